Source: an optimization exercise on an open RTL-to-GDS flow (aim: small area). Production flows keep margins and buffers that such runs may drop.
Where RTL was checked, it was by simulation tests only, not by an equivalence proof against the original.
Order is by start time. A run may have started before the one above it ended, and the first run may already hold edits.
The series may have gaps, and a smaller design here may also do less where the tests do not look.
No functional check of the RTL was part of runs 1 and 4.
Power and IR drop assume default switching activity.

==> flow/design.v <==
module testpattern
(
    input              I_pxl_clk   , 
    input              I_rst_n     , 
    input      [2:0]   I_mode      , 
    input      [15:0]  I_sqr_width ,
    input      [7:0]   I_single_r  ,
    input      [7:0]   I_single_g  ,
    input      [7:0]   I_single_b  ,
    input      [15:0]  I_h_total   , 
    input      [15:0]  I_h_sync    , 
    input      [15:0]  I_h_bporch  , 
    input      [15:0]  I_h_res     , 
    input      [15:0]  I_v_total   , 
    input      [15:0]  I_v_sync    , 
    input      [15:0]  I_v_bporch  , 
    input      [15:0]  I_v_res     , 
    input              I_hs_pol    , 
    input              I_vs_pol    , 
    output             O_de        ,   
    output reg         O_hs        ,
    output reg         O_vs        ,
    output     [7:0]   O_data_r    ,    
    output     [7:0]   O_data_g    ,
    output     [7:0]   O_data_b    
); 
localparam N = 5;  
localparam    WHITE   = {8'd255 , 8'd255 , 8'd255 }; 
localparam    YELLOW  = {8'd0   , 8'd255 , 8'd255 };
localparam    CYAN    = {8'd255 , 8'd255 , 8'd0   };
localparam    GREEN   = {8'd0   , 8'd255 , 8'd0   };
localparam    MAGENTA = {8'd255 , 8'd0   , 8'd255 };
localparam    RED     = {8'd0   , 8'd0   , 8'd255 };
localparam    BLUE    = {8'd255 , 8'd0   , 8'd0   };
localparam    BLACK   = {8'd0   , 8'd0   , 8'd0   };
reg  [15:0]   V_cnt     ;
reg  [15:0]   H_cnt     ;
wire          Pout_de_w    ;                          
wire          Pout_hs_w    ;
wire          Pout_vs_w    ;
reg  [N-1:0]  Pout_de_dn   ;                          
reg  [N-1:0]  Pout_hs_dn   ;
reg  [N-1:0]  Pout_vs_dn   ;
wire          De_pos;
wire          De_neg;
wire          Vs_pos;
reg  [15:0]   De_vcnt     ;
reg  [15:0]   De_hcnt     ;
reg  [15:0]   De_hcnt_d1  ;
reg  [15:0]   De_hcnt_d2  ;
reg  [15:0]   De_cyc_vcnt ;
reg  [15:0]   De_cyc_hcnt ;
reg  [15:0]   Color_trig_num; 
reg           Color_trig    ;
reg  [3:0]    Color_cnt     ;
reg  [23:0]   Color_bar     ;
reg           Net_h_trig;
reg           Net_v_trig;
wire [1:0]    Net_pos   ;
reg  [23:0]   Net_grid  ;
reg  [23:0]   Gray;
reg  [23:0]   Gray_d1;
reg           Sqr_h_trig ;
reg           Sqr_v_trig ;
wire [1:0]    Sqr_pos    ;
reg  [23:0]   Sqr_data   ;
reg  [23:0]   Sqr_data_d1;
wire [23:0]   Single_color;
wire [23:0]   Data_sel;
reg  [23:0]   Data_tmp;
always@(posedge I_pxl_clk or negedge I_rst_n)
begin
    if(!I_rst_n)
        V_cnt <= 16'd0;
    else     
        begin
            if((V_cnt >= (I_v_total-1'b1)) && (H_cnt >= (I_h_total-1'b1)))
                V_cnt <= 16'd0;
            else if(H_cnt >= (I_h_total-1'b1))
                V_cnt <=  V_cnt + 1'b1;
            else
                V_cnt <= V_cnt;
        end
end
always @(posedge I_pxl_clk or negedge I_rst_n)
begin
    if(!I_rst_n)
        H_cnt <=  16'd0; 
    else if(H_cnt >= (I_h_total-1'b1))
        H_cnt <=  16'd0 ; 
    else 
        H_cnt <=  H_cnt + 1'b1 ;           
end
assign  Pout_de_w = ((H_cnt>=(I_h_sync+I_h_bporch))&(H_cnt<=(I_h_sync+I_h_bporch+I_h_res-1'b1)))&
                    ((V_cnt>=(I_v_sync+I_v_bporch))&(V_cnt<=(I_v_sync+I_v_bporch+I_v_res-1'b1))) ;
assign  Pout_hs_w =  ~((H_cnt>=16'd0) & (H_cnt<=(I_h_sync-1'b1))) ;
assign  Pout_vs_w =  ~((V_cnt>=16'd0) & (V_cnt<=(I_v_sync-1'b1))) ;  
always@(posedge I_pxl_clk or negedge I_rst_n)
begin
    if(!I_rst_n)
        begin
            Pout_de_dn  <= {N{1'b0}};                          
            Pout_hs_dn  <= {N{1'b1}};
            Pout_vs_dn  <= {N{1'b1}}; 
        end
    else 
        begin
            Pout_de_dn  <= {Pout_de_dn[N-2:0],Pout_de_w};                          
            Pout_hs_dn  <= {Pout_hs_dn[N-2:0],Pout_hs_w};
            Pout_vs_dn  <= {Pout_vs_dn[N-2:0],Pout_vs_w}; 
        end
end
assign O_de = Pout_de_dn[4]; 
always@(posedge I_pxl_clk or negedge I_rst_n)
begin
    if(!I_rst_n)
        begin                        
            O_hs  <= 1'b1;
            O_vs  <= 1'b1; 
        end
    else 
        begin                         
            O_hs  <= I_hs_pol ? ~Pout_hs_dn[3] : Pout_hs_dn[3] ;
            O_vs  <= I_vs_pol ? ~Pout_vs_dn[3] : Pout_vs_dn[3] ;
        end
end
assign De_pos    = !Pout_de_dn[1] & Pout_de_dn[0];  
assign De_neg    = Pout_de_dn[1] && !Pout_de_dn[0]; 
assign Vs_pos    = !Pout_vs_dn[1] && Pout_vs_dn[0]; 
always @(posedge I_pxl_clk or negedge I_rst_n)
begin
    if(!I_rst_n)
        De_hcnt <= 16'd0;
    else if (De_pos == 1'b1)
        De_hcnt <= 16'd0;
    else if (Pout_de_dn[1] == 1'b1)
        De_hcnt <= De_hcnt + 1'b1;
    else
        De_hcnt <= De_hcnt;
end
always @(posedge I_pxl_clk or negedge I_rst_n)
begin
    if(!I_rst_n) 
        De_vcnt <= 16'd0;
    else if (Vs_pos == 1'b1)
        De_vcnt <= 16'd0;
    else if (De_neg == 1'b1)
        De_vcnt <= De_vcnt + 1'b1;
    else
        De_vcnt <= De_vcnt;
end
always @(posedge I_pxl_clk or negedge I_rst_n)
begin
    if(!I_rst_n)
        De_cyc_hcnt <= 16'd0;
    else if (De_pos == 1'b1)
        De_cyc_hcnt <= 16'd0;
    else if (Pout_de_dn[1] == 1'b1)
        begin
            if(De_cyc_hcnt==(I_sqr_width-1'b1))
                De_cyc_hcnt <= 16'd0;
            else
                De_cyc_hcnt <= De_cyc_hcnt + 1'b1;
        end
    else
        De_cyc_hcnt <= De_cyc_hcnt;
end
always @(posedge I_pxl_clk or negedge I_rst_n)
begin
    if(!I_rst_n) 
        De_cyc_vcnt <= 16'd0;
    else if (Vs_pos == 1'b1)
        De_cyc_vcnt <= 16'd0;
    else if (De_neg == 1'b1)
        begin
            if(De_cyc_vcnt==(I_sqr_width-1'b1))
                De_cyc_vcnt <= 16'd0;
            else
                De_cyc_vcnt <= De_cyc_vcnt + 1'b1;
        end
    else
        De_cyc_vcnt <= De_cyc_vcnt;
end
always @(posedge I_pxl_clk or negedge I_rst_n)
begin
    if(!I_rst_n)
        Color_trig_num <= 16'd0;
    else if (Pout_de_dn[1] == 1'b0)
        Color_trig_num <= I_h_res[15:3];  
    else if ((Color_trig == 1'b1) && (Pout_de_dn[1] == 1'b1))
        Color_trig_num <= Color_trig_num + I_h_res[15:3];
    else
        Color_trig_num <= Color_trig_num;
end
always @(posedge I_pxl_clk or negedge I_rst_n)
begin
    if(!I_rst_n)
        Color_trig <= 1'b0;
    else if (De_hcnt == (Color_trig_num-1'b1)) 
        Color_trig <= 1'b1;
    else
        Color_trig <= 1'b0;
end
always @(posedge I_pxl_clk or negedge I_rst_n)
begin
    if(!I_rst_n)
        Color_cnt <= 3'd0;
    else if (Pout_de_dn[1] == 1'b0)
        Color_cnt <= 3'd0;
    else if ((Color_trig == 1'b1) && (Pout_de_dn[1] == 1'b1))
        Color_cnt <= Color_cnt + 1'b1;
    else
        Color_cnt <= Color_cnt;
end
always @(posedge I_pxl_clk or negedge I_rst_n)
begin
    if(!I_rst_n)
        Color_bar <= 24'd0;
    else if(Pout_de_dn[2] == 1'b1)
        case(Color_cnt)
            3'd0    :    Color_bar    <=    WHITE  ;
            3'd1    :    Color_bar    <=    YELLOW ;
            3'd2    :    Color_bar    <=    CYAN   ;
            3'd3    :    Color_bar    <=    GREEN  ;
            3'd4    :    Color_bar    <=    MAGENTA;
            3'd5    :    Color_bar    <=    RED    ;
            3'd6    :    Color_bar    <=    BLUE   ;
            3'd7    :    Color_bar    <=    BLACK  ;
            default :    Color_bar    <=    BLACK  ;
        endcase
    else
        Color_bar    <=    BLACK  ;
end
always @(posedge I_pxl_clk or negedge I_rst_n)
begin
    if(!I_rst_n)
        Net_h_trig <= 1'b0;
    else if (((De_hcnt[4:0] == 5'd0) || (De_hcnt == (I_h_res-1'b1))) && (Pout_de_dn[1] == 1'b1))
        Net_h_trig <= 1'b1;
    else
        Net_h_trig <= 1'b0;
end
always @(posedge I_pxl_clk or negedge I_rst_n)
begin
    if(!I_rst_n)
        Net_v_trig <= 1'b0;
    else if (((De_vcnt[4:0] == 5'd0) || (De_vcnt == (I_v_res-1'b1))) && (Pout_de_dn[1] == 1'b1))
        Net_v_trig <= 1'b1;
    else
        Net_v_trig <= 1'b0;
end
assign Net_pos = {Net_v_trig,Net_h_trig};
always @(posedge I_pxl_clk or negedge I_rst_n)
begin
    if(!I_rst_n)
        Net_grid <= 24'd0;
    else if(Pout_de_dn[2] == 1'b1)
        case(Net_pos)
            2'b00    :    Net_grid    <=    BLACK  ;
            2'b01    :    Net_grid    <=    RED    ;
            2'b10    :    Net_grid    <=    RED    ;
            2'b11    :    Net_grid    <=    RED    ;
            default  :    Net_grid    <=    BLACK  ;
        endcase
    else
        Net_grid    <=    BLACK  ;
end
always @(posedge I_pxl_clk or negedge I_rst_n)
begin
    if(!I_rst_n)
        Gray <= 24'd0;
    else
        Gray <= {De_hcnt[7:0],De_hcnt[7:0],De_hcnt[7:0]};
end
always @(posedge I_pxl_clk or negedge I_rst_n)
begin
    if(!I_rst_n)
        Gray_d1 <= 24'd0;
    else
        Gray_d1 <= Gray;
end
always @(posedge I_pxl_clk or negedge I_rst_n)
begin
    if(!I_rst_n)
        Sqr_h_trig <= 1'b0;
    else if(De_pos == 1'b1)
        Sqr_h_trig <= 1'b0;
    else if ((De_cyc_hcnt==(I_sqr_width-1'b1)) && (Pout_de_dn[1] == 1'b1))
        Sqr_h_trig <= ~Sqr_h_trig;
    else
        Sqr_h_trig <= Sqr_h_trig;
end
always @(posedge I_pxl_clk or negedge I_rst_n)
begin
    if(!I_rst_n)
        Sqr_v_trig <= 1'b0;
    else if (Vs_pos == 1'b1)
        Sqr_v_trig <= 1'b0;
    else if ((De_cyc_vcnt==(I_sqr_width-1'b1)) && De_neg == 1'b1)
        Sqr_v_trig <= ~Sqr_v_trig;
    else
        Sqr_v_trig <= Sqr_v_trig;
end
assign Sqr_pos = {Sqr_v_trig,Sqr_h_trig};
always @(posedge I_pxl_clk or negedge I_rst_n)
begin
    if(!I_rst_n)
        Sqr_data <= 24'd0;
    else if(Pout_de_dn[1] == 1'b1)
        case(Sqr_pos)
            2'b00    :    Sqr_data    <=    WHITE  ;
            2'b01    :    Sqr_data    <=    BLACK  ;
            2'b10    :    Sqr_data    <=    BLACK  ;
            2'b11    :    Sqr_data    <=    WHITE  ;
            default  :    Sqr_data    <=    BLACK  ;
        endcase
    else
        Sqr_data    <=    BLACK  ;
end
always @(posedge I_pxl_clk or negedge I_rst_n)
begin
    if(!I_rst_n)
        Sqr_data_d1 <= 24'd0;
    else
        Sqr_data_d1 <= Sqr_data;
end
assign Single_color = {I_single_b,I_single_g,I_single_r};
assign Data_sel = (I_mode[2:0] == 3'b000) ? Color_bar           : 
                  (I_mode[2:0] == 3'b001) ? Net_grid            : 
                  (I_mode[2:0] == 3'b010) ? Gray_d1             : 
                  (I_mode[2:0] == 3'b011) ? Sqr_data_d1         : 
                  (I_mode[2:0] == 3'b111) ? Single_color        : BLUE;
always @(posedge I_pxl_clk or negedge I_rst_n)
begin
    if(!I_rst_n) 
        Data_tmp <= 24'd0;
    else
        Data_tmp <= Data_sel;
end
assign O_data_r = Data_tmp[ 7: 0];
assign O_data_g = Data_tmp[15: 8];
assign O_data_b = Data_tmp[23:16];
endmodule       
==> flow/run.sh <==
#!/bin/bash
# synth_recipe.tcl (not shown) runs the flow's synth.tcl, then flattens the netlist and writes it again
# the make line also repeats each setting of config.mk as NAME=value (left out here)
make -C /OpenROAD-flow-scripts/flow DESIGN_CONFIG=/design/flow/config.mk WORK_HOME=/design/flow/orfs CLKGATE_MAP_FILE= SYNTH_SCRIPT=/design/flow/synth_recipe.tcl finish
==> flow/config.mk <==
export PLATFORM = sky130hd
export DESIGN_NAME = testpattern
export DESIGN_NICKNAME = testpattern
export VERILOG_FILES = /design/flow/design.v
export SDC_FILE = /design/flow/constraint.sdc
export NUM_CORES = 4
export LEC_CHECK = 0
export CAP_MARGIN = 20
export CORE_MARGIN = 2
export CORE_UTILIZATION = 40
export SLEW_MARGIN = 20
==> flow/constraint.sdc <==
create_clock -name core_clock -period 10.0 [get_ports {I_pxl_clk}]
set_input_delay 2.0000 -clock core_clock [delete_from_list [all_inputs] [get_ports {I_pxl_clk}]]
set_output_delay 2.0000 -clock core_clock [all_outputs]
set_load 0.01 [all_outputs]
==> results of run 1 <==
-- registers in the layout, summed over array words and instances, names as in the netlist, 5 cells and up --
signal,cells
De_hcnt,16
Color_trig_num,16
Data_tmp,24
V_cnt,16
De_cyc_vcnt,16
De_cyc_hcnt,16
Gray,8
De_vcnt,16
Pout_de_dn,5
H_cnt,16
Gray_d1,8
-- cells in the final DEF, fill, tap and decap left out, types with 10 or more instances in the layout --
cell / count
dfrtp_1: 171
nand4_1: 32
ha_1: 226
or2_2: 18
a31oi_1: 12
o21ai_0: 125
nand3_1: 70
dfstp_2: 10
a211oi_1: 11
or4_1: 15
nor3b_1: 30
o22ai_1: 10
or3_1: 29
nand2b_1: 22
xnor2_1: 154
inv_1: 118
and3_1: 43
nor4_1: 34
mux2i_1: 17
o211ai_1: 12
nor2b_1: 29
nand2_1: 102
nor2_1: 168
clkdlybuf4s50_1: 200
a21o_1: 68
o21a_1: 25
nor3_1: 67
and2_1: 11
a21oi_1: 106
clkbuf_16: 17
xor2_1: 107
-- worst paths after layout --
path / start / endpoint / slack (ns)
worst max-delay path: I_h_sync[0] / Pout_de_dn[0]$_DFF_PN0_ / 2.22
worst min-delay path: Pout_hs_dn[2]$_DFF_PN1_ / Pout_hs_dn[3]$_DFF_PN1_ / 0.36
worst max register to register: Color_trig_num[3]$_DFFE_PN0P_ / Color_trig$_DFF_PN0_ / 6.69
worst min register to register: Pout_hs_dn[2]$_DFF_PN1_ / Pout_hs_dn[3]$_DFF_PN1_ / 0.36
max in group asynchronous: I_rst_n / H_cnt[0]$_DFF_PN0_ / 7.32
min in group asynchronous: I_rst_n / De_cyc_vcnt[14]$_DFFE_PN0P_ / 1.46
-- where the power goes --
| group | total [mW] | internal, mW | switching (mW) |
|---|---|---|---|
| registers | 0.855 | 0.777 | 0.0777 |
| clock network | 0.749 | 0.356 | 0.393 |
| logic | 1.19 | 0.558 | 0.631 |
-- through the flow --
| step | utilization [%] | total power [mW] | cells | worst slack, ns |
|---|---|---|---|---|
| floorplan | - | 1.69 | 2024 | 2.93 |
| global placement | 46.3 | 2.03 | 2757 | 1.95 |
| detailed placement | 46.3 | 2.06 | 2757 | 1.78 |
| CTS | 47.8 | 2.82 | 2789 | 2.25 |
| global route | 47.9 | 3.02 | 2790 | 1.72 |
| finish | 47.9 | 2.79 | 2790 | 2.22 |
-- synthesized netlist by cell type (all sizes together) (68+ instances only) --
cell	instances
ha	226
dfrtp	172
nor2	168
xnor2	154
o21ai	125
inv	118
xor2	107
a21oi	106
nand2	102
nand3	70
nor3	69
a21o	68
-- cell type report --
type | count | area, µm² | share of cell area [%]
Clock inverter | 15 | 228 | 1.11
Multi-Input combinational cell | 1666 | 12100 | 58.8
Tap cell | 585 | 732 | 3.56
Sequential cell | 182 | 4570 | 22.2
Clock buffer | 17 | 425 | 2.07
Timing Repair Buffer | 207 | 2080 | 10.1
Inverter | 118 | 443 | 2.15
-- metal layers --
metal	wire, µm	part of all wire [%]
met1	21400	47
met2	21400	47
met3	1450	3.2
met4	1220	2.7
met5	0	0
-- kinds of logic (layout without fill, tap and decap cells) --
| kind of cell | after synthesis | count (layout) |
|---|---|---|
| multiplexers | 18 | 18 |
| AND/OR/NAND/NOR | 703 | 703 |
| AO/OA/AOI/OAI | 440 | 440 |
| buffers and inverters | 176 | 357 |
| flip-flops | 182 | 182 |
| XOR/XNOR | 270 | 270 |
| adder cells (fa/ha/maj) | 235 | 235 |
==> impl_metrics.ini, run 1 <==
[status]
status = complete, no violations

[finish]
num_antenna_cells = 0
area_delta_synth_final_pct = 18.7
finalNetCount = 2598
fillCellCount = 4186
fin_area_um2 = 20600
layout-drive-gt1-share_pct = 3.67

[timing]
tns_ns = 0
post-route-period-util_pct = 77.8
setup_viol = 0
hold_viol_final = 0
slew_headroom_pct = 35.0
rsz0062_at_grt = false
fmax_mhz = 129
clock-skew-final_ns = 0.0154
whs_ns = 0.357
tightest_slew_ns = 0.966
period_needed_ns = 7.78
slew_violations = 0

[clock_tree]
cts_resized = 0
cts_buffer_depth = 2
clock-sinks = 182
cts_tree = done
cts_hold_buf = 0
clk_latency_ns = 0.46
cts.htree.levels = 4
cts_buffers = 17
root_buffer = clkbuf_16
clk_pin_slew_ns = 0.09
post-cts-setup-buffers = 0

[grt]
met2_usage_pct = 34.7
grt_busiest_layer = met2
grt_pass1_vias = 14800
grt_use_total_pct = 20.4
grt_use_met3_pct = 2.56
use_met1_pct = 26.8
grt_antenna_before_repair = 0
grt_start_max_net_pins = 124
overflow = 0
grt_pass1_wl_um = 74300

[routing]
drt_iter0_drc = 733
viasPerCell = 5.42
wl_um = 45500
drc = 0
detail-route-antenna-nets = 0
routedWlPerCell_um = 16.3
firstDrtPassIters = 5
vias = 15100

[placement]
port_buffers = 201
place_congestion = 0.911
dpl-instance-area_um2 = 19900
hpwl_um = 36400

[logic_synthesis]
synth_top_family_by_area = simple AND/OR/NAND/NOR gates
ys_seq_elements = 182
synth_adder_area_share_pct = 17.1
synth.area.top_cells = dfrtp_1, ha_1, xnor2_1, xor2_1, nor2_1
netlist_area_um2 = 17300
yosysSeqAreaShare_pct = 26.3
synth_fp_nets = 2430
synth.avg_cell_area_um2 = 8.57
synth_top_area_cell = dfrtp_1
synth-main-ff-cell = dfrtp_1
async_flop_share_pct = 100
synth_edf_count = 0
synth_simple_gate_area_share_pct = 21.3
syn_inst = 2024
yosysTopAreaCellShare_pct = 24.8
synth-xor-area-share_pct = 14.3
ys_types = 73
muxShareOfSynthArea_pct = 1.05
yosys_warnings = 1
synth_compound_area_share_pct = 16.0

[min_path]
hold_class = reg -> reg
hold_depth = 0

[setup_path]
max_stage_delay_ns = 0.48
worstRegToRegCells = 9
worstPathRequired_ns = 10.39
end_kind = flip-flop
start_kind = primary input
crit_cells = 28
path_max_fanout = 5
critical-path-top-delay-family = compound AO/OA/AOI/OAI gates
path_buf_inv = 2
cp_slowest_cell = clkdlybuf4s50_1
crit_type = in -> reg
arrival_ns = 8.17
crit_top_cell = ha_1

[floorplan]
start_util_pct = 40.4
num_rows = 76
dieArea_um2 = 45000
die_w_um = 212
ios = 202
coreArea_um2 = 43000
die_height_um = 212

[pwr]
ir_worst_vdd_mv = 0.0929
p_leak_nw = 9.26
power.density_nw_per_um2 = 136

[run]
maxCapViolCount = 0
==> run 2, diff against run 1 <==
==> flow/design.v (replaced) <==
module testpattern
(
    input              I_pxl_clk   , 
    input              I_rst_n     , 
    input      [2:0]   I_mode      , 
    input      [15:0]  I_sqr_width ,
    input      [7:0]   I_single_r  ,
    input      [7:0]   I_single_g  ,
    input      [7:0]   I_single_b  ,
    input      [15:0]  I_h_total   , 
    input      [15:0]  I_h_sync    , 
    input      [15:0]  I_h_bporch  , 
    input      [15:0]  I_h_res     , 
    input      [15:0]  I_v_total   , 
    input      [15:0]  I_v_sync    , 
    input      [15:0]  I_v_bporch  , 
    input      [15:0]  I_v_res     , 
    input              I_hs_pol    , 
    input              I_vs_pol    , 
    output reg         O_de        ,
    output reg         O_hs        ,
    output reg         O_vs        ,
    output     [7:0]   O_data_r    ,
    output     [7:0]   O_data_g    ,
    output     [7:0]   O_data_b
);
reg           pre;       
reg           hs_a;      
reg           hbp;       
reg           hact;      
reg           vs_a;      
reg           vbp;       
reg           vact;      
reg  [15:0]   H_cnt;     
reg  [15:0]   V_cnt;     
reg  [15:0]   A_cnt;     
reg  [15:0]   C_cnt;     
reg  [15:0]   B_cnt;     
reg  [15:0]   Cv_cnt;    
reg  [12:0]   U_cnt;     
reg  [3:0]    K_cnt;     
reg           Sqr_h;
reg           Sqr_v;
reg  [23:0]   Data_tmp;
wire [15:0] H_inc    = H_cnt + 1'b1;
wire        start    = pre & (H_cnt[1:0] == 2'd3);
wire        line_end = ~pre & (H_inc == I_h_total);
wire        hs_end   = hs_a & (H_inc == I_h_sync);
wire        bp_zero  = (I_h_bporch == 16'd0);
wire [15:0] C_inc    = C_cnt + 1'b1;
wire        hbp_end  = hbp & (C_inc == I_h_bporch);
wire        act_start= (hs_end & bp_zero) | hbp_end;
wire        de       = hact & vact;
wire [15:0] A_inc    = A_cnt + de;
wire        act_last = hact & (A_inc == I_h_res);
wire        hact_n   = act_start | (hact & ~act_last & ~line_end);
wire [15:0] V_inc    = V_cnt + line_end;
wire        frame_end= line_end & (V_inc == I_v_total);
wire        vs_end   = line_end & vs_a & (V_inc == I_v_sync);
wire        vbp_zero = (I_v_bporch == 16'd0);
wire        B_last   = (B_cnt == I_v_res);
wire        vbp_end  = line_end & vbp & (B_cnt == I_v_bporch);
wire        vact_start = (vs_end & vbp_zero) | vbp_end;
wire        vact_end = line_end & vact & B_last;
wire        vact_n   = vact_start | (vact & ~vact_end);
wire        de_n     = hact_n & vact_n;
wire        de_start = act_start & vact;
wire        de_fall  = de & ~de_n;
always @(posedge I_pxl_clk or negedge I_rst_n)
begin
    if (!I_rst_n) begin
        pre  <= 1'b1;
        hs_a <= 1'b0;
        hbp  <= 1'b0;
        hact <= 1'b0;
        vs_a <= 1'b0;
        vbp  <= 1'b0;
        vact <= 1'b0;
        H_cnt[1:0] <= 2'd0;
    end else begin
        pre  <= pre & ~start;
        hs_a <= start | line_end | (hs_a & ~hs_end);
        hbp  <= (hs_end & ~bp_zero) | (hbp & ~hbp_end);
        hact <= hact_n;
        vs_a <= start | frame_end | (vs_a & ~vs_end);
        vbp  <= (vs_end & ~vbp_zero) | (vbp & ~vbp_end);
        vact <= vact_n;
        H_cnt[1:0] <= (start | line_end) ? 2'd0 : H_cnt[1:0] + 1'b1;
    end
end
always @(posedge I_pxl_clk)
begin
    H_cnt[15:2] <= (start | line_end) ? 14'd0 : H_inc[15:2];
    V_cnt  <= (start | frame_end) ? 16'd0 : V_inc;
    B_cnt  <= (vs_end | vact_start) ? 16'd1 : B_cnt + line_end;
end
always @(posedge I_pxl_clk or negedge I_rst_n)
begin
    if (!I_rst_n)
        A_cnt <= 16'd0;
    else if (de_start)
        A_cnt <= 16'd0;
    else
        A_cnt <= A_inc;
end
wire        sqr_h_hit = de & (C_inc == I_sqr_width);
wire [15:0] Cv_inc    = Cv_cnt + de_fall;
wire        sqr_v_hit = de_fall & (Cv_inc == I_sqr_width);
always @(posedge I_pxl_clk)
begin
    C_cnt  <= (hs_end | act_start | sqr_h_hit) ? 16'd0 : C_inc;
    Sqr_h  <= act_start ? 1'b0 : (Sqr_h ^ sqr_h_hit);
    Cv_cnt <= (vs_end | sqr_v_hit) ? 16'd0 : Cv_inc;
    Sqr_v  <= vs_end ? 1'b0 : (Sqr_v ^ sqr_v_hit);
end
wire [12:0] bar_w  = I_h_res[15:3];
wire [12:0] U_inc  = U_cnt + 1'b1;
wire        U_wrap = (U_inc == bar_w);
wire        w_one  = (bar_w == 13'd1);
wire [2:0]  res_r  = I_h_res[2:0];
reg         w_div;
always @(*) begin
    w_div = 1'b0;
    if (I_h_res[15:7] == 9'd0)
        case (I_h_res[6:3])
            4'd2: w_div = res_r[0];
            4'd3: w_div = (res_r == 3'd2) | (res_r == 3'd5);
            4'd4: w_div = (res_r[1:0] == 2'd3);
            4'd5: w_div = (res_r == 3'd4);
            4'd6: w_div = (res_r == 3'd5);
            4'd7: w_div = (res_r == 3'd6);
            4'd8: w_div = (res_r == 3'd7);
            default: w_div = 1'b0;
        endcase
end
reg         K_ch;
wire        K_t0   = O_de ? (w_one ? K_ch : w_div) : (w_one & ~A_cnt[3]);
wire        k_inc  = de_start ? K_t0 :
                     de & (w_one ? (K_ch | ~O_de) : (U_wrap & ~K_ch));
always @(posedge I_pxl_clk)
begin
    U_cnt <= (act_start | U_wrap) ? 13'd0 : U_inc;
    K_cnt <= de_n ? (K_cnt + k_inc) : 4'd0;
    K_ch  <= de_start ? K_t0 : (K_ch & ~(de & U_wrap & ~w_one));
end
wire        net  = de & ((A_cnt[4:0] == 5'd0) | act_last | (B_cnt[4:0] == 5'd1) | B_last);
wire        sqr  = de & (Sqr_h == Sqr_v);
wire        cb_r = de & ~K_cnt[3] & ~K_cnt[1];
wire        cb_g = de & ~K_cnt[3] & ~K_cnt[2];
wire        cb_b = de & ~K_cnt[3] & ~K_cnt[0];
wire        m_bar  = (I_mode == 3'b000);
wire        m_net  = (I_mode == 3'b001);
wire        m_gray = (I_mode == 3'b010);
wire        m_sqr  = (I_mode == 3'b011);
wire        m_one  = (I_mode == 3'b111);
wire        m_blue = I_mode[2] & ~m_one;
wire        r_c = (m_bar & cb_r) | (m_net & net) | (m_sqr & sqr);
wire        g_c = (m_bar & cb_g) | (m_sqr & sqr);
wire        b_c = (m_bar & cb_b) | (m_sqr & sqr) | m_blue;
wire [7:0]  gray = A_cnt[7:0];
always @(posedge I_pxl_clk or negedge I_rst_n)
begin
    if (!I_rst_n) begin
        O_de     <= 1'b0;
        O_hs     <= 1'b1;
        O_vs     <= 1'b1;
        Data_tmp <= 24'd0;
    end else begin
        O_de     <= de;
        O_hs     <= I_hs_pol ? hs_a : ~hs_a;
        O_vs     <= I_vs_pol ? vs_a : ~vs_a;
        Data_tmp <= {{8{b_c}} | ({8{m_gray}} & gray) | ({8{m_one}} & I_single_b),
                     {8{g_c}} | ({8{m_gray}} & gray) | ({8{m_one}} & I_single_g),
                     {8{r_c}} | ({8{m_gray}} & gray) | ({8{m_one}} & I_single_r)};
    end
end
assign O_data_r = Data_tmp[ 7: 0];
assign O_data_g = Data_tmp[15: 8];
assign O_data_b = Data_tmp[23:16];
endmodule
==> run 2 against run 1 <==
Effect of this change:
- fmax decreased by 17%
- synthesized cell count down 36%
- setup slack got worse by 1.6 ns
- sequential power shrank 14%
- largest cell class unchanged
- first-iteration DRC count is 12% higher
- largest power group is now sequential cells
==> impl_metrics.ini, run 2 <==
[status]
status = complete, no violations

[routing]
wl_um = 32800
drc = 0
firstDrtPassIters = 5
viasPerCell = 5.58
routedWlPerCell_um = 18.2
drt_iter0_drc = 823
detail-route-antenna-nets = 0
vias = 10100

[finish]
finalNetCount = 1646
largest_reg_flops = 24
largest-register = Data_tmp
layout_common_cells = clkdlybuf4s50_1, xnor2_1, nor2_1
layout.cells.most_common = clkdlybuf4s50_1
area_delta_synth_final_pct = 26.3
num_antenna_cells = 0
layout-drive-gt1-share_pct = 4.96

[setup_path]
cp_slowest_cell = or4_1
cp-endpoint = Sqr_v$_SDFF_PP0_
arrival_ns = 9.72
worstRegToRegCells = 29
reg2reg_from = H_cnt[3]$_SDFF_PP0_
crit_type = in -> reg
startpoint = I_h_total[5]
start_kind = primary input
r2r_slack_ns = 1.04
end_kind = flip-flop
crit_top_cell = ha_1
worstPathRequired_ns = 10.31
path_max_fanout = 7
rr_endpoint = Sqr_v$_SDFF_PP0_
max_stage_delay_ns = 0.64

[floorplan]
coreArea_um2 = 26200
start_util_pct = 41.0
dieArea_um2 = 28200
num_rows = 59
ios = 202
die_height_um = 168
die_w_um = 168

[timing]
slew_headroom_pct = 35.3
setup_viol = 0
whs_ns = 0.490
tightest_slew_ns = 0.964
fmax_mhz = 106
slew_violations = 0
post-route-period-util_pct = 94.1
period_needed_ns = 9.41
tns_ns = 0
rsz0062_at_grt = false
hold_viol_final = 0
clock-skew-final_ns = 0.0224

[clock_tree]
clk_pin_slew_ns = 0.07
root_buffer = clkbuf_16
clk_latency_ns = 0.44
cts_tree = done
cts_buffer_depth = 2
clock-sinks = 150
cts_buffers = 17
post-cts-setup-buffers = 0
cts.htree.levels = 4
cts_hold_buf = 0

[logic_synthesis]
yosys-top-cells-count = xnor2_1, nor2_1, dfxtp_1
ys_seq_elements = 150
async_flop_share_pct = 34.7
synth.area.top_cells = dfxtp_1, xnor2_1, dfrtp_1, xor2_1, nor2_1
yosysMostFrequentCell = xnor2_1
synth_fp_nets = 1477
yosysSeqAreaShare_pct = 30.4
synth_top_area_cell = dfxtp_1
netlist_area_um2 = 10700
synth.avg_cell_area_um2 = 8.34
synth_edf_count = 0
ys_types = 78
synth-main-ff-cell = dfxtp_1
yosysTopAreaCellShare_pct = 18.3
syn_inst = 1289
yosys_warnings = 1

[grt]
grt_pass1_wl_um = 52500
grt_pass1_vias = 9883
overflow = 0
grt_antenna_before_repair = 0
grt_use_total_pct = 23.1
grt_start_max_net_pins = 53

[pwr]
p_leak_nw = 4.92
pwr-share-clk_pct = 34.5
power.density_nw_per_um2 = 133
power_switching_uw = 584
swShare_pct = 32.4
power_frac_comb_pct = 24.7
seq_power_share_pct = 40.8
ir_worst_vdd_mv = 0.120
intPower_mw = 1.22

[min_path]
hold_class = reg -> reg
hold_depth = 1

[placement]
hpwl_um = 25500
place_congestion = 0.931
port_buffers = 201

[run]
maxCapViolCount = 0
-- run 2: cell count changes in the layout (fill, tap and decap cells not counted), moves of 62 or more --
| cell | before | now |
|---|---|---|
| ha_1 | 226 | 13 |
| dfxtp_1 | 0 | 98 |
| dfrtp_1 | 171 | 49 |
| a21o_1 | 68 | 6 |
| o21ai_0 | 125 | 52 |
| inv_1 | 118 | 32 |
-- run 2: routing by layer --
metal | vias up | track usage, % | wire [µm]
met4 | 0 | 5.94 | 496
met2 | 281 | 38.6 | 15600
met1 | 4824 | 31.8 | 15200
met5 | - | 0 | 0
li1 | 4941 | - | -
met3 | 31 | 3.01 | 1570
-- run 2: cell type report --
class / instances / area (µm²)
well taps: 335 / 419
fillers: 2503 / 12600
clock inverters: 13 / 110
inverters: 32 / 120
repair buffers: 211 / 2080
flip-flops and latches: 150 / 3270
multi-input cells: 1046 / 7130
clock buffers: 19 / 443
-- run 2: worst min-delay path by stage --
| stage | startpoint | end | slack (ns) |
|---|---|---|---|
| global route | pre$_DFF_PN1_ | pre$_DFF_PN1_ | 0.52 |
| CTS | U_cnt[0]$_SDFF_PP0_ | U_cnt[0]$_SDFF_PP0_ | 0.50 |
| finish | U_cnt[0]$_SDFF_PP0_ | U_cnt[0]$_SDFF_PP0_ | 0.49 |
| detailed placement | U_cnt[0]$_SDFF_PP0_ | U_cnt[0]$_SDFF_PP0_ | 0.48 |
| floorplan | vs_a$_DFF_PN0_ | O_vs$_DFF_PN1_ | 0.43 |
| global placement | U_cnt[0]$_SDFF_PP0_ | U_cnt[0]$_SDFF_PP0_ | 0.47 |
-- run 2: repair_timing --
action	CTS	global route
endpoints found under the hold margin	0	0
resized for setup	0	2
endpoints found under the setup margin	0	17
-- run 2: metrics by stage --
step / instances / worst slack (ns) / area [µm²] / utilization [%] / total power, mW
6_report: 1806 / 0.588 / 13600 / 51.8 / 1.80
5_1_grt: 1806 / 0.00987 / 13600 / 51.8 / 1.89
4_1_cts: 1806 / 0.458 / 13600 / 51.7 / 1.81
3_5_place_dp: 1774 / 0.0552 / 13000 / 49.6 / 1.19
3_3_place_gp: 1774 / 0.333 / 13000 / 49.6 / 1.18
2_1_floorplan: 1289 / 1.64 / 10700 / - / 1.01
-- run 2: cell families after synthesis --
| group | synth area share, % |
|---|---|
| DFF | 30.4 |
| muxes | 0.722 |
| adders and majority gates | 1.51 |
| AOI/OAI and AO/OA | 12.0 |
| and+or+nand+nor | 27.8 |
| xor gates and xnor gates | 24.1 |
| buffers and inverters | 3.48 |
-- run 2: worst max-delay path: cells and delay by family --
kind            cells  cell delay, ns
mux                 1            0.30
buf+inv             2            0.69
fa+ha+maj           4            0.90
compound gates     11            2.76
simple gates       12            3.05
-- run 2: power groups by stage --
stage	Sequential [mW]	Clock (mW)	Combinational, mW
after floorplan	0.696	0	0.316
after global placement	0.746	0	0.436
after detailed placement	0.747	0	0.440
after CTS	0.735	0.636	0.443
after global routing	0.744	0.662	0.487
final	0.736	0.622	0.446
==> run 3, diff against run 2 <==
==> flow/flow/run.sh (new file) <==
#!/bin/bash
# Standard ORFS layout, with the smallest buffer (buf_1) on the ports instead
# of the default port buffer. Make's full output goes to flow_make.log here;
# ORFS also keeps each step's log under orfs/logs/.
set -euo pipefail
bash standard.sh "BUFFER_PORTS_ARGS=-buffer_cell sky130_fd_sc_hd__buf_1" finish > flow_make.log 2>&1
==> flow/standard.sh (new file) <==
#!/bin/bash
# synth_recipe.tcl (not shown) runs the flow's synth.tcl, then flattens the netlist and writes it again
# the make line also repeats each setting of config.mk as NAME=value (left out here)
make -C /OpenROAD-flow-scripts/flow DESIGN_CONFIG=/design/flow/config.mk WORK_HOME=/design/flow/orfs CLKGATE_MAP_FILE= SYNTH_SCRIPT=/design/flow/synth_recipe.tcl "${@:-finish}"
removed: flow/run.sh
==> run 3 against run 2 <==
Effect of this change:
- critical path type unchanged
- combinational power fell by 12%
- count of clock-buffer cells in the layout rose by 3
- sequential share of layout area rose by 2.4 points
- power fell by 2.7%
- largest power group unchanged
- clock power rose by 1%
- via count fell by 0.29%
- still clean
- first-iteration DRC count fell by 13%
==> impl_metrics.ini, run 3 <==
[status]
status = complete, no violations

[placement]
hpwl_um = 24300
place_congestion = 1.01
place_inst = 1774
port_buffers = 201

[grt]
overflow = 0
grt_start_max_net_pins = 53
grt_use_total_pct = 21.8
grt_antenna_before_repair = 0
grt_pass1_vias = 9632
grt_pass1_wl_um = 49600

[logic_synthesis]
synth_fp_nets = 1477
synth-main-ff-cell = dfxtp_1
netlist_area_um2 = 10700
async_flop_share_pct = 34.7
yosysTopAreaCellShare_pct = 18.3
yosys_warnings = 1
synth.avg_cell_area_um2 = 8.34
synth_edf_count = 0
syn_inst = 1289
yosys-top-cells-count = xnor2_1, nor2_1, dfxtp_1
synth.area.top_cells = dfxtp_1, xnor2_1, dfrtp_1, xor2_1, nor2_1
ys_seq_elements = 150
yosysMostFrequentCell = xnor2_1
ys_types = 78
synth_top_area_cell = dfxtp_1
yosysSeqAreaShare_pct = 30.4

[finish]
largest-register = Data_tmp
layout_common_cells = buf_1, xnor2_1, nor2_1
layout-drive-gt1-share_pct = 4.96
largest_reg_flops = 24
finish.utilization_pct = 47.1
layout.cells.most_common = buf_1
fin_cells = 1806
fillCellCount = 2658
area_delta_synth_final_pct = 14.9
num_antenna_cells = 0
finalNetCount = 1646

[routing]
routedWlPerCell_um = 17.3
viasPerCell = 5.56
detail-route-antenna-nets = 0
drt_iter0_drc = 720
wl_um = 31300
vias = 10000
firstDrtPassIters = 7
drc = 0

[floorplan]
die_w_um = 168
die_height_um = 168
start_util_pct = 41.0
ios = 202
dieArea_um2 = 28200
num_rows = 59
coreArea_um2 = 26200

[timing]
whs_ns = 0.495
slew_headroom_pct = 43.0
tns_ns = 0
clock-skew-final_ns = 0.0204
setup_viol = 0
tightest_slew_ns = 0.855
post-route-period-util_pct = 92.7
hold_viol_final = 0
slew_violations = 0
period_needed_ns = 9.27
fmax_mhz = 108

[clock_tree]
clock-sinks = 150
cts.htree.levels = 4
cts_buffer_depth = 2
root_buffer = clkbuf_16
clk_latency_ns = 0.43
clk_pin_slew_ns = 0.07
cts_tree = done
cts_buffers = 17
cts_hold_buf = 0

[setup_path]
cp_slowest_cell = a311oi_4
end_kind = flip-flop
crit_top_cell = ha_1
crit_type = in -> reg
start_kind = primary input
r2r_slack_ns = 0.87
reg2reg_from = H_cnt[0]$_DFF_PN0_
worstRegToRegCells = 30
path_max_fanout = 14
max_stage_delay_ns = 0.64
worstPathRequired_ns = 10.32
rr_endpoint = Sqr_v$_SDFF_PP0_
arrival_ns = 9.58

[pwr]
finalPower_mw = 1.75
ir_worst_vdd_mv = 0.0955
power.density_nw_per_um2 = 142
p_leak_nw = 4.38

[min_path]
hold_class = reg -> reg
hold_depth = 1
min_to = O_hs$_DFF_PN1_
hp-start = hs_a$_DFF_PN0_

[run]
maxCapViolCount = 0
[run 3: final cells by class]
type	count	area [µm²]	share of cell area, %
repair buffers	211	831	6.73
flip-flops and latches	150	3270	26.5
clock inverters	10	87.6	0.710
multi-input cells	1046	7130	57.8
clock buffers	22	485	3.93
well taps	335	419	3.40
inverters	32	120	0.973
[run 3: repair_timing]
action | 4_1_cts | 5_1_grt
setup buffers | 0 | 0
endpoints found under the setup margin | 0 | 17
resized for setup | 0 | 4
[run 3: cells by family after synthesis]
| group | count (synthesis) | synth area share [%] |
|---|---|---|
| XOR/XNOR | 270 | 24.1 |
| AND/OR/NAND/NOR | 560 | 27.8 |
| flip-flops | 150 | 30.4 |
| adder cells (fa/ha/maj) | 13 | 1.51 |
| AO/OA/AOI/OAI | 196 | 12.0 |
| buffers and inverters | 93 | 3.48 |
| multiplexers | 7 | 0.722 |
[run 3: per-stage QoR]
step | area, µm² | setup slack, ns
after floorplan | 10700 | 1.64
after global placement | 11700 | 0.179
after detailed placement | 11800 | -0.0223
after CTS | 12300 | 0.418
after global routing | 12300 | -0.00166
final | 12300 | 0.733
[run 3: worst max-delay path, delay by kind of cell]
kind | cells | cell delay, ns
compound gates | 10 | 2.78
buf+inv | 2 | 0.28
fa+ha+maj | 4 | 0.93
xor+xnor | 1 | 0.12
simple gates | 12 | 3.16
mux | 1 | 0.33
[run 3: worst max-delay path by stage]
stage | end | start
floorplan | Sqr_v$_SDFF_PP0_ | I_h_total[5]
global placement | Sqr_v$_SDFF_PP0_ | I_h_total[5]
detailed placement | Sqr_v$_SDFF_PP0_ | I_h_total[5]
CTS | Sqr_v$_SDFF_PP0_ | I_h_total[5]
global route | Sqr_v$_SDFF_PP0_ | I_h_total[4]
finish | Sqr_v$_SDFF_PP0_ | I_h_total[5]
[run 3: metal layers]
metal / part of all wire [%] / wire length, µm / GRT usage [%] / up-vias
li1: - / - / - / 4939
met1: 46 / 14400 / 29.4 / 4743
met2: 47 / 14600 / 35.8 / 313
met3: 5.0 / 1580 / 3.29 / 53
met4: 2.2 / 693 / 7.18 / 0
met5: 0 / 0 / 0 / -
[run 3: where the power goes]
part | leakage, nW | switching (mW) | total [mW] | internal (mW)
clock network | 0.269 | 0.277 | 0.629 | 0.352
registers | 1.39 | 0.0815 | 0.733 | 0.651
logic | 2.72 | 0.209 | 0.393 | 0.183
total | 4.38 | 0.568 | 1.75 | 1.19
==> run 4, diff against run 3 <==
--- a/flow/design.v
+++ b/flow/design.v
@@ -54,9 +54,8 @@
 wire [15:0] A_inc    = A_cnt + de;
 wire        act_last = hact & (A_inc == I_h_res);
 wire        hact_n   = act_start | (hact & ~act_last & ~line_end);
-wire [15:0] V_inc    = V_cnt + line_end;
-wire        frame_end= line_end & (V_inc == I_v_total);
-wire        vs_end   = line_end & vs_a & (V_inc == I_v_sync);
+wire        frame_end= line_end & (V_cnt == I_v_total);
+wire        vs_end   = line_end & vs_a & (V_cnt == I_v_sync);
 wire        vbp_zero = (I_v_bporch == 16'd0);
 wire        B_last   = (B_cnt == I_v_res);
 wire        vbp_end  = line_end & vbp & (B_cnt == I_v_bporch);
@@ -91,7 +90,7 @@
 always @(posedge I_pxl_clk)
 begin
     H_cnt[15:2] <= (start | line_end) ? 14'd0 : H_inc[15:2];
-    V_cnt  <= (start | frame_end) ? 16'd0 : V_inc;
+    V_cnt  <= (start | frame_end) ? 16'd1 : V_cnt + line_end;
     B_cnt  <= (vs_end | vact_start) ? 16'd1 : B_cnt + line_end;
 end
 always @(posedge I_pxl_clk or negedge I_rst_n)
@@ -104,13 +103,12 @@
         A_cnt <= A_inc;
 end
 wire        sqr_h_hit = de & (C_inc == I_sqr_width);
-wire [15:0] Cv_inc    = Cv_cnt + de_fall;
-wire        sqr_v_hit = de_fall & (Cv_inc == I_sqr_width);
+wire        sqr_v_hit = de_fall & (Cv_cnt == I_sqr_width);
 always @(posedge I_pxl_clk)
 begin
     C_cnt  <= (hs_end | act_start | sqr_h_hit) ? 16'd0 : C_inc;
     Sqr_h  <= act_start ? 1'b0 : (Sqr_h ^ sqr_h_hit);
-    Cv_cnt <= (vs_end | sqr_v_hit) ? 16'd0 : Cv_inc;
+    Cv_cnt <= (vs_end | sqr_v_hit) ? 16'd1 : Cv_cnt + de_fall;
     Sqr_v  <= vs_end ? 1'b0 : (Sqr_v ^ sqr_v_hit);
 end
 wire [12:0] bar_w  = I_h_res[15:3];
==> flow/flow/run.sh (replaced) <==
#!/bin/bash
# Standard ORFS layout (standard.sh) with two changes:
#  - synthesis maps logic with an area-oriented ABC script (flow/synth.tcl);
#  - ports get the smallest buffer (buf_1).
# Make's full output goes to flow_make.log here; ORFS keeps each step's log
# under orfs/logs/.
set -euo pipefail
here=$(pwd)
export MY_ABC_SCRIPT=$here/flow/abc_area.script
bash standard.sh "SYNTH_SCRIPT=$here/flow/synth.tcl" \
  "BUFFER_PORTS_ARGS=-buffer_cell sky130_fd_sc_hd__buf_1" finish > flow_make.log 2>&1
==> flow/flow/abc_area.script (new file) <==
&get -n
&st
&dc2
&dch -f
&nf -R 2000 -a
&put
==> flow/flow/synth.tcl (new file) <==
# The standard synthesis script (synth_recipe.tcl), with one change: Yosys's
# abc mapping step runs an area-oriented ABC script (flow/abc_area.script)
# instead of ORFS's speed script. Everything before it (and so every
# register) is unchanged.
proc synth {args} { yosys synth -nofsm -noshare {*}$args }
proc abc {args} {
  set i [lsearch $args -script]
  set args [lreplace $args [expr {$i+1}] [expr {$i+1}] $::env(MY_ABC_SCRIPT)]
  yosys abc {*}$args
}
source $::env(SCRIPTS_DIR)/synth.tcl
# left out here: clear keep_hierarchy, flatten, clean up, hide names made inside functions, write 1_2_yosys.v
==> run 4 against run 3 <==
Effect of this change:
- largest cell class unchanged
- cell area shrank 19%
- non-clock buffer count is 8 lower
- critical path type unchanged
- synthesized area fell by 23%
==> impl_metrics.ini, run 4 <==
[status]
status = complete, no violations

[grt]
grt_start_max_net_pins = 53
grt_pass1_wl_um = 36300
grt_use_total_pct = 20.7
grt_pass1_vias = 7279
overflow = 0
grt_antenna_before_repair = 1

[clock_tree]
clock-sinks = 150
cts_tree = done
cts.htree.levels = 4
clk_latency_ns = 0.42
cts_hold_buf = 0
cts_resized = 0
cts_buffers = 17
cts_buffer_depth = 2
root_buffer = clkbuf_16
post-cts-setup-buffers = 0
clk_pin_slew_ns = 0.06

[min_path]
hold_class = reg -> reg
min_to = Sqr_h$_SDFF_PP0_
hp-start = Sqr_h$_SDFF_PP0_
hold_depth = 2

[setup_path]
worstPathRequired_ns = 10.29
end_kind = flip-flop
worstRegToRegCells = 20
path_max_fanout = 10
arrival_ns = 6.07
crit_type = in -> reg
rr_endpoint = Cv_cnt[15]$_SDFF_PP0_
r2r_slack_ns = 4.43
start_kind = primary input
reg2reg_from = H_cnt[0]$_DFF_PN0_

[routing]
drc = 0
wl_um = 22600
drt_iter0_drc = 389
detail-route-antenna-nets = 0
vias = 7685
routedWlPerCell_um = 15.5
firstDrtPassIters = 5
viasPerCell = 5.26

[timing]
tns_ns = 0
rsz0062_at_grt = false
slew_headroom_pct = 35.7
slew_violations = 0
tightest_slew_ns = 0.960
hold_viol_final = 0
fmax_mhz = 173
period_needed_ns = 5.78
post-route-period-util_pct = 57.8
clock-skew-final_ns = 0.00974
setup_viol = 0
whs_ns = 0.480

[logic_synthesis]
ys_seq_elements = 150
synth_fp_nets = 1144
yosysSeqAreaShare_pct = 39.5
yosysMostFrequentCell = xor2_1
synth.avg_cell_area_um2 = 8.65
synth.area.top_cells = dfxtp_1, dfrtp_1, xor2_1, xnor2_1, nor2_1
synth-main-ff-cell = dfxtp_1
ys_types = 54
synth_edf_count = 0
netlist_area_um2 = 8270
yosysTopAreaCellShare_pct = 23.7
yosys_warnings = 1
syn_inst = 956
yosys-top-cells-count = xor2_1, nor2_1, dfxtp_1
synth_top_area_cell = dfxtp_1
async_flop_share_pct = 34.7

[pwr]
p_leak_nw = 3.90
ir_worst_vdd_mv = 0.126
finalPower_mw = 1.54
power.density_nw_per_um2 = 154

[placement]
port_buffers = 201
dpl-instance-area_um2 = 9380
hpwl_um = 17800
place_congestion = 0.886

[floorplan]
die_height_um = 148
die_w_um = 148
num_rows = 52
ios = 202
dieArea_um2 = 21800
coreArea_um2 = 20200
start_util_pct = 40.9

[finish]
largest_reg_flops = 24
fin_area_um2 = 10000
largest-register = Data_tmp
layout.cells.most_common = buf_1
finish.utilization_pct = 49.4
finalNetCount = 1366
layout_common_cells = buf_1, xor2_1, nor2_1
area_delta_synth_final_pct = 20.9
layout-drive-gt1-share_pct = 3.19

[run]
maxCapViolCount = 0
==> run 4: cell types whose count changed in the layout (fill, tap and decap cells not counted), moves of 17 or more <==
cell      delta
and3_1      +20
clkinv_1    +39
inv_1       -32
nand2b_1    -17
o21ai_0     -37
nor4_1      -34
nand4_1     -17
nor2_1      -37
xor2_1      +31
and2_1      -25
xnor2_1     -95
==> run 4: how the worst max path moves through the flow <==
stage,from,to,slack (ns),cells past startpoint
floorplan,I_h_total[2],Cv_cnt[15]$_SDFF_PP0_,4.51,18
global placement,I_h_total[2],Cv_cnt[14]$_SDFF_PP0_,3.99,20
detailed placement,I_h_total[2],Cv_cnt[15]$_SDFF_PP0_,3.82,19
CTS,I_h_total[2],Cv_cnt[15]$_SDFF_PP0_,4.25,19
global route,I_h_total[2],Cv_cnt[14]$_SDFF_PP0_,3.79,20
finish,I_h_total[2],Cv_cnt[15]$_SDFF_PP0_,4.22,19
==> run 4: worst max-delay path, stage by stage <==
cell and delay, ns:
buf_1 0.08, xnor2_1 0.11, nor4_1 0.28, o21a_1 0.19
nand4_1 0.08, nor3_1 0.18, nand4_1 0.21, or4_1 0.76
o211ai_1 0.45, a21oi_1 0.17, ha_1 0.25, and4_1 0.22
and3_1 0.21, and3_1 0.21, and3_1 0.20, and3_1 0.19
nand2_1 0.07, xor2_1 0.15, nor2_1 0.06
==> run 4: cell families (layout without fill, tap and decap cells) <==
kind of cell | after synthesis | after routing | synth area share, %
fa+ha+maj | 13 | 13 | 1.97
other cells | 0 | 1 | 0
buf+inv | 39 | 274 | 1.77
simple gates | 424 | 424 | 25.1
flops | 150 | 150 | 39.5
compound gates | 139 | 139 | 11.4
xor+xnor | 190 | 190 | 20.1
mux | 1 | 1 | 0.121
==> run 4: power breakdown <==
part / total (mW) / leakage (nW) / switching, mW / internal, mW
Combinational: 0.213 / 2.21 / 0.126 / 0.0872
Sequential: 0.667 / 1.39 / 0.0290 / 0.638
Clock: 0.661 / 0.299 / 0.262 / 0.399
==> run 4: layer usage <==
layer  vias to the layer above  part of all wire, %  GRT usage [%]
li1                       3868                    -              -
met2                       237                   47           33.9
met5                         -                    0              0
met3                        29                  5.7           4.07
met4                         0                  1.7           6.35
met1                      3551                   46           27.7
==> run 4: area by class of cell <==
class	count	area (µm²)
Antenna cell	1	2.50
Clock buffer	20	478
Clock inverter	12	141
Fill cell	2033	10200
Inverter	39	146
Multi-Input combinational cell	767	4860
Sequential cell	150	3270
Tap cell	270	338
Timing Repair Buffer	203	771
==> run 4: per-stage QoR <==
stage | setup WS [ns] | cells
after global placement | 3.99 | 1429
after global routing | 3.79 | 1462
after CTS | 4.25 | 1461
after floorplan | 4.51 | 956
after detailed placement | 3.82 | 1429
final | 4.22 | 1462
==> run 5, diff against run 4 <==
--- a/flow/design.v
+++ b/flow/design.v
@@ -32,35 +32,37 @@
 reg           vbp;       
 reg           vact;      
 reg  [15:0]   H_cnt;     
+reg  [15:0]   C_cnt;     
 reg  [15:0]   V_cnt;     
-reg  [15:0]   A_cnt;     
-reg  [15:0]   C_cnt;     
 reg  [15:0]   B_cnt;     
 reg  [15:0]   Cv_cnt;    
+reg  [15:0]   A_cnt;     
 reg  [12:0]   U_cnt;     
 reg  [3:0]    K_cnt;     
+reg           K_ch;
 reg           Sqr_h;
 reg           Sqr_v;
 reg  [23:0]   Data_tmp;
-wire [15:0] H_inc    = H_cnt + 1'b1;
+wire        H_end    = (H_cnt == 16'hFFFE);
+wire        C_end    = (C_cnt == 16'hFFFE);
 wire        start    = pre & (H_cnt[1:0] == 2'd3);
-wire        line_end = ~pre & (H_inc == I_h_total);
-wire        hs_end   = hs_a & (H_inc == I_h_sync);
+wire        line_end = ~pre & H_end;
+wire        hs_end   = hs_a & C_end;
 wire        bp_zero  = (I_h_bporch == 16'd0);
-wire [15:0] C_inc    = C_cnt + 1'b1;
-wire        hbp_end  = hbp & (C_inc == I_h_bporch);
+wire        hbp_end  = hbp & C_end;
 wire        act_start= (hs_end & bp_zero) | hbp_end;
 wire        de       = hact & vact;
 wire [15:0] A_inc    = A_cnt + de;
 wire        act_last = hact & (A_inc == I_h_res);
 wire        hact_n   = act_start | (hact & ~act_last & ~line_end);
-wire        frame_end= line_end & (V_cnt == I_v_total);
-wire        vs_end   = line_end & vs_a & (V_cnt == I_v_sync);
+wire        V_end    = (V_cnt == 16'hFFFE);
+wire        B_end    = (B_cnt == 16'hFFFE);
+wire        frame_end= line_end & V_end;
+wire        vs_end   = line_end & vs_a & B_end;
 wire        vbp_zero = (I_v_bporch == 16'd0);
-wire        B_last   = (B_cnt == I_v_res);
-wire        vbp_end  = line_end & vbp & (B_cnt == I_v_bporch);
+wire        vbp_end  = line_end & vbp & B_end;
 wire        vact_start = (vs_end & vbp_zero) | vbp_end;
-wire        vact_end = line_end & vact & B_last;
+wire        vact_end = line_end & vact & B_end;
 wire        vact_n   = vact_start | (vact & ~vact_end);
 wire        de_n     = hact_n & vact_n;
 wire        de_start = act_start & vact;
@@ -84,14 +86,30 @@
         vs_a <= start | frame_end | (vs_a & ~vs_end);
         vbp  <= (vs_end & ~vbp_zero) | (vbp & ~vbp_end);
         vact <= vact_n;
-        H_cnt[1:0] <= (start | line_end) ? 2'd0 : H_cnt[1:0] + 1'b1;
+        H_cnt[1:0] <= (start | line_end) ? ~I_h_total[1:0] : H_cnt[1:0] + 1'b1;
     end
 end
+wire [15:0] H_inc = H_cnt + 1'b1;
 always @(posedge I_pxl_clk)
 begin
-    H_cnt[15:2] <= (start | line_end) ? 14'd0 : H_inc[15:2];
-    V_cnt  <= (start | frame_end) ? 16'd1 : V_cnt + line_end;
-    B_cnt  <= (vs_end | vact_start) ? 16'd1 : B_cnt + line_end;
+    H_cnt[15:2] <= (start | line_end) ? ~I_h_total[15:2] : H_inc[15:2];
+    if (start | line_end)
+        C_cnt <= ~I_h_sync;
+    else if (hs_end & ~bp_zero)
+        C_cnt <= ~I_h_bporch;
+    else if (act_start | (hact & C_end))
+        C_cnt <= ~I_sqr_width;
+    else
+        C_cnt <= C_cnt + 1'b1;
+    V_cnt <= (start | frame_end) ? ~I_v_total : V_cnt + line_end;
+    if (start | frame_end)
+        B_cnt <= ~I_v_sync;
+    else if (vs_end & ~vbp_zero)
+        B_cnt <= ~I_v_bporch;
+    else if (vact_start)
+        B_cnt <= ~I_v_res;
+    else
+        B_cnt <= B_cnt + line_end;
 end
 always @(posedge I_pxl_clk or negedge I_rst_n)
 begin
@@ -102,18 +120,16 @@
     else
         A_cnt <= A_inc;
 end
-wire        sqr_h_hit = de & (C_inc == I_sqr_width);
-wire        sqr_v_hit = de_fall & (Cv_cnt == I_sqr_width);
+wire        sqr_h_hit = de & C_end;
+wire        sqr_v_hit = de_fall & (Cv_cnt == 16'hFFFE);
 always @(posedge I_pxl_clk)
 begin
-    C_cnt  <= (hs_end | act_start | sqr_h_hit) ? 16'd0 : C_inc;
     Sqr_h  <= act_start ? 1'b0 : (Sqr_h ^ sqr_h_hit);
-    Cv_cnt <= (vs_end | sqr_v_hit) ? 16'd1 : Cv_cnt + de_fall;
+    Cv_cnt <= (vs_end | sqr_v_hit) ? ~I_sqr_width : Cv_cnt + de_fall;
     Sqr_v  <= vs_end ? 1'b0 : (Sqr_v ^ sqr_v_hit);
 end
 wire [12:0] bar_w  = I_h_res[15:3];
-wire [12:0] U_inc  = U_cnt + 1'b1;
-wire        U_wrap = (U_inc == bar_w);
+wire        U_wrap = (U_cnt == 13'h1FFE);
 wire        w_one  = (bar_w == 13'd1);
 wire [2:0]  res_r  = I_h_res[2:0];
 reg         w_div;
@@ -131,17 +147,16 @@
             default: w_div = 1'b0;
         endcase
 end
-reg         K_ch;
 wire        K_t0   = O_de ? (w_one ? K_ch : w_div) : (w_one & ~A_cnt[3]);
 wire        k_inc  = de_start ? K_t0 :
                      de & (w_one ? (K_ch | ~O_de) : (U_wrap & ~K_ch));
 always @(posedge I_pxl_clk)
 begin
-    U_cnt <= (act_start | U_wrap) ? 13'd0 : U_inc;
+    U_cnt <= (act_start | U_wrap) ? ~bar_w : U_cnt + 1'b1;
     K_cnt <= de_n ? (K_cnt + k_inc) : 4'd0;
     K_ch  <= de_start ? K_t0 : (K_ch & ~(de & U_wrap & ~w_one));
 end
-wire        net  = de & ((A_cnt[4:0] == 5'd0) | act_last | (B_cnt[4:0] == 5'd1) | B_last);
+wire        net  = de & ((A_cnt[4:0] == 5'd0) | act_last | (B_cnt[4:0] == ~I_v_res[4:0]) | B_end);
 wire        sqr  = de & (Sqr_h == Sqr_v);
 wire        cb_r = de & ~K_cnt[3] & ~K_cnt[1];
 wire        cb_g = de & ~K_cnt[3] & ~K_cnt[2];
==> run 5 against run 4 <==
Effect of this change:
- sequential share of layout area increased by 2.1 points
- fmax increased by 11%
- clock power decreased by 3.8%
- synthesized area decreased by 7.3%
- critical endpoint is now Cv_cnt[15]$_DFF_P_
- highest routed layer unchanged
- sequential power increased by 5.7%
- register-to-register slack improved by 0.38 ns
- critical path type is now reg -> reg
- clock skew increased by 0.0019 ns
==> impl_metrics.ini, run 5 <==
[status]
status = complete, no violations

[setup_path]
crit_type = reg -> reg
cp_slowest_cell = a211oi_1
crit_top_cell = nand3_1
reg2reg_from = vact$_DFF_PN0_
path_max_fanout = 8
end_kind = flip-flop
worstPathRequired_ns = 10.28
startpoint = vact$_DFF_PN0_
worstRegToRegCells = 24
rr_endpoint = Cv_cnt[15]$_DFF_P_
path_buf_inv = 1
max_stage_delay_ns = 0.46
arrival_ns = 5.47
critical-path-top-delay-family = simple AND/OR/NAND/NOR gates
crit_cells = 24
cp-endpoint = Cv_cnt[15]$_DFF_P_
r2r_slack_ns = 4.81
start_kind = flip-flop
path_cells = nand2_1, clkinv_1, ha_1, nand3_1, nor4_1, xnor2_1, xnor2_1, a221o_1, nor3_1, nand4_1, a211oi_1, o31ai_1, a21oi_1, ha_1, and3_1, nand3_1, nor2_1, nand3_1, nor2_1, and3_1, nand3_1, xnor2_1, nand2_1, o21ai_0

[finish]
fillCellCount = 1931
largest-register = Data_tmp
layout_common_cells = buf_1, nand2_1, o21ai_0
fin_area_um2 = 9390
layout-drive-gt1-share_pct = 3.99
largest_reg_flops = 24
area_delta_synth_final_pct = 22.6
finalNetCount = 1330
fin_cells = 1387
layout.cells.most_common = buf_1

[placement]
dpl-instance-area_um2 = 8790
place_inst = 1354
hpwl_um = 16200
port_buffers = 201
place_congestion = 0.859

[pwr]
p_leak_nw = 3.93
ir_worst_vdd_mv = 0.122
power.density_nw_per_um2 = 165
finalPower_mw = 1.55

[routing]
detail-route-antenna-nets = 0
drc = 0
routedWlPerCell_um = 15.5
drt_iter0_drc = 331
firstDrtPassIters = 7
vias = 7452
wl_um = 21500
viasPerCell = 5.37

[floorplan]
die_w_um = 142
dieArea_um2 = 20300
die_height_um = 142
coreArea_um2 = 18800
start_util_pct = 40.8
ios = 202
num_rows = 50

[timing]
post-route-period-util_pct = 51.9
tns_ns = 0
fmax_mhz = 193
setup_viol = 0
tightest_slew_ns = 1.05
clock-skew-final_ns = 0.0117
rsz0062_at_grt = false
hold_viol_final = 0
slew_violations = 0
whs_ns = 0.490
period_needed_ns = 5.19
slew_headroom_pct = 29.8

[logic_synthesis]
synth-main-ff-cell = dfxtp_1
yosysTopAreaCellShare_pct = 25.6
yosys_warnings = 1
synth_edf_count = 0
synth.avg_cell_area_um2 = 8.41
ys_seq_elements = 150
netlist_area_um2 = 7660
async_flop_share_pct = 34.7
yosys-top-cells-count = nand2_1, o21ai_0, dfxtp_1
synth_top_area_cell = dfxtp_1
syn_inst = 911
yosysSeqAreaShare_pct = 42.6
ys_types = 45
synth.area.top_cells = dfxtp_1, dfrtp_1, o21ai_0, nand2_1, xnor2_1
yosysMostFrequentCell = nand2_1
synth_fp_nets = 1102

[clock_tree]
root_buffer = clkbuf_16
cts_buffers = 17
clock-sinks = 150
clk_latency_ns = 0.43
cts.htree.levels = 4
post-cts-setup-buffers = 0
clk_pin_slew_ns = 0.06
cts_resized = 0
cts_buffer_depth = 2
cts_tree = done
cts_hold_buf = 0

[grt]
grt_pass1_wl_um = 34700
grt_start_max_net_pins = 53
grt_use_total_pct = 21.5
grt_antenna_before_repair = 1
overflow = 0
grt_pass1_vias = 7108

[run]
maxCapViolCount = 0

[min_path]
hold_class = reg -> reg
run 5: changes by cell type in the layout (fill, tap and decap cells not counted), sizes merged, moves of 33 or more:
cell and change:
a21oi +38, nand2 +44, nor2 -35, nor3 -33, o21ai +92, xor2 -71
run 5: worst min path at each step:
stage | start | end | slack, ns | depth (start not counted)
after floorplan | vbp$_DFF_PN0_ | vbp$_DFF_PN0_ | 0.45 | 2
after global placement | vbp$_DFF_PN0_ | vbp$_DFF_PN0_ | 0.47 | 2
after detailed placement | vbp$_DFF_PN0_ | vbp$_DFF_PN0_ | 0.47 | 2
after CTS | vbp$_DFF_PN0_ | vbp$_DFF_PN0_ | 0.49 | 2
after global routing | pre$_DFF_PN1_ | pre$_DFF_PN1_ | 0.52 | 1
final | vbp$_DFF_PN0_ | vbp$_DFF_PN0_ | 0.49 | 2
run 5: worst reg2reg max path: cells and delay by family (launching register included):
family                   cells  cell delay [ns]
AO/OA/AOI/OAI                5             1.27
XOR/XNOR                     3             0.47
adder cells (fa/ha/maj)      2             0.44
buffers and inverters        1             0.20
flip-flops                   1             0.44
AND/OR/NAND/NOR             13             2.24
run 5: layout make-up:
cell class	instances	area, µm²	share of cell area (%)
diodes	1	2.50	0.0266
clock buffers	22	497	5.29
clock inverters	10	92.6	0.986
inverters	14	52.6	0.559
multi-input cells	747	4370	46.5
flip-flops and latches	150	3270	34.8
well taps	234	293	3.12
repair buffers	209	823	8.77
run 5: cell families (layout without fill, tap and decap cells):
family                     Yosys count  in the layout  synth area share [%]
AOI/OAI and AO/OA                  230            230                  16.6
xor gates and xnor gates            99             99                  11.3
adders and majority gates           16             16                  2.61
buffers and inverters               14            255                 0.686
DFF                                150            150                  42.6
muxes                               13             13                  1.71
other                                0              1                     0
and+or+nand+nor                    389            389                  24.4
run 5: stage by stage:
stage                     util (%)  setup WS [ns]
final                         50.0           4.81
after global routing          50.0           4.38
after CTS                     50.0           4.75
after detailed placement      46.9           4.39
after global placement        46.7           4.53
after floorplan                  -           4.56
run 5: power breakdown:
| group | internal [mW] | switching [mW] |
|---|---|---|
| Combinational | 0.0913 | 0.117 |
| Clock | 0.379 | 0.257 |
| Sequential | 0.655 | 0.0507 |
run 5: metal layers:
metal | part of all wire (%) | vias up | wire length, µm | track usage, %
li1 | - | 3762 | - | -
met1 | 45 | 3430 | 9780 | 28.0
met2 | 46 | 224 | 9980 | 35.1
met3 | 6.0 | 36 | 1290 | 4.74
met4 | 2.1 | 0 | 449 | 8.18
met5 | 0 | - | 0 | 0
==> run 6, diff against run 5 <==
==> flow/flow/run.sh (replaced) <==
#!/bin/bash
# Standard ORFS layout (standard.sh) with three changes:
#  - synthesis maps logic with an area-oriented ABC script (flow/synth.tcl);
#  - ports get the smallest buffer (buf_1);
#  - clock tree: clkbuf_16 root, clkbuf_8 elsewhere.
# Make's full output goes to flow_make.log here; ORFS keeps each step's log
# under orfs/logs/.
set -euo pipefail
here=$(pwd)
export MY_ABC_SCRIPT=$here/flow/abc_area.script
bash standard.sh "SYNTH_SCRIPT=$here/flow/synth.tcl" \
  "BUFFER_PORTS_ARGS=-buffer_cell sky130_fd_sc_hd__buf_1" \
  "CTS_ARGS=-sink_clustering_enable -repair_clock_nets -root_buf sky130_fd_sc_hd__clkbuf_16 -buf_list sky130_fd_sc_hd__clkbuf_8" \
  finish > flow_make.log 2>&1
==> run 6 against run 5 <==
Effect of this change:
- routed wire length fell by 0.30%
- die area did not move
- sequential power barely moved
- largest cell class unchanged
- critical path depth did not move
- first-iteration DRC count rose by 3.9%
- non-clock buffer count did not move
- combinational power barely moved
- synthesized cell count did not move
- sequential cell count did not move
- via count fell by 0.60%
- cell area fell by 1.8%
==> impl_metrics.ini, run 6 <==
[status]
status = complete, no violations

[timing]
clock-skew-final_ns = 0.0134
post-route-period-util_pct = 51.8
fmax_mhz = 193
tns_ns = 0
slew_headroom_pct = 29.0
rsz0062_at_grt = false
fin_ws_ns = 4.82
tightest_slew_ns = 1.06
period_needed_ns = 5.18
setup_viol = 0
hold_viol_final = 0
slew_violations = 0
whs_ns = 0.494

[clock_tree]
cts_tree = done
cts_buffers = 17
root_buffer = clkbuf_16
clock-sinks = 150
cts_buffer_depth = 2
cts.htree.levels = 4
clk_latency_ns = 0.38
clk_pin_slew_ns = 0.08
cts_hold_buf = 0
cts_resized = 0
post-cts-setup-buffers = 0

[placement]
dp_slack_ns = 4.39
port_buffers = 201
dpl-instance-area_um2 = 8790
place_inst = 1354
hpwl_um = 16200
place_congestion = 0.859

[grt]
grt_antenna_before_repair = 1
overflow = 0
grt_pass1_vias = 7042
grt_use_total_pct = 21.4
grt_pass1_wl_um = 34500
grt_start_max_net_pins = 53

[routing]
wl_met3_um = 1290
viasPerCell = 5.34
drc = 0
dr_wl_met2_um = 9830
top_layer = met4
firstDrtPassIters = 5
met1Wirelength_um = 9970
wl_um = 21400
routedWlPerCell_um = 15.5
drt_iter0_drc = 344
vias = 7407
detail-route-antenna-nets = 0

[finish]
largest-register = Data_tmp
area_delta_synth_final_pct = 20.4
layout.cells.most_common = buf_1
finalNetCount = 1330
finish.utilization_pct = 49.1
largest_reg_flops = 24
layout-drive-gt1-share_pct = 3.99
layout_common_cells = buf_1, nand2_1, o21ai_0
fillCellCount = 1948
fin_area_um2 = 9220
fin_cells = 1387

[min_path]
hold_class = reg -> reg
hp-start = vbp$_DFF_PN0_
hold_depth = 2
min_to = vbp$_DFF_PN0_

[pwr]
power.density_nw_per_um2 = 153
ir_worst_vdd_mv = 0.0946
intPower_mw = 1.01
power_frac_comb_pct = 14.8
power_switching_uw = 402
swShare_pct = 28.6
finalPower_mw = 1.41
p_leak_nw = 3.86
pwr-share-clk_pct = 35.3
seq_power_share_pct = 50.0

[floorplan]
die_height_um = 142
num_rows = 50
ios = 202
dieArea_um2 = 20300
coreArea_um2 = 18800
start_util_pct = 40.8
die_w_um = 142

[setup_path]
path_cells = nand2_1, clkinv_1, ha_1, nand3_1, nor4_1, xnor2_1, xnor2_1, a221o_1, nor3_1, nand4_1, a211oi_1, o31ai_1, a21oi_1, ha_1, and3_1, nand3_1, nor2_1, nand3_1, nor2_1, and3_1, nand3_1, xnor2_1, nand2_1, o21ai_0
worstRegToRegCells = 24
worstPathRequired_ns = 10.24
critical-path-top-delay-family = simple AND/OR/NAND/NOR gates
start_kind = flip-flop
r2r_slack_ns = 4.82
rr_endpoint = Cv_cnt[15]$_DFF_P_
path_buf_inv = 1
end_kind = flip-flop
arrival_ns = 5.41
reg2reg_from = vact$_DFF_PN0_
crit_top_cell = nand3_1
path_max_fanout = 8
max_stage_delay_ns = 0.45
cp_slowest_cell = dfrtp_1
crit_type = reg -> reg

[logic_synthesis]
synth_edf_count = 0
ys_types = 45
yosysSeqAreaShare_pct = 42.6
netlist_area_um2 = 7660
muxShareOfSynthArea_pct = 1.71
syn_inst = 911
yosysMostFrequentCell = nand2_1
synth_top_family_by_area = simple AND/OR/NAND/NOR gates
synth_top_area_cell = dfxtp_1
async_flop_share_pct = 34.7
synth-main-ff-cell = dfxtp_1
synth_compound_area_share_pct = 16.6
synth_fp_nets = 1102
synth_adder_area_share_pct = 2.61
ys_seq_elements = 150
synth-xor-area-share_pct = 11.3
yosys-top-cells-count = nand2_1, o21ai_0, dfxtp_1
synth.area.top_cells = dfxtp_1, dfrtp_1, o21ai_0, nand2_1, xnor2_1
yosysTopAreaCellShare_pct = 25.6
synth.avg_cell_area_um2 = 8.41
synth_simple_gate_area_share_pct = 24.4
yosys_warnings = 1

[run]
maxCapViolCount = 0
run 6: cell families after synthesis:
family                     count (synthesis)
AOI/OAI and AO/OA                        230
xor gates and xnor gates                  99
adders and majority gates                 16
buffers and inverters                     14
DFF                                      150
muxes                                     13
and+or+nand+nor                          389
run 6: worst max path at each step:
| stage | slack (ns) | depth (start not counted) | startpoint | endpoint |
|---|---|---|---|---|
| 3_3_place_gp | 4.53 | 20 | I_h_res[5] | Cv_cnt[15]$_DFF_P_ |
| 2_1_floorplan | 4.56 | 9 | I_v_bporch[7] | Cv_cnt[13]$_DFF_P_ |
| 6_report | 4.82 | 24 | vact$_DFF_PN0_ | Cv_cnt[15]$_DFF_P_ |
| 4_1_cts | 4.78 | 20 | I_h_res[5] | Cv_cnt[15]$_DFF_P_ |
| 5_1_grt | 4.39 | 24 | vact$_DFF_PN0_ | Cv_cnt[15]$_DFF_P_ |
| 3_5_place_dp | 4.39 | 20 | I_h_res[5] | Cv_cnt[15]$_DFF_P_ |
run 6: final cells by class:
type | instances | area [µm²] | area share (%)
Antenna cell | 1 | 2.50 | 0.0271
Clock buffer | 18 | 259 | 2.81
Clock inverter | 14 | 160 | 1.74
Inverter | 14 | 52.6 | 0.570
Multi-Input combinational cell | 747 | 4370 | 47.3
Sequential cell | 150 | 3270 | 35.4
Tap cell | 234 | 293 | 3.17
Timing Repair Buffer | 209 | 823 | 8.93
run 6: power by group through the flow:
stage / registers [mW] / logic (mW) / clock network [mW]
after CTS: 0.704 / 0.211 / 0.511
after global routing: 0.714 / 0.236 / 0.537
after detailed placement: 0.717 / 0.210 / 0
after floorplan: 0.712 / 0.125 / 0
after global placement: 0.717 / 0.209 / 0
final: 0.704 / 0.208 / 0.497
run 6: per-layer routing:
layer  vias up  track usage, %
met5         -               0
li1       3762               -
met3        24            5.45
met2       205            35.1
met4         0            6.10
met1      3416            28.0
run 6: worst reg2reg max path, cell delays in order, from the launching register on:
cell and delay (ns):
dfrtp_1 0.45, nand2_1 0.19, clkinv_1 0.20, ha_1 0.24
nand3_1 0.19, nor4_1 0.38, xnor2_1 0.23, xnor2_1 0.11
a221o_1 0.27, nor3_1 0.21, nand4_1 0.13, a211oi_1 0.43
o31ai_1 0.22, a21oi_1 0.23, ha_1 0.20, and3_1 0.20
nand3_1 0.12, nor2_1 0.17, nand3_1 0.14, nor2_1 0.15
and3_1 0.21, nand3_1 0.10, xnor2_1 0.13, nand2_1 0.06
o21ai_0 0.08
==> run 7, diff against run 6 <==
==> flow/flow/run.sh (replaced) <==
#!/bin/bash
# Standard ORFS layout (standard.sh) with three changes:
#  - synthesis maps logic with an area-oriented ABC script (flow/synth.tcl);
#  - ports get the smallest buffer (buf_1);
#  - clock tree: clkbuf_16 root, clkbuf_8 elsewhere, no dummy loads.
# Make's full output goes to flow_make.log here; ORFS keeps each step's log
# under orfs/logs/.
set -euo pipefail
here=$(pwd)
export MY_ABC_SCRIPT=$here/flow/abc_area.script
bash standard.sh "SYNTH_SCRIPT=$here/flow/synth.tcl" \
  "BUFFER_PORTS_ARGS=-buffer_cell sky130_fd_sc_hd__buf_1" \
  "CTS_ARGS=-sink_clustering_enable -repair_clock_nets -dont_use_dummy_load -root_buf sky130_fd_sc_hd__clkbuf_16 -buf_list sky130_fd_sc_hd__clkbuf_8" \
  finish > flow_make.log 2>&1
==> run 7 against run 6 <==
Effect of this change:
- routed wire length decreased by 0.61%
- power decreased by 9.9%
- fmax decreased by 1.2%
- largest cell class unchanged
==> impl_metrics.ini, run 7 <==
[timing]
clock-skew-final_ns = 0.0288
post-route-period-util_pct = 52.4
tightest_slew_ns = 1.05
rsz0062_at_grt = false
slew_headroom_pct = 29.8
slew_violations = 0
period_needed_ns = 5.24
fmax_mhz = 191
setup_viol = 0
hold_viol_final = 0
tns_ns = 0

[pwr]
power.density_nw_per_um2 = 140
p_leak_nw = 3.77
ir_worst_vdd_mv = 0.0913

[floorplan]
ios = 202
dieArea_um2 = 20300
num_rows = 50
die_w_um = 142
die_height_um = 142
start_util_pct = 40.8
coreArea_um2 = 18800

[grt]
grt_pass1_vias = 7015
grt_use_total_pct = 21.2
grt_antenna_before_repair = 1
grt_pass1_wl_um = 34300
grt_start_max_net_pins = 53
overflow = 0

[finish]
multi_input_area_um2 = 4370
largest_reg_flops = 24
finalNetCount = 1330
fin_cells = 1372
largest-register = Data_tmp
layout-drive-gt1-share_pct = 2.90
area.sequential_um2 = 3270
fillCellCount = 1966
layout.cells.most_common = buf_1
area_delta_synth_final_pct = 18.1
layout_common_cells = buf_1, nand2_1, o21ai_0

[setup_path]
arrival_ns = 5.46
max_stage_delay_ns = 0.47
crit_type = in -> reg
path_max_fanout = 6
worstRegToRegCells = 24
worstPathRequired_ns = 10.22
rr_endpoint = Cv_cnt[15]$_DFF_P_
start_kind = primary input
crit_top_cell = nand3_1
path_cells = buf_1, clkinv_1, xnor2_1, o21ai_0, nor3_1, nand4_1, a211oi_1, o31ai_1, a21oi_1, ha_1, and3_1, nand3_1, nor2_1, nand3_1, nor2_1, and3_1, nand3_1, xnor2_1, nand2_1, o21ai_0
end_kind = flip-flop
critical-path-top-delay-family = simple AND/OR/NAND/NOR gates
r2r_slack_ns = 4.78
cp_slowest_cell = a211oi_1
path_buf_inv = 2
reg2reg_from = vact$_DFF_PN0_
startpoint = I_h_res[5]

[clock_tree]
clk_pin_slew_ns = 0.07
post-cts-setup-buffers = 0
cts_buffer_depth = 2
cts_tree = done
root_buffer = clkbuf_16
cts_hold_buf = 0
cts_resized = 0
clock-sinks = 150
clk_latency_ns = 0.37
cts.htree.levels = 4
cts_buffers = 17

[logic_synthesis]
yosysMostFrequentCell = nand2_1
netlist_area_um2 = 7660
synth_top_area_cell = dfxtp_1
yosys_warnings = 1
ys_seq_elements = 150
synth.avg_cell_area_um2 = 8.41
yosysTopAreaCellShare_pct = 25.6
yosys-top-cells-count = nand2_1, o21ai_0, dfxtp_1
syn_inst = 911
ys_types = 45
yosysSeqAreaShare_pct = 42.6
synth_edf_count = 0
synth.area.top_cells = dfxtp_1, dfrtp_1, o21ai_0, nand2_1, xnor2_1
synth-main-ff-cell = dfxtp_1
async_flop_share_pct = 34.7
synth_fp_nets = 1102

[status]
status = complete, no violations

[routing]
drt_iter0_drc = 394
viasPerCell = 5.39
wl_um = 21300
drc = 0
routedWlPerCell_um = 15.5
detail-route-antenna-nets = 0
vias = 7392
firstDrtPassIters = 4

[min_path]
min_to = vbp$_DFF_PN0_
hold_depth = 2
hold_class = reg -> reg
hp-start = vbp$_DFF_PN0_

[placement]
hpwl_um = 16200
place_congestion = 0.859
place_inst = 1354
port_buffers = 201

[run]
maxCapViolCount = 0
==> run 7: final cells by class <==
cell class / count / share of cell area [%]
antenna: 1 / 0.0277
clock buffer: 17 / 2.71
inverter: 14 / 0.581
multi-input combinational: 747 / 48.2
sequential: 150 / 36.1
tap: 234 / 3.24
timing repair buffer: 209 / 9.10
==> run 7: stage by stage <==
| stage | worst slack (ns) | hold slack, ns | total power, mW | utilization [%] | cell area [µm²] |
|---|---|---|---|---|---|
| floorplan | 4.56 | 0.448 | 0.837 | - | 7660 |
| global placement | 4.53 | 0.468 | 0.926 | 46.7 | 8770 |
| detailed placement | 4.39 | 0.472 | 0.927 | 46.9 | 8790 |
| CTS | 4.76 | 0.486 | 1.29 | 48.2 | 9040 |
| global route | 4.40 | 0.518 | 1.34 | 48.2 | 9050 |
| finish | 4.76 | 0.485 | 1.27 | 48.2 | 9050 |
==> run 7: routing by layer <==
metal | GRT usage [%] | up-vias | wire length [µm]
met1 | 27.7 | 3406 | 9880
li1 | - | 3745 | -
met2 | 35.0 | 215 | 9830
met4 | 6.10 | 0 | 356
met3 | 5.15 | 26 | 1230
met5 | 0 | - | 0
==> run 7: worst max path at each step <==
stage / endpoint / slack (ns) / depth (start not counted)
4_1_cts: Cv_cnt[15]$_DFF_P_ / 4.76 / 20
2_1_floorplan: Cv_cnt[13]$_DFF_P_ / 4.56 / 9
6_report: Cv_cnt[15]$_DFF_P_ / 4.76 / 20
3_3_place_gp: Cv_cnt[15]$_DFF_P_ / 4.53 / 20
5_1_grt: Cv_cnt[15]$_DFF_P_ / 4.40 / 24
3_5_place_dp: Cv_cnt[15]$_DFF_P_ / 4.39 / 20
==> run 7: worst register-to-register path: cells and delay by family, from the launching register on <==
kind / cells / cell delay, ns
buffers and inverters: 1 / 0.20
and+or+nand+nor: 13 / 2.26
DFF: 1 / 0.44
adders and majority gates: 2 / 0.44
xor gates and xnor gates: 3 / 0.47
AOI/OAI and AO/OA: 5 / 1.28
==> run 7: logic make-up (layout without fill, tap and decap cells) <==
kind of cell               after synthesis  count (layout)  share of synthesized area [%]
other                                    0               1                              0
muxes                                   13              13                           1.71
DFF                                    150             150                           42.6
xor gates and xnor gates                99              99                           11.3
AOI/OAI and AO/OA                      230             230                           16.6
buffers and inverters                   14             240                          0.686
adders and majority gates               16              16                           2.61
and+or+nand+nor                        389             389                           24.4
==> run 7: report_power, final <==
part	total (mW)	switching (mW)	internal [mW]
clock	0.357	0.196	0.161
combinational	0.208	0.117	0.0912
sequential	0.705	0.0504	0.654
==> run 8, diff against run 7 <==
--- a/flow/design.v
+++ b/flow/design.v
@@ -52,7 +52,8 @@
 wire        hbp_end  = hbp & C_end;
 wire        act_start= (hs_end & bp_zero) | hbp_end;
 wire        de       = hact & vact;
-wire [15:0] A_inc    = A_cnt + de;
+wire [8:0]  A_lo_inc = A_cnt[7:0] + de;
+wire [15:0] A_inc    = {A_cnt[15:8] + A_lo_inc[8], A_lo_inc[7:0]};
 wire        act_last = hact & (A_inc == I_h_res);
 wire        hact_n   = act_start | (hact & ~act_last & ~line_end);
 wire        V_end    = (V_cnt == 16'hFFFE);
@@ -114,11 +115,18 @@
 always @(posedge I_pxl_clk or negedge I_rst_n)
 begin
     if (!I_rst_n)
-        A_cnt <= 16'd0;
+        A_cnt[7:0] <= 8'd0;
     else if (de_start)
-        A_cnt <= 16'd0;
-    else
-        A_cnt <= A_inc;
+        A_cnt[7:0] <= 8'd0;
+    else
+        A_cnt[7:0] <= A_inc[7:0];
+end
+always @(posedge I_pxl_clk)
+begin
+    if (de_start)
+        A_cnt[15:8] <= 8'd0;
+    else
+        A_cnt[15:8] <= A_inc[15:8];
 end
 wire        sqr_h_hit = de & C_end;
 wire        sqr_v_hit = de_fall & (Cv_cnt == 16'hFFFE);
--- a/flow/config.mk
+++ b/flow/config.mk
@@ -7,5 +7,5 @@
 export LEC_CHECK = 0
 export CAP_MARGIN = 20
 export CORE_MARGIN = 2
-export CORE_UTILIZATION = 40
+export CORE_UTILIZATION = 65
 export SLEW_MARGIN = 20
==> run 8 against run 7 <==
Effect of this change:
- still clean on timing, DRC and antenna
- worst hold slack improved by 0.0073 ns
- die area decreased by 38%
- sequential power up 6.5%
- clock power down 4%
- critical path type is now reg -> reg
- largest cell class unchanged
- highest routed layer unchanged
==> impl_metrics.ini, run 8 <==
[grt]
grt_antenna_before_repair = 0
grt_pass1_vias = 7058
grt_pass1_wl_um = 31900
grt_start_max_net_pins = 45
overflow = 0
grt_use_total_pct = 30.9

[clock_tree]
post-cts-setup-buffers = 0
clock-sinks = 150
cts_hold_buf = 0
root_buffer = clkbuf_16
cts.htree.levels = 4
cts_resized = 0
clk_pin_slew_ns = 0.06
cts_buffer_depth = 2
cts_tree = done
cts_buffers = 17
clk_latency_ns = 0.37

[status]
status = complete, no violations

[placement]
dpl-instance-area_um2 = 8640
port_buffers = 201
place_inst = 1271
place_congestion = 0.861
hpwl_um = 14700

[finish]
finalNetCount = 1341
finish.utilization_pct = 78.1
multi_input_area_um2 = 4380
area.sequential_um2 = 3230
fin_area_um2 = 8910
largest-register = Data_tmp
layout-drive-gt1-share_pct = 2.88
layout_common_cells = buf_1, nand2_1, dfxtp_1, o21ai_0, a21oi_1
layout.cells.most_common = buf_1
num_antenna_cells = 0
fin_cells = 1289
largest_reg_flops = 24
fillCellCount = 887
area_delta_synth_final_pct = 16.8

[logic_synthesis]
synth.area.top_cells = dfxtp_1, dfrtp_1, nand2_1, o21ai_0, xnor2_1
synth.avg_cell_area_um2 = 8.30
synth_edf_count = 0
synth_fp_nets = 1113
yosys-top-cells-count = nand2_1, dfxtp_1, o21ai_0
ys_seq_elements = 150
yosys_warnings = 1
yosysSeqAreaShare_pct = 42.3
async_flop_share_pct = 29.3
netlist_area_um2 = 7630
syn_inst = 920
synth-main-ff-cell = dfxtp_1
ys_types = 43
yosysMostFrequentCell = nand2_1
yosysTopAreaCellShare_pct = 27.8
synth_top_area_cell = dfxtp_1

[floorplan]
dieArea_um2 = 12600
die_height_um = 112
ios = 202
die_w_um = 112
num_rows = 39
start_util_pct = 66.8
coreArea_um2 = 11400

[timing]
slew_violations = 0
tightest_slew_ns = 0.851
fmax_mhz = 178
setup_viol = 0
period_needed_ns = 5.62
tns_ns = 0
post-route-period-util_pct = 56.2
rsz0062_at_grt = false
clock-skew-final_ns = 0.0250
hold_viol_final = 0
slew_headroom_pct = 42.5

[routing]
detail-route-antenna-nets = 0
vias = 7552
routedWlPerCell_um = 15.2
firstDrtPassIters = 5
wl_um = 19600
drt_iter0_drc = 665
drc = 0
viasPerCell = 5.86

[setup_path]
crit_type = reg -> reg
end_kind = flip-flop
start_kind = flip-flop
path_buf_inv = 1
arrival_ns = 5.85
max_stage_delay_ns = 0.54
cp_slowest_cell = nor4_1
critical-path-top-delay-family = simple AND/OR/NAND/NOR gates
path_max_fanout = 6
worstPathRequired_ns = 10.24

[pwr]
finalPower_mw = 1.35
p_leak_nw = 3.77
ir_worst_vdd_mv = 0.124
power.density_nw_per_um2 = 151

[run]
maxCapViolCount = 0

[min_path]
hold_class = reg -> reg
-- run 8: cell types whose count changed after synthesis, moves of 6 or more --
cell     change
nor2_1       -6
a21oi_1     +11
nor2b_1      -6
nor4_1       -7
dfrtp_1      -8
dfxtp_1      +8
or3_1        -8
nand2_1     +14
-- run 8: area by class of cell --
cell class,instances,area share [%]
well taps,143,2.01
multi-input cells,755,49.2
clock buffers,17,2.75
inverters,15,0.632
flip-flops and latches,150,36.2
repair buffers,209,9.24
-- run 8: stage by stage --
| stage | hold slack (ns) | setup slack (ns) |
|---|---|---|
| 2_1_floorplan | 0.456 | 4.89 |
| 6_report | 0.492 | 4.38 |
| 3_5_place_dp | 0.490 | 4.05 |
| 5_1_grt | 0.525 | 3.83 |
| 3_3_place_gp | 0.474 | 4.24 |
| 4_1_cts | 0.495 | 4.43 |
-- run 8: worst paths after layout --
| path | start | slack, ns | cells past startpoint | to |
|---|---|---|---|---|
| min reg2reg | K_ch$_DFF_P_ | 0.49 | 2 | K_ch$_DFF_P_ |
| max reg2reg | hact$_DFF_PN0_ | 4.38 | 26 | Cv_cnt[15]$_DFF_P_ |
| max in group asynchronous | I_rst_n | 7.88 | 2 | hbp$_DFF_PN0_ |
| min in group asynchronous | I_rst_n | 1.72 | 2 | Data_tmp[20]$_DFF_PN0_ |
| min | K_ch$_DFF_P_ | 0.49 | 2 | K_ch$_DFF_P_ |
| max | hact$_DFF_PN0_ | 4.38 | 26 | Cv_cnt[15]$_DFF_P_ |
-- run 8: cell families (layout without fill, tap and decap cells) --
logic type	count (synthesis)	count (layout)	synth area share [%]
simple gates	392	392	24.4
fa+ha+maj	18	18	2.95
flops	150	150	42.3
buf+inv	15	241	0.738
mux	13	13	1.70
xor+xnor	104	104	11.9
compound gates	228	228	16.0
-- run 8: worst register-to-register path: stages, from the launching register on --
cell and delay [ns]:
dfrtp_1 0.43, nand2_1 0.19, clkinv_1 0.21, ha_1 0.26, ha_1 0.22, nand2_1 0.07
nor2_1 0.06, and3_1 0.19, ha_1 0.22, nand2_1 0.12, xor2_1 0.11, a2111oi_0 0.48
o2111ai_1 0.19, nor4_1 0.54, o21bai_1 0.28, a21oi_1 0.31, ha_1 0.25, and3_1 0.21
nand3_1 0.13, nor2_1 0.19, nand3_1 0.14, nor2_1 0.16, and3_1 0.21, nand3_1 0.10
xnor2_1 0.13, nand2_1 0.06, o21ai_0 0.07
-- run 8: power by group --
part / switching (mW) / internal (mW) / total [mW]
clock: 0.184 / 0.160 / 0.344
combinational: 0.137 / 0.117 / 0.253
sequential: 0.0742 / 0.677 / 0.751
-- run 8: per-layer routing --
layer / vias up / routed length [µm] / GRT usage, %
met4: 0 / 590 / 10.8
met3: 48 / 1200 / 6.10
li1: 3743 / - / -
met1: 3479 / 8030 / 37.6
met2: 282 / 9800 / 54.9
met5: - / 0 / 0
==> run 9, diff against run 8 <==
--- a/flow/config.mk
+++ b/flow/config.mk
@@ -7,5 +7,5 @@
 export LEC_CHECK = 0
 export CAP_MARGIN = 20
 export CORE_MARGIN = 2
-export CORE_UTILIZATION = 65
+export CORE_UTILIZATION = 40
 export SLEW_MARGIN = 20
==> run 9 against run 8 <==
Effect of this change:
- still clean
- die area is 60% higher
- first-iteration DRC count is 55% lower
- critical path type unchanged
- combinational power is 2% higher
- sequential cell count stayed put
- clock skew is 0.0041 ns higher
==> impl_metrics.ini, run 9 <==
[logic_synthesis]
netlist_area_um2 = 7630
synth_top_area_cell = dfxtp_1
async_flop_share_pct = 29.3
syn_inst = 920
yosysSeqAreaShare_pct = 42.3
synth.avg_cell_area_um2 = 8.30
synth-main-ff-cell = dfxtp_1
yosysTopAreaCellShare_pct = 27.8
yosysMostFrequentCell = nand2_1
synth_edf_count = 0
yosys-top-cells-count = nand2_1, dfxtp_1, o21ai_0
synth.area.top_cells = dfxtp_1, dfrtp_1, nand2_1, o21ai_0, xnor2_1
yosys_warnings = 1
ys_types = 43
ys_seq_elements = 150
synth_fp_nets = 1113

[clock_tree]
clk_pin_slew_ns = 0.08
cts_buffers = 17
clock-sinks = 150
cts.htree.levels = 4
cts_tree = done
root_buffer = clkbuf_16
cts_buffer_depth = 2
cts_resized = 0
clk_latency_ns = 0.38
cts_hold_buf = 0
post-cts-setup-buffers = 0

[grt]
grt_antenna_before_repair = 0
overflow = 0
grt_pass1_vias = 7057
grt_pass1_wl_um = 34600
grt_start_max_net_pins = 45
grt_use_total_pct = 21.5

[timing]
tns_ns = 0
setup_viol = 0
fmax_mhz = 184
clock-skew-final_ns = 0.0291
slew_violations = 0
slew_headroom_pct = 27.4
hold_viol_final = 0
tightest_slew_ns = 1.09
period_needed_ns = 5.43
post-route-period-util_pct = 54.3
rsz0062_at_grt = false

[pwr]
pwr-share-clk_pct = 26.5
p_leak_nw = 3.77
intPower_uw = 954
power_frac_comb_pct = 18.8
seq_power_share_pct = 54.7
finalPower_mw = 1.37
power_switching_uw = 421
swShare_pct = 30.6
power.density_nw_per_um2 = 152
ir_worst_vdd_mv = 0.0796

[routing]
viasPerCell = 5.32
vias = 7349
detail-route-antenna-nets = 0
wl_um = 21500
routedWlPerCell_um = 15.5
drc = 0
firstDrtPassIters = 5
drt_iter0_drc = 301

[setup_path]
path_max_fanout = 6
worstPathRequired_ns = 10.26
r2r_slack_ns = 4.57
rr_endpoint = Cv_cnt[15]$_DFF_P_
start_kind = flip-flop
crit_type = reg -> reg
arrival_ns = 5.69
startpoint = hact$_DFF_PN0_
end_kind = flip-flop
reg2reg_from = hact$_DFF_PN0_
worstRegToRegCells = 26

[finish]
multi_input_area_um2 = 4370
fin_cells = 1381
largest-register = Data_tmp
layout.cells.most_common = buf_1
area.sequential_um2 = 3230
num_antenna_cells = 0
layout-drive-gt1-share_pct = 2.96
area_delta_synth_final_pct = 18.2
finalNetCount = 1342
layout_common_cells = buf_1, nand2_1, dfxtp_1, o21ai_0, a21oi_1
largest_reg_flops = 24
fillCellCount = 1930
finish.utilization_pct = 48.2

[floorplan]
die_w_um = 142
num_rows = 50
die_height_um = 142
coreArea_um2 = 18700
start_util_pct = 40.8
ios = 202
dieArea_um2 = 20200

[placement]
port_buffers = 201
place_inst = 1364
place_congestion = 0.839
hpwl_um = 16200

[min_path]
hold_depth = 2
min_to = K_ch$_DFF_P_
hp-start = K_ch$_DFF_P_
hold_class = reg -> reg

[run]
maxCapViolCount = 0

[status]
status = complete, no violations
## run 9: cell counts after synthesis
Identical to the previous run, type by type.
## run 9: worst max-delay path by stage
stage / to / cells past startpoint
6_report: Cv_cnt[15]$_DFF_P_ / 26
5_1_grt: Cv_cnt[15]$_DFF_P_ / 26
4_1_cts: Cv_cnt[15]$_DFF_P_ / 26
3_5_place_dp: Cv_cnt[15]$_DFF_P_ / 18
3_3_place_gp: Cv_cnt[15]$_DFF_P_ / 18
2_1_floorplan: Cv_cnt[15]$_DFF_P_ / 18
## run 9: power groups by stage
stage | logic, mW | registers [mW] | clock network, mW
final | 0.258 | 0.753 | 0.364
after global routing | 0.294 | 0.768 | 0.401
after CTS | 0.260 | 0.753 | 0.376
after detailed placement | 0.259 | 0.765 | 0
after global placement | 0.257 | 0.764 | 0
after floorplan | 0.163 | 0.754 | 0
## run 9: logic make-up (layout without fill, tap and decap cells)
group / Yosys count / in the layout / share of synthesized area, %
multiplexers: 13 / 13 / 1.70
flip-flops: 150 / 150 / 42.3
buffers and inverters: 15 / 242 / 0.738
AND/OR/NAND/NOR: 392 / 392 / 24.4
adder cells (fa/ha/maj): 18 / 18 / 2.95
AO/OA/AOI/OAI: 228 / 228 / 16.0
XOR/XNOR: 104 / 104 / 11.9
## run 9: routing by layer
| layer | part of all wire (%) | up-vias | global-route usage, % |
|---|---|---|---|
| met2 | 49 | 185 | 37.6 |
| met5 | 0 | - | 0 |
| met1 | 45 | 3394 | 27.1 |
| met3 | 4.5 | 26 | 3.90 |
| li1 | - | 3744 | - |
| met4 | 1.9 | 0 | 6.42 |
## run 9: layout make-up
type / instances / share of cell area, %
clock buffers: 17 / 2.72
multi-input cells: 755 / 48.5
flip-flops and latches: 150 / 35.8
inverters: 15 / 0.624
well taps: 234 / 3.25
repair buffers: 210 / 9.13
## run 9: critical path, stage by stage, from the launching register on
cell and delay (ns):
dfrtp_1 0.42, nand2_1 0.16, clkinv_1 0.19, ha_1 0.24
ha_1 0.22, nand2_1 0.08, nor2_1 0.06, and3_1 0.20
ha_1 0.21, nand2_1 0.12, xor2_1 0.11, a2111oi_0 0.43
o2111ai_1 0.21, nor4_1 0.49, o21bai_1 0.26, a21oi_1 0.30
ha_1 0.23, and3_1 0.21, nand3_1 0.13, nor2_1 0.18
nand3_1 0.13, nor2_1 0.16, and3_1 0.21, nand3_1 0.10
xnor2_1 0.13, nand2_1 0.06, o21ai_0 0.07
## run 9: metrics by stage
stage               cell area, µm²  setup slack [ns]  hold slack [ns]
floorplan                     7630              4.89            0.456
global placement              8770              4.43            0.474
detailed placement            8770              4.29            0.482
CTS                           9020              4.57            0.488
global route                  9020              4.01            0.516
finish                        9020              4.57            0.487
==> run 10, diff against run 9 <==
==> flow/flow/run.sh (replaced) <==
#!/bin/bash
# Standard ORFS layout (standard.sh) with these changes:
#  - synthesis: no hard half/full-adder cells (ADDER_MAP_FILE empty), and
#    logic mapped with an area-oriented ABC script (flow/synth.tcl,
#    flow/abc_area.script); registers are the standard synthesis's;
#  - ports get the smallest buffer (buf_1);
#  - clock tree: clkbuf_16 root, clkbuf_8 elsewhere, no dummy loads.
# Make's full output goes to flow_make.log here; ORFS keeps each step's log
# under orfs/logs/.
set -euo pipefail
here=$(pwd)
export MY_ABC_SCRIPT=$here/flow/abc_area.script
bash standard.sh "SYNTH_SCRIPT=$here/flow/synth.tcl" "ADDER_MAP_FILE=" \
  "BUFFER_PORTS_ARGS=-buffer_cell sky130_fd_sc_hd__buf_1" \
  "CTS_ARGS=-sink_clustering_enable -repair_clock_nets -dont_use_dummy_load -root_buf sky130_fd_sc_hd__clkbuf_16 -buf_list sky130_fd_sc_hd__clkbuf_8" \
  finish > flow_make.log 2>&1
==> run 10 against run 9 <==
Effect of this change:
- via count down 2.2%
- sequential cell count unchanged
- non-clock buffer count down 1
- largest power group unchanged
- sequential share of layout area grew 1.5 points
- synthesized area shrank 4.3%
- combinational power shrank 23%
- largest cell class unchanged
- critical endpoint unchanged
- global-route usage fell by 1.2 points
- sequential power decreased by 5.8%
- die area shrank 4.2%
- clock skew up 0.0039 ns
- critical path depth fell by 1
- cell count fell by 2.4%
==> impl_metrics.ini, run 10 <==
[logic_synthesis]
yosysSeqAreaShare_pct = 44.2
synth.avg_cell_area_um2 = 8.18
yosysMostFrequentCell = nand2_1
synth.area.top_cells = dfxtp_1, dfrtp_1, o21ai_0, a21oi_1, xnor2_1
synth-main-ff-cell = dfxtp_1
synth_fp_nets = 1068
yosysTopAreaCellShare_pct = 29.1
yosys_warnings = 1
syn_inst = 893
ys_types = 46
async_flop_share_pct = 29.3
synth_edf_count = 0
netlist_area_um2 = 7300
ys_seq_elements = 150
yosys-top-cells-count = nand2_1, o21ai_0, dfxtp_1
synth_top_area_cell = dfxtp_1

[clock_tree]
root_buffer = clkbuf_16
cts_buffers = 17
cts_resized = 0
post-cts-setup-buffers = 0
cts_hold_buf = 0
clk_pin_slew_ns = 0.08
clk_latency_ns = 0.38
cts.htree.levels = 4
cts_buffer_depth = 2
cts_tree = done
clock-sinks = 150

[routing]
drc = 0
detail-route-antenna-nets = 0
vias = 7187
wl_um = 20100
drt_iter0_drc = 369
routedWlPerCell_um = 14.9
firstDrtPassIters = 5
viasPerCell = 5.33

[finish]
num_antenna_cells = 0
finalNetCount = 1296
largest-register = Data_tmp
layout.cells.most_common = buf_1
layout_common_cells = buf_1, nand2_1, o21ai_0
area_delta_synth_final_pct = 18.6
layout-drive-gt1-share_pct = 2.77
fillCellCount = 1857
largest_reg_flops = 24

[placement]
hpwl_um = 15200
place_congestion = 0.890
port_buffers = 201

[timing]
slew_violations = 0
setup_viol = 0
tns_ns = 0
hold_viol_final = 0
post-route-period-util_pct = 60.5
slew_headroom_pct = 31.9
period_needed_ns = 6.05
fmax_mhz = 165
clock-skew-final_ns = 0.0330
tightest_slew_ns = 1.02
rsz0062_at_grt = false

[floorplan]
die_height_um = 139
dieArea_um2 = 19300
start_util_pct = 40.6
num_rows = 49
coreArea_um2 = 18000
ios = 202
die_w_um = 139

[min_path]
hold_class = reg -> reg
hold_depth = 2

[grt]
grt_start_max_net_pins = 45
overflow = 0
grt_antenna_before_repair = 0
grt_pass1_wl_um = 32300
grt_use_total_pct = 20.4
grt_pass1_vias = 6530

[pwr]
ir_worst_vdd_mv = 0.0969
power_switching_uw = 351
seq_power_share_pct = 56.2
intPower_uw = 912
pwr-share-clk_pct = 28.2
finalPower_mw = 1.26
swShare_pct = 27.8
power.density_nw_per_um2 = 146
p_leak_nw = 3.34
power_frac_comb_pct = 15.6

[setup_path]
start_kind = flip-flop
worstPathRequired_ns = 10.26
end_kind = flip-flop
path_max_fanout = 11
max_stage_delay_ns = 0.49
crit_type = reg -> reg
arrival_ns = 6.31
cp_slowest_cell = and2_0
crit_top_cell = nand3_1
worstRegToRegCells = 25

[run]
maxCapViolCount = 0

[status]
status = complete, no violations
[run 10: cell types whose count changed in the layout (fill, tap and decap cells not counted), sizes merged, moves of 7 or more]
cell	before	now
and3	22	15
nand2	150	124
clkinv	15	22
xor2	48	20
mux2i	13	5
nor2	59	66
nand4	29	22
ha	18	0
a21oi	88	105
nand3	68	52
[run 10: critical path, delay by kind of cell (launching register included)]
kind            cells  cell delay, ns
flops               1            0.40
simple gates       20            4.90
xor+xnor            3            0.47
compound gates      2            0.19
[run 10: cell families after synthesis]
logic type	after synthesis	share of synthesized area, %
and+or+nand+nor	366	24.1
xor gates and xnor gates	75	9.00
buffers and inverters	22	1.13
AOI/OAI and AO/OA	275	20.9
muxes	5	0.686
DFF	150	44.2
[run 10: power by group through the flow]
stage	logic [mW]	registers (mW)	clock network, mW
2_1_floorplan	0.122	0.715	0
3_3_place_gp	0.198	0.721	0
3_5_place_dp	0.198	0.721	0
4_1_cts	0.199	0.708	0.371
5_1_grt	0.224	0.718	0.394
6_report	0.198	0.709	0.356
[run 10: stage by stage]
stage	hold slack, ns	instance area [µm²]	setup WS, ns	cells	utilization (%)
CTS	0.509	8660	3.94	1348	48.2
finish	0.507	8660	3.95	1348	48.2
detailed placement	0.493	8420	4.01	1331	46.8
global placement	0.486	8420	4.21	1331	46.8
floorplan	0.454	7300	4.96	893	-
global route	0.519	8660	3.25	1348	48.2
[run 10: routing by layer]
metal  vias up  track usage, %  share of wire [%]  wire length, µm
li1       3694               -                  -                -
met1      3251            28.3                 48             9580
met2       218            31.4                 45             8960
met3        24            4.39                5.7             1150
met4         0            7.34                1.8              365
met5         -               0                  0                0
[run 10: final timing paths]
path,start,end,slack [ns]
worst min register to register,H_cnt[7]$_DFF_P_,H_cnt[7]$_DFF_P_,0.51
min in group asynchronous,I_rst_n,A_cnt[3]$_DFF_PN0_,1.71
worst min-delay path,H_cnt[7]$_DFF_P_,H_cnt[7]$_DFF_P_,0.51
worst max-delay path,hact$_DFF_PN0_,Cv_cnt[15]$_DFF_P_,3.95
worst max register to register,hact$_DFF_PN0_,Cv_cnt[15]$_DFF_P_,3.95
max in group asynchronous,I_rst_n,H_cnt[1]$_DFF_PN0_,7.88
[run 10: area by class of cell]
| cell class | count | area (µm²) | area share (%) |
|---|---|---|---|
| repair buffers | 209 | 816 | 9.42 |
| flip-flops and latches | 150 | 3230 | 37.3 |
| clock buffers | 17 | 245 | 2.83 |
| multi-input cells | 721 | 4000 | 46.2 |
| well taps | 229 | 287 | 3.31 |
| inverters | 22 | 82.6 | 0.953 |
==> run 11, diff against run 10 <==
==> flow/flow/abc_area.script (replaced) <==
&get -n
&st
&dc2
&dch -f
&nf -R 2000 -a
&st
&dc2
&dch -f
&nf -R 2000 -a
&put
==> run 11 against run 10 <==
Effect of this change:
- combinational power shrank 17%
- synthesized cell count shrank 2.7%
- first-iteration DRC count grew 28%
- setup slack gained 0.33 ns
- cell count shrank 2.1%
- cell area shrank 1.5%
- largest cell class unchanged
- largest power group unchanged
- non-clock buffer count is the same
==> impl_metrics.ini, run 11 <==
[timing]
tns_ns = 0
fmax_mhz = 175
slew_violations = 0
tightest_slew_ns = 1.04
period_needed_ns = 5.72
post-route-period-util_pct = 57.2
setup_viol = 0
hold_viol_final = 0
rsz0062_at_grt = false
slew_headroom_pct = 30.3
clock-skew-final_ns = 0.0277

[clock_tree]
cts_resized = 0
clk_pin_slew_ns = 0.08
cts_buffer_depth = 2
cts_hold_buf = 0
clk_latency_ns = 0.38
clock-sinks = 150
cts_buffers = 17
cts_tree = done
post-cts-setup-buffers = 0
root_buffer = clkbuf_16
cts.htree.levels = 4

[finish]
fillCellCount = 1780
num_antenna_cells = 0
largest_reg_flops = 24
layout-drive-gt1-share_pct = 3.01
area_delta_synth_final_pct = 19.0
layout_common_cells = buf_1, o21ai_0, a21oi_1
finish.utilization_pct = 49.0
layout.cells.most_common = buf_1
largest-register = Data_tmp
finalNetCount = 1272

[grt]
overflow = 0
grt_antenna_before_repair = 0
grt_start_max_net_pins = 45
grt_pass1_wl_um = 31600
grt_pass1_vias = 6500
grt_use_total_pct = 21.0

[logic_synthesis]
synth.area.top_cells = dfxtp_1, dfrtp_1, o21ai_0, a21oi_1, nand2_1
yosys_warnings = 1
synth_edf_count = 0
yosysSeqAreaShare_pct = 45.0
synth-main-ff-cell = dfxtp_1
netlist_area_um2 = 7170
async_flop_share_pct = 29.3
yosysTopAreaCellShare_pct = 29.6
yosysMostFrequentCell = o21ai_0
ys_seq_elements = 150
ys_types = 45
synth_top_area_cell = dfxtp_1
yosys-top-cells-count = o21ai_0, a21oi_1, dfxtp_1
synth.avg_cell_area_um2 = 8.26
syn_inst = 869
synth_fp_nets = 1044

[setup_path]
max_stage_delay_ns = 0.47
cp_slowest_cell = a2111oi_0
start_kind = primary input
path_max_fanout = 5
worstPathRequired_ns = 10.26
end_kind = flip-flop
arrival_ns = 5.98
crit_type = in -> reg
path_cells = buf_1, clkinv_1, xnor2_1, nand4_1, nor4b_1, nand3_1, a2111oi_0, nand3_1, a21oi_1, o2111ai_1, a21o_1, a21oi_1, nand2_1, nor2_1, nand2_1, nor2_1, and3_1, a21oi_1, mux2_1
crit_top_cell = a21oi_1

[routing]
drc = 0
drt_iter0_drc = 472
firstDrtPassIters = 5
routedWlPerCell_um = 15.2
vias = 7054
wl_um = 20100
viasPerCell = 5.34
detail-route-antenna-nets = 0

[floorplan]
die_height_um = 138
ios = 202
dieArea_um2 = 19000
die_w_um = 138
num_rows = 48
start_util_pct = 41.2
coreArea_um2 = 17400

[placement]
port_buffers = 201
place_congestion = 0.879
hpwl_um = 15000

[status]
status = complete, no violations

[min_path]
hold_class = reg -> reg

[pwr]
ir_worst_vdd_mv = 0.0852
p_leak_nw = 3.37
power.density_nw_per_um2 = 142

[run]
maxCapViolCount = 0
-- run 11: cell type report --
class | instances | area [µm²] | share of cell area, %
multi-input cells | 702 | 3900 | 45.7
repair buffers | 209 | 816 | 9.56
flip-flops and latches | 150 | 3230 | 37.8
inverters | 17 | 63.8 | 0.748
well taps | 225 | 282 | 3.30
clock buffers | 17 | 245 | 2.87
-- run 11: routing by layer --
layer	up-vias	GRT usage (%)	part of all wire, %
met5	-	0	0
met2	196	33.6	45
met4	0	4.88	0.86
met3	14	4.57	6.5
met1	3244	29.1	48
li1	3600	-	-
-- run 11: cell families after synthesis --
kind of cell	Yosys count	synth area share [%]
compound gates	272	20.8
simple gates	358	24.4
xor+xnor	65	7.94
mux	7	1.01
buf+inv	17	0.889
flops	150	45.0
-- run 11: final timing paths --
check	endpoint	slack [ns]	depth (start not counted)	startpoint
max	Cv_cnt[14]$_DFF_P_	4.28	19	I_h_res[2]
min	vbp$_DFF_PN0_	0.49	2	vbp$_DFF_PN0_
max reg2reg	Cv_cnt[14]$_DFF_P_	4.80	23	hact$_DFF_PN0_
min reg2reg	vbp$_DFF_PN0_	0.49	2	vbp$_DFF_PN0_
max in group asynchronous	O_de$_DFF_PN0_	7.87	2	I_rst_n
min in group asynchronous	Data_tmp[6]$_DFF_PN0_	1.70	2	I_rst_n
-- run 11: worst max-delay path, delay by kind of cell --
kind	cells	cell delay, ns
AOI/OAI and AO/OA	6	1.40
buffers and inverters	2	0.30
and+or+nand+nor	9	1.78
xor gates and xnor gates	1	0.17
muxes	1	0.31
-- run 11: power breakdown --
group | internal [mW] | switching, mW | total, mW
clock | 0.161 | 0.197 | 0.358
sequential | 0.652 | 0.0399 | 0.692
combinational | 0.0796 | 0.0844 | 0.164
-- run 11: metrics by stage --
stage          instances  power, mW  hold WS [ns]  worst slack, ns  area (µm²)
2_1_floorplan        869      0.799         0.446             4.79        7170
3_5_place_dp        1303      0.868         0.470             3.98        8280
6_report            1320       1.21         0.494             4.28        8530
3_3_place_gp        1303      0.867         0.467             4.16        8280
4_1_cts             1320       1.23         0.492             4.37        8530
5_1_grt             1320       1.28         0.517             3.87        8530
==> run 12, diff against run 11 <==
==> flow/flow/run.sh (replaced) <==
#!/bin/bash
# Standard ORFS layout (standard.sh) with these changes:
#  - synthesis: no hard half/full-adder cells (ADDER_MAP_FILE empty), and
#    logic mapped with an area-oriented ABC script (flow/synth.tcl,
#    flow/abc_area.script); registers are the standard synthesis's;
#  - ports get the smallest buffer (buf_1);
#  - clock tree: clkbuf_8 throughout, no dummy loads.
# Make's full output goes to flow_make.log here; ORFS keeps each step's log
# under orfs/logs/.
set -euo pipefail
here=$(pwd)
export MY_ABC_SCRIPT=$here/flow/abc_area.script
bash standard.sh "SYNTH_SCRIPT=$here/flow/synth.tcl" "ADDER_MAP_FILE=" \
  "BUFFER_PORTS_ARGS=-buffer_cell sky130_fd_sc_hd__buf_1" \
  "CTS_ARGS=-sink_clustering_enable -repair_clock_nets -dont_use_dummy_load -root_buf sky130_fd_sc_hd__clkbuf_8 -buf_list sky130_fd_sc_hd__clkbuf_8" \
  finish > flow_make.log 2>&1
==> run 12 against run 11 <==
Effect of this change:
- synthesized area is the same
- clock skew about the same
- fmax up 1.3%
- sequential share of layout area about the same
- register-to-register slack about the same
- global-route usage is the same
- cell count unchanged
- first-iteration DRC count is the same
- worst hold slack is essentially flat
- count of clock-buffer cells in the layout unchanged
- routed wire length hardly changed
- sequential cell count unchanged
- critical path type unchanged
==> impl_metrics.ini, run 12 <==
[finish]
layout-drive-gt1-share_pct = 3.01
finalNetCount = 1272
layout.cells.most_common = buf_1
num_antenna_cells = 0
largest_reg_flops = 24
layout_common_cells = buf_1, o21ai_0, a21oi_1
area_delta_synth_final_pct = 18.8
fillCellCount = 1782
multi_input_area_um2 = 3900
area.sequential_um2 = 3230
largest-register = Data_tmp
fin_area_um2 = 8520

[clock_tree]
clk_latency_ns = 0.45
cts_buffers = 17
root_buffer = clkbuf_8
clk_pin_slew_ns = 0.08
post-cts-setup-buffers = 0
cts_hold_buf = 0
cts_buffer_depth = 2
clock-sinks = 150
cts.htree.levels = 4
cts_resized = 0
cts_tree = done

[setup_path]
r2r_slack_ns = 4.80
cp_slowest_cell = a2111oi_0
crit_top_cell = a21oi_1
path_max_fanout = 5
worstPathRequired_ns = 10.33
startpoint = I_h_res[2]
end_kind = flip-flop
worstRegToRegCells = 23
reg2reg_from = hact$_DFF_PN0_
max_stage_delay_ns = 0.47
start_kind = primary input
path_cells = buf_1, clkinv_1, xnor2_1, nand4_1, nor4b_1, nand3_1, a2111oi_0, nand3_1, a21oi_1, o2111ai_1, a21o_1, a21oi_1, nand2_1, nor2_1, nand2_1, nor2_1, and3_1, a21oi_1, mux2_1
critical-path-top-delay-family = simple AND/OR/NAND/NOR gates
rr_endpoint = Cv_cnt[14]$_DFF_P_
path_buf_inv = 2
arrival_ns = 5.98
crit_type = in -> reg

[pwr]
ir_worst_vdd_mv = 0.0793
power.density_nw_per_um2 = 141
p_leak_nw = 3.37

[run]
maxCapViolCount = 0

[routing]
drt_iter0_drc = 472
vias = 7060
detail-route-antenna-nets = 0
wl_um = 20100
routedWlPerCell_um = 15.2
firstDrtPassIters = 5
drc = 0
viasPerCell = 5.35

[timing]
period_needed_ns = 5.65
hold_viol_final = 0
setup_viol = 0
post-route-period-util_pct = 56.5
tightest_slew_ns = 1.05
tns_ns = 0
slew_headroom_pct = 29.9
rsz0062_at_grt = false
whs_ns = 0.495
slew_violations = 0
clock-skew-final_ns = 0.0278
fmax_mhz = 177

[floorplan]
die_w_um = 138
start_util_pct = 41.2
dieArea_um2 = 19000
die_height_um = 138
num_rows = 48
coreArea_um2 = 17400
ios = 202

[logic_synthesis]
ys_types = 45
ys_seq_elements = 150
synth_top_family_by_area = simple AND/OR/NAND/NOR gates
synth_edf_count = 0
yosys_warnings = 1
yosysMostFrequentCell = o21ai_0
synth_fp_nets = 1044
async_flop_share_pct = 29.3
yosysSeqAreaShare_pct = 45.0
synth.avg_cell_area_um2 = 8.26
yosysTopAreaCellShare_pct = 29.6
synth_compound_area_share_pct = 20.8
synth_top_area_cell = dfxtp_1
synth.area.top_cells = dfxtp_1, dfrtp_1, o21ai_0, a21oi_1, nand2_1
netlist_area_um2 = 7170
yosys-top-cells-count = o21ai_0, a21oi_1, dfxtp_1
synth_simple_gate_area_share_pct = 24.4
synth_adder_area_share_pct = 0
synth-xor-area-share_pct = 7.94
muxShareOfSynthArea_pct = 1.01
synth-main-ff-cell = dfxtp_1
syn_inst = 869

[grt]
grt_pass1_vias = 6500
grt_start_max_net_pins = 45
overflow = 0
grt_use_total_pct = 21.0
grt_antenna_before_repair = 0
grt_pass1_wl_um = 31600

[min_path]
hold_class = reg -> reg
hp-start = vbp$_DFF_PN0_
min_to = vbp$_DFF_PN0_
hold_depth = 2

[placement]
hpwl_um = 15000
dpl-instance-area_um2 = 8280
place_congestion = 0.879
port_buffers = 201

[status]
status = complete, no violations
==> run 12: cell types whose count changed in the layout (fill, tap and decap cells not counted) <==
cell       change
clkbuf_16      -1
clkbuf_8       +1
==> run 12: report_power, final <==
group          total, mW  internal (mW)  switching [mW]
clock              0.347          0.150           0.197
sequential         0.692          0.652          0.0399
combinational      0.164         0.0796          0.0844
total               1.20          0.882           0.322
==> run 12: cell families (layout without fill, tap and decap cells) <==
kind of cell              count (synthesis)  in the layout
DFF                                     150            150
and+or+nand+nor                         358            358
buffers and inverters                    17            243
muxes                                     7              7
AOI/OAI and AO/OA                       272            272
xor gates and xnor gates                 65             65
==> run 12: area by class of cell <==
cell class                      instances  area share (%)
Multi-Input combinational cell        702            45.8
Sequential cell                       150            37.9
Timing Repair Buffer                  209            9.57
Tap cell                              225            3.30
Clock buffer                           17            2.75
Inverter                               17           0.749
==> run 12: how the worst max path moves through the flow <==
stage / to / slack, ns / cells after the start
CTS: Cv_cnt[14]$_DFF_P_ / 4.45 / 19
global placement: Cv_cnt[14]$_DFF_P_ / 4.16 / 19
global route: Cv_cnt[15]$_DFF_P_ / 3.95 / 21
floorplan: Cv_cnt[14]$_DFF_P_ / 4.79 / 15
detailed placement: Cv_cnt[14]$_DFF_P_ / 3.98 / 19
finish: Cv_cnt[14]$_DFF_P_ / 4.35 / 19
==> run 12: worst register-to-register path: cells and delay by family (launching register included) <==
family	cells	cell delay (ns)
AND/OR/NAND/NOR	12	2.30
AO/OA/AOI/OAI	7	1.46
XOR/XNOR	2	0.45
flip-flops	1	0.42
multiplexers	1	0.31
buffers and inverters	1	0.18
==> run 12: metal layers <==
layer  part of all wire [%]  vias up  GRT usage [%]  wire length (µm)
met5                      0        -              0                 0
met4                   0.86        0           4.88               172
met3                    6.5       14           4.57              1300
met2                     45      198           33.6              9040
li1                       -     3600              -                 -
met1                     48     3248           29.1              9560
==> run 12: through the flow <==
step,util [%],power [mW],instances,setup WS [ns]
6_report,48.9,1.20,1320,4.35
5_1_grt,48.9,1.27,1320,3.95
4_1_cts,48.9,1.22,1320,4.45
3_5_place_dp,47.6,0.868,1303,3.98
3_3_place_gp,47.6,0.867,1303,4.16
2_1_floorplan,-,0.799,869,4.79
==> run 13, diff against run 12 <==
==> flow/flow/run.sh (replaced) <==
#!/bin/bash
# Standard ORFS layout (standard.sh) with these changes:
#  - synthesis: no hard half/full-adder cells (ADDER_MAP_FILE empty), and
#    logic mapped with an area-oriented ABC script (flow/synth.tcl,
#    flow/abc_area.script); registers are the standard synthesis's;
#  - ports get the smallest buffer (buf_1);
#  - clock tree: clkbuf_16 H-tree without sink clustering, no dummy loads.
# Make's full output goes to flow_make.log here; ORFS keeps each step's log
# under orfs/logs/.
set -euo pipefail
here=$(pwd)
export MY_ABC_SCRIPT=$here/flow/abc_area.script
bash standard.sh "SYNTH_SCRIPT=$here/flow/synth.tcl" "ADDER_MAP_FILE=" \
  "BUFFER_PORTS_ARGS=-buffer_cell sky130_fd_sc_hd__buf_1" \
  "CTS_ARGS=-repair_clock_nets -dont_use_dummy_load -root_buf sky130_fd_sc_hd__clkbuf_16 -buf_list sky130_fd_sc_hd__clkbuf_16" \
  finish > flow_make.log 2>&1
==> run 13 against run 12 <==
Effect of this change:
- combinational power hardly changed
- clock power is 48% higher
- synthesized cell count stayed put
- sequential cell count stayed put
- clock skew is 0.0073 ns lower
- global-route usage is 0.095 points higher
- register-to-register slack hardly changed
- routed wire length is 0.18% higher
- critical path type unchanged
- highest routed layer unchanged
- fmax is 0.30% higher
==> impl_metrics.ini, run 13 <==
[setup_path]
crit_top_cell = a21oi_1
worstPathRequired_ns = 10.31
max_stage_delay_ns = 0.44
crit_type = in -> reg
start_kind = primary input
end_kind = flip-flop
path_cells = buf_1, clkinv_1, xnor2_1, nand4_1, nor4b_1, nand3_1, a2111oi_0, nand3_1, a21oi_1, o2111ai_1, a21o_1, a21oi_1, nand2_1, nor2_1, nand2_1, nor2_1, and3_1, a21oi_1, mux2_1
path_max_fanout = 5
critical-path-top-delay-family = simple AND/OR/NAND/NOR gates
cp_slowest_cell = a2111oi_0
path_buf_inv = 2
arrival_ns = 5.94

[finish]
num_antenna_cells = 0
layout_common_cells = buf_1, o21ai_0, a21oi_1
fin_area_um2 = 8710
area_delta_synth_final_pct = 21.5
largest_reg_flops = 24
fillCellCount = 1759
layout-drive-gt1-share_pct = 3.01
layout.cells.most_common = buf_1
largest-register = Data_tmp
finalNetCount = 1272

[clock_tree]
cts_hold_buf = 0
cts_buffer_depth = 2
root_buffer = clkbuf_16
cts.htree.levels = 4
clk_latency_ns = 0.42
cts_buffers = 17
clock-sinks = 150
post-cts-setup-buffers = 0
cts_tree = done
cts_resized = 0
clk_pin_slew_ns = 0.06

[grt]
grt_antenna_before_repair = 0
overflow = 0
grt_pass1_vias = 6491
grt_start_max_net_pins = 45
grt_pass1_wl_um = 31700
grt_use_total_pct = 21.1

[floorplan]
num_rows = 48
ios = 202
die_height_um = 138
dieArea_um2 = 19000
start_util_pct = 41.2
coreArea_um2 = 17400
die_w_um = 138

[pwr]
p_leak_nw = 3.45
finalPower_mw = 1.37
power.density_nw_per_um2 = 157
ir_worst_vdd_mv = 0.114

[timing]
tns_ns = 0
slew_violations = 0
fmax_mhz = 178
clock-skew-final_ns = 0.0205
rsz0062_at_grt = false
slew_headroom_pct = 28.3
post-route-period-util_pct = 56.3
hold_viol_final = 0
period_needed_ns = 5.63
whs_ns = 0.491
setup_viol = 0
tightest_slew_ns = 1.07

[logic_synthesis]
synth-main-ff-cell = dfxtp_1
yosysMostFrequentCell = o21ai_0
ys_seq_elements = 150
yosysTopAreaCellShare_pct = 29.6
synth_edf_count = 0
async_flop_share_pct = 29.3
syn_inst = 869
synth_fp_nets = 1044
synth.avg_cell_area_um2 = 8.26
ys_types = 45
yosysSeqAreaShare_pct = 45.0
synth_top_area_cell = dfxtp_1
synth.area.top_cells = dfxtp_1, dfrtp_1, o21ai_0, a21oi_1, nand2_1
yosys-top-cells-count = o21ai_0, a21oi_1, dfxtp_1
netlist_area_um2 = 7170
yosys_warnings = 1

[run]
maxCapViolCount = 0

[min_path]
hold_class = reg -> reg

[placement]
dpl-instance-area_um2 = 8280
place_congestion = 0.879
port_buffers = 201
hpwl_um = 15000

[routing]
drc = 0
vias = 7025
firstDrtPassIters = 5
detail-route-antenna-nets = 0
routedWlPerCell_um = 15.2
drt_iter0_drc = 385
wl_um = 20100
viasPerCell = 5.32

[status]
status = complete, no violations
==> run 13: cell counts after synthesis <==
Identical to the previous run, type by type.
==> run 13: stage by stage <==
step	cells	util (%)	worst slack, ns
final	1320	50.0	4.37
after global routing	1320	50.0	3.91
after CTS	1320	50.0	4.41
after detailed placement	1303	47.6	3.98
after global placement	1303	47.6	4.16
after floorplan	869	-	4.79
==> run 13: final cells by class <==
cell class                 count  area, µm²  share of cell area, %
sequential                   150       3230                   37.0
clock buffer                  17        425                   4.88
inverter                      17       63.8                  0.732
timing repair buffer         209        816                   9.36
multi-input combinational    702       3900                   44.8
tap                          225        282                   3.23
==> run 13: kinds of logic (layout without fill, tap and decap cells) <==
kind of cell    count (synthesis)  count (layout)  share of synthesized area, %
mux                             7               7                          1.01
flops                         150             150                          45.0
simple gates                  358             358                          24.4
buf+inv                        17             243                         0.889
compound gates                272             272                          20.8
xor+xnor                       65              65                          7.94
==> run 13: report_power, final <==
| part | switching [mW] | internal [mW] | total [mW] |
|---|---|---|---|
| logic | 0.0842 | 0.0796 | 0.164 |
| registers | 0.0399 | 0.654 | 0.693 |
| clock network | 0.219 | 0.294 | 0.513 |
==> run 13: path summary, 6_finish.rpt <==
path	start	end	slack, ns	cells past startpoint
worst max-delay path	I_h_res[2]	Cv_cnt[14]$_DFF_P_	4.37	19
worst min-delay path	vbp$_DFF_PN0_	vbp$_DFF_PN0_	0.49	2
worst max register to register	hact$_DFF_PN0_	Cv_cnt[14]$_DFF_P_	4.81	24
worst min register to register	vbp$_DFF_PN0_	vbp$_DFF_PN0_	0.49	2
max in group asynchronous	I_rst_n	O_de$_DFF_PN0_	7.93	2
min in group asynchronous	I_rst_n	Data_tmp[15]$_DFF_PN0_	1.66	2
==> run 13: routing by layer <==
metal  routed length (µm)  part of all wire, %  track usage, %
met5                    0                    0               0
met4                  244                  1.2            6.07
met1                 9590                   48            29.6
met3                 1270                  6.3            3.87
met2                 9010                   45            33.3
==> run 13: worst reg2reg max path: cells and delay by family, from the launching register on <==
family          cells  cell delay (ns)
xor+xnor            2             0.37
mux                 1             0.31
flops               1             0.43
buf+inv             1             0.17
compound gates      5             0.93
simple gates       15             2.89
==> run 14, diff against run 13 <==
==> flow/flow/run.sh (replaced) <==
#!/bin/bash
# Standard ORFS layout (standard.sh) with these changes:
#  - synthesis: no hard half/full-adder cells (ADDER_MAP_FILE empty), and
#    logic mapped with an area-oriented ABC script (flow/synth.tcl,
#    flow/abc_area.script); registers are the standard synthesis's;
#  - ports get the smallest buffer (buf_1);
#  - clock tree: clkbuf_8 root, clkbuf_4 elsewhere, no dummy loads.
# Make's full output goes to flow_make.log here; ORFS keeps each step's log
# under orfs/logs/.
set -euo pipefail
here=$(pwd)
export MY_ABC_SCRIPT=$here/flow/abc_area.script
bash standard.sh "SYNTH_SCRIPT=$here/flow/synth.tcl" "ADDER_MAP_FILE=" \
  "BUFFER_PORTS_ARGS=-buffer_cell sky130_fd_sc_hd__buf_1" \
  "CTS_ARGS=-sink_clustering_enable -repair_clock_nets -dont_use_dummy_load -root_buf sky130_fd_sc_hd__clkbuf_8 -buf_list sky130_fd_sc_hd__clkbuf_4" \
  finish > flow_make.log 2>&1
--- a/flow/config.mk
+++ b/flow/config.mk
@@ -7,5 +7,5 @@
 export LEC_CHECK = 0
 export CAP_MARGIN = 20
 export CORE_MARGIN = 2
-export CORE_UTILIZATION = 40
+export CORE_UTILIZATION = 55
 export SLEW_MARGIN = 20
==> run 14 against run 13 <==
Effect of this change:
- count of clock-buffer cells in the layout stayed put
- synthesized area did not move
- largest power group unchanged
- sequential share of layout area up 1.6 points
- sequential cell count is the same
- first-iteration DRC count increased by 69%
- global-route usage up 5.9 points
- clock skew grew 0.016 ns
- setup slack better by 0.12 ns
- combinational power about the same
- synthesized cell count unchanged
- sequential power about the same
- cell area down 4.2%
==> impl_metrics.ini, run 14 <==
[finish]
largest_reg_flops = 24
largest-register = Data_tmp
fillCellCount = 1183
fin_cells = 1267
layout-drive-gt1-share_pct = 2.92
area_delta_synth_final_pct = 16.4
layout_common_cells = buf_1, o21ai_0, a21oi_1
finalNetCount = 1272
num_antenna_cells = 0
layout.cells.most_common = buf_1

[routing]
viasPerCell = 5.63
drt_iter0_drc = 650
vias = 7135
drc = 0
detail-route-antenna-nets = 0
routedWlPerCell_um = 14.8
firstDrtPassIters = 5
wl_um = 18700

[placement]
hpwl_um = 14100
place_congestion = 0.910
port_buffers = 201
place_inst = 1250

[floorplan]
die_w_um = 118
die_height_um = 118
num_rows = 41
dieArea_um2 = 14000
coreArea_um2 = 12700
start_util_pct = 56.6
ios = 202

[clock_tree]
cts_resized = 0
clk_pin_slew_ns = 0.09
root_buffer = clkbuf_8
cts_buffers = 17
cts_tree = done
clk_latency_ns = 0.43
cts_buffer_depth = 2
post-cts-setup-buffers = 0
cts_hold_buf = 0
clock-sinks = 150
cts.htree.levels = 4

[run]
maxCapViolCount = 0

[setup_path]
arrival_ns = 5.81
worstPathRequired_ns = 10.30
max_stage_delay_ns = 0.43
path_cells = buf_1, clkinv_1, xnor2_1, nand4_1, nor4b_1, nand3_1, a2111oi_0, nand3_1, a21oi_1, o2111ai_1, a21o_1, a21oi_1, nand2_1, nor2_1, nand2_1, nor2_1, and3_1, a21oi_1, mux2_1
path_max_fanout = 5
path_buf_inv = 2
end_kind = flip-flop
cp_slowest_cell = a2111oi_0
start_kind = primary input
critical-path-top-delay-family = simple AND/OR/NAND/NOR gates
crit_top_cell = a21oi_1
crit_type = in -> reg

[timing]
post-route-period-util_pct = 55.1
tightest_slew_ns = 1.03
rsz0062_at_grt = false
period_needed_ns = 5.51
slew_headroom_pct = 30.6
hold_viol_final = 0
slew_violations = 0
tns_ns = 0
fmax_mhz = 182
setup_viol = 0
clock-skew-final_ns = 0.0361

[logic_synthesis]
synth_edf_count = 0
yosysTopAreaCellShare_pct = 29.6
synth.avg_cell_area_um2 = 8.26
synth-main-ff-cell = dfxtp_1
ys_types = 45
yosysSeqAreaShare_pct = 45.0
syn_inst = 869
ys_seq_elements = 150
synth_top_area_cell = dfxtp_1
async_flop_share_pct = 29.3
synth_fp_nets = 1044
yosys_warnings = 1
yosys-top-cells-count = o21ai_0, a21oi_1, dfxtp_1
netlist_area_um2 = 7170
synth.area.top_cells = dfxtp_1, dfrtp_1, o21ai_0, a21oi_1, nand2_1
yosysMostFrequentCell = o21ai_0

[pwr]
power.density_nw_per_um2 = 134
ir_worst_vdd_mv = 0.140
p_leak_nw = 3.32

[grt]
grt_start_max_net_pins = 45
overflow = 0
grt_pass1_wl_um = 30800
grt_antenna_before_repair = 0
grt_use_total_pct = 27.0
grt_pass1_vias = 6553

[min_path]
hold_class = reg -> reg

[status]
status = complete, no violations
-- run 14: worst reg2reg max path, stage by stage (launching register included) --
cell,delay [ns]
dfrtp_1,0.42
nand2_1,0.12
clkinv_1,0.17
nand3_1,0.17
nor2_1,0.25
nand3_1,0.17
nor2_1,0.22
nand3_1,0.19
nor2_1,0.23
nand3_1,0.17
nor2_1,0.25
xnor2_1,0.20
xor2_1,0.18
nand3_1,0.08
a21oi_1,0.13
o2111ai_1,0.18
a21o_1,0.23
a21oi_1,0.28
nand2_1,0.15
nor2_1,0.25
nand2_1,0.17
nor2_1,0.24
and3_1,0.25
a21oi_1,0.10
mux2_1,0.31
-- run 14: layout make-up --
class                           instances  area (µm²)  area share, %
Clock buffer                           17         134           1.60
Inverter                               17        63.8          0.764
Multi-Input combinational cell        702        3900           46.7
Sequential cell                       150        3230           38.6
Tap cell                              172         215           2.58
Timing Repair Buffer                  209         816           9.77
-- run 14: logic make-up after synthesis --
group                     count (synthesis)  share of synthesized area (%)
and+or+nand+nor                         358                           24.4
AOI/OAI and AO/OA                       272                           20.8
DFF                                     150                           45.0
xor gates and xnor gates                 65                           7.94
buffers and inverters                    17                          0.889
muxes                                     7                           1.01
-- run 14: worst paths after layout --
kind | end | startpoint | slack [ns] | cells past startpoint
worst min-delay path | vbp$_DFF_PN0_ | vbp$_DFF_PN0_ | 0.49 | 2
worst max register to register | Cv_cnt[14]$_DFF_P_ | hact$_DFF_PN0_ | 4.77 | 24
worst max-delay path | Cv_cnt[14]$_DFF_P_ | I_h_res[2] | 4.49 | 19
worst min register to register | vbp$_DFF_PN0_ | vbp$_DFF_PN0_ | 0.49 | 2
min in group asynchronous | Data_tmp[11]$_DFF_PN0_ | I_rst_n | 1.62 | 2
max in group asynchronous | O_hs$_DFF_PN1_ | I_rst_n | 7.95 | 2
-- run 14: report_power, final --
group | total, mW | switching (mW) | internal, mW
logic | 0.163 | 0.0832 | 0.0795
registers | 0.693 | 0.0407 | 0.652
clock network | 0.263 | 0.179 | 0.0836
total | 1.12 | 0.303 | 0.815
-- run 14: per-layer routing --
| metal | global-route usage (%) | part of all wire (%) |
|---|---|---|
| met4 | 7.00 | 1.4 |
| met2 | 42.4 | 45 |
| met5 | 0 | 0 |
| met3 | 6.66 | 6.6 |
| met1 | 37.3 | 47 |
-- run 14: stage by stage --
| stage | util [%] | power (mW) | cell area, µm² | setup slack, ns | hold WS [ns] |
|---|---|---|---|---|---|
| floorplan | - | 0.799 | 7170 | 4.79 | 0.446 |
| finish | 65.9 | 1.12 | 8350 | 4.49 | 0.487 |
| CTS | 65.9 | 1.12 | 8350 | 4.51 | 0.489 |
| global route | 65.9 | 1.18 | 8350 | 4.05 | 0.513 |
| global placement | 64.8 | 0.866 | 8220 | 4.22 | 0.464 |
| detailed placement | 64.8 | 0.868 | 8220 | 4.08 | 0.469 |
==> run 15, diff against run 14 <==
==> flow/flow/run.sh (replaced) <==
#!/bin/bash
# Standard ORFS layout (standard.sh) with these changes:
#  - synthesis: no hard half/full-adder cells (ADDER_MAP_FILE empty), and
#    logic mapped with an area-oriented ABC script (flow/synth.tcl,
#    flow/abc_area.script); registers are the standard synthesis's;
#  - ports get the smallest buffer (buf_1);
#  - clock tree: clkbuf_8 root, clkbuf_4 or clkbuf_8 elsewhere, no dummy loads.
# Make's full output goes to flow_make.log here; ORFS keeps each step's log
# under orfs/logs/.
set -euo pipefail
here=$(pwd)
export MY_ABC_SCRIPT=$here/flow/abc_area.script
bash standard.sh "SYNTH_SCRIPT=$here/flow/synth.tcl" "ADDER_MAP_FILE=" \
  "BUFFER_PORTS_ARGS=-buffer_cell sky130_fd_sc_hd__buf_1" \
  "CTS_ARGS=-sink_clustering_enable -repair_clock_nets -dont_use_dummy_load -root_buf sky130_fd_sc_hd__clkbuf_8 -buf_list sky130_fd_sc_hd__clkbuf_4 sky130_fd_sc_hd__clkbuf_8" \
  finish > flow_make.log 2>&1
==> run 15 against run 14 <==
Effect of this change:
- the run now fails in clock tree synthesis
- synthesized cell count stayed put
- synthesized area unchanged
==> impl_metrics.ini, run 15 <==
[logic_synthesis]
synth_adder_area_share_pct = 0
synth-main-ff-cell = dfxtp_1
netlist_area_um2 = 7170
synth_simple_gate_area_share_pct = 24.4
yosysSeqAreaShare_pct = 45.0
muxShareOfSynthArea_pct = 1.01
synth_top_family_by_area = simple AND/OR/NAND/NOR gates
synth_edf_count = 0
async_flop_share_pct = 29.3
synth-xor-area-share_pct = 7.94
yosys-top-cells-count = o21ai_0, a21oi_1, dfxtp_1
synth_top_area_cell = dfxtp_1
synth_fp_nets = 1044
yosysTopAreaCellShare_pct = 29.6
ys_types = 45
synth.avg_cell_area_um2 = 8.26
ys_seq_elements = 150
synth.area.top_cells = dfxtp_1, dfrtp_1, o21ai_0, a21oi_1, nand2_1
syn_inst = 869
yosysMostFrequentCell = o21ai_0
yosys_warnings = 1
synth_compound_area_share_pct = 20.8

[placement]
place_congestion = 0.910
dpl-instance-area_um2 = 8220
port_buffers = 201
hpwl_um = 14100

[floorplan]
die_w_um = 118
ios = 202
die_height_um = 118
start_util_pct = 56.6
num_rows = 41

[status]
lastStage = clock tree synthesis
status = did not finish
firstError = [ERROR STA-0564] clock_tree_synthesis positional arguments not supported.
[run 15: cell counts after synthesis]
Identical to the previous run, type by type.
[run 15: stage by stage]
step                hold WS, ns  std cells  setup slack (ns)  utilization, %
floorplan                 0.446        869              4.79               -
global placement          0.464       1250              4.22            64.8
detailed placement        0.469       1250              4.08            64.8
[run 15: how the worst max path moves through the flow]
| stage | startpoint | to | slack, ns | cells past startpoint |
|---|---|---|---|---|
| after floorplan | I_h_res[2] | Cv_cnt[14]$_DFF_P_ | 4.79 | 15 |
| after global placement | I_h_res[2] | Cv_cnt[14]$_DFF_P_ | 4.22 | 19 |
| after detailed placement | I_h_res[2] | Cv_cnt[14]$_DFF_P_ | 4.08 | 19 |
[run 15: power by group through the flow]
stage	clock network [mW]	logic (mW)	registers, mW
floorplan	0	0.0994	0.700
global placement	0	0.162	0.704
detailed placement	0	0.162	0.706
[run 15: cells by family after synthesis]
group,count (synthesis)
AO/OA/AOI/OAI,272
XOR/XNOR,65
buffers and inverters,17
flip-flops,150
multiplexers,7
AND/OR/NAND/NOR,358
==> run 16, diff against run 15 <==
==> flow/flow/run.sh (replaced) <==
#!/bin/bash
# Standard ORFS layout (standard.sh) with these changes:
#  - synthesis: no hard half/full-adder cells (ADDER_MAP_FILE empty), and
#    logic mapped with an area-oriented ABC script (flow/synth.tcl,
#    flow/abc_area.script); registers are the standard synthesis's;
#  - ports get the smallest buffer (buf_1);
#  - clock tree: clkbuf_8 root, clkbuf_4 elsewhere, no dummy loads.
# Make's full output goes to flow_make.log here; ORFS keeps each step's log
# under orfs/logs/.
set -euo pipefail
here=$(pwd)
export MY_ABC_SCRIPT=$here/flow/abc_area.script
bash standard.sh "SYNTH_SCRIPT=$here/flow/synth.tcl" "ADDER_MAP_FILE=" \
  "BUFFER_PORTS_ARGS=-buffer_cell sky130_fd_sc_hd__buf_1" \
  "CTS_ARGS=-sink_clustering_enable -repair_clock_nets -dont_use_dummy_load -root_buf sky130_fd_sc_hd__clkbuf_8 -buf_list sky130_fd_sc_hd__clkbuf_4" \
  finish > flow_make.log 2>&1
--- a/flow/config.mk
+++ b/flow/config.mk
@@ -7,5 +7,6 @@
 export LEC_CHECK = 0
 export CAP_MARGIN = 20
 export CORE_MARGIN = 2
-export CORE_UTILIZATION = 55
+export CORE_UTILIZATION = 65
+export PLACE_DENSITY = 0.75
 export SLEW_MARGIN = 20
==> run 16 against run 15 <==
Effect of this change:
- the run now finishes clean
- synthesized area unchanged
- synthesized cell count unchanged
==> impl_metrics.ini, run 16 <==
[status]
status = complete, no violations

[setup_path]
path_max_fanout = 5
arrival_ns = 5.95
crit_type = in -> reg
path_cells = buf_1, clkinv_1, xnor2_1, nand4_1, nor4b_1, nand3_1, a2111oi_0, nand3_1, a21oi_1, o2111ai_1, a21o_1, a21oi_1, nand2_1, nor2_1, nand2_1, nor2_1, and3_1, a21oi_1, mux2_1
max_stage_delay_ns = 0.47
cp_slowest_cell = a2111oi_0
end_kind = flip-flop
start_kind = primary input
worstPathRequired_ns = 10.30
crit_top_cell = a21oi_1

[clock_tree]
clock-sinks = 150
cts_buffer_depth = 2
cts_tree = done
cts.htree.levels = 4
cts_hold_buf = 0
cts_resized = 0
root_buffer = clkbuf_8
post-cts-setup-buffers = 0
clk_pin_slew_ns = 0.10
cts_buffers = 17
clk_latency_ns = 0.43

[finish]
num_antenna_cells = 0
largest-register = Data_tmp
finalNetCount = 1269
finish.utilization_pct = 76.8
area.sequential_um2 = 3230
layout-drive-gt1-share_pct = 2.56
fillCellCount = 865
layout.cells.most_common = buf_1
layout_common_cells = buf_1, o21ai_0, a21oi_1
largest_reg_flops = 24
area_delta_synth_final_pct = 15.5
multi_input_area_um2 = 3890

[floorplan]
ios = 202
die_height_um = 109
dieArea_um2 = 11900
die_w_um = 109
start_util_pct = 66.5
coreArea_um2 = 10800
num_rows = 38

[routing]
drt_iter0_drc = 702
vias = 7348
viasPerCell = 5.96
drc = 0
wl_um = 18800
routedWlPerCell_um = 15.3
detail-route-antenna-nets = 0
firstDrtPassIters = 5

[timing]
rsz0062_at_grt = false
tns_ns = 0
post-route-period-util_pct = 56.5
whs_ns = 0.521
hold_viol_final = 0
setup_viol = 0
clock-skew-final_ns = 0.0293
fmax_mhz = 177
fin_ws_ns = 4.35
tightest_slew_ns = 1.06
slew_headroom_pct = 29.0
period_needed_ns = 5.65
slew_violations = 0

[logic_synthesis]
synth.avg_cell_area_um2 = 8.26
syn_inst = 869
yosysTopAreaCellShare_pct = 29.6
synth_fp_nets = 1044
ys_types = 45
synth-main-ff-cell = dfxtp_1
yosys-top-cells-count = o21ai_0, a21oi_1, dfxtp_1
ys_seq_elements = 150
yosysMostFrequentCell = o21ai_0
netlist_area_um2 = 7170
synth.area.top_cells = dfxtp_1, dfrtp_1, o21ai_0, a21oi_1, nand2_1
yosys_warnings = 1
yosysSeqAreaShare_pct = 45.0
synth_top_area_cell = dfxtp_1
synth_edf_count = 0
async_flop_share_pct = 29.3

[pwr]
p_leak_nw = 3.31
power.density_nw_per_um2 = 135
ir_worst_vdd_mv = 0.145

[placement]
port_buffers = 201
dp_slack_ns = 3.90
place_congestion = 0.903
hpwl_um = 14300

[min_path]
hold_class = reg -> reg

[grt]
grt_pass1_vias = 6661
grt_antenna_before_repair = 0
grt_start_max_net_pins = 45
grt_use_total_pct = 31.8
grt_pass1_wl_um = 29700
overflow = 0

[run]
maxCapViolCount = 0
## run 16: cells by family after synthesis
group,count (synthesis),synth area share (%)
xor+xnor,65,7.94
buf+inv,17,0.889
simple gates,358,24.4
mux,7,1.01
compound gates,272,20.8
flops,150,45.0
## run 16: final timing paths
check	slack, ns	endpoint	cells past startpoint	startpoint
worst max-delay path	4.35	Cv_cnt[14]$_DFF_P_	19	I_h_res[2]
worst min-delay path	0.52	vbp$_DFF_PN0_	2	vbp$_DFF_PN0_
worst max register to register	4.73	Cv_cnt[14]$_DFF_P_	23	hact$_DFF_PN0_
max in group asynchronous	7.68	Data_tmp[3]$_DFF_PN0_	1	I_rst_n
min in group asynchronous	1.71	Data_tmp[13]$_DFF_PN0_	1	I_rst_n
worst min register to register	0.52	vbp$_DFF_PN0_	2	vbp$_DFF_PN0_
## run 16: critical path, delay by kind of cell
family,cells,cell delay [ns]
AND/OR/NAND/NOR,9,1.69
AO/OA/AOI/OAI,6,1.40
multiplexers,1,0.35
buffers and inverters,2,0.32
XOR/XNOR,1,0.17
## run 16: area by class of cell
class / instances / share of cell area, %
timing repair buffer: 206 / 9.57
sequential: 150 / 38.9
inverter: 17 / 0.770
clock buffer: 17 / 1.62
multi-input combinational: 702 / 47.0
tap: 140 / 2.11
## run 16: where the power goes
part | internal, mW | switching (mW) | total, mW
logic | 0.0793 | 0.0885 | 0.168
registers | 0.652 | 0.0399 | 0.692
clock network | 0.0834 | 0.178 | 0.261
## run 16: layer usage
metal,vias to the layer above,global-route usage (%),routed length (µm)
met2,337,53.0,8800
li1,3604,-,-
met5,-,0,0
met3,52,6.40,1590
met4,0,12.1,446
met1,3355,40.8,8000
## run 16: metrics by stage
stage               area [µm²]  std cells  total power, mW
global route              8290       1232             1.18
finish                    8290       1232             1.12
floorplan                 7170        869            0.799
global placement          8150       1215            0.864
CTS                       8290       1232             1.12
detailed placement        8150       1215            0.870
==> run 17, diff against run 16 <==
--- a/flow/config.mk
+++ b/flow/config.mk
@@ -8,5 +8,6 @@
 export CAP_MARGIN = 20
 export CORE_MARGIN = 2
 export CORE_UTILIZATION = 65
+export GPL_TIMING_DRIVEN = 0
 export PLACE_DENSITY = 0.75
 export SLEW_MARGIN = 20
==> run 17 against run 16 <==
Effect of this change:
- critical endpoint unchanged
- cell area is 0.53% higher
- fmax is 1.4% lower
- synthesized cell count stayed put
- synthesized area stayed put
- worst hold slack worse by 0.031 ns
- largest power group unchanged
- sequential power hardly changed
==> impl_metrics.ini, run 17 <==
[setup_path]
worstPathRequired_ns = 10.32
reg2reg_from = vact$_DFF_PN0_
worstRegToRegCells = 24
end_kind = flip-flop
cp-endpoint = Cv_cnt[14]$_DFF_P_
arrival_ns = 6.04
r2r_slack_ns = 4.65
path_cells = buf_1, clkinv_1, xnor2_1, nand4_1, nor4b_1, nand3_1, a2111oi_0, nand3_1, a21oi_1, o2111ai_1, a21o_1, a21oi_1, nand2_1, nor2_1, nand2_1, nor2_1, and3_1, a21oi_1, mux2_1
crit_top_cell = a21oi_1
start_kind = primary input
rr_endpoint = Cv_cnt[14]$_DFF_P_
startpoint = I_h_res[2]
crit_type = in -> reg
max_stage_delay_ns = 0.43
path_max_fanout = 5
cp_slowest_cell = a2111oi_0

[timing]
tns_ns = 0
clock-skew-final_ns = 0.0392
tightest_slew_ns = 1.04
hold_viol_final = 0
rsz0062_at_grt = false
slew_headroom_pct = 30.1
setup_viol = 0
period_needed_ns = 5.73
fin_ws_ns = 4.27
slew_violations = 0
fmax_mhz = 175
post-route-period-util_pct = 57.3

[logic_synthesis]
synth_edf_count = 0
yosysSeqAreaShare_pct = 45.0
ys_types = 45
yosys-top-cells-count = o21ai_0, a21oi_1, dfxtp_1
synth_top_area_cell = dfxtp_1
async_flop_share_pct = 29.3
syn_inst = 869
yosys_warnings = 1
synth.area.top_cells = dfxtp_1, dfrtp_1, o21ai_0, a21oi_1, nand2_1
netlist_area_um2 = 7170
yosysTopAreaCellShare_pct = 29.6
synth_fp_nets = 1044
synth.avg_cell_area_um2 = 8.26
ys_seq_elements = 150
yosysMostFrequentCell = o21ai_0
synth-main-ff-cell = dfxtp_1

[clock_tree]
clk_pin_slew_ns = 0.11
cts.htree.levels = 4
cts_buffer_depth = 2
cts_hold_buf = 0
clock-sinks = 150
cts_buffers = 17
cts_tree = done
root_buffer = clkbuf_8
post-cts-setup-buffers = 0
cts_resized = 0
clk_latency_ns = 0.43

[finish]
layout_common_cells = buf_1, o21ai_0, a21oi_1
area_delta_synth_final_pct = 16.1
area.sequential_um2 = 3230
layout-drive-gt1-share_pct = 2.75
finalNetCount = 1267
largest_reg_flops = 24
largest-register = Data_tmp
multi_input_area_um2 = 3920
fin_cells = 1230
fillCellCount = 879
num_antenna_cells = 0
layout.cells.most_common = buf_1

[routing]
firstDrtPassIters = 6
wl_um = 18500
routedWlPerCell_um = 15.0
drc = 0
viasPerCell = 5.88
detail-route-antenna-nets = 0
drt_iter0_drc = 865
vias = 7236

[floorplan]
num_rows = 38
ios = 202
dieArea_um2 = 11900
start_util_pct = 66.5
die_w_um = 109
coreArea_um2 = 10800
die_height_um = 109

[placement]
place_congestion = 0.893
place_inst = 1213
dp_slack_ns = 3.78
hpwl_um = 14100
port_buffers = 201

[pwr]
p_leak_nw = 3.32
power.density_nw_per_um2 = 134
ir_worst_vdd_mv = 0.144

[run]
maxCapViolCount = 0

[min_path]
hold_class = reg -> reg

[grt]
overflow = 0
grt_use_total_pct = 30.8
grt_pass1_wl_um = 28700
grt_antenna_before_repair = 0
grt_start_max_net_pins = 38
grt_pass1_vias = 6235

[status]
status = complete, no violations
run 17: cell counts after synthesis:
Identical to the previous run, type by type.
run 17: final cells by class:
type                       count  area share [%]
timing repair buffer         204            9.73
clock buffer                  17            1.61
tap                          140            2.10
sequential                   150            38.7
inverter                      17           0.766
multi-input combinational    702            47.1
run 17: through the flow:
step	util (%)	power (mW)	cell area (µm²)	hold slack, ns
6_report	77.2	1.11	8330	0.489
5_1_grt	77.2	1.18	8330	0.532
4_1_cts	77.1	1.12	8320	0.492
3_5_place_dp	75.9	0.868	8190	0.470
3_3_place_gp	75.1	0.861	8100	0.461
2_1_floorplan	-	0.799	7170	0.446
run 17: power by group:
| group | switching [mW] | internal [mW] |
|---|---|---|
| Sequential | 0.0410 | 0.652 |
| Clock | 0.173 | 0.0835 |
| Combinational | 0.0841 | 0.0800 |
run 17: kinds of logic after synthesis:
family          Yosys count  share of synthesized area (%)
compound gates          272                           20.8
xor+xnor                 65                           7.94
buf+inv                  17                          0.889
flops                   150                           45.0
mux                       7                           1.01
simple gates            358                           24.4
run 17: how the worst min path moves through the flow:
stage | to | cells past startpoint | startpoint | slack (ns)
2_1_floorplan | Cv_cnt[7]$_DFF_P_ | 2 | Cv_cnt[7]$_DFF_P_ | 0.45
3_3_place_gp | vbp$_DFF_PN0_ | 2 | vbp$_DFF_PN0_ | 0.46
3_5_place_dp | vbp$_DFF_PN0_ | 2 | vbp$_DFF_PN0_ | 0.47
4_1_cts | vbp$_DFF_PN0_ | 2 | vbp$_DFF_PN0_ | 0.49
5_1_grt | U_cnt[11]$_DFF_P_ | 1 | U_cnt[11]$_DFF_P_ | 0.53
6_report | vbp$_DFF_PN0_ | 2 | vbp$_DFF_PN0_ | 0.49
run 17: routing by layer:
layer	wire, µm	vias up	global-route usage, %	part of all wire, %
met4	351	0	10.7	1.9
met1	7840	3296	39.6	42
met2	8810	312	51.2	48
met5	0	-	0	0
li1	-	3596	-	-
met3	1480	32	6.63	8.0
run 17: worst max-delay path, delay by kind of cell:
kind | cells | cell delay (ns)
AOI/OAI and AO/OA | 6 | 1.44
and+or+nand+nor | 9 | 1.80
xor gates and xnor gates | 1 | 0.16
muxes | 1 | 0.34
buffers and inverters | 2 | 0.30
==> run 18, diff against run 17 <==
==> flow/flow/run.sh (replaced) <==
#!/bin/bash
# Standard ORFS layout (standard.sh) with these changes:
#  - synthesis: no hard half/full-adder cells (ADDER_MAP_FILE empty), and
#    logic mapped with an area-oriented ABC script (flow/synth.tcl,
#    flow/abc_area.script); registers are the standard synthesis's;
#  - ports get the smallest buffer (buf_1);
#  - clock tree: clkbuf_4 throughout, no dummy loads.
# Make's full output goes to flow_make.log here; ORFS keeps each step's log
# under orfs/logs/.
set -euo pipefail
here=$(pwd)
export MY_ABC_SCRIPT=$here/flow/abc_area.script
bash standard.sh "SYNTH_SCRIPT=$here/flow/synth.tcl" "ADDER_MAP_FILE=" \
  "BUFFER_PORTS_ARGS=-buffer_cell sky130_fd_sc_hd__buf_1" \
  "CTS_ARGS=-sink_clustering_enable -repair_clock_nets -dont_use_dummy_load -root_buf sky130_fd_sc_hd__clkbuf_4 -buf_list sky130_fd_sc_hd__clkbuf_4" \
  finish > flow_make.log 2>&1
--- a/flow/config.mk
+++ b/flow/config.mk
@@ -8,6 +8,5 @@
 export CAP_MARGIN = 20
 export CORE_MARGIN = 2
 export CORE_UTILIZATION = 65
-export GPL_TIMING_DRIVEN = 0
 export PLACE_DENSITY = 0.75
 export SLEW_MARGIN = 20
==> run 18 against run 17 <==
Effect of this change:
- synthesized cell count unchanged
- still clean
- clock power about the same
- clock skew is 0.011 ns lower
- largest power group unchanged
- cell area is 0.60% lower
- first-iteration DRC count shrank 26%
- non-clock buffer count rose by 2
- critical path depth unchanged
==> impl_metrics.ini, run 18 <==
[grt]
grt_pass1_vias = 6665
overflow = 0
grt_use_total_pct = 31.8
grt_start_max_net_pins = 45
grt_pass1_wl_um = 29700
grt_antenna_before_repair = 0

[setup_path]
worstRegToRegCells = 23
worstPathRequired_ns = 10.42
cp-endpoint = Cv_cnt[14]$_DFF_P_
reg2reg_from = hact$_DFF_PN0_
end_kind = flip-flop
crit_type = in -> reg
rr_endpoint = Cv_cnt[14]$_DFF_P_
path_max_fanout = 5
r2r_slack_ns = 4.75
start_kind = primary input
arrival_ns = 5.93
startpoint = I_h_res[2]

[pwr]
swShare_pct = 27.4
pwr-share-clk_pct = 22.9
power.density_nw_per_um2 = 135
seq_power_share_pct = 62.1
ir_worst_vdd_mv = 0.145
finalPower_mw = 1.12
p_leak_nw = 3.31
intPower_uw = 809
power_frac_comb_pct = 15.1
power_switching_uw = 306

[routing]
detail-route-antenna-nets = 0
routedWlPerCell_um = 15.3
wl_um = 18800
drt_iter0_drc = 639
drc = 0
vias = 7351
firstDrtPassIters = 7
viasPerCell = 5.97

[logic_synthesis]
synth.area.top_cells = dfxtp_1, dfrtp_1, o21ai_0, a21oi_1, nand2_1
yosys_warnings = 1
yosysSeqAreaShare_pct = 45.0
synth.avg_cell_area_um2 = 8.26
synth_edf_count = 0
synth_top_area_cell = dfxtp_1
netlist_area_um2 = 7170
ys_seq_elements = 150
yosys-top-cells-count = o21ai_0, a21oi_1, dfxtp_1
syn_inst = 869
yosysTopAreaCellShare_pct = 29.6
synth-main-ff-cell = dfxtp_1
synth_fp_nets = 1044
ys_types = 45
yosysMostFrequentCell = o21ai_0
async_flop_share_pct = 29.3

[timing]
slew_violations = 0
hold_viol_final = 0
tns_ns = 0
period_needed_ns = 5.52
whs_ns = 0.521
fin_ws_ns = 4.48
clock-skew-final_ns = 0.0280
tightest_slew_ns = 1.08
rsz0062_at_grt = false
post-route-period-util_pct = 55.2
slew_headroom_pct = 27.6
fmax_mhz = 181
setup_viol = 0

[clock_tree]
post-cts-setup-buffers = 0
clock-sinks = 150
cts.htree.levels = 4
cts_resized = 0
clk_latency_ns = 0.54
cts_hold_buf = 0
cts_tree = done
cts_buffer_depth = 2
clk_pin_slew_ns = 0.10
root_buffer = clkbuf_4
cts_buffers = 17

[finish]
layout_common_cells = buf_1, o21ai_0, a21oi_1
fillCellCount = 869
largest-register = Data_tmp
fin_cells = 1232
multi_input_area_um2 = 3890
largest_reg_flops = 24
finalNetCount = 1269
area_delta_synth_final_pct = 15.4
num_antenna_cells = 0
fin_area_um2 = 8280
layout-drive-gt1-share_pct = 2.56
finish.utilization_pct = 76.7
layout.cells.most_common = buf_1
area.sequential_um2 = 3230

[floorplan]
die_height_um = 109
dieArea_um2 = 11900
start_util_pct = 66.5
coreArea_um2 = 10800
die_w_um = 109
ios = 202
num_rows = 38

[placement]
dpl-instance-area_um2 = 8150
port_buffers = 201
place_congestion = 0.903
hpwl_um = 14300
place_inst = 1215
dp_slack_ns = 3.90

[min_path]
hold_class = reg -> reg

[run]
maxCapViolCount = 0

[status]
status = complete, no violations
[run 18: cell counts after synthesis]
Identical to the previous run, type by type.
[run 18: worst min-delay path by stage]
stage          slack [ns]  cells after the start                 to              start
6_report             0.52                      2      vbp$_DFF_PN0_      vbp$_DFF_PN0_
2_1_floorplan        0.45                      2  Cv_cnt[7]$_DFF_P_  Cv_cnt[7]$_DFF_P_
4_1_cts              0.52                      2       K_ch$_DFF_P_       K_ch$_DFF_P_
3_5_place_dp         0.50                      1  U_cnt[11]$_DFF_P_  U_cnt[11]$_DFF_P_
3_3_place_gp         0.46                      2      vbp$_DFF_PN0_      vbp$_DFF_PN0_
5_1_grt              0.54                      1      pre$_DFF_PN1_      pre$_DFF_PN1_
[run 18: cell type report]
cell class,count,share of cell area (%)
clock buffers,17,1.54
inverters,17,0.771
multi-input cells,702,47.0
flip-flops and latches,150,39.0
well taps,140,2.12
repair buffers,206,9.58
[run 18: routing by layer]
layer	global-route usage [%]	wire, µm	vias up
met5	0	0	-
met4	11.7	426	0
met3	6.93	1360	39
met2	52.8	8850	311
met1	40.8	8190	3399
li1	-	-	3602
[run 18: worst max-delay path, stage by stage]
cell and delay, ns:
buf_1 0.18, clkinv_1 0.14, xnor2_1 0.17, nand4_1 0.12, nor4b_1 0.28, nand3_1 0.10
a2111oi_0 0.47, nand3_1 0.13, a21oi_1 0.13, o2111ai_1 0.18, a21o_1 0.23, a21oi_1 0.28
nand2_1 0.14, nor2_1 0.26, nand2_1 0.17, nor2_1 0.24, and3_1 0.25, a21oi_1 0.10
mux2_1 0.35
[run 18: cells by family after synthesis]
family	Yosys count	share of synthesized area (%)
and+or+nand+nor	358	24.4
AOI/OAI and AO/OA	272	20.8
buffers and inverters	17	0.889
xor gates and xnor gates	65	7.94
muxes	7	1.01
DFF	150	45.0
[run 18: power by group through the flow]
stage	clock [mW]	combinational (mW)	sequential, mW
global placement	0	0.161	0.703
detailed placement	0	0.164	0.705
CTS	0.258	0.167	0.692
global route	0.288	0.190	0.699
floorplan	0	0.0994	0.700
finish	0.255	0.168	0.692
==> run 19, diff against run 18 <==
--- a/flow/design.v
+++ b/flow/design.v
@@ -36,7 +36,7 @@
 reg  [15:0]   V_cnt;     
 reg  [15:0]   B_cnt;     
 reg  [15:0]   Cv_cnt;    
-reg  [15:0]   A_cnt;     
+reg  [7:0]    A_cnt;     
 reg  [12:0]   U_cnt;     
 reg  [3:0]    K_cnt;     
 reg           K_ch;
@@ -52,9 +52,8 @@
 wire        hbp_end  = hbp & C_end;
 wire        act_start= (hs_end & bp_zero) | hbp_end;
 wire        de       = hact & vact;
-wire [8:0]  A_lo_inc = A_cnt[7:0] + de;
-wire [15:0] A_inc    = {A_cnt[15:8] + A_lo_inc[8], A_lo_inc[7:0]};
-wire        act_last = hact & (A_inc == I_h_res);
+wire [7:0]  A_inc    = A_cnt + de;
+wire        act_last;
 wire        hact_n   = act_start | (hact & ~act_last & ~line_end);
 wire        V_end    = (V_cnt == 16'hFFFE);
 wire        B_end    = (B_cnt == 16'hFFFE);
@@ -115,18 +114,11 @@
 always @(posedge I_pxl_clk or negedge I_rst_n)
 begin
     if (!I_rst_n)
-        A_cnt[7:0] <= 8'd0;
+        A_cnt <= 8'd0;
     else if (de_start)
-        A_cnt[7:0] <= 8'd0;
+        A_cnt <= 8'd0;
     else
-        A_cnt[7:0] <= A_inc[7:0];
-end
-always @(posedge I_pxl_clk)
-begin
-    if (de_start)
-        A_cnt[15:8] <= 8'd0;
-    else
-        A_cnt[15:8] <= A_inc[15:8];
+        A_cnt <= A_inc;
 end
 wire        sqr_h_hit = de & C_end;
 wire        sqr_v_hit = de_fall & (Cv_cnt == 16'hFFFE);
@@ -155,6 +147,11 @@
             default: w_div = 1'b0;
         endcase
 end
+wire        w_small = (I_h_res[15:4] == 12'd0);     
+wire        r_eq    = (A_inc[2:0] == res_r);
+assign      act_last = hact & (w_small ? (r_eq & (A_inc[3] == I_h_res[3])) :
+                       (res_r == 3'd0) ? ((K_cnt == 4'd7) & U_wrap) :
+                                         (K_cnt[3] & r_eq));
 wire        K_t0   = O_de ? (w_one ? K_ch : w_div) : (w_one & ~A_cnt[3]);
 wire        k_inc  = de_start ? K_t0 :
                      de & (w_one ? (K_ch | ~O_de) : (U_wrap & ~K_ch));
==> flow/flow/run.sh (replaced) <==
#!/bin/bash
# Standard ORFS layout (standard.sh) with these changes:
#  - synthesis: no hard half/full-adder cells (ADDER_MAP_FILE empty), and
#    logic mapped with an area-oriented ABC script (flow/synth.tcl,
#    flow/abc_area.script); registers are the standard synthesis's;
#  - ports get the smallest buffer (buf_1);
#  - clock tree: clkbuf_8 root, clkbuf_4 or clkbuf_8 elsewhere, no dummy loads.
# Make's full output goes to flow_make.log here; ORFS keeps each step's log
# under orfs/logs/.
set -euo pipefail
here=$(pwd)
export MY_ABC_SCRIPT=$here/flow/abc_area.script
bash standard.sh "SYNTH_SCRIPT=$here/flow/synth.tcl" "ADDER_MAP_FILE=" \
  "BUFFER_PORTS_ARGS=-buffer_cell sky130_fd_sc_hd__buf_1" \
  "CTS_ARGS=-sink_clustering_enable -repair_clock_nets -dont_use_dummy_load -root_buf sky130_fd_sc_hd__clkbuf_8 -buf_list {sky130_fd_sc_hd__clkbuf_4 sky130_fd_sc_hd__clkbuf_8}" \
  finish > flow_make.log 2>&1
==> run 19 against run 18 <==
Effect of this change:
- combinational power is 4% higher
- non-clock buffer count is 1 higher
- fmax is 21% higher
- die area is 4.4% lower
- core utilization is 1.7 points higher
- count of clock-buffer cells in the layout stayed put
- largest power group unchanged
- first-iteration DRC count is 17% lower
- synthesized cell count is 2.5% lower
- routed wire length is 8.6% lower
- sequential cell count is 8 lower
==> impl_metrics.ini, run 19 <==
[floorplan]
die_w_um = 107
num_rows = 37
die_height_um = 107
dieArea_um2 = 11400
ios = 202
start_util_pct = 66.6
coreArea_um2 = 10300

[routing]
viasPerCell = 5.76
vias = 6957
wl_um = 17200
detail-route-antenna-nets = 0
firstDrtPassIters = 5
drt_iter0_drc = 530
routedWlPerCell_um = 14.3
drc = 0

[min_path]
hold_class = reg -> reg
hp-start = vbp$_DFF_PN0_
hold_depth = 2
min_to = vbp$_DFF_PN0_

[logic_synthesis]
syn_inst = 847
yosysSeqAreaShare_pct = 44.8
synth.avg_cell_area_um2 = 8.08
synth_top_area_cell = dfxtp_1
yosys-top-cells-count = a21oi_1, nand2_1, o21ai_0
yosysTopAreaCellShare_pct = 28.7
synth_top_family_by_area = simple AND/OR/NAND/NOR gates
yosysMostFrequentCell = a21oi_1
synth_edf_count = 0
ys_types = 49
muxShareOfSynthArea_pct = 0.749
netlist_area_um2 = 6850
synth_simple_gate_area_share_pct = 24.2
synth.area.top_cells = dfxtp_1, dfrtp_1, a21oi_1, o21ai_0, nand2_1
async_flop_share_pct = 31.0
synth_compound_area_share_pct = 23.1
synth_adder_area_share_pct = 0
synth_fp_nets = 1022
synth-main-ff-cell = dfxtp_1
ys_seq_elements = 142
yosys_warnings = 1
synth-xor-area-share_pct = 5.89

[grt]
grt_pass1_wl_um = 28300
grt_start_max_net_pins = 45
grt_use_total_pct = 31.0
grt_use_met3_pct = 7.84
grt_antenna_before_repair = 0
use_met1_pct = 41.3
grt_pass1_vias = 6225
met2_usage_pct = 49.7
grt_busiest_layer = met2
overflow = 0

[finish]
largest_reg_flops = 24
finish.utilization_pct = 78.4
layout-drive-gt1-share_pct = 2.71
layout.cells.most_common = buf_1
layout_common_cells = buf_1, a21oi_1, nand2_1
num_antenna_cells = 0
area_delta_synth_final_pct = 17.7
largest-register = Data_tmp
finalNetCount = 1248

[setup_path]
max_stage_delay_ns = 0.34
crit_cells = 15
crit_type = in -> reg
path_buf_inv = 2
r2r_slack_ns = 6.14
reg2reg_from = U_cnt[4]$_DFF_P_
critical-path-top-delay-family = simple AND/OR/NAND/NOR gates
end_kind = flip-flop
rr_endpoint = Cv_cnt[9]$_DFF_P_
arrival_ns = 4.87
path_max_fanout = 5
worstRegToRegCells = 13
start_kind = primary input
path_cells = buf_1, nor4_1, nand3_1, nor2_1, nand2_1, o21ai_0, o22ai_1, a31oi_1, clkinv_1, a21oi_1, nand2_1, nor2_1, and2_0, a21oi_1, mux2_1
worstPathRequired_ns = 10.32
cp_slowest_cell = mux2_1

[pwr]
ir_worst_vdd_mv = 0.140
p_leak_nw = 3.23
intPower_uw = 865
swShare_pct = 26.7
power.density_nw_per_um2 = 146
seq_power_share_pct = 57.5
power_frac_comb_pct = 14.8
power_switching_uw = 316
pwr-share-clk_pct = 27.6

[placement]
dp_slack_ns = 5.00
port_buffers = 201
place_congestion = 0.936
hpwl_um = 12700

[timing]
slew_headroom_pct = 30.3
fmax_mhz = 219
tightest_slew_ns = 1.04
hold_viol_final = 0
rsz0062_at_grt = false
fin_ws_ns = 5.44
clock-skew-final_ns = 0.0288
period_needed_ns = 4.56
setup_viol = 0
tns_ns = 0
post-route-period-util_pct = 45.6
slew_violations = 0
whs_ns = 0.489

[clock_tree]
clk_pin_slew_ns = 0.07
cts_resized = 0
clock-sinks = 142
cts_tree = done
cts_hold_buf = 0
cts.htree.levels = 4
cts_buffer_depth = 2
post-cts-setup-buffers = 0
cts_buffers = 17
clk_latency_ns = 0.44
root_buffer = clkbuf_8

[run]
maxCapViolCount = 0

[status]
status = complete, no violations
run 19: cell types whose count changed after synthesis, sizes merged, moves of 7 or more:
cell	delta
a21o	-7
xor2	-7
nand2	+10
xnor2	-12
dfxtp	-8
and3	-9
a21oi	+10
run 19: routing by layer:
metal	wire length, µm	up-vias
met5	0	-
met1	7640	3121
li1	-	3544
met4	293	0
met2	8040	263
met3	1250	29
run 19: metrics by stage:
step | total power, mW | cells | instance area (µm²)
global placement | 0.858 | 1190 | 7830
detailed placement | 0.863 | 1190 | 7830
finish | 1.18 | 1207 | 8060
floorplan | 0.794 | 847 | 6850
global route | 1.24 | 1207 | 8060
CTS | 1.19 | 1207 | 8060
run 19: area by class of cell:
cell class / instances / area, µm²
fill: 827 / 2220
timing repair buffer: 207 / 801
tap: 136 / 170
inverter: 23 / 86.3
multi-input combinational: 682 / 3700
clock buffer: 17 / 234
sequential: 142 / 3070
run 19: tightest hold or removal path, stage by stage, from the launching register on:
cell,delay [ns]
dfrtp_1,0.34
nand2_1,0.05
nand2_1,0.06
run 19: worst max path at each step:
stage	startpoint	end
4_1_cts	I_h_res[9]	Cv_cnt[9]$_DFF_P_
6_report	I_h_res[9]	Cv_cnt[9]$_DFF_P_
2_1_floorplan	I_v_bporch[7]	Cv_cnt[9]$_DFF_P_
5_1_grt	I_h_res[9]	Cv_cnt[9]$_DFF_P_
3_5_place_dp	I_h_res[9]	Cv_cnt[9]$_DFF_P_
3_3_place_gp	I_h_res[9]	Cv_cnt[9]$_DFF_P_
run 19: cells by family after synthesis:
| kind of cell | count (synthesis) |
|---|---|
| muxes | 5 |
| AOI/OAI and AO/OA | 286 |
| and+or+nand+nor | 345 |
| DFF | 142 |
| xor gates and xnor gates | 46 |
| buffers and inverters | 23 |
run 19: power groups by stage:
stage | Sequential [mW] | Combinational, mW | Clock (mW)
floorplan | 0.685 | 0.109 | 0
global placement | 0.689 | 0.169 | 0
detailed placement | 0.690 | 0.173 | 0
CTS | 0.679 | 0.175 | 0.332
global route | 0.690 | 0.199 | 0.355
finish | 0.679 | 0.175 | 0.326
==> run 20, diff against run 19 <==
==> flow/flow/run.sh (replaced) <==
#!/bin/bash
# Standard ORFS layout (standard.sh) with these changes:
#  - synthesis: no hard half/full-adder cells (ADDER_MAP_FILE empty), and
#    logic mapped with an area-oriented ABC script (flow/synth.tcl,
#    flow/abc_area.script); registers are the standard synthesis's;
#  - ports get the smallest buffer (buf_1);
#  - clock tree: clkbuf_8 throughout, no dummy loads.
# Make's full output goes to flow_make.log here; ORFS keeps each step's log
# under orfs/logs/.
set -euo pipefail
here=$(pwd)
export MY_ABC_SCRIPT=$here/flow/abc_area.script
bash standard.sh "SYNTH_SCRIPT=$here/flow/synth.tcl" "ADDER_MAP_FILE=" \
  "BUFFER_PORTS_ARGS=-buffer_cell sky130_fd_sc_hd__buf_1" \
  "CTS_ARGS=-sink_clustering_enable -repair_clock_nets -dont_use_dummy_load -root_buf sky130_fd_sc_hd__clkbuf_8 -buf_list sky130_fd_sc_hd__clkbuf_8" \
  finish > flow_make.log 2>&1
==> run 20 against run 19 <==
Effect of this change:
- still clean on timing, DRC and antenna
- power stayed put
- fmax is the same
- clock power about the same
- synthesized area is the same
- sequential share of layout area did not move
- combinational power about the same
==> impl_metrics.ini, run 20 <==
[routing]
wl_um = 17200
vias = 6957
drt_iter0_drc = 530
drc = 0
routedWlPerCell_um = 14.3
viasPerCell = 5.76
detail-route-antenna-nets = 0
firstDrtPassIters = 5

[clock_tree]
cts_hold_buf = 0
clk_pin_slew_ns = 0.07
cts_tree = done
cts.htree.levels = 4
cts_buffers = 17
cts_buffer_depth = 2
clk_latency_ns = 0.44
cts_resized = 0
clock-sinks = 142
post-cts-setup-buffers = 0
root_buffer = clkbuf_8

[timing]
fin_ws_ns = 5.44
tightest_slew_ns = 1.04
fmax_mhz = 219
post-route-period-util_pct = 45.6
setup_viol = 0
period_needed_ns = 4.56
slew_violations = 0
rsz0062_at_grt = false
hold_viol_final = 0
clock-skew-final_ns = 0.0288
slew_headroom_pct = 30.3
tns_ns = 0

[setup_path]
end_kind = flip-flop
path_max_fanout = 5
startpoint = I_h_res[9]
crit_type = in -> reg
reg2reg_from = U_cnt[4]$_DFF_P_
critical-path-top-delay-family = simple AND/OR/NAND/NOR gates
arrival_ns = 4.87
max_stage_delay_ns = 0.34
worstPathRequired_ns = 10.32
cp_slowest_cell = mux2_1
path_buf_inv = 2
path_cells = buf_1, nor4_1, nand3_1, nor2_1, nand2_1, o21ai_0, o22ai_1, a31oi_1, clkinv_1, a21oi_1, nand2_1, nor2_1, and2_0, a21oi_1, mux2_1
start_kind = primary input

[pwr]
p_leak_nw = 3.23
power.density_nw_per_um2 = 146
ir_worst_vdd_mv = 0.140

[grt]
grt_pass1_wl_um = 28300
grt_antenna_before_repair = 0
overflow = 0
grt_start_max_net_pins = 45
grt_pass1_vias = 6225
grt_use_total_pct = 31.0

[logic_synthesis]
yosysTopAreaCellShare_pct = 28.7
synth_top_area_cell = dfxtp_1
yosys_warnings = 1
netlist_area_um2 = 6850
ys_types = 49
synth-main-ff-cell = dfxtp_1
ys_seq_elements = 142
yosysMostFrequentCell = a21oi_1
synth.avg_cell_area_um2 = 8.08
yosysSeqAreaShare_pct = 44.8
synth.area.top_cells = dfxtp_1, dfrtp_1, a21oi_1, o21ai_0, nand2_1
yosys-top-cells-count = a21oi_1, nand2_1, o21ai_0
async_flop_share_pct = 31.0
synth_edf_count = 0
syn_inst = 847
synth_fp_nets = 1022

[placement]
place_congestion = 0.936
place_inst = 1190
hpwl_um = 12700
port_buffers = 201
dp_slack_ns = 5.00

[floorplan]
num_rows = 37
dieArea_um2 = 11400
ios = 202
die_height_um = 107
start_util_pct = 66.6
die_w_um = 107
coreArea_um2 = 10300

[finish]
largest-register = Data_tmp
num_antenna_cells = 0
layout_common_cells = buf_1, a21oi_1, nand2_1
finalNetCount = 1248
fin_cells = 1207
layout.cells.most_common = buf_1
layout-drive-gt1-share_pct = 2.71
largest_reg_flops = 24
fillCellCount = 827
area_delta_synth_final_pct = 17.7

[min_path]
hp-start = vbp$_DFF_PN0_
hold_class = reg -> reg

[run]
maxCapViolCount = 0

[status]
status = complete, no violations
## run 20: cell counts after synthesis
Identical to the previous run, type by type.
## run 20: area by class of cell
cell class	instances	area [µm²]	area share (%)
tap	136	170	2.11
clock buffer	17	234	2.90
timing repair buffer	207	801	9.93
sequential	142	3070	38.0
multi-input combinational	682	3700	45.9
inverter	23	86.3	1.07
## run 20: logic make-up (layout without fill, tap and decap cells)
kind of cell,count (synthesis),after routing,share of synthesized area [%]
muxes,5,5,0.749
xor gates and xnor gates,46,46,5.89
and+or+nand+nor,345,345,24.2
AOI/OAI and AO/OA,286,286,23.1
buffers and inverters,23,247,1.26
DFF,142,142,44.8
## run 20: metrics by stage
stage               power [mW]  util (%)  instance area [µm²]  hold slack [ns]
global placement         0.858      76.2                 7830            0.464
floorplan                0.794         -                 6850            0.444
detailed placement       0.863      76.2                 7830            0.476
CTS                       1.19      78.4                 8060            0.493
global route              1.24      78.4                 8060            0.525
finish                    1.18      78.4                 8060            0.489
## run 20: routing by layer
metal  track usage [%]  vias to the layer above  wire [µm]
met3              7.84                       29       1250
li1                  -                     3544          -
met2              49.7                      263       8040
met1              41.3                     3121       7640
met4              9.93                        0        293
met5                 0                        -          0
## run 20: worst reg2reg max path: cells and delay by family (launching register included)
kind	cells	cell delay [ns]
AOI/OAI and AO/OA	5	0.95
buffers and inverters	1	0.12
DFF	1	0.38
muxes	1	0.34
and+or+nand+nor	6	1.95
## run 20: where the power goes
group          internal [mW]  switching [mW]
Sequential             0.630          0.0492
Clock                  0.149           0.176
Combinational         0.0854          0.0899
## run 20: path summary, 6_finish.rpt
check | endpoint | slack, ns | cells after the start
setup / recovery | Cv_cnt[9]$_DFF_P_ | 5.44 | 15
max in group asynchronous | vact$_DFF_PN0_ | 7.64 | 1
min in group asynchronous | A_cnt[6]$_DFF_PN0_ | 1.74 | 1
setup reg to reg | Cv_cnt[9]$_DFF_P_ | 6.14 | 13
hold reg to reg | vbp$_DFF_PN0_ | 0.49 | 2
hold / removal | vbp$_DFF_PN0_ | 0.49 | 2

-- port drivers added, routing unchanged --
How much do the figures lean on ideal ports? The routed layouts below were timed once more, with nothing changed but the port constraints.
Step 1, drivers: a clkbuf_16 drives I_pxl_clk and a buf_2 each remaining input, both assumed.
Step 2 times the ports against the registers' clock, not the clock port: input delays grow and output delays shrink by t, the midpoint of the rising clock arrivals with the driver on.
Three values: ideal, step 1, step 2; two values: the first two.
run	t, ns	setup WS [ns]	latest minus earliest clock arrival (ns)	slew at the worst register clock pin (ns)
run 1	0.506	2.224 / 2.252 / 1.746	0.019 / 0.018	0.09 / 0.09
run 2	0.472	0.588 / 0.610 / 0.138	0.023 / 0.023	0.08 / 0.08
run 3	0.468	0.733 / 0.757 / 0.289	0.021 / 0.022	0.07 / 0.07
run 4	0.466	4.220 / 4.247 / 3.781	0.010 / 0.010	0.07 / 0.07
run 5	0.468	4.809 / 4.809 / 4.376	0.013 / 0.013	0.06 / 0.06
run 6	0.421	4.824 / 4.824 / 4.439	0.013 / 0.014	0.09 / 0.09
run 7	0.406	4.759 / 4.784 / 4.377	0.029 / 0.029	0.09 / 0.09
run 8	0.395	4.383 / 4.383 / 4.137	0.026 / 0.026	0.08 / 0.08
run 9	0.404	4.573 / 4.573 / 4.303	0.029 / 0.029	0.08 / 0.08
run 10	0.410	3.948 / 3.948 / 3.948	0.036 / 0.036	0.09 / 0.09
run 11	0.406	4.281 / 4.303 / 3.897	0.027 / 0.028	0.09 / 0.09
run 12	0.473	4.353 / 4.370 / 3.897	0.028 / 0.028	0.09 / 0.09
run 13	0.454	4.370 / 4.392 / 3.938	0.020 / 0.021	0.06 / 0.06
run 14	0.450	4.490 / 4.505 / 4.055	0.036 / 0.036	0.13 / 0.13
run 16	0.452	4.350 / 4.365 / 3.914	0.030 / 0.029	0.11 / 0.11
run 17	0.442	4.273 / 4.283 / 3.841	0.040 / 0.039	0.12 / 0.12
run 18	0.566	4.482 / 4.495 / 3.929	0.028 / 0.029	0.12 / 0.12
run 19	0.467	5.442 / 5.457 / 4.990	0.029 / 0.029	0.08 / 0.08
run 20	0.467	5.442 / 5.457 / 4.990	0.029 / 0.029	0.08 / 0.08
After both steps setup and hold are still met in every run listed. For run 18, which loses most, drivers alone change the setup slack by +0.013 ns; drivers and shift together by -0.553 ns.
